Context: an optimization exercise on an open-source flow, tuned for small area, a short achievable clock period and few clock cycles. The choices shown serve that exercise and are no tape-out recipe.
At most, simulation tests tie the RTL to the original design; equivalence was not proved.
Runs are listed by start time; runs that overlapped did not see each other's results, and the first one shown may already differ from the original design.
Not every run is shown, and edits may drop behaviour that the tests do not exercise.
The RTL of runs 2 and 3 was laid out without a check of its function.

`flow/design.v`:
```
module RoundAnyRawFNToRecFN_7(
  input         io_invalidExc,	 
                io_infiniteExc,	 
                io_in_isNaN,	 
                io_in_isInf,	 
                io_in_isZero,	 
                io_in_sign,	 
  input  [12:0] io_in_sExp,	 
  input  [55:0] io_in_sig,	 
  input  [2:0]  io_roundingMode,	 
  output [64:0] io_out,	 
  output [4:0]  io_exceptionFlags	 
);
  wire        roundingMode_near_even = io_roundingMode == 3'h0;	 
  wire        roundingMode_odd = io_roundingMode == 3'h6;	 
  wire        roundMagUp = io_roundingMode == 3'h2 & io_in_sign | io_roundingMode == 3'h3 & ~io_in_sign;	 
  wire [11:0] _roundMask_T_1 = ~(io_in_sExp[11:0]);	 
  wire [64:0] roundMask_shift = $signed(65'sh10000000000000000 >>> _roundMask_T_1[5:0]);	 
  wire [7:0]  _GEN = {{roundMask_shift[24:21], roundMask_shift[28:27]} & 6'h33, 2'h0} | {roundMask_shift[28:25], roundMask_shift[32:29]} & 8'h33;	 
  wire [18:0] _GEN_0 = {roundMask_shift[18:17], roundMask_shift[20:19], roundMask_shift[22:21], _GEN, roundMask_shift[32:31], roundMask_shift[34:33], roundMask_shift[36]} & 19'h55555;	 
  wire [64:0] roundMask_shift_1 = $signed(65'sh10000000000000000 >>> _roundMask_T_1[5:0]);	 
  wire [53:0] _roundMask_T_129 = _roundMask_T_1[11] ? (_roundMask_T_1[10] ? {~(_roundMask_T_1[9] | _roundMask_T_1[8] | _roundMask_T_1[7] | _roundMask_T_1[6] ? 51'h0 : ~{roundMask_shift[13], roundMask_shift[14], roundMask_shift[15], roundMask_shift[16], roundMask_shift[17], _GEN_0[18:15] | {roundMask_shift[20:19], roundMask_shift[22:21]} & 4'h5, _GEN_0[14:7] | _GEN & 8'h55, _GEN[1], _GEN_0[5] | roundMask_shift[31], roundMask_shift[32], roundMask_shift[33], {_GEN_0[2:0], 1'h0} | {roundMask_shift[36:35], roundMask_shift[38:37]} & 4'h5, roundMask_shift[38], roundMask_shift[39], roundMask_shift[40], roundMask_shift[41], roundMask_shift[42], roundMask_shift[43], roundMask_shift[44], roundMask_shift[45], roundMask_shift[46], roundMask_shift[47], roundMask_shift[48], roundMask_shift[49], {{roundMask_shift[50:49], roundMask_shift[52]} & 3'h5, 1'h0} | {roundMask_shift[52:51], roundMask_shift[54:53]} & 4'h5, roundMask_shift[54], roundMask_shift[55], roundMask_shift[56], roundMask_shift[57], roundMask_shift[58], roundMask_shift[59], roundMask_shift[60], roundMask_shift[61], roundMask_shift[62], roundMask_shift[63]}), 3'h7} : {51'h0, _roundMask_T_1[9] & _roundMask_T_1[8] & _roundMask_T_1[7] & _roundMask_T_1[6] ? {roundMask_shift_1[0], roundMask_shift_1[1], roundMask_shift_1[2]} : 3'h0}) : 54'h0;	 
  wire [54:0] _GEN_1 = {1'h1, ~_roundMask_T_129};	 
  wire [54:0] _GEN_2 = {_roundMask_T_129, 1'h1};	 
  wire [54:0] _roundPosBit_T = io_in_sig[55:1] & _GEN_1 & _GEN_2;	 
  wire [54:0] _anyRoundExtra_T = io_in_sig[54:0] & _GEN_2;	 
  wire        anyRound = (|_roundPosBit_T) | (|_anyRoundExtra_T);	 
  wire        _overflow_roundMagUp_T = roundingMode_near_even | io_roundingMode == 3'h4;	 
  wire [54:0] roundedSig = _overflow_roundMagUp_T & (|_roundPosBit_T) | roundMagUp & anyRound ? {1'h0, io_in_sig[55:2] | _roundMask_T_129} + 55'h1 & ~(roundingMode_near_even & (|_roundPosBit_T) & ~(|_anyRoundExtra_T) ? {_roundMask_T_129, 1'h1} : 55'h0) : {1'h0, io_in_sig[55:2] & ~_roundMask_T_129} | (roundingMode_odd & anyRound ? _GEN_1 & _GEN_2 : 55'h0);	 
  wire [13:0] sRoundedExp = {io_in_sExp[12], io_in_sExp} + {12'h0, roundedSig[54:53]};	 
  wire        common_totalUnderflow = $signed(sRoundedExp) < 14'sh3CE;	 
  wire        isNaNOut = io_invalidExc | io_in_isNaN;	 
  wire        notNaN_isSpecialInfOut = io_infiniteExc | io_in_isInf;	 
  wire        commonCase = ~isNaNOut & ~notNaN_isSpecialInfOut & ~io_in_isZero;	 
  wire        overflow = commonCase & $signed(sRoundedExp[13:10]) > 4'sh2;	 
  wire        overflow_roundMagUp = _overflow_roundMagUp_T | roundMagUp;	 
  wire        pegMinNonzeroMagOut = commonCase & common_totalUnderflow & (roundMagUp | roundingMode_odd);	 
  wire        pegMaxFiniteMagOut = overflow & ~overflow_roundMagUp;	 
  wire        notNaN_isInfOut = notNaN_isSpecialInfOut | overflow & overflow_roundMagUp;	 
  assign io_out = {~isNaNOut & io_in_sign, sRoundedExp[11:0] & ~(io_in_isZero | common_totalUnderflow ? 12'hE00 : 12'h0) & ~(pegMinNonzeroMagOut ? 12'hC31 : 12'h0) & {1'h1, ~pegMaxFiniteMagOut, 10'h3FF} & {2'h3, ~notNaN_isInfOut, 9'h1FF} | (pegMinNonzeroMagOut ? 12'h3CE : 12'h0) | (pegMaxFiniteMagOut ? 12'hBFF : 12'h0) | (notNaN_isInfOut ? 12'hC00 : 12'h0) | (isNaNOut ? 12'hE00 : 12'h0), (isNaNOut | io_in_isZero | common_totalUnderflow ? {isNaNOut, 51'h0} : roundedSig[51:0]) | {52{pegMaxFiniteMagOut}}};	 
  assign io_exceptionFlags = {io_invalidExc, io_infiniteExc, overflow, commonCase & (common_totalUnderflow | anyRound & io_in_sExp[12:11] != 2'h1 & _roundMask_T_129[0]), overflow | commonCase & (common_totalUnderflow | anyRound)};	 
endmodule
module RoundRawFNToRecFN_2(
  input         io_invalidExc,	 
                io_infiniteExc,	 
                io_in_isNaN,	 
                io_in_isInf,	 
                io_in_isZero,	 
                io_in_sign,	 
  input  [12:0] io_in_sExp,	 
  input  [55:0] io_in_sig,	 
  input  [2:0]  io_roundingMode,	 
  output [64:0] io_out,	 
  output [4:0]  io_exceptionFlags	 
);
  RoundAnyRawFNToRecFN_7 roundAnyRawFNToRecFN (	 
    .io_invalidExc     (io_invalidExc),
    .io_infiniteExc    (io_infiniteExc),
    .io_in_isNaN       (io_in_isNaN),
    .io_in_isInf       (io_in_isInf),
    .io_in_isZero      (io_in_isZero),
    .io_in_sign        (io_in_sign),
    .io_in_sExp        (io_in_sExp),
    .io_in_sig         (io_in_sig),
    .io_roundingMode   (io_roundingMode),
    .io_out            (io_out),
    .io_exceptionFlags (io_exceptionFlags)
  );
endmodule
module SrtStage(
  input         sqrt,
  input  [57:0] ws,
  input  [57:0] wc,
  input  [54:0] q,
  input  [54:0] qm,
  input  [54:0] m,        
  input  [57:0] dv,       
  output [57:0] ws_o,
  output [57:0] wc_o,
  output [54:0] q_o,
  output [54:0] qm_o
);
  wire [4:0] es = ws[56:52];
  wire [4:0] ec = wc[56:52];
  wire       dz = &(es ^ ec);           
  wire [4:0] ey = es + ec;
  wire       dp = ~dz & ~ey[4];         
  wire       dn = ~dz & ey[4];          
  wire [57:0] xp = sqrt ? {2'b0, q, 1'b0} | {3'b0, m} : dv;
  wire [57:0] xn = sqrt ? {2'b0, qm, 1'b0} | {2'b0, m, 1'b0} | {3'b0, m} : dv;
  wire [57:0] f  = ({58{dp}} & ~xp) | ({58{dn}} & xn);
  wire [57:0] a  = {ws[56:0], 1'b0};
  wire [57:0] b  = {wc[56:0], 1'b0};
  wire [57:0] mj = (a & b) | (a & f) | (b & f);
  assign ws_o = a ^ b ^ f;
  assign wc_o = {mj[56:0], dp};
  assign q_o  = dp ? (q | m) : dz ? q : (qm | m);
  assign qm_o = dp ? q : dz ? (qm | m) : qm;
endmodule
module DivSqrtRecF64(
  input         clock,
                reset,
  output        io_inReady_div,
                io_inReady_sqrt,
  input         io_inValid,
                io_sqrtOp,
  input  [64:0] io_a,
                io_b,
  input  [2:0]  io_roundingMode,
  output        io_outValid_div,
                io_outValid_sqrt,
  output [64:0] io_out,
  output [4:0]  io_exceptionFlags
);
  reg         busy;
  reg  [4:0]  cnt;
  reg         sqrtOp;
  reg  [2:0]  rm;
  reg         sign;
  reg         isNaN, isInf, isZero, majorExc;
  reg  [12:0] sExp;
  reg  [11:0] expB;
  reg  [51:0] fractB;
  reg  [57:0] ws, wc;
  reg  [54:0] q, qm;
  reg  [64:0] out;
  reg  [4:0]  flags;
  reg         ovDiv, ovSqrt;
  wire rawA_isZero = io_a[63:61] == 3'h0;
  wire rawA_isNaN  = (&io_a[63:62]) & io_a[61];
  wire rawA_isInf  = (&io_a[63:62]) & ~io_a[61];
  wire rawB_isZero = io_b[63:61] == 3'h0;
  wire rawB_isNaN  = (&io_b[63:62]) & io_b[61];
  wire rawB_isInf  = (&io_b[63:62]) & ~io_b[61];
  wire nvDiv  = rawA_isZero & rawB_isZero | rawA_isInf & rawB_isInf;
  wire nvSqrt = ~rawB_isNaN & ~rawB_isZero & io_b[64];
  wire majorExc_S = io_sqrtOp
    ? rawB_isNaN & ~io_b[51] | nvSqrt
    : rawA_isNaN & ~io_a[51] | rawB_isNaN & ~io_b[51] | nvDiv
      | ~rawA_isNaN & ~rawA_isInf & rawB_isZero;
  wire isNaN_S  = io_sqrtOp ? rawB_isNaN | nvSqrt : rawA_isNaN | rawB_isNaN | nvDiv;
  wire isInf_S  = io_sqrtOp ? rawB_isInf : rawA_isInf | rawB_isZero;
  wire isZero_S = io_sqrtOp ? rawB_isZero : rawA_isZero | rawB_isInf;
  wire sign_S   = ~io_sqrtOp & io_a[64] ^ io_b[64];
  wire [57:0] ws0 = io_sqrtOp
    ? (io_b[52] ? {4'b0, 1'b1, io_b[51:0], 1'b0} : {5'b0, 1'b1, io_b[51:0]})
    : {4'b0, 1'b1, io_a[51:0], 1'b1};
  wire [57:0] wc0 = io_sqrtOp ? {4'hF, 54'h0} : ~{4'b0, 1'b1, io_b[51:0], 1'b0};
  wire [57:0] dv = {4'b0, 1'b1, fractB, 1'b0};
  wire [54:0] m1 = 55'h1 << (6'd53 - {cnt, 1'b0});
  wire [54:0] m2 = {1'b0, m1[54:1]};
  wire [57:0] ws1, wc1, ws2, wc2;
  wire [54:0] q1, qm1, q2, qm2;
  SrtStage st1 (.sqrt(sqrtOp), .ws(ws),  .wc(wc),  .q(q),  .qm(qm),  .m(m1), .dv(dv),
                .ws_o(ws1), .wc_o(wc1), .q_o(q1), .qm_o(qm1));
  SrtStage st2 (.sqrt(sqrtOp), .ws(ws1), .wc(wc1), .q(q1), .qm(qm1), .m(m2), .dv(dv),
                .ws_o(ws2), .wc_o(wc2), .q_o(q2), .qm_o(qm2));
  wire [57:0] wsum = ws + wc;
  wire        remNeg = wsum[57];
  wire [57:0] zt0 = (ws ^ wc) ^ {(ws[56:0] | wc[56:0]), 1'b0};
  wire        remZero = ~|zt0;
  wire [57:0] xr = sqrtOp ? {2'b0, qm, 1'b1} : dv;
  wire [57:0] rs = ws ^ wc ^ xr;
  wire [57:0] rc = {((ws[56:0] & wc[56:0]) | (ws[56:0] & xr[56:0]) | (wc[56:0] & xr[56:0])), 1'b0};
  wire [57:0] zt1 = (rs ^ rc) ^ {(rs[56:0] | rc[56:0]), 1'b0};
  wire        remZeroN = ~|zt1;
  wire [54:0] qf = remNeg ? qm : q;
  wire        stk = remNeg ? ~remZeroN : ~remZero;
  wire [54:0] sigF = qf[54] ? {qf[54:1], qf[0] | stk} : {qf[53:0], stk};
  wire [13:0] sExpQuot = {1'b0, sExp} + {{3{expB[11]}}, ~expB[10:0]};
  wire [12:0] sExpDiv  = {$signed(sExpQuot) > 14'shDFF ? 4'h6 : sExpQuot[12:9], sExpQuot[8:0]};
  wire [12:0] sExpSqrt = {2'b0, expB[11:1]} + 13'h400;
  wire [64:0] rOut;
  wire [4:0]  rFlags;
  RoundRawFNToRecFN_2 round (
    .io_invalidExc     (majorExc & isNaN),
    .io_infiniteExc    (majorExc & ~isNaN),
    .io_in_isNaN       (isNaN),
    .io_in_isInf       (isInf),
    .io_in_isZero      (isZero),
    .io_in_sign        (sign),
    .io_in_sExp        (sExp),
    .io_in_sig         ({1'b0, q}),
    .io_roundingMode   (rm),
    .io_out            (rOut),
    .io_exceptionFlags (rFlags)
  );
  always @(posedge clock) begin
    if (reset) begin
      busy   <= 1'b0;
      ovDiv  <= 1'b0;
      ovSqrt <= 1'b0;
    end else begin
      busy   <= busy ? cnt != 5'd28 : io_inValid;
      ovDiv  <= busy & cnt == 5'd28 & ~sqrtOp;
      ovSqrt <= busy & cnt == 5'd28 & sqrtOp;
    end
    cnt <= busy ? cnt + 5'd1 : 5'd0;
    if (~busy) begin
      sqrtOp   <= io_sqrtOp;
      rm       <= io_roundingMode;
      sign     <= sign_S;
      isNaN    <= isNaN_S;
      isInf    <= isInf_S;
      isZero   <= isZero_S;
      majorExc <= majorExc_S;
      expB     <= io_b[63:52];
      fractB   <= io_b[51:0];
    end
    if (~busy)
      sExp <= {1'b0, io_a[63:52]};
    else if (cnt == 5'd0)
      sExp <= sqrtOp ? sExpSqrt : sExpDiv;
    else if (cnt == 5'd27)
      sExp <= sExp + {12'h0, qf[54]};
    ws <= busy ? ws2 : ws0;
    wc <= busy ? wc2 : wc0;
    q  <= ~busy ? {1'b1, 54'h0} : cnt == 5'd27 ? sigF : q2;
    qm <= ~busy ? 55'h0 : qm2;
    out   <= rOut;
    flags <= rFlags;
  end
  assign io_inReady_div    = ~busy;
  assign io_inReady_sqrt   = ~busy;
  assign io_outValid_div   = ovDiv;
  assign io_outValid_sqrt  = ovSqrt;
  assign io_out            = out;
  assign io_exceptionFlags = flags;
endmodule
```
`flow/config.mk`:
```
export PLATFORM = sky130hd
export DESIGN_NAME = DivSqrtRecF64
export DESIGN_NICKNAME = DivSqrtRecF64
export VERILOG_FILES = /design/flow/design.v
export SDC_FILE = /design/flow/constraint.sdc
export NUM_CORES = 8
export LEC_CHECK = 0
export CAP_MARGIN = 20
export CORE_MARGIN = 2
export CORE_UTILIZATION = 40
export SETUP_SLACK_MARGIN = 0.3
export SLEW_MARGIN = 20
```
`flow/constraint.sdc`:
```
create_clock -name core_clock -period 11.0 [get_ports {clock}]
set_input_delay 2.2000 -clock core_clock [delete_from_list [all_inputs] [get_ports {clock}]]
set_output_delay 2.2000 -clock core_clock [all_outputs]
set_load 0.01 [all_outputs]
```
`flow/run.sh`:
```
#!/bin/bash
# synth_recipe.tcl (not shown) runs the flow's synth.tcl, then flattens the netlist and writes it again
# the make line also repeats each setting of config.mk as NAME=value (left out here)
make -C /OpenROAD-flow-scripts/flow DESIGN_CONFIG=/design/flow/config.mk WORK_HOME=/design/flow/orfs CLKGATE_MAP_FILE= SYNTH_SCRIPT=/design/flow/synth_recipe.tcl finish
```
==> run notes, run 1 <==
Yosys cell types 102; final setup fails 0; CTS tree yes; Hold Vio Cnt, Final 0; Synthesized Nets 5232; # placed instances 5873; post-route ant nets 0; starting density of the core 40.2%; worst hold margin 0.507 ns; CORE AREA 94600 µm²; average size of a mapped cell 8.05 µm²; FMAX 117 MHz; global route overflow 0; RD Place Congestion 1.05; Yosys top cell by area dfxtp_1; DR WL/cell 27.4 µm; Yosys top cell area share 16.0%; vias in the first global route 35900; ys flop type dfxtp_1; Pre-antenna DRT Iters 6; crit end category flip-flop; I/O pin total 211; Fill cells 9405; final setup TNS 0 ns; Multi-input gate area 26800 µm²; Max stage delay on crit path 0.84 ns; max_cap viols 0; Worst Path Buf+Inv 1; Yosys reg bits 390; Final Non-Filler Cells 5966; routed vias/inst 6.25; unrepaired setup endpoints after global routing false; largest cells by area after synthesis dfxtp_1 16%, fa_1 8.8%, mux2i_1 7.2%, edfxtp_1 6.7%, ha_1 6.5%; H-tree depth 2; DRT iter0 DRCs 4014; Max Slew Vio Count 0; Clock Pin Slew Worst Setup and Hold Paths 0.06 ns; Die ar. 97600 µm²; Crit Path Max Fanout 37; WL final 163000 µm; pin count of the biggest net entering global routing 204; run status no timing/DRC/antenna violations; initial antenna violation count 2; clk_skew 0.0235 ns; period utilization 77.7%; Worst Hold Depth 1; placed wire-length estimate 121000 µm; width of the die 312 µm; first-pass GRT wire length 240000 µm; GRT Util Overall 32.5%; most frequent cells in the layout 439 x o21ai_0, 378 x nor2_1, 375 x nand2_1; area grow syn2layout 12.2%; Post-synth EDFFs 85; Top delay family on crit path simple AND/OR/NAND/NOR gates; Req. time, crit path 11.52 ns; Die Ht 312 µm; Post-CTS Setup Inserts 0; Worst Hold Class reg -> reg; CTS root buffer clkbuf_16; clock latency on the worst-skew pair 0.64 ns; cts repair resizes 0; share of cells above drive strength 1 7.26%; Least-Margin Pin Slew 1.15 ns; Worst path depth 21; # nets final 5163; Register-to-Register Path Depth 21; Clock Path Buffers 3; Crit-path slowest cell a21oi_2; via count 37300; Crit path arrival time 9.07 ns; asr flop ratio synth 0%; critical path class reg -> reg; total CTS buffers 50; cell area after synthesis 38100 µm²; crit-path cells or2_1 -> a21oi_2 -> a211oi_1 -> or4b_2 -> nor4_4 -> and3_1 -> o211ai_1 -> o32ai_1 -> ha_1 -> inv_1 -> fa_1 -> and4b_1 -> nand3_1 -> mux2i_1 -> nand2_1 -> a32o_1 -> nand3b_2 -> nor2_1 -> nand2_2 -> or4_1 -> o311ai_1; Slew HR 21.6%; min Tclk post-route 8.55 ns; commonest non-fill, non-tap cell in the layout o21ai_0; Num Clock Sinks 390; CP Launch Type flip-flop; row cnt 113; Post-CTS Hold Buffers 0; PortBufs 210; sequential area share after synthesis 22.8%; synth warn 1; Residual DRC 0; FF+latch area 8670 µm²; cell count after synthesis 4729
==> logic make-up (layout without fill, tap and decap cells) <==
kind of cell,Yosys count,count (layout),share of synthesized area [%]
other,0,1,0
buffers and inverters,694,665,7.30
flip-flops,390,390,22.8
XOR/XNOR,271,271,6.24
multiplexers,357,357,9.67
AO/OA/AOI/OAI,1397,1397,23.2
adder cells (fa/ha/maj),366,366,15.3
AND/OR/NAND/NOR,1254,1254,15.5
==> path summary, 6_finish.rpt <==
kind	start	end	slack (ns)
setup / recovery	sExp[10]	out[44]	2.45
hold / removal	majorExc	flags[4]	0.51
setup reg to reg	sExp[10]	out[44]	2.45
hold reg to reg	majorExc	flags[4]	0.51
==> registers in the layout, summed over array words and instances (netlist names) <==
signal / flops
q: 55
majorExc: 1
out: 65
sign: 1
rm: 3
flags: 5
isInf: 1
ws: 58
fractB: 52
wc: 58
expB: 12
busy: 1
isNaN: 1
ovSqrt: 1
isZero: 1
qm: 55
cnt: 5
sqrtOp: 1
ovDiv: 1
sExp: 13
==> per-layer routing <==
layer	routed length, µm	vias up	track usage, %
li1	-	16900	-
met1	66000	17900	42.0
met2	72500	2071	51.2
met3	13800	483	5.29
met4	11000	2	19.3
met5	11	-	0
==> metrics by stage <==
| step | utilization, % | cell area (µm²) | worst slack (ns) |
|---|---|---|---|
| final | 45.2 | 42700 | 2.45 |
| after global routing | 45.1 | 42700 | 1.94 |
| after CTS | 45.1 | 42700 | 2.59 |
| after detailed placement | 43.3 | 40900 | 2.63 |
| after global placement | 43.2 | 40900 | 2.78 |
| after floorplan | - | 38100 | 4.47 |
==> cells in the mapped netlist, drive strengths merged, types with 15 or more instances <==
master / instances
o32a: 28
and2: 24
o22a: 29
nor2b: 17
nand2b: 20
a21oi: 368
nor3: 102
nand3b: 15
o21ai: 445
a221oi: 86
inv: 273
xnor2: 194
nand3: 135
dfxtp: 305
fa: 167
mux2: 85
mux2i: 272
or2: 15
buf: 119
edfxtp: 85
or3: 16
o22ai: 49
o211ai: 41
a21o: 18
nand2: 379
clkbuf: 302
a31oi: 67
nor2: 385
xor2: 77
a211oi: 22
nor4: 32
ha: 199
o2111ai: 33
o311ai: 46
o31ai: 25
nand4: 46
==> final cells by class <==
| type | count | area share, % |
|---|---|---|
| repair buffers | 300 | 6.61 |
| flip-flops and latches | 390 | 20.3 |
| clock inverters | 21 | 0.771 |
| clock buffers | 71 | 3.38 |
| inverters | 273 | 2.41 |
| well taps | 1265 | 3.71 |
| diodes | 1 | 0.00586 |
| multi-input cells | 3645 | 62.8 |
Testbench counts, summed over its fixed seeds: cycles 720,008.
Power of run 1 is not shown: default switching activity piles up to over one toggle a cycle in this logic, so the estimate is an artifact.
==> run 2, diff against run 1 <==
==> flow/design.v (replaced) <==
module RoundMask(
  input  [12:0] sExp,
  output [53:0] mask
);
  wire [11:0] _roundMask_T_1 = ~(sExp[11:0]);
  wire [64:0] roundMask_shift = $signed(65'sh10000000000000000 >>> _roundMask_T_1[5:0]);
  wire [7:0]  _GEN = {{roundMask_shift[24:21], roundMask_shift[28:27]} & 6'h33, 2'h0} | {roundMask_shift[28:25], roundMask_shift[32:29]} & 8'h33;
  wire [18:0] _GEN_0 = {roundMask_shift[18:17], roundMask_shift[20:19], roundMask_shift[22:21], _GEN, roundMask_shift[32:31], roundMask_shift[34:33], roundMask_shift[36]} & 19'h55555;
  wire [64:0] roundMask_shift_1 = $signed(65'sh10000000000000000 >>> _roundMask_T_1[5:0]);
  wire [53:0] _roundMask_T_129 = _roundMask_T_1[11] ? (_roundMask_T_1[10] ? {~(_roundMask_T_1[9] | _roundMask_T_1[8] | _roundMask_T_1[7] | _roundMask_T_1[6] ? 51'h0 : ~{roundMask_shift[13], roundMask_shift[14], roundMask_shift[15], roundMask_shift[16], roundMask_shift[17], _GEN_0[18:15] | {roundMask_shift[20:19], roundMask_shift[22:21]} & 4'h5, _GEN_0[14:7] | _GEN & 8'h55, _GEN[1], _GEN_0[5] | roundMask_shift[31], roundMask_shift[32], roundMask_shift[33], {_GEN_0[2:0], 1'h0} | {roundMask_shift[36:35], roundMask_shift[38:37]} & 4'h5, roundMask_shift[38], roundMask_shift[39], roundMask_shift[40], roundMask_shift[41], roundMask_shift[42], roundMask_shift[43], roundMask_shift[44], roundMask_shift[45], roundMask_shift[46], roundMask_shift[47], roundMask_shift[48], roundMask_shift[49], {{roundMask_shift[50:49], roundMask_shift[52]} & 3'h5, 1'h0} | {roundMask_shift[52:51], roundMask_shift[54:53]} & 4'h5, roundMask_shift[54], roundMask_shift[55], roundMask_shift[56], roundMask_shift[57], roundMask_shift[58], roundMask_shift[59], roundMask_shift[60], roundMask_shift[61], roundMask_shift[62], roundMask_shift[63]}), 3'h7} : {51'h0, _roundMask_T_1[9] & _roundMask_T_1[8] & _roundMask_T_1[7] & _roundMask_T_1[6] ? {roundMask_shift_1[0], roundMask_shift_1[1], roundMask_shift_1[2]} : 3'h0}) : 54'h0;
  assign mask = _roundMask_T_129;
endmodule
module RoundPre(
  input  [12:0] sExp,
  input  [54:0] sig,         
  output [53:0] kept,        
  output        roundPos,
  output        extra
);
  wire [53:0] mask;
  RoundMask rm (.sExp(sExp), .mask(mask));
  wire [55:0] s = {1'b0, sig};
  assign kept     = s[55:2] | mask;
  assign roundPos = |(s[55:1] & {1'b1, ~mask} & {mask, 1'b1});
  assign extra    = |(s[54:0] & {mask, 1'b1});
endmodule
module RoundPost(
  input         io_invalidExc,
                io_infiniteExc,
                io_in_isNaN,
                io_in_isInf,
                io_in_isZero,
                io_in_sign,
  input  [12:0] io_in_sExp,
  input  [53:0] kept,
  input         roundPos,
  input         extra,
  input  [2:0]  io_roundingMode,
  output [64:0] io_out,
  output [4:0]  io_exceptionFlags
);
  wire [53:0] mask;
  RoundMask rm (.sExp(io_in_sExp), .mask(mask));
  wire        roundingMode_near_even = io_roundingMode == 3'h0;
  wire        roundingMode_odd = io_roundingMode == 3'h6;
  wire        roundMagUp = io_roundingMode == 3'h2 & io_in_sign | io_roundingMode == 3'h3 & ~io_in_sign;
  wire [54:0] _GEN_1 = {1'h1, ~mask};
  wire [54:0] _GEN_2 = {mask, 1'h1};
  wire        anyRound = roundPos | extra;
  wire        _overflow_roundMagUp_T = roundingMode_near_even | io_roundingMode == 3'h4;
  wire        doInc = _overflow_roundMagUp_T & roundPos | roundMagUp & anyRound;
  wire [54:0] incSig = {1'h0, kept} + 55'h1 & ~(roundingMode_near_even & roundPos & ~extra ? {mask, 1'h1} : 55'h0);
  wire [54:0] truncSig = {1'h0, kept & ~mask} | (roundingMode_odd & anyRound ? _GEN_1 & _GEN_2 : 55'h0);
  wire [54:0] roundedSig = doInc ? incSig : truncSig;
  wire [13:0] e0 = {io_in_sExp[12], io_in_sExp};
  wire [13:0] e1 = e0 + 14'h1;
  wire [13:0] e2 = e0 + 14'h2;
  wire        tu0 = $signed(e0) < 14'sh3CE;
  wire        tu1 = $signed(e1) < 14'sh3CE;
  wire        tu2 = $signed(e2) < 14'sh3CE;
  wire        ov0 = $signed(e0[13:10]) > 4'sh2;
  wire        ov1 = $signed(e1[13:10]) > 4'sh2;
  wire        ov2 = $signed(e2[13:10]) > 4'sh2;
  wire        sel1 = ~roundedSig[54] & roundedSig[53];
  wire        sel2 = roundedSig[54];
  wire [13:0] sRoundedExp = sel2 ? e2 : sel1 ? e1 : e0;
  wire        common_totalUnderflow = sel2 ? tu2 : sel1 ? tu1 : tu0;
  wire        expOverflow = sel2 ? ov2 : sel1 ? ov1 : ov0;
  wire        isNaNOut = io_invalidExc | io_in_isNaN;
  wire        notNaN_isSpecialInfOut = io_infiniteExc | io_in_isInf;
  wire        commonCase = ~isNaNOut & ~notNaN_isSpecialInfOut & ~io_in_isZero;
  wire        overflow = commonCase & expOverflow;
  wire        overflow_roundMagUp = _overflow_roundMagUp_T | roundMagUp;
  wire        pegMinNonzeroMagOut = commonCase & common_totalUnderflow & (roundMagUp | roundingMode_odd);
  wire        pegMaxFiniteMagOut = overflow & ~overflow_roundMagUp;
  wire        notNaN_isInfOut = notNaN_isSpecialInfOut | overflow & overflow_roundMagUp;
  assign io_out = {~isNaNOut & io_in_sign, sRoundedExp[11:0] & ~(io_in_isZero | common_totalUnderflow ? 12'hE00 : 12'h0) & ~(pegMinNonzeroMagOut ? 12'hC31 : 12'h0) & {1'h1, ~pegMaxFiniteMagOut, 10'h3FF} & {2'h3, ~notNaN_isInfOut, 9'h1FF} | (pegMinNonzeroMagOut ? 12'h3CE : 12'h0) | (pegMaxFiniteMagOut ? 12'hBFF : 12'h0) | (notNaN_isInfOut ? 12'hC00 : 12'h0) | (isNaNOut ? 12'hE00 : 12'h0), (isNaNOut | io_in_isZero | common_totalUnderflow ? {isNaNOut, 51'h0} : roundedSig[51:0]) | {52{pegMaxFiniteMagOut}}};
  assign io_exceptionFlags = {io_invalidExc, io_infiniteExc, overflow, commonCase & (common_totalUnderflow | anyRound & io_in_sExp[12:11] != 2'h1 & mask[0]), overflow | commonCase & (common_totalUnderflow | anyRound)};
endmodule
module SrtDigit(
  input  [4:0] es,
  input  [4:0] ec,
  output       dp,
  output       dz,
  output       dn
);
  wire [4:0] ey = es + ec;
  assign dz = &(es ^ ec);
  assign dp = ~dz & ~ey[4];
  assign dn = ~dz & ey[4];
endmodule
module SrtStep(
  input  [57:0] ws,
  input  [57:0] wc,
  input  [54:0] q,
  input  [54:0] qm,
  input  [54:0] m,        
  input  [57:0] xp,
  input  [57:0] xn,
  input         dp,
  input         dz,
  input         dn,
  output [57:0] ws_o,
  output [57:0] wc_o,
  output [54:0] q_o,
  output [54:0] qm_o
);
  wire [57:0] f  = ({58{dp}} & ~xp) | ({58{dn}} & xn);
  wire [57:0] a  = {ws[56:0], 1'b0};
  wire [57:0] b  = {wc[56:0], 1'b0};
  wire [57:0] mj = (a & b) | (a & f) | (b & f);
  assign ws_o = a ^ b ^ f;
  assign wc_o = {mj[56:0], dp};
  assign q_o  = dp ? (q | m) : dz ? q : (qm | m);
  assign qm_o = dp ? q : dz ? (qm | m) : qm;
endmodule
module SrtNextDigit(
  input  [5:0] ws,        
  input  [5:0] wc,
  input  [5:0] xp,        
  input  [5:0] xn,
  input        dp,
  input        dn,
  output       ndp,
  output       ndz,
  output       ndn
);
  wire [5:0] f  = ({6{dp}} & ~xp) | ({6{dn}} & xn);
  wire [5:0] s  = ws ^ wc ^ f;
  wire [5:0] c  = (ws & wc) | (ws & f) | (wc & f);
  SrtDigit d (.es(s[5:1]), .ec(c[4:0]), .dp(ndp), .dz(ndz), .dn(ndn));
endmodule
module DivSqrtRecF64(
  input         clock,
                reset,
  output        io_inReady_div,
                io_inReady_sqrt,
  input         io_inValid,
                io_sqrtOp,
  input  [64:0] io_a,
                io_b,
  input  [2:0]  io_roundingMode,
  output        io_outValid_div,
                io_outValid_sqrt,
  output [64:0] io_out,
  output [4:0]  io_exceptionFlags
);
  reg         busy;
  reg         ready;       
  reg  [4:0]  cnt;
  reg         sqrtOp;
  reg  [2:0]  rm;
  reg         sign;
  reg         isNaN, isInf, isZero, majorExc;
  reg  [12:0] sExp;
  reg  [11:0] expB;
  reg  [51:0] fractB;
  reg  [57:0] ws, wc;
  reg  [54:0] q, qm;
  reg  [64:0] out;
  reg  [4:0]  flags;
  reg         ovDiv, ovSqrt;
  reg         nrm, rExtra;
  wire rawA_isZero = io_a[63:61] == 3'h0;
  wire rawA_isNaN  = (&io_a[63:62]) & io_a[61];
  wire rawA_isInf  = (&io_a[63:62]) & ~io_a[61];
  wire rawB_isZero = io_b[63:61] == 3'h0;
  wire rawB_isNaN  = (&io_b[63:62]) & io_b[61];
  wire rawB_isInf  = (&io_b[63:62]) & ~io_b[61];
  wire nvDiv  = rawA_isZero & rawB_isZero | rawA_isInf & rawB_isInf;
  wire nvSqrt = ~rawB_isNaN & ~rawB_isZero & io_b[64];
  wire majorExc_S = io_sqrtOp
    ? rawB_isNaN & ~io_b[51] | nvSqrt
    : rawA_isNaN & ~io_a[51] | rawB_isNaN & ~io_b[51] | nvDiv
      | ~rawA_isNaN & ~rawA_isInf & rawB_isZero;
  wire isNaN_S  = io_sqrtOp ? rawB_isNaN | nvSqrt : rawA_isNaN | rawB_isNaN | nvDiv;
  wire isInf_S  = io_sqrtOp ? rawB_isInf : rawA_isInf | rawB_isZero;
  wire isZero_S = io_sqrtOp ? rawB_isZero : rawA_isZero | rawB_isInf;
  wire sign_S   = ~io_sqrtOp & io_a[64] ^ io_b[64];
  wire [57:0] ws0 = io_sqrtOp
    ? (io_b[52] ? {4'b0, 1'b1, io_b[51:0], 1'b0} : {5'b0, 1'b1, io_b[51:0]})
    : {4'b0, 1'b1, io_a[51:0], 1'b1};
  wire [57:0] wc0 = io_sqrtOp ? {4'hF, 54'h0} : ~{4'b0, 1'b1, io_b[51:0], 1'b0};
  wire [57:0] dv = {4'b0, 1'b1, fractB, 1'b0};
  wire [54:0] m1, m2;
  genvar k;
  generate
    for (k = 0; k < 27; k = k + 1) begin : g_pos
      wire hit = cnt == k;
      assign m1[53 - 2*k] = hit;
      assign m1[52 - 2*k] = 1'b0;
      assign m2[52 - 2*k] = hit;
      assign m2[53 - 2*k] = 1'b0;
    end
  endgenerate
  assign m1[54] = 1'b0;
  assign m2[54] = 1'b0;
  wire [57:0] xp1 = sqrtOp ? {2'b0, q, 1'b0} | {3'b0, m1} : dv;
  wire [57:0] xn1 = sqrtOp ? {2'b0, qm, 1'b0} | {2'b0, m1, 1'b0} | {3'b0, m1} : dv;
  wire        dp1, dz1, dn1;
  SrtDigit dg1 (.es(ws[56:52]), .ec(wc[56:52]), .dp(dp1), .dz(dz1), .dn(dn1));
  wire        pdp, pdz, pdn, zdp, zdz, zdn, ndp, ndz, ndn;
  SrtNextDigit nxp (.ws(ws[55:50]), .wc(wc[55:50]), .xp(xp1[56:51]), .xn(xn1[56:51]),
                    .dp(1'b1), .dn(1'b0), .ndp(pdp), .ndz(pdz), .ndn(pdn));
  SrtNextDigit nxz (.ws(ws[55:50]), .wc(wc[55:50]), .xp(xp1[56:51]), .xn(xn1[56:51]),
                    .dp(1'b0), .dn(1'b0), .ndp(zdp), .ndz(zdz), .ndn(zdn));
  SrtNextDigit nxn (.ws(ws[55:50]), .wc(wc[55:50]), .xp(xp1[56:51]), .xn(xn1[56:51]),
                    .dp(1'b0), .dn(1'b1), .ndp(ndp), .ndz(ndz), .ndn(ndn));
  wire        dp2 = dp1 ? pdp : dz1 ? zdp : ndp;
  wire        dz2 = dp1 ? pdz : dz1 ? zdz : ndz;
  wire        dn2 = dp1 ? pdn : dz1 ? zdn : ndn;
  wire [57:0] ws1, wc1, ws2, wc2;
  wire [54:0] q1, qm1, q2, qm2;
  SrtStep st1 (.ws(ws), .wc(wc), .q(q), .qm(qm), .m(m1), .xp(xp1), .xn(xn1),
               .dp(dp1), .dz(dz1), .dn(dn1), .ws_o(ws1), .wc_o(wc1), .q_o(q1), .qm_o(qm1));
  wire [57:0] xp2 = sqrtOp ? {2'b0, q1, 1'b0} | {3'b0, m2} : dv;
  wire [57:0] xn2 = sqrtOp ? {2'b0, qm1, 1'b0} | {2'b0, m2, 1'b0} | {3'b0, m2} : dv;
  SrtStep st2 (.ws(ws1), .wc(wc1), .q(q1), .qm(qm1), .m(m2), .xp(xp2), .xn(xn2),
               .dp(dp2), .dz(dz2), .dn(dn2), .ws_o(ws2), .wc_o(wc2), .q_o(q2), .qm_o(qm2));
  wire [57:0] wsum = ws + wc;
  wire        remNeg = wsum[57];
  wire [57:0] zt0 = (ws ^ wc) ^ {(ws[56:0] | wc[56:0]), 1'b0};
  wire        remZero = ~|zt0;
  wire [57:0] xr = sqrtOp ? {2'b0, qm, 1'b1} : dv;
  wire [57:0] rs = ws ^ wc ^ xr;
  wire [57:0] rc = {((ws[56:0] & wc[56:0]) | (ws[56:0] & xr[56:0]) | (wc[56:0] & xr[56:0])), 1'b0};
  wire [57:0] zt1 = (rs ^ rc) ^ {(rs[56:0] | rc[56:0]), 1'b0};
  wire        remZeroN = ~|zt1;
  wire [54:0] sigQ  = nrm ? {q[54:1], q[0]} : {q[53:0], 1'b0};
  wire [54:0] sigQM = nrm ? {qm[54:1], qm[0]} : {qm[53:0], 1'b0};
  wire [54:0] sigS  = remNeg ? sigQM : sigQ;
  wire        stk   = remNeg ? ~remZeroN : ~remZero;
  wire [54:0] sigF  = {sigS[54:1], sigS[0] | stk};
  wire [53:0] kept;
  wire        roundPos, extra;
  RoundPre rpre (.sExp(sExp), .sig(sigF), .kept(kept), .roundPos(roundPos), .extra(extra));
  wire [13:0] sExpQuot = {1'b0, sExp} + {{3{expB[11]}}, ~expB[10:0]};
  wire [12:0] sExpDiv  = {$signed(sExpQuot) > 14'shDFF ? 4'h6 : sExpQuot[12:9], sExpQuot[8:0]};
  wire [12:0] sExpSqrt = {2'b0, expB[11:1]} + 13'h400;
  wire        ge = ws[52:1] >= fractB;       
  wire [64:0] rOut;
  wire [4:0]  rFlags;
  RoundPost rpost (
    .io_invalidExc     (majorExc & isNaN),
    .io_infiniteExc    (majorExc & ~isNaN),
    .io_in_isNaN       (isNaN),
    .io_in_isInf       (isInf),
    .io_in_isZero      (isZero),
    .io_in_sign        (sign),
    .io_in_sExp        (sExp),
    .kept              (q[53:0]),
    .roundPos          (q[54]),
    .extra             (rExtra),
    .io_roundingMode   (rm),
    .io_out            (rOut),
    .io_exceptionFlags (rFlags)
  );
  always @(posedge clock) begin
    if (reset) begin
      busy   <= 1'b0;
      ready  <= 1'b1;
      ovDiv  <= 1'b0;
      ovSqrt <= 1'b0;
    end else begin
      busy   <= busy ? cnt != 5'd28 : io_inValid;
      ready  <= busy ? cnt == 5'd28 : ~io_inValid;
      ovDiv  <= busy & cnt == 5'd28 & ~sqrtOp;
      ovSqrt <= busy & cnt == 5'd28 & sqrtOp;
    end
    cnt <= busy ? cnt + 5'd1 : 5'd0;
    if (~busy) begin
      sqrtOp   <= io_sqrtOp;
      rm       <= io_roundingMode;
      sign     <= sign_S;
      isNaN    <= isNaN_S;
      isInf    <= isInf_S;
      isZero   <= isZero_S;
      majorExc <= majorExc_S;
      expB     <= io_b[63:52];
      fractB   <= io_b[51:0];
    end
    if (~busy)
      sExp <= {1'b0, io_a[63:52]};
    else if (cnt == 5'd0)
      sExp <= sqrtOp ? sExpSqrt : sExpDiv;
    else if (cnt == 5'd1)
      sExp <= sExp + {12'h0, nrm};
    if (cnt == 5'd0)
      nrm <= ~sqrtOp & ge;
    if (cnt == 5'd27)
      rExtra <= extra;
    ws <= busy ? ws2 : ws0;
    wc <= busy ? wc2 : wc0;
    q  <= ~busy ? {1'b1, 54'h0} : cnt == 5'd27 ? {roundPos, kept} : q2;
    qm <= ~busy ? 55'h0 : qm2;
    out   <= rOut;
    flags <= rFlags;
  end
  assign io_inReady_div    = ready;
  assign io_inReady_sqrt   = ready;
  assign io_outValid_div   = ovDiv;
  assign io_outValid_sqrt  = ovSqrt;
  assign io_out            = out;
  assign io_exceptionFlags = flags;
endmodule
==> flow/flow/run.sh (new file) <==
#!/bin/bash
# The standard layout, with the timing repair asked to leave extra setup slack
# (the clock, constraints and every other setting stay the design's).
set -euo pipefail
bash standard.sh SETUP_SLACK_MARGIN=7.7 finish > layout.log 2>&1
==> flow/standard.sh (new file) <==
#!/bin/bash
# synth_recipe.tcl (not shown) runs the flow's synth.tcl, then flattens the netlist and writes it again
# the make line also repeats each setting of config.mk as NAME=value (left out here)
make -C /OpenROAD-flow-scripts/flow DESIGN_CONFIG=/design/flow/config.mk WORK_HOME=/design/flow/orfs CLKGATE_MAP_FILE= SYNTH_SCRIPT=/design/flow/synth_recipe.tcl "${@:-finish}"
removed: flow/run.sh
==> run notes, run 2 <==
Max Slew Vio Count 0; CORE AREA 91700 µm²; DRT iter0 DRCs 6331; CTS tree yes; Largest register FFs 65; area grow syn2layout 35.3%; Num Clock Sinks 393; final setup fails 0; FF+latch area 9060 µm²; Req. time, crit path 11.59 ns; average size of a mapped cell 7.96 µm²; via count 40600; sequential area share after synthesis 23.6%; first-pass GRT wire length 268000 µm; Yosys top cell area share 16.6%; post-route ant nets 0; min Tclk post-route 4.67 ns; Yosys top cell by area dfxtp_1; Residual DRC 0; Crit path arrival time 5.26 ns; ys flop type dfxtp_1; global route overflow 0; pin count of the biggest net entering global routing 94; vias in the first global route 37700; PortBufs 210; top cells by count, synth 467 x nand2_1, 445 x o21ai_0, 403 x nor2_1; Slew HR 24.6%; period utilization 42.5%; r2r setup slk 6.33 ns; Register-to-Register Path Depth 13; CTS root buffer clkbuf_16; cell count after synthesis 4647; Top delay family on crit path simple AND/OR/NAND/NOR gates; crit-path cells inv_2 -> ha_4 -> and4_4 -> nand2_1 -> nand2_2 -> buf_8 -> mux2i_1 -> a31oi_1 -> o21ai_2 -> o211ai_1 -> fa_2 -> nand2_1 -> o21ai_1; # nets final 5515; Clock Path Buffers 3; crit end category flip-flop; row cnt 111; DR WL/cell 31.6 µm; asr flop ratio synth 0%; Worst Hold Class reg -> reg; Yosys cell types 78; GRT Util Overall 38.7%; cell mode on critical path nand2_1; CP Launch Type flip-flop; Hold Vio Cnt, Final 0; Clock Pin Slew Worst Setup and Hold Paths 0.06 ns; RD Place Congestion 1.05; Fill cells 8293; placed wire-length estimate 129000 µm; Crit Path Max Fanout 62; count leader, synth nand2_1; commonest non-fill, non-tap cell in the layout nand2_1; H-tree depth 2; initial antenna violation count 7; Die Ht 308 µm; final setup TNS 0 ns; Crit-path slowest cell mux2i_1; Least-Margin Pin Slew 1.13 ns; synth warn 1; most frequent cells in the layout 439 x nand2_1, 357 x nor2_1, 324 x inv_1; clock latency on the worst-skew pair 0.67 ns; starting density of the core 40.3%; share of cells above drive strength 1 27.7%; Worst Path Buf+Inv 2; critical path class reg -> reg; Max stage delay on crit path 0.88 ns; width of the die 308 µm; WL final 195000 µm; unrepaired setup endpoints after global routing true; Worst Hold Depth 1; cell area after synthesis 37000 µm²; Pre-antenna DRT Iters 9; Post-synth EDFFs 87; Largest regs out x65, wc x58, ws x58; clk_skew 0.0239 ns; total CTS buffers 50; I/O pin total 211; max_cap viols 0; run status no timing/DRC/antenna violations; largest reg by FF count out; Worst path depth 13; largest cells by area after synthesis dfxtp_1 17%, fa_1 9.6%, ha_1 8.9%, edfxtp_1 7.1%, o21ai_0 6.0%; routed vias/inst 6.58; FMAX 214 MHz; Die ar. 94900 µm²; Yosys reg bits 393; Multi-input gate area 29700 µm²; Synthesized Nets 5225
-- run 2: cells by family after synthesis --
logic type / Yosys count / synth area share [%]
compound gates: 1340 / 22.3
simple gates: 1404 / 17.1
fa+ha+maj: 441 / 18.5
mux: 164 / 6.27
buf+inv: 699 / 7.24
flops: 393 / 23.6
xor+xnor: 206 / 4.88
-- run 2: per-stage QoR --
stage          setup slack (ns)  hold slack [ns]  utilization, %  area [µm²]  cells
2_1_floorplan              6.82            0.424               -       38000   4647
3_3_place_gp               5.04            0.441            44.1       40500   5749
3_5_place_dp               4.87            0.447            44.1       40500   5749
4_1_cts                    6.48            0.461            51.6       47300   6044
5_1_grt                    6.26            0.495            54.6       50000   6166
6_report                   6.33            0.487            54.6       50000   6171
-- run 2: layer usage --
layer / vias to the layer above / global-route usage, % / share of wire (%)
li1: 17200 / - / -
met1: 19400 / 50.8 / 38
met2: 3145 / 55.2 / 41
met5: - / 0.672 / 0.14
met3: 826 / 12.1 / 13
met4: 10 / 23.2 / 8.0
-- run 2: worst paths after layout --
path                             start      to
worst min-delay path            cnt[0]  cnt[0]
worst max register to register  ws[54]  ws[45]
worst min register to register  cnt[0]  cnt[0]
worst max-delay path            ws[54]  ws[45]
-- run 2: timing repair --
action                     4_1_cts  5_1_grt
resized for setup             1125      387
hold buffers                     0        0
gates cloned                    45       17
pin swaps                      149      164
buffers inserted               156      104
setup endpoints to repair      372      342
-- run 2: area by class of cell --
cell class	count	area share, %
multi-input cells	3564	59.4
flip-flops and latches	393	18.1
repair buffers	574	13.2
well taps	1186	2.97
inverters	353	2.79
clock buffers	61	2.68
clock inverters	33	0.818
diodes	6	0.0300
repair inverters	1	0.0100
Power of run 2 is left out for the same reason.
==> run 3, diff against run 2 <==
--- a/flow/design.v
+++ b/flow/design.v
@@ -79,32 +79,26 @@
 endmodule
 module SrtDigit(
-  input  [4:0] es,
-  input  [4:0] ec,
+  input  [3:0] es,
+  input  [3:0] ec,
   output       dp,
   output       dz,
   output       dn
 );
-  wire [4:0] ey = es + ec;
-  assign dz = &(es ^ ec);
-  assign dp = ~dz & ~ey[4];
-  assign dn = ~dz & ey[4];
+  wire [3:0] g = es & ec;
+  wire [3:0] t = es | ec;
+  wire       c3 = g[2] | t[2] & g[1] | t[2] & t[1] & g[0];    
+  wire       neg = es[3] ^ ec[3] ^ c3;                        
+  assign dz = &(t & ~g);                                      
+  assign dp = ~dz & ~neg;
+  assign dn = ~dz & neg;
 endmodule
 module SrtStep(
   input  [57:0] ws,
   input  [57:0] wc,
-  input  [54:0] q,
-  input  [54:0] qm,
-  input  [54:0] m,        
-  input  [57:0] xp,
-  input  [57:0] xn,
-  input         dp,
-  input         dz,
-  input         dn,
+  input  [57:0] f,
+  input         dp,       
   output [57:0] ws_o,
-  output [57:0] wc_o,
-  output [54:0] q_o,
-  output [54:0] qm_o
+  output [57:0] wc_o
 );
-  wire [57:0] f  = ({58{dp}} & ~xp) | ({58{dn}} & xn);
   wire [57:0] a  = {ws[56:0], 1'b0};
   wire [57:0] b  = {wc[56:0], 1'b0};
@@ -112,12 +106,10 @@
   assign ws_o = a ^ b ^ f;
   assign wc_o = {mj[56:0], dp};
-  assign q_o  = dp ? (q | m) : dz ? q : (qm | m);
-  assign qm_o = dp ? q : dz ? (qm | m) : qm;
 endmodule
 module SrtNextDigit(
-  input  [5:0] ws,        
-  input  [5:0] wc,
-  input  [5:0] xp,        
-  input  [5:0] xn,
+  input  [4:0] ws,        
+  input  [4:0] wc,
+  input  [4:0] xp,        
+  input  [4:0] xn,
   input        dp,
   input        dn,
@@ -126,8 +118,8 @@
   output       ndn
 );
-  wire [5:0] f  = ({6{dp}} & ~xp) | ({6{dn}} & xn);
-  wire [5:0] s  = ws ^ wc ^ f;
-  wire [5:0] c  = (ws & wc) | (ws & f) | (wc & f);
-  SrtDigit d (.es(s[5:1]), .ec(c[4:0]), .dp(ndp), .dz(ndz), .dn(ndn));
+  wire [4:0] f  = ({5{dp}} & ~xp) | ({5{dn}} & xn);
+  wire [4:0] s  = ws ^ wc ^ f;
+  wire [4:0] c  = (ws & wc) | (ws & f) | (wc & f);
+  SrtDigit d (.es(s[4:1]), .ec(c[3:0]), .dp(ndp), .dz(ndz), .dn(ndn));
 endmodule
 module DivSqrtRecF64(
@@ -162,4 +154,6 @@
   reg         ovDiv, ovSqrt;
   reg         nrm, rExtra;
+  reg         c0, c1;      
+  reg  [4:0]  xpt, xnt;    
   wire rawA_isZero = io_a[63:61] == 3'h0;
   wire rawA_isNaN  = (&io_a[63:62]) & io_a[61];
@@ -180,12 +174,12 @@
   wire [57:0] ws0 = io_sqrtOp
     ? (io_b[52] ? {4'b0, 1'b1, io_b[51:0], 1'b0} : {5'b0, 1'b1, io_b[51:0]})
-    : {4'b0, 1'b1, io_a[51:0], 1'b1};
-  wire [57:0] wc0 = io_sqrtOp ? {4'hF, 54'h0} : ~{4'b0, 1'b1, io_b[51:0], 1'b0};
-  wire [57:0] dv = {4'b0, 1'b1, fractB, 1'b0};
+    : {3'b0, 1'b1, io_a[51:0], 2'b01};
+  wire [57:0] wc0 = io_sqrtOp ? {4'hF, 54'h0} : ~{3'b0, 1'b1, io_b[51:0], 2'b00};
+  wire [57:0] dv = {3'b0, 1'b1, fractB, 2'b0};
   wire [54:0] m1, m2;
   genvar k;
   generate
     for (k = 0; k < 27; k = k + 1) begin : g_pos
-      wire hit = cnt == k;
+      wire hit = k == 0 ? c0 : k == 1 ? c1 : cnt == k;
       assign m1[53 - 2*k] = hit;
       assign m1[52 - 2*k] = 1'b0;
@@ -196,31 +190,52 @@
   assign m1[54] = 1'b0;
   assign m2[54] = 1'b0;
-  wire [57:0] xp1 = sqrtOp ? {2'b0, q, 1'b0} | {3'b0, m1} : dv;
-  wire [57:0] xn1 = sqrtOp ? {2'b0, qm, 1'b0} | {2'b0, m1, 1'b0} | {3'b0, m1} : dv;
+  wire [57:0] pa  = sqrtOp ? {2'b0, q, 1'b0}  : dv;
+  wire [57:0] pb  = sqrtOp ? {2'b0, qm, 1'b0} : dv;
+  wire [57:0] m1p = sqrtOp ? {3'b0, m1} : 58'h0;
+  wire [57:0] m1n = sqrtOp ? {2'b0, m1, 1'b0} : 58'h0;
+  wire [57:0] m2p = sqrtOp ? {3'b0, m2} : 58'h0;
+  wire [57:0] m2n = sqrtOp ? {2'b0, m2, 1'b0} : 58'h0;
+  wire [57:0] xp1 = pa | m1p;
+  wire [57:0] xn1 = pb | m1n | m1p;
   wire        dp1, dz1, dn1;
-  SrtDigit dg1 (.es(ws[56:52]), .ec(wc[56:52]), .dp(dp1), .dz(dz1), .dn(dn1));
+  SrtDigit dg1 (.es(ws[56:53]), .ec(wc[56:53]), .dp(dp1), .dz(dz1), .dn(dn1));
   wire        pdp, pdz, pdn, zdp, zdz, zdn, ndp, ndz, ndn;
-  SrtNextDigit nxp (.ws(ws[55:50]), .wc(wc[55:50]), .xp(xp1[56:51]), .xn(xn1[56:51]),
+  SrtNextDigit nxp (.ws(ws[55:51]), .wc(wc[55:51]), .xp(xpt), .xn(xnt),
                     .dp(1'b1), .dn(1'b0), .ndp(pdp), .ndz(pdz), .ndn(pdn));
-  SrtNextDigit nxz (.ws(ws[55:50]), .wc(wc[55:50]), .xp(xp1[56:51]), .xn(xn1[56:51]),
+  SrtNextDigit nxz (.ws(ws[55:51]), .wc(wc[55:51]), .xp(xpt), .xn(xnt),
                     .dp(1'b0), .dn(1'b0), .ndp(zdp), .ndz(zdz), .ndn(zdn));
-  SrtNextDigit nxn (.ws(ws[55:50]), .wc(wc[55:50]), .xp(xp1[56:51]), .xn(xn1[56:51]),
+  SrtNextDigit nxn (.ws(ws[55:51]), .wc(wc[55:51]), .xp(xpt), .xn(xnt),
                     .dp(1'b0), .dn(1'b1), .ndp(ndp), .ndz(ndz), .ndn(ndn));
   wire        dp2 = dp1 ? pdp : dz1 ? zdp : ndp;
   wire        dz2 = dp1 ? pdz : dz1 ? zdz : ndz;
   wire        dn2 = dp1 ? pdn : dz1 ? zdn : ndn;
+  wire [57:0] f1 = ({58{dp1}} & ~xp1) | ({58{dn1}} & xn1);
   wire [57:0] ws1, wc1, ws2, wc2;
-  wire [54:0] q1, qm1, q2, qm2;
-  SrtStep st1 (.ws(ws), .wc(wc), .q(q), .qm(qm), .m(m1), .xp(xp1), .xn(xn1),
-               .dp(dp1), .dz(dz1), .dn(dn1), .ws_o(ws1), .wc_o(wc1), .q_o(q1), .qm_o(qm1));
-  wire [57:0] xp2 = sqrtOp ? {2'b0, q1, 1'b0} | {3'b0, m2} : dv;
-  wire [57:0] xn2 = sqrtOp ? {2'b0, qm1, 1'b0} | {2'b0, m2, 1'b0} | {3'b0, m2} : dv;
-  SrtStep st2 (.ws(ws1), .wc(wc1), .q(q1), .qm(qm1), .m(m2), .xp(xp2), .xn(xn2),
-               .dp(dp2), .dz(dz2), .dn(dn2), .ws_o(ws2), .wc_o(wc2), .q_o(q2), .qm_o(qm2));
+  SrtStep st1 (.ws(ws), .wc(wc), .f(f1), .dp(dp1), .ws_o(ws1), .wc_o(wc1));
+  wire [57:0] xp2 = (dn1 ? pb : pa) | (m1n & {58{~dz1}}) | m2p;
+  wire [57:0] xn2 = (dp1 ? pa : pb) | (m1n & {58{dz1}}) | m2n | m2p;
+  wire [57:0] f2 = ({58{dp2}} & ~xp2) | ({58{dn2}} & xn2);
+  SrtStep st2 (.ws(ws1), .wc(wc1), .f(f2), .dp(dp2), .ws_o(ws2), .wc_o(wc2));
+  wire        vge = dp1 | dz1 & ~dn2;
+  wire        vgt = dp1 | dz1 & dp2;
+  wire        hiq = ~dz1 ^ dn2;                  
+  wire        loq = ~dz2;
+  wire        him = dz1 ^ dp2;                   
+  wire        lom = dz2;
+  wire [54:0] q2  = (vge ? q : qm) | (m1 & {55{hiq}}) | (m2 & {55{loq}});
+  wire [54:0] qm2 = (vgt ? q : qm) | (m1 & {55{him}}) | (m2 & {55{lom}});
+  wire        sqN  = busy ? sqrtOp : io_sqrtOp;
+  wire [54:0] qN   = busy ? q2 : {1'b1, 54'h0};
+  wire [54:0] qmN  = busy ? qm2 : 55'h0;
+  wire [1:0]  fbN  = busy ? fractB[51:50] : io_b[51:50];
+  wire        c0N  = ~busy;
+  wire        c1N  = busy & c0;
+  wire [4:0]  xptN = sqN ? {1'b0, qN[54], qN[53], qN[52] | c0N, qN[51]} : {2'b0, 1'b1, fbN};
+  wire [4:0]  xntN = sqN ? {1'b0, qmN[54], qmN[53] | c0N, qmN[52] | c0N, qmN[51] | c1N} : {2'b0, 1'b1, fbN};
   wire [57:0] wsum = ws + wc;
   wire        remNeg = wsum[57];
   wire [57:0] zt0 = (ws ^ wc) ^ {(ws[56:0] | wc[56:0]), 1'b0};
   wire        remZero = ~|zt0;
-  wire [57:0] xr = sqrtOp ? {2'b0, qm, 1'b1} : dv;
+  wire [57:0] xr = pb | {57'h0, sqrtOp};
   wire [57:0] rs = ws ^ wc ^ xr;
   wire [57:0] rc = {((ws[56:0] & wc[56:0]) | (ws[56:0] & xr[56:0]) | (wc[56:0] & xr[56:0])), 1'b0};
@@ -229,14 +244,16 @@
   wire [54:0] sigQ  = nrm ? {q[54:1], q[0]} : {q[53:0], 1'b0};
   wire [54:0] sigQM = nrm ? {qm[54:1], qm[0]} : {qm[53:0], 1'b0};
-  wire [54:0] sigS  = remNeg ? sigQM : sigQ;
   wire        stk   = remNeg ? ~remZeroN : ~remZero;
-  wire [54:0] sigF  = {sigS[54:1], sigS[0] | stk};
-  wire [53:0] kept;
-  wire        roundPos, extra;
-  RoundPre rpre (.sExp(sExp), .sig(sigF), .kept(kept), .roundPos(roundPos), .extra(extra));
+  wire [53:0] keptQ, keptQM;
+  wire        posQ, posQM, extQ, extQM;
+  RoundPre rpq  (.sExp(sExp), .sig(sigQ),  .kept(keptQ),  .roundPos(posQ),  .extra(extQ));
+  RoundPre rpqm (.sExp(sExp), .sig(sigQM), .kept(keptQM), .roundPos(posQM), .extra(extQM));
+  wire [53:0] kept     = remNeg ? keptQM : keptQ;
+  wire        roundPos = remNeg ? posQM : posQ;
+  wire        extra    = (remNeg ? extQM : extQ) | stk;
   wire [13:0] sExpQuot = {1'b0, sExp} + {{3{expB[11]}}, ~expB[10:0]};
   wire [12:0] sExpDiv  = {$signed(sExpQuot) > 14'shDFF ? 4'h6 : sExpQuot[12:9], sExpQuot[8:0]};
   wire [12:0] sExpSqrt = {2'b0, expB[11:1]} + 13'h400;
-  wire        ge = ws[52:1] >= fractB;       
+  wire        ge = ws[53:2] >= fractB;       
   wire [64:0] rOut;
   wire [4:0]  rFlags;
@@ -269,4 +286,8 @@
     end
     cnt <= busy ? cnt + 5'd1 : 5'd0;
+    c0  <= c0N;
+    c1  <= c1N;
+    xpt <= xptN;
+    xnt <= xntN;
     if (~busy) begin
       sqrtOp   <= io_sqrtOp;
==> flow/flow/run.sh (replaced) <==
#!/bin/bash
# The standard layout (standard.sh), with two changes to how it is made:
#  - adders are left to ABC as plain gates instead of being mapped to the
#    library's full/half adder cells (ADDER_MAP_FILE empty);
#  - the timing repair steps aim for extra setup slack (SETUP_SLACK_MARGIN).
# The clock, the constraints and the rest of the flow are the design's.
set -euo pipefail
bash standard.sh ADDER_MAP_FILE= SETUP_SLACK_MARGIN=7.9 finish > layout.log 2>&1
--- a/flow/config.mk
+++ b/flow/config.mk
@@ -6,4 +6,5 @@
 export NUM_CORES = 8
 export LEC_CHECK = 0
+export ABC_AREA = 1
 export CAP_MARGIN = 20
 export CORE_MARGIN = 2
==> run notes, run 3 <==
run status no timing/DRC/antenna violations; CP Launch Type flip-flop; FMAX 301 MHz; Clock Path Buffers 3; Die ar. 98800 µm²; H-tree depth 2; row cnt 113; ys flop type dfxtp_1; global route overflow 0; first-pass GRT wire length 296000 µm; Clock Pin Slew Worst Setup and Hold Paths 0.06 ns; commonest non-fill, non-tap cell in the layout nand2_1; top cells by count, synth 2106 x nand2_1, 887 x inv_1, 803 x nor2_1; Hold Vio Cnt, Final 0; period utilization 30.2%; unrepaired setup endpoints after global routing true; crit end category output port; final setup TNS 0 ns; Worst Path Buf+Inv 1; count leader, synth nand2_1; Post-CTS Hold Buffers 0; Crit path arrival time 1.13 ns; Worst path depth 1; Yosys reg bits 403; synth warn 1; Yosys top cell by area nand2_1; max_cap viols 0; GRT Util Overall 40.4%; Crit-path slowest cell dfxtp_2; Num Clock Sinks 403; clk_skew 0.0367 ns; share of cells above drive strength 1 11.7%; Max stage delay on crit path 0.36 ns; initial antenna violation count 8; Residual DRC 0; starting density of the core 40.5%; vias in the first global route 43200; clock latency on the worst-skew pair 0.69 ns; asr flop ratio synth 0%; DRT iter0 DRCs 6868; RD Place Congestion 1.07; Synthesized Nets 7036; placed wire-length estimate 153000 µm; cell count after synthesis 6899; DR WL/cell 24.9 µm; largest reg by FF count out; critical path class reg -> out; # nets final 7257; routed vias/inst 5.83; final setup fails 0; Crit Path Max Fanout 2; Yosys top cell area share 20.5%; Max Slew Vio Count 0; Worst Hold Class reg -> reg; Least-Margin Pin Slew 1.02 ns; via count 49200; Req. time, crit path 8.80 ns; Yosys cell types 70; sequential area share after synthesis 23.2%; crit-path cells buf_6; area grow syn2layout 21.5%; PortBufs 210; Slew HR 32.1%; I/O pin total 211; Largest register FFs 65; width of the die 314 µm; Largest regs out x65, wc x58, ws x58; cell area after synthesis 38500 µm²; min Tclk post-route 3.33 ns; WL final 210000 µm; average size of a mapped cell 5.58 µm²; Post-synth EDFFs 86; CTS root buffer clkbuf_16; Worst Hold Depth 2; Register-to-Register Path Depth 19; Pre-antenna DRT Iters 8; total CTS buffers 51; most frequent cells in the layout 2042 x nand2_1, 859 x inv_1, 731 x nor2_1; Top delay family on crit path flip-flops; CORE AREA 95200 µm²; Die Ht 314 µm; post-route ant nets 0; largest cells by area after synthesis nand2_1 21%, dfxtp_1 16%, o21ai_0 9.8%, inv_1 8.6%, nor2_1 7.8%; pin count of the biggest net entering global routing 104; CTS tree yes
## run 3: cell count changes after synthesis, moves of 178 or more
cell     change
fa_1       -178
ha_1       -263
inv_1      +537
nand2_1   +1639
nand3_1    +467
nor2_1     +400
o21ai_0    +307
## run 3: layout make-up
class | count | area, µm²
Antenna cell | 5 | 12.5
Multi-Input combinational cell | 5328 | 26600
Fill cell | 10400 | 48300
Timing Repair Buffer | 429 | 4240
Inverter | 903 | 3510
Clock buffer | 67 | 1470
Sequential cell | 403 | 9010
Tap cell | 1265 | 1580
Timing Repair inverter | 4 | 37.5
Clock inverter | 28 | 382
## run 3: timing repair
| item | in CTS | in global routing |
|---|---|---|
| resized for setup | 582 | 292 |
| endpoints found under the hold margin | 0 | 0 |
| pin swaps | 32 | 33 |
| gates cloned | 22 | 9 |
| setup buffers | 81 | 68 |
| endpoints found under the setup margin | 376 | 371 |
## run 3: worst register-to-register path: cells and delay by family, from the launching register on
family | cells | cell delay [ns]
flip-flops | 1 | 0.48
AO/OA/AOI/OAI | 2 | 0.41
buffers and inverters | 3 | 0.53
AND/OR/NAND/NOR | 14 | 1.50
## run 3: path summary, 6_finish.rpt
path / start / to / slack (ns)
worst min-delay path: qm[44] / qm[44] / 0.49
worst min register to register: qm[44] / qm[44] / 0.49
worst max-delay path: ready / io_inReady_div / 7.67
worst max register to register: sExp[2] / rExtra / 7.83
## run 3: cell families after synthesis
| group | after synthesis | synth area share [%] |
|---|---|---|
| mux | 1 | 0.0260 |
| compound gates | 1358 | 19.8 |
| buf+inv | 1184 | 12.0 |
| flops | 403 | 23.2 |
| simple gates | 3740 | 40.1 |
| xor+xnor | 213 | 4.84 |
## run 3: stage by stage
| stage | setup WS (ns) | util (%) | hold WS [ns] | area, µm² | instances |
|---|---|---|---|---|---|
| detailed placement | 5.73 | 43.6 | 0.484 | 41500 | 8152 |
| finish | 7.67 | 49.2 | 0.494 | 46800 | 8432 |
| CTS | 7.65 | 47.5 | 0.494 | 45200 | 8350 |
| global placement | 5.94 | 43.6 | 0.478 | 41500 | 8151 |
| floorplan | 7.90 | - | 0.432 | 38600 | 6899 |
| global route | 7.66 | 49.2 | 0.524 | 46800 | 8427 |
## run 3: routing by layer
layer,track usage [%],up-vias,wire [µm]
met5,0,-,59
met4,24.0,8,15200
met3,8.46,636,24700
met2,60.1,3159,86700
met1,53.8,22600,83700
li1,-,22800,-
Power of run 3 is not shown: the default activity estimate is doubtful for this run.
==> run 4, diff against run 3 <==
==> flow/design.v (replaced) <==
module RoundTinyShift(
  input  [12:0] sExp,
  output [5:0]  shift,
  output        tiny         
);
  wire [11:0] e = sExp[11:0];
  wire [11:0] d = 12'h402 - e;
  assign tiny  = e <= 12'h401;
  assign shift = e <= 12'h3CC ? 6'd54 : tiny ? d[5:0] : 6'd0;
endmodule
module RoundFix(
  input         io_invalidExc,
                io_infiniteExc,
                io_in_isNaN,
                io_in_isInf,
                io_in_isZero,
                io_in_sign,
  input  [12:0] io_in_sExp,
  input  [53:0] kept,        
  input         keptTop,     
  input         roundPos,
  input         extra,
  input         passThru,    
  input         anyIn,
  input  [2:0]  io_roundingMode,
  output [54:0] roundedSig,
  output        anyRound,    
  output [64:0] io_out,
  output [4:0]  io_exceptionFlags
);
  wire        roundingMode_near_even = io_roundingMode == 3'h0;
  wire        roundingMode_odd = io_roundingMode == 3'h6;
  wire        roundMagUp = io_roundingMode == 3'h2 & io_in_sign | io_roundingMode == 3'h3 & ~io_in_sign;
  wire        _overflow_roundMagUp_T = roundingMode_near_even | io_roundingMode == 3'h4;
  assign      anyRound = roundPos | extra;
  wire        doInc = _overflow_roundMagUp_T & roundPos | roundMagUp & anyRound;
  wire [54:0] incSig = {1'h0, kept} + 55'h1 & ~{54'h0, roundingMode_near_even & roundPos & ~extra};
  wire [54:0] truncSig = {keptTop, kept} | {54'h0, roundingMode_odd & anyRound};
  assign      roundedSig = doInc ? incSig : truncSig;
  wire        anyR = passThru ? anyIn : anyRound;
  wire [5:0]  shift;
  wire        tiny;
  RoundTinyShift ts (.sExp(io_in_sExp), .shift(shift), .tiny(tiny));
  wire [13:0] e0 = {io_in_sExp[12], io_in_sExp};
  wire [13:0] e1 = e0 + 14'h1;
  wire [13:0] e2 = e0 + 14'h2;
  wire        tu0 = $signed(e0) < 14'sh3CE;
  wire        tu1 = $signed(e1) < 14'sh3CE;
  wire        tu2 = $signed(e2) < 14'sh3CE;
  wire        ov0 = $signed(e0[13:10]) > 4'sh2;
  wire        ov1 = $signed(e1[13:10]) > 4'sh2;
  wire        ov2 = $signed(e2[13:10]) > 4'sh2;
  wire        sel1 = ~roundedSig[54] & roundedSig[53];
  wire        sel2 = roundedSig[54];
  wire [13:0] sRoundedExp = sel2 ? e2 : sel1 ? e1 : e0;
  wire        common_totalUnderflow = sel2 ? tu2 : sel1 ? tu1 : tu0;
  wire        expOverflow = sel2 ? ov2 : sel1 ? ov1 : ov0;
  wire        isNaNOut = io_invalidExc | io_in_isNaN;
  wire        notNaN_isSpecialInfOut = io_infiniteExc | io_in_isInf;
  wire        commonCase = ~isNaNOut & ~notNaN_isSpecialInfOut & ~io_in_isZero;
  wire        overflow = commonCase & expOverflow;
  wire        overflow_roundMagUp = _overflow_roundMagUp_T | roundMagUp;
  wire        pegMinNonzeroMagOut = commonCase & common_totalUnderflow & (roundMagUp | roundingMode_odd);
  wire        pegMaxFiniteMagOut = overflow & ~overflow_roundMagUp;
  wire        notNaN_isInfOut = notNaN_isSpecialInfOut | overflow & overflow_roundMagUp;
  assign io_out = {~isNaNOut & io_in_sign, sRoundedExp[11:0] & ~(io_in_isZero | common_totalUnderflow ? 12'hE00 : 12'h0) & ~(pegMinNonzeroMagOut ? 12'hC31 : 12'h0) & {1'h1, ~pegMaxFiniteMagOut, 10'h3FF} & {2'h3, ~notNaN_isInfOut, 9'h1FF} | (pegMinNonzeroMagOut ? 12'h3CE : 12'h0) | (pegMaxFiniteMagOut ? 12'hBFF : 12'h0) | (notNaN_isInfOut ? 12'hC00 : 12'h0) | (isNaNOut ? 12'hE00 : 12'h0), (isNaNOut | io_in_isZero | common_totalUnderflow ? {isNaNOut, 51'h0} : roundedSig[51:0]) | {52{pegMaxFiniteMagOut}}};
  assign io_exceptionFlags = {io_invalidExc, io_infiniteExc, overflow, commonCase & (common_totalUnderflow | anyR & io_in_sExp[12:11] != 2'h1 & tiny), overflow | commonCase & (common_totalUnderflow | anyR)};
endmodule
module SrtDigit(
  input  [3:0] es,
  input  [3:0] ec,
  output       dp,
  output       dz,
  output       dn
);
  wire [3:0] g = es & ec;
  wire [3:0] t = es | ec;
  wire       c3 = g[2] | t[2] & g[1] | t[2] & t[1] & g[0];    
  wire       neg = es[3] ^ ec[3] ^ c3;                        
  assign dz = &(t & ~g);                                      
  assign dp = ~dz & ~neg;
  assign dn = ~dz & neg;
endmodule
module SrtStep(
  input  [56:0] ws,
  input  [56:0] wc,
  input  [56:0] f,
  input         dp,       
  output [56:0] ws_o,
  output [56:0] wc_o
);
  wire [56:0] a  = {ws[55:0], 1'b0};
  wire [56:0] b  = {wc[55:0], 1'b0};
  wire [56:0] mj = (a & b) | (a & f) | (b & f);
  assign ws_o = a ^ b ^ f;
  assign wc_o = {mj[55:0], dp};
endmodule
module SrtNextDigit(
  input  [4:0] ws,        
  input  [4:0] wc,
  input  [4:0] xp,        
  input  [4:0] xn,
  input        dp,
  input        dn,
  output       ndp,
  output       ndz,
  output       ndn
);
  wire [4:0] f  = ({5{dp}} & ~xp) | ({5{dn}} & xn);
  wire [4:0] s  = ws ^ wc ^ f;
  wire [4:0] c  = (ws & wc) | (ws & f) | (wc & f);
  SrtDigit d (.es(s[4:1]), .ec(c[3:0]), .dp(ndp), .dz(ndz), .dn(ndn));
endmodule
module DivSqrtRecF64(
  input         clock,
                reset,
  output        io_inReady_div,
                io_inReady_sqrt,
  input         io_inValid,
                io_sqrtOp,
  input  [64:0] io_a,
                io_b,
  input  [2:0]  io_roundingMode,
  output        io_outValid_div,
                io_outValid_sqrt,
  output [64:0] io_out,
  output [4:0]  io_exceptionFlags
);
  reg         busy;
  reg         ready;       
  reg  [4:0]  cnt;
  reg         sqrtOp;
  reg  [2:0]  rm;
  reg         sign;
  reg         isNaN, isInf, isZero, majorExc;
  reg  [12:0] sExp;
  reg  [11:0] expB;
  reg  [51:0] fractB;
  reg  [56:0] ws, wc;
  reg  [54:0] q, qm;
  reg  [64:0] out;
  reg  [4:0]  flags;
  reg         ovDiv, ovSqrt;
  reg         rExtra, rAny;
  reg         shr, shl;    
  reg  [5:0]  tcnt;
  reg         c0, c1;      
  reg  [4:0]  xpt, xnt;    
  wire rawA_isZero = io_a[63:61] == 3'h0;
  wire rawA_isNaN  = (&io_a[63:62]) & io_a[61];
  wire rawA_isInf  = (&io_a[63:62]) & ~io_a[61];
  wire rawB_isZero = io_b[63:61] == 3'h0;
  wire rawB_isNaN  = (&io_b[63:62]) & io_b[61];
  wire rawB_isInf  = (&io_b[63:62]) & ~io_b[61];
  wire nvDiv  = rawA_isZero & rawB_isZero | rawA_isInf & rawB_isInf;
  wire nvSqrt = ~rawB_isNaN & ~rawB_isZero & io_b[64];
  wire majorExc_S = io_sqrtOp
    ? rawB_isNaN & ~io_b[51] | nvSqrt
    : rawA_isNaN & ~io_a[51] | rawB_isNaN & ~io_b[51] | nvDiv
      | ~rawA_isNaN & ~rawA_isInf & rawB_isZero;
  wire isNaN_S  = io_sqrtOp ? rawB_isNaN | nvSqrt : rawA_isNaN | rawB_isNaN | nvDiv;
  wire isInf_S  = io_sqrtOp ? rawB_isInf : rawA_isInf | rawB_isZero;
  wire isZero_S = io_sqrtOp ? rawB_isZero : rawA_isZero | rawB_isInf;
  wire sign_S   = ~io_sqrtOp & io_a[64] ^ io_b[64];
  wire [56:0] ws0 = io_sqrtOp ? {4'b0, 1'b1, io_b[51:0]} : {2'b0, 1'b1, io_a[51:0], 2'b01};
  wire [56:0] wc0 = io_sqrtOp ? {3'h7, 1'b0, io_b[52], {52{io_b[52]}} & io_b[51:0]}
                              : ~{2'b0, 1'b1, io_b[51:0], 2'b00};
  wire [56:0] dv = {2'b0, 1'b1, fractB, 2'b0};
  wire [54:0] m1, m2;
  genvar k;
  generate
    for (k = 0; k < 27; k = k + 1) begin : g_pos
      wire hit = k == 0 ? c0 : k == 1 ? c1 : cnt == k;
      assign m1[53 - 2*k] = hit;
      assign m1[52 - 2*k] = 1'b0;
      assign m2[52 - 2*k] = hit;
      assign m2[53 - 2*k] = 1'b0;
    end
  endgenerate
  assign m1[54] = 1'b0;
  assign m2[54] = 1'b0;
  wire [56:0] pa  = sqrtOp ? {1'b0, q, 1'b0}  : dv;
  wire [56:0] pb  = sqrtOp ? {1'b0, qm, 1'b0} : dv;
  wire [56:0] m1p = sqrtOp ? {2'b0, m1} : 57'h0;
  wire [56:0] m1n = sqrtOp ? {1'b0, m1, 1'b0} : 57'h0;
  wire [56:0] m2p = sqrtOp ? {2'b0, m2} : 57'h0;
  wire [56:0] m2n = sqrtOp ? {1'b0, m2, 1'b0} : 57'h0;
  wire [56:0] xp1 = pa | m1p;
  wire [56:0] xn1 = pb | m1n | m1p;
  wire        dp1, dz1, dn1;
  SrtDigit dg1 (.es(ws[56:53]), .ec(wc[56:53]), .dp(dp1), .dz(dz1), .dn(dn1));
  wire        pdp, pdz, pdn, zdp, zdz, zdn, ndp, ndz, ndn;
  SrtNextDigit nxp (.ws(ws[55:51]), .wc(wc[55:51]), .xp(xpt), .xn(xnt),
                    .dp(1'b1), .dn(1'b0), .ndp(pdp), .ndz(pdz), .ndn(pdn));
  SrtNextDigit nxz (.ws(ws[55:51]), .wc(wc[55:51]), .xp(xpt), .xn(xnt),
                    .dp(1'b0), .dn(1'b0), .ndp(zdp), .ndz(zdz), .ndn(zdn));
  SrtNextDigit nxn (.ws(ws[55:51]), .wc(wc[55:51]), .xp(xpt), .xn(xnt),
                    .dp(1'b0), .dn(1'b1), .ndp(ndp), .ndz(ndz), .ndn(ndn));
  wire        dp2 = dp1 ? pdp : dz1 ? zdp : ndp;
  wire        dz2 = dp1 ? pdz : dz1 ? zdz : ndz;
  wire        dn2 = dp1 ? pdn : dz1 ? zdn : ndn;
  wire [56:0] f1 = ({57{dp1}} & ~xp1) | ({57{dn1}} & xn1);
  wire [56:0] ws1, wc1, ws2, wc2;
  SrtStep st1 (.ws(ws), .wc(wc), .f(f1), .dp(dp1), .ws_o(ws1), .wc_o(wc1));
  wire        sa = dp2 & ~dn1, sb = dp2 & dn1, sc = dn2 & dp1, sd = dn2 & ~dp1;
  wire [56:0] mp2 = (m1n & {57{~dz1}}) | m2p;                
  wire [56:0] mn2 = (m1n & {57{dz1}}) | m2n | m2p;           
  wire [56:0] f2 = (({57{sa}} & ~pa) | ({57{sb}} & ~pb) | ({57{sc}} & pa) | ({57{sd}} & pb))
                   & ~(mp2 & {57{dp2}}) | (mn2 & {57{dn2}});
  SrtStep st2 (.ws(ws1), .wc(wc1), .f(f2), .dp(dp2), .ws_o(ws2), .wc_o(wc2));
  wire        vge = dp1 | dz1 & ~dn2;
  wire        vgt = dp1 | dz1 & dp2;
  wire        hiq = ~dz1 ^ dn2;                  
  wire        loq = ~dz2;
  wire        him = dz1 ^ dp2;                   
  wire        lom = dz2;
  wire [54:0] q2  = (vge ? q : qm) | (m1 & {55{hiq}}) | (m2 & {55{loq}});
  wire [54:0] qm2 = (vgt ? q : qm) | (m1 & {55{him}}) | (m2 & {55{lom}});
  wire        sqN  = busy ? sqrtOp : io_sqrtOp;
  wire [54:0] qN   = busy ? q2 : {1'b1, 54'h0};
  wire [54:0] qmN  = busy ? qm2 : 55'h0;
  wire [1:0]  fbN  = busy ? fractB[51:50] : io_b[51:50];
  wire        c0N  = ~busy;
  wire        c1N  = busy & c0;
  wire [4:0]  xptN = sqN ? {1'b0, qN[54], qN[53], qN[52] | c0N, qN[51]} : {2'b0, 1'b1, fbN};
  wire [4:0]  xntN = sqN ? {1'b0, qmN[54], qmN[53] | c0N, qmN[52] | c0N, qmN[51] | c1N} : {2'b0, 1'b1, fbN};
  wire [56:0] wsum = ws + wc;
  wire        remNeg = wsum[56];
  wire [56:0] zt0 = (ws ^ wc) ^ {(ws[55:0] | wc[55:0]), 1'b0};
  wire        remZero = ~|zt0;
  wire [56:0] xr = pb | {56'h0, sqrtOp};
  wire [56:0] rs = ws ^ wc ^ xr;
  wire [56:0] rc = {((ws[55:0] & wc[55:0]) | (ws[55:0] & xr[55:0]) | (wc[55:0] & xr[55:0])), 1'b0};
  wire [56:0] zt1 = (rs ^ rc) ^ {(rs[55:0] | rc[55:0]), 1'b0};
  wire        remZeroN = ~|zt1;
  wire        stk   = remNeg ? ~remZeroN : ~remZero;
  wire [54:0] sigU  = remNeg ? qm : q;
  wire [54:0] qF    = {sigU[0], sigU[54:1]};
  wire [5:0]  tShift, tShift1;
  wire        tiny, tiny1;
  RoundTinyShift ts (.sExp(sExp), .shift(tShift), .tiny(tiny));
  wire        nrm   = ~sqrtOp & sigU[54];
  wire [12:0] sExp1 = sExp + 13'h1;
  RoundTinyShift ts1 (.sExp(sExp1), .shift(tShift1), .tiny(tiny1));
  wire [5:0]  tShiftF = nrm ? tShift1 + 6'd1 : tShift;
  wire        shrF    = nrm | tiny;
  wire        tDone = tcnt == 6'd0;
  wire        last  = cnt == 5'd28 & (shl ? tDone : ~tiny & (~shr | tDone));
  wire [13:0] sExpQuot = {1'b0, sExp} + {{3{expB[11]}}, ~expB[10:0]};
  wire [12:0] sExpDiv  = {$signed(sExpQuot) > 14'shDFF ? 4'h6 : sExpQuot[12:9], sExpQuot[8:0]};
  wire [12:0] sExpSqrt = {2'b0, expB[11:1]} + 13'h400;
  wire [64:0] rOut;
  wire [4:0]  rFlags;
  wire [54:0] rSig;
  wire        rAnyNow;
  RoundFix rfix (
    .io_invalidExc     (majorExc & isNaN),
    .io_infiniteExc    (majorExc & ~isNaN),
    .io_in_isNaN       (isNaN),
    .io_in_isInf       (isInf),
    .io_in_isZero      (isZero),
    .io_in_sign        (sign),
    .io_in_sExp        (sExp),
    .kept              (q[53:0]),
    .keptTop           (shl & q[54]),
    .roundPos          (~shl & q[54]),
    .extra             (~shl & rExtra),
    .passThru          (shl),
    .anyIn             (rAny),
    .io_roundingMode   (rm),
    .roundedSig        (rSig),
    .anyRound          (rAnyNow),
    .io_out            (rOut),
    .io_exceptionFlags (rFlags)
  );
  always @(posedge clock) begin
    if (reset) begin
      busy   <= 1'b0;
      ready  <= 1'b1;
      ovDiv  <= 1'b0;
      ovSqrt <= 1'b0;
    end else begin
      busy   <= busy ? ~last : io_inValid;
      ready  <= busy ? last : ~io_inValid;
      ovDiv  <= busy & last & ~sqrtOp;
      ovSqrt <= busy & last & sqrtOp;
    end
    cnt <= busy ? cnt + {4'h0, cnt != 5'd28} : 5'd0;
    c0  <= c0N;
    c1  <= c1N;
    xpt <= xptN;
    xnt <= xntN;
    if (~busy) begin
      sqrtOp   <= io_sqrtOp;
      rm       <= io_roundingMode;
      sign     <= sign_S;
      isNaN    <= isNaN_S;
      isInf    <= isInf_S;
      isZero   <= isZero_S;
      majorExc <= majorExc_S;
      expB     <= io_b[63:52];
      fractB   <= io_b[51:0];
    end
    if (~busy)
      sExp <= {1'b0, io_a[63:52]};
    else if (cnt == 5'd0)
      sExp <= sqrtOp ? sExpSqrt : sExpDiv;
    else if (cnt == 5'd27 & nrm)
      sExp <= sExp1;
    if (cnt == 5'd27) begin
      rExtra <= stk;
      tcnt   <= tShiftF;
      shr    <= shrF;
      shl    <= 1'b0;
    end else if (shr) begin
      if (~tDone) begin
        rExtra <= rExtra | q[54];
        tcnt   <= tcnt - 6'd1;
      end else if (tiny) begin
        rAny   <= rAnyNow;
        tcnt   <= tShift;
        shr    <= 1'b0;
        shl    <= 1'b1;
      end
    end else if (~tDone)
      tcnt <= tcnt - 6'd1;
    ws <= busy ? ws2 : ws0;
    wc <= busy ? wc2 : wc0;
    q  <= ~busy ? {1'b1, 54'h0} : cnt == 5'd27 ? qF :
          cnt != 5'd28 ? q2 :
          ~shr ? {q[53:0], 1'b0} :                 
          ~tDone ? {q[0], 1'b0, q[53:1]} : rSig;   
    qm <= ~busy ? 55'h0 : qm2;
    out   <= rOut;
    flags <= rFlags;
  end
  assign io_inReady_div    = ready;
  assign io_inReady_sqrt   = ready;
  assign io_outValid_div   = ovDiv;
  assign io_outValid_sqrt  = ovSqrt;
  assign io_out            = out;
  assign io_exceptionFlags = flags;
endmodule
--- a/flow/flow/run.sh
+++ b/flow/flow/run.sh
@@ -5,4 +5,5 @@
 #  - the timing repair steps aim for extra setup slack (SETUP_SLACK_MARGIN).
 # The clock, the constraints and the rest of the flow are the design's.
+# make's output goes to layout.log; ORFS keeps each step's log under orfs/logs.
 set -euo pipefail
-bash standard.sh ADDER_MAP_FILE= SETUP_SLACK_MARGIN=7.9 finish > layout.log 2>&1
+bash standard.sh ADDER_MAP_FILE= SETUP_SLACK_MARGIN=7.7 finish > layout.log 2>&1
--- a/flow/config.mk
+++ b/flow/config.mk
@@ -9,5 +9,5 @@
 export CAP_MARGIN = 20
 export CORE_MARGIN = 2
-export CORE_UTILIZATION = 40
+export CORE_UTILIZATION = 50
 export SETUP_SLACK_MARGIN = 0.3
 export SLEW_MARGIN = 20
==> run notes, run 4 <==
Least-Margin Pin Slew 1.12 ns; CTS tree yes; RD Place Congestion 1.01; run status no timing/DRC/antenna violations; main combinational cell family by area after synthesis simple AND/OR/NAND/NOR gates; crit-path cells inv_1 -> nand2_1 -> nor2_1 -> nand2_2 -> clkbuf_8 -> nor2_1 -> inv_1 -> o21ai_0 -> a21oi_1 -> nor2_1; Largest register FFs 65; Max Slew Vio Count 0; FMAX 304 MHz; ys flop type dfxtp_1; Post-synth EDFFs 92; routed vias/inst 5.93; adder-cell area share of the yosys netlist 0%; worst hold margin 0.536 ns; PortBufs 210; vias in the first global route 36500; largest cells by area after synthesis nand2_1 20%, dfxtp_1 18%, edfxtp_1 7.9%, nand3_1 7.7%, inv_1 7.1%; CP Launch Type flip-flop; Largest regs out x65, wc x57, ws x57; critical path class reg -> reg; Num Clock Sinks 409; DR WL/cell 21.9 µm; # nets final 6137; largest reg by FF count out; crit end category flip-flop; DRT iter0 DRCs 5779; Hold Vio Cnt, Final 0; first-pass GRT wire length 223000 µm; synth warn 1; most frequent cells in the layout 1810 x nand2_1, 654 x inv_1, 532 x nand3_1; Synth Area in XOR/XNOR 5.59%; final setup fails 0; Die Ht 268 µm; cell area after synthesis 34800 µm²; clock latency on the worst-skew pair 0.65 ns; Worst Hold Class reg -> reg; cell count after synthesis 5918; multiplexer share of the synthesized area 0.0863%; H-tree depth 2; post-route ant nets 0; Post-Synth Simple-Gate Area 38.2%; global route overflow 0; asr flop ratio synth 0%; Yosys top cell by area nand2_1; GRT busiest layer met2; count leader, synth nand2_1; Crit path arrival time 3.86 ns; sequential area share after synthesis 26.2%; row cnt 96; Max stage delay on crit path 0.69 ns; I/O pin total 211; Req. time, crit path 11.57 ns; Clock Path Buffers 3; GRT Util Overall 40.7%; met1 usage 55.8%; Post-CTS Hold Buffers 0; pin count of the biggest net entering global routing 102; Crit Path Max Fanout 64; starting density of the core 50.7%; share of cells above drive strength 1 8.01%; Crit-path slowest cell nor2_1; Residual DRC 0; area grow syn2layout 13.7%; Pre-antenna DRT Iters 7; final setup TNS 0 ns; clk_skew 0.0371 ns; commonest non-fill, non-tap cell in the layout nand2_1; Clock Pin Slew Worst Setup and Hold Paths 0.07 ns; Yosys top cell area share 19.7%; met3 Use GR 8.27%; final setup margin 7.71 ns; via count 41400; period utilization 29.9%; CTS root buffer clkbuf_16; # placed instances 6840; max_cap viols 0; Slew HR 25.0%; min Tclk post-route 3.29 ns; unrepaired setup endpoints after global routing true; Yosys reg bits 409; Synthesized Nets 6055; cell mode on critical path nor2_1; Die ar. 71700 µm²; compound-cell area share of the yosys netlist 19.0%; CORE AREA 68700 µm²; dpl ws 6.25 ns; WL final 153000 µm; Yosys cell types 61; average size of a mapped cell 5.88 µm²; total CTS buffers 48; GR met2 Demand/Resource 61.6%; initial antenna violation count 10; placed wire-length estimate 110000 µm; top cells by count, synth 1822 x nand2_1, 658 x inv_1, 535 x nand3_1; width of the die 268 µm; Final Non-Filler Cells 6975
## run 4: cell count changes in the layout (fill, tap and decap cells not counted), moves of 41 or more
cell and change:
buf_4 -111, inv_1 -205, o21ai_0 -262, nor2_1 -229, a22oi_1 +41, a21oi_1 +187
nand2_1 -232
## run 4: worst paths after layout
check,startpoint,cells past startpoint,slack (ns),endpoint
max,cnt[0],10,7.71,q[9]
min,qm[42],2,0.54,qm[42]
max reg2reg,cnt[0],10,7.71,q[9]
min reg2reg,qm[42],2,0.54,qm[42]
## run 4: area by class of cell
type / count / area [µm²]
fill: 7102 / 29100
multi-input combinational: 4574 / 22300
sequential: 409 / 9160
inverter: 688 / 2660
timing repair buffer: 279 / 2650
clock buffer: 60 / 1330
tap: 931 / 1160
clock inverter: 30 / 338
antenna: 4 / 10.0
## run 4: cell families (layout without fill, tap and decap cells)
logic type                Yosys count  in the layout
and+or+nand+nor                  3157           3160
AOI/OAI and AO/OA                1190           1191
buffers and inverters             940           1057
DFF                               409            409
xor gates and xnor gates          219            220
muxes                               3              3
other                               0              4
## run 4: stage by stage
step / utilization [%] / area (µm²)
after floorplan: - / 34800
after global placement: 54.1 / 37100
after detailed placement: 54.1 / 37100
after CTS: 56.7 / 39000
after global routing: 57.6 / 39600
final: 57.6 / 39600
## run 4: routing by layer
layer  wire length (µm)  up-vias
met5                 68        -
met4               7600       10
met3              19600      400
met2              64500     2655
met1              61000    18800
li1                   -    19500
## run 4: worst max-delay path: cells and delay by family (launching register included)
kind,cells,cell delay (ns)
compound gates,2,0.41
buf+inv,3,0.85
flops,1,0.31
simple gates,5,1.60
## run 4: repair_timing
item / 4_1_cts / 5_1_grt
setup endpoints to repair: 391 / 261
gates cloned: 5 / 6
buffers inserted: 12 / 18
gates resized for setup: 392 / 116
pin swaps: 4 / 7
Testbench counts for the RTL of run 4, summed over its fixed seeds: cycles 727,358.
Power of run 4 is not shown: the default activity estimate is doubtful for this run.
==> run 5, diff against run 4 <==
--- a/flow/design.v
+++ b/flow/design.v
@@ -42,18 +42,7 @@
   wire        tiny;
   RoundTinyShift ts (.sExp(io_in_sExp), .shift(shift), .tiny(tiny));
-  wire [13:0] e0 = {io_in_sExp[12], io_in_sExp};
-  wire [13:0] e1 = e0 + 14'h1;
-  wire [13:0] e2 = e0 + 14'h2;
-  wire        tu0 = $signed(e0) < 14'sh3CE;
-  wire        tu1 = $signed(e1) < 14'sh3CE;
-  wire        tu2 = $signed(e2) < 14'sh3CE;
-  wire        ov0 = $signed(e0[13:10]) > 4'sh2;
-  wire        ov1 = $signed(e1[13:10]) > 4'sh2;
-  wire        ov2 = $signed(e2[13:10]) > 4'sh2;
-  wire        sel1 = ~roundedSig[54] & roundedSig[53];
-  wire        sel2 = roundedSig[54];
-  wire [13:0] sRoundedExp = sel2 ? e2 : sel1 ? e1 : e0;
-  wire        common_totalUnderflow = sel2 ? tu2 : sel1 ? tu1 : tu0;
-  wire        expOverflow = sel2 ? ov2 : sel1 ? ov1 : ov0;
+  wire [13:0] sRoundedExp = {io_in_sExp[12], io_in_sExp} + {12'h0, roundedSig[54:53]};
+  wire        common_totalUnderflow = $signed(sRoundedExp) < 14'sh3CE;
+  wire        expOverflow = $signed(sRoundedExp[13:10]) > 4'sh2;
   wire        isNaNOut = io_invalidExc | io_in_isNaN;
   wire        notNaN_isSpecialInfOut = io_infiniteExc | io_in_isInf;
@@ -139,6 +128,4 @@
   reg  [56:0] ws, wc;
   reg  [54:0] q, qm;
-  reg  [64:0] out;
-  reg  [4:0]  flags;
   reg         ovDiv, ovSqrt;
   reg         rExtra, rAny;
@@ -163,7 +150,12 @@
   wire isZero_S = io_sqrtOp ? rawB_isZero : rawA_isZero | rawB_isInf;
   wire sign_S   = ~io_sqrtOp & io_a[64] ^ io_b[64];
-  wire [56:0] ws0 = io_sqrtOp ? {4'b0, 1'b1, io_b[51:0]} : {2'b0, 1'b1, io_a[51:0], 2'b01};
-  wire [56:0] wc0 = io_sqrtOp ? {3'h7, 1'b0, io_b[52], {52{io_b[52]}} & io_b[51:0]}
+  wire        sqOne = io_b[52] & io_b[51];
+  wire [56:0] ws0 = ~io_sqrtOp ? {2'b0, 1'b1, io_a[51:0], 2'b01} :
+                     io_b[52] ? {1'b0, 1'b1, io_b[51:0], 3'b000} : {2'b0, 1'b1, io_b[51:0], 2'b00};
+  wire [56:0] wc0 = io_sqrtOp ? {1'b1, 1'b0, ~sqOne, ~sqOne, ~sqOne, 52'h0}
                               : ~{2'b0, 1'b1, io_b[51:0], 2'b00};
+  wire [54:0] q0  = io_sqrtOp & ~sqOne ? {3'b011, 52'h0} : {1'b1, 54'h0};
+  wire [54:0] qm0 = ~io_sqrtOp ? 55'h0 : sqOne ? {3'b011, 52'h0} : {3'b010, 52'h0};
+  wire [12:0] sExpSqrtIn = {io_b[63], ~io_b[63], io_b[62:53]};    
   wire [56:0] dv = {2'b0, 1'b1, fractB, 2'b0};
   wire [54:0] m1, m2;
@@ -218,9 +210,9 @@
   wire [54:0] qm2 = (vgt ? q : qm) | (m1 & {55{him}}) | (m2 & {55{lom}});
   wire        sqN  = busy ? sqrtOp : io_sqrtOp;
-  wire [54:0] qN   = busy ? q2 : {1'b1, 54'h0};
-  wire [54:0] qmN  = busy ? qm2 : 55'h0;
+  wire [54:0] qN   = busy ? q2 : q0;
+  wire [54:0] qmN  = busy ? qm2 : qm0;
   wire [1:0]  fbN  = busy ? fractB[51:50] : io_b[51:50];
-  wire        c0N  = ~busy;
-  wire        c1N  = busy & c0;
+  wire        c0N  = ~busy & ~io_sqrtOp;
+  wire        c1N  = busy ? c0 : io_sqrtOp;
   wire [4:0]  xptN = sqN ? {1'b0, qN[54], qN[53], qN[52] | c0N, qN[51]} : {2'b0, 1'b1, fbN};
   wire [4:0]  xntN = sqN ? {1'b0, qmN[54], qmN[53] | c0N, qmN[52] | c0N, qmN[51] | c1N} : {2'b0, 1'b1, fbN};
@@ -249,5 +241,4 @@
   wire [13:0] sExpQuot = {1'b0, sExp} + {{3{expB[11]}}, ~expB[10:0]};
   wire [12:0] sExpDiv  = {$signed(sExpQuot) > 14'shDFF ? 4'h6 : sExpQuot[12:9], sExpQuot[8:0]};
-  wire [12:0] sExpSqrt = {2'b0, expB[11:1]} + 13'h400;
   wire [64:0] rOut;
   wire [4:0]  rFlags;
@@ -286,5 +277,5 @@
       ovSqrt <= busy & last & sqrtOp;
     end
-    cnt <= busy ? cnt + {4'h0, cnt != 5'd28} : 5'd0;
+    cnt <= busy ? cnt + {4'h0, cnt != 5'd28} : {4'h0, io_sqrtOp};
     c0  <= c0N;
     c1  <= c1N;
@@ -303,7 +294,7 @@
     end
     if (~busy)
-      sExp <= {1'b0, io_a[63:52]};
+      sExp <= io_sqrtOp ? sExpSqrtIn : {1'b0, io_a[63:52]};
     else if (cnt == 5'd0)
-      sExp <= sqrtOp ? sExpSqrt : sExpDiv;
+      sExp <= sExpDiv;
     else if (cnt == 5'd27 & nrm)
       sExp <= sExp1;
@@ -327,11 +318,10 @@
     ws <= busy ? ws2 : ws0;
     wc <= busy ? wc2 : wc0;
-    q  <= ~busy ? {1'b1, 54'h0} : cnt == 5'd27 ? qF :
+    q  <= ~busy ? q0 : cnt == 5'd27 ? qF :
           cnt != 5'd28 ? q2 :
+          last ? {3'h0, rOut[51:0]} :               
           ~shr ? {q[53:0], 1'b0} :                 
           ~tDone ? {q[0], 1'b0, q[53:1]} : rSig;   
-    qm <= ~busy ? 55'h0 : qm2;
-    out   <= rOut;
-    flags <= rFlags;
+    qm <= ~busy ? qm0 : last ? {37'h0, rFlags, rOut[64:52]} : qm2;
   end
   assign io_inReady_div    = ready;
@@ -339,5 +329,5 @@
   assign io_outValid_div   = ovDiv;
   assign io_outValid_sqrt  = ovSqrt;
-  assign io_out            = out;
-  assign io_exceptionFlags = flags;
+  assign io_out            = {qm[12:0], q[51:0]};
+  assign io_exceptionFlags = qm[17:13];
 endmodule
--- a/flow/flow/run.sh
+++ b/flow/flow/run.sh
@@ -7,3 +7,3 @@
 # make's output goes to layout.log; ORFS keeps each step's log under orfs/logs.
 set -euo pipefail
-bash standard.sh ADDER_MAP_FILE= SETUP_SLACK_MARGIN=7.7 finish > layout.log 2>&1
+bash standard.sh ADDER_MAP_FILE= SETUP_SLACK_MARGIN=7.6 finish > layout.log 2>&1
--- a/flow/config.mk
+++ b/flow/config.mk
@@ -10,4 +10,5 @@
 export CORE_MARGIN = 2
 export CORE_UTILIZATION = 50
+export PLACE_DENSITY = 0.75
 export SETUP_SLACK_MARGIN = 0.3
 export SLEW_MARGIN = 20
==> run notes, run 5 <==
run status no timing/DRC/antenna violations; Multi-input gate area 21400 µm²; main combinational cell family by area after synthesis simple AND/OR/NAND/NOR gates; area grow syn2layout 23.2%; Pre-antenna DRT Iters 11; GRT Util Overall 45.3%; CTS tree yes; Slew HR 23.1%; Hold EP qm[50]; Fill cells 5951; width of the die 257 µm; crit end category output port; Crit Path Max Fanout 3; critical path class reg -> out; pin count of the biggest net entering global routing 94; cell area after synthesis 32000 µm²; CP Launch Type flip-flop; Num Clock Sinks 339; reg2reg end q[47]; # nets final 5680; sequential area share after synthesis 24.2%; DRT iter0 DRCs 6628; most frequent cells in the layout 1314 x nand2_1, 659 x inv_1, 594 x o21ai_0; Crit path arrival time 1.31 ns; Worst Hold Depth 2; Clock Path Buffers 3; top cells by count, synth 1362 x nand2_1, 682 x inv_1, 655 x o21ai_0; Yosys top cell area share 16.0%; ys flop type dfxtp_1; Yosys cell types 60; total CTS buffers 42; I/O pin total 211; Max Slew Vio Count 0; H-tree depth 2; Least-Margin Pin Slew 1.15 ns; final setup TNS 0 ns; Die ar. 65900 µm²; period utilization 31.9%; average size of a mapped cell 5.99 µm²; adder-cell area share of the yosys netlist 0%; Clock Pin Slew Worst Setup and Hold Paths 0.07 ns; r2r setup slk 7.51 ns; WL final 161000 µm; clk_skew 0.0268 ns; reg2reg start rExtra; Residual DRC 0; Register-to-Register Path Depth 19; Post-synth EDFFs 94; Largest regs wc x57, ws x57; max_cap viols 0; commonest non-fill, non-tap cell in the layout nand2_1; count leader, synth nand2_1; compound-cell area share of the yosys netlist 24.3%; share of cells above drive strength 1 15.1%; CTS root buffer clkbuf_16; Yosys top cell by area nand2_1; starting density of the core 50.7%; multiplexer share of the synthesized area 0%; FF+latch area 7990 µm²; post-route ant nets 0; Hold Crit Start c1; final setup fails 0; Worst Hold Class reg -> reg; clock latency on the worst-skew pair 0.61 ns; via count 40100; Die Ht 257 µm; Hold Vio Cnt, Final 0; placed wire-length estimate 106000 µm; CORE AREA 63100 µm²; synth warn 1; Synthesized Nets 5473; largest cells by area after synthesis nand2_1 16%, dfxtp_1 15%, o21ai_0 10%, edfxtp_1 8.8%, inv_1 8.0%; Synth Area in XOR/XNOR 8.33%; initial antenna violation count 19; DR WL/cell 25.0 µm; first-pass GRT wire length 226000 µm; PortBufs 210; unrepaired setup endpoints after global routing true; routed vias/inst 6.25; Req. time, crit path 8.80 ns; min Tclk post-route 3.51 ns; row cnt 92; cell count after synthesis 5336; vias in the first global route 35100; global route overflow 0; RD Place Congestion 1.07; Yosys reg bits 339; Post-Synth Simple-Gate Area 30.2%; asr flop ratio synth 0%; FMAX 285 MHz
run 5: changes by cell type after synthesis, sizes merged, moves of 61 or more:
cell,change
clkbuf,+61
nand2,-472
xnor2,+61
o21ai,+153
nand3,-284
nor2,-112
dfxtp,-72
run 5: worst max-delay path by stage:
stage	from	endpoint	slack, ns	cells after the start
after floorplan	io_sqrtOp	nxn.f[1]	7.60	9
after global placement	ws[55]	wc[36]	5.97	17
after detailed placement	io_sqrtOp	nxn.f[1]	5.78	9
after CTS	q[8]	q[3]	7.56	24
after global routing	q[21]	q[47]	7.39	22
final	q[9]	io_out[9]	7.49	3
run 5: metal layers:
layer	track usage (%)	up-vias	routed length [µm]
li1	-	18000	-
met1	59.7	18100	59000
met2	64.4	3202	62600
met3	16.3	779	27000
met4	23.5	18	12100
met5	0	-	106
run 5: cells by family after synthesis:
group,Yosys count
AO/OA/AOI/OAI,1380
buffers and inverters,1015
XOR/XNOR,304
AND/OR/NAND/NOR,2298
flip-flops,339
run 5: through the flow:
step	instance area [µm²]	setup slack, ns	utilization [%]	std cells	hold slack (ns)
floorplan	32000	7.60	-	5336	0.454
global placement	34000	5.97	53.9	6128	0.467
detailed placement	34000	5.78	53.9	6128	0.483
CTS	37500	7.56	59.5	6346	0.491
global route	39300	7.39	62.4	6421	0.528
finish	39400	7.49	62.4	6423	0.499
run 5: area by class of cell:
class                      instances  area share, %
timing repair inverter             6          0.175
antenna                            2         0.0127
multi-input combinational       3992           54.3
timing repair buffer             460           11.8
tap                              846           2.69
clock buffer                      56           3.06
inverter                         702           7.16
sequential                       339           20.3
clock inverter                    20          0.550
run 5: timing repair:
action,4_1_cts,5_1_grt
buffers inserted,123,64
setup endpoints to repair,320,226
gates cloned,19,11
pin swaps,16,71
hold buffers,0,0
resized for setup,543,347
run 5: worst max-delay path, stage by stage, from the launching register on:
cell     delay, ns
dfxtp_2       0.33
buf_8         0.12
buf_12        0.13
buf_6         0.12
Testbench counts for the RTL of run 5, summed over its fixed seeds: cycles 717,792.
Power of run 5 is not shown: the default activity estimate is doubtful for this run.
==> run 6, diff against run 5 <==
--- a/flow/flow/run.sh
+++ b/flow/flow/run.sh
@@ -7,3 +7,3 @@
 # make's output goes to layout.log; ORFS keeps each step's log under orfs/logs.
 set -euo pipefail
-bash standard.sh ADDER_MAP_FILE= SETUP_SLACK_MARGIN=7.6 finish > layout.log 2>&1
+bash standard.sh ADDER_MAP_FILE= SETUP_SLACK_MARGIN=7.7 finish > layout.log 2>&1
--- a/flow/config.mk
+++ b/flow/config.mk
@@ -10,5 +10,4 @@
 export CORE_MARGIN = 2
 export CORE_UTILIZATION = 50
-export PLACE_DENSITY = 0.75
 export SETUP_SLACK_MARGIN = 0.3
 export SLEW_MARGIN = 20
==> run notes, run 6 <==
Clock Path Buffers 3; FMAX 285 MHz; # nets final 5745; crit-path cells buf_8 -> buf_12 -> buf_6; Worst Path Buf+Inv 3; Slew HR 20.4%; ys flop type dfxtp_1; share of cells above drive strength 1 18.3%; PortBufs 210; crit end category output port; Pre-antenna DRT Iters 9; compound-cell area share of the yosys netlist 24.3%; Worst Hold Depth 2; Post-CTS Hold Buffers 0; Worst Hold Class reg -> reg; clock latency on the worst-skew pair 0.61 ns; CORE AREA 63100 µm²; Least-Margin Pin Slew 1.18 ns; pin count of the biggest net entering global routing 121; unrepaired setup endpoints after global routing true; Crit-path slowest cell dfxtp_2; count leader, synth nand2_1; Yosys cell types 60; min Tclk post-route 3.50 ns; Synthesized Nets 5473; placed wire-length estimate 107000 µm; top cells by count, synth 1362 x nand2_1, 682 x inv_1, 655 x o21ai_0; H-tree depth 2; CP Launch Type flip-flop; RD Place Congestion 1.03; Max stage delay on crit path 0.32 ns; average size of a mapped cell 5.99 µm²; Register-to-Register Path Depth 26; routed vias/inst 6.21; Worst path depth 3; Yosys top cell by area nand2_1; Yosys top cell area share 16.0%; Die Ht 257 µm; Num Clock Sinks 339; Die ar. 65900 µm²; row cnt 92; first-pass GRT wire length 228000 µm; Max Slew Vio Count 0; DR WL/cell 25.2 µm; Req. time, crit path 8.80 ns; DRT iter0 DRCs 6485; cell count after synthesis 5336; Yosys reg bits 339; width of the die 257 µm; asr flop ratio synth 0%; post-route ant nets 0; commonest non-fill, non-tap cell in the layout nand2_1; global route overflow 0; GRT Util Overall 45.8%; main combinational cell family by area after synthesis simple AND/OR/NAND/NOR gates; synth warn 1; final setup TNS 0 ns; initial antenna violation count 12; Crit path arrival time 1.30 ns; Crit Path Max Fanout 2; max_cap viols 0; most frequent cells in the layout 1301 x nand2_1, 650 x inv_1, 579 x o21ai_0; dpl ws 5.77 ns; critical path class reg -> out; total CTS buffers 44; WL final 163000 µm; final setup fails 0; run status no timing/DRC/antenna violations; Core Util, Final 64.9%; area grow syn2layout 28.2%; starting density of the core 50.7%; adder-cell area share of the yosys netlist 0%; Top delay family on crit path buffers and inverters; vias in the first global route 35600; CTS root buffer clkbuf_16; CTS tree yes; I/O pin total 211; clk_skew 0.0184 ns; period utilization 31.9%; Post-Synth Simple-Gate Area 30.2%; Clock Pin Slew Worst Setup and Hold Paths 0.06 ns; Hold Vio Cnt, Final 0; Residual DRC 0; via count 40400; Largest regs wc x57, ws x57; Synth Area in XOR/XNOR 8.33%; multiplexer share of the synthesized area 0%; sequential area share after synthesis 24.2%; cell area after synthesis 32000 µm²; largest cells by area after synthesis nand2_1 16%, dfxtp_1 15%, o21ai_0 10%, edfxtp_1 8.8%, inv_1 8.0%; final setup margin 7.50 ns; Post-synth EDFFs 94
[run 6: cell counts after synthesis]
No cell type changed its count.
[run 6: metrics by stage]
| stage | hold slack, ns | cell area [µm²] | cells |
|---|---|---|---|
| 2_1_floorplan | 0.454 | 32000 | 5336 |
| 3_3_place_gp | 0.472 | 34000 | 6128 |
| 3_5_place_dp | 0.476 | 34000 | 6129 |
| 4_1_cts | 0.485 | 38300 | 6381 |
| 5_1_grt | 0.517 | 40900 | 6490 |
| 6_report | 0.483 | 41000 | 6496 |
[run 6: layout make-up]
class | count | area, µm²
Fill cell | 5938 | 22100
Multi-Input combinational cell | 3989 | 22000
Sequential cell | 339 | 7990
Timing Repair Buffer | 523 | 5500
Inverter | 702 | 2810
Clock buffer | 61 | 1240
Tap cell | 846 | 1060
Clock inverter | 20 | 184
Timing Repair inverter | 9 | 156
Antenna cell | 7 | 17.5
[run 6: cells by family (layout without fill, tap and decap cells)]
| kind of cell | count (synthesis) | count (layout) |
|---|---|---|
| compound gates | 1380 | 1381 |
| xor+xnor | 304 | 304 |
| buf+inv | 1015 | 1315 |
| simple gates | 2298 | 2304 |
| flops | 339 | 339 |
| other cells | 0 | 7 |
[run 6: final timing paths]
kind	startpoint	end	slack, ns
hold / removal	c1	qm[50]	0.48
hold reg to reg	c1	qm[50]	0.48
setup reg to reg	q[17]	q[5]	7.53
setup / recovery	q[10]	io_out[10]	7.50
[run 6: repair_timing]
item                                    4_1_cts  5_1_grt
resized for setup                           766      413
buffers inserted                            151       93
gates cloned                                 20       15
endpoints found under the setup margin      323      234
pin swaps                                    39      103
[run 6: metal layers]
layer,vias to the layer above,track usage [%],part of all wire [%]
li1,18200,-,-
met3,710,14.8,16
met5,-,0,0.045
met2,3035,65.3,40
met4,12,24.0,7.2
met1,18500,61.2,37
[run 6: worst reg2reg max path: cells and delay by family, from the launching register on]
family                 cells  cell delay, ns
AOI/OAI and AO/OA          3            0.43
DFF                        1            0.37
and+or+nand+nor           15            1.62
buffers and inverters      8            0.96
Power of run 6 is not shown: the default activity estimate is doubtful for this run.
==> run 7, diff against run 6 <==
--- a/flow/design.v
+++ b/flow/design.v
@@ -129,4 +129,6 @@
   reg  [54:0] q, qm;
   reg         ovDiv, ovSqrt;
+  reg  [64:0] out;
+  reg  [4:0]  flags;
   reg         rExtra, rAny;
   reg         shr, shl;    
@@ -320,8 +322,9 @@
     q  <= ~busy ? q0 : cnt == 5'd27 ? qF :
           cnt != 5'd28 ? q2 :
-          last ? {3'h0, rOut[51:0]} :               
           ~shr ? {q[53:0], 1'b0} :                 
           ~tDone ? {q[0], 1'b0, q[53:1]} : rSig;   
-    qm <= ~busy ? qm0 : last ? {37'h0, rFlags, rOut[64:52]} : qm2;
+    qm <= ~busy ? qm0 : qm2;
+    out   <= rOut;
+    flags <= rFlags;
   end
   assign io_inReady_div    = ready;
@@ -329,5 +332,5 @@
   assign io_outValid_div   = ovDiv;
   assign io_outValid_sqrt  = ovSqrt;
-  assign io_out            = {qm[12:0], q[51:0]};
-  assign io_exceptionFlags = qm[17:13];
+  assign io_out            = out;
+  assign io_exceptionFlags = flags;
 endmodule
==> run notes, run 7 <==
run status no timing/DRC/antenna violations; Largest regs out x65, wc x57, ws x57; Largest register FFs 65; Max Slew Vio Count 0; reg2reg start sqrtOp; clock latency on the worst-skew pair 0.67 ns; RD Place Congestion 1.06; Num Clock Sinks 409; GRT Util Overall 42.3%; post-route ant nets 0; Yosys top cell by area dfxtp_1; dpl cell area 35900 µm²; Final Instance Area 39900 µm²; FMAX 303 MHz; Worst Path Buf+Inv 4; vias in the first global route 35000; Max stage delay on crit path 0.27 ns; Worst setup startpoint io_b[52]; Yosys cell types 66; starting density of the core 50.7%; largest reg by FF count out; Die Ht 262 µm; critical path class in -> reg; most frequent cells in the layout 1474 x nand2_1, 650 x inv_1, 433 x o21ai_0; Die ar. 68800 µm²; WL final 156000 µm; DRT iter0 DRCs 5678; Hold Crit Start majorExc; share of cells above drive strength 1 12.4%; Clock Path Buffers 3; largest cells by area after synthesis dfxtp_1 19%, nand2_1 17%, edfxtp_1 8.5%, inv_1 7.5%, o21ai_0 7.0%; PortBufs 210; via count 39400; pin count of the biggest net entering global routing 109; total CTS buffers 49; sequential area share after synthesis 27.4%; max_cap viols 0; Crit Path Max Fanout 33; synth warn 1; cell count after synthesis 5419; crit-path cells buf_2 -> buf_8 -> inv_2 -> buf_12 -> nand2_1 -> a21oi_1 -> a21oi_4 -> o22ai_1; Post-CTS Hold Buffers 0; crit end category flip-flop; CTS root buffer clkbuf_16; final setup fails 0; I/O pin total 211; Clock Pin Slew Worst Setup and Hold Paths 0.06 ns; worst hold margin 0.464 ns; row cnt 94; Crit-path slowest cell a21oi_4; ys flop type dfxtp_1; placed wire-length estimate 108000 µm; CORE AREA 65900 µm²; CP Launch Type input pin; Pre-antenna DRT Iters 7; initial antenna violation count 7; Worst Hold Class reg -> reg; Slew HR 22.5%; commonest non-fill, non-tap cell in the layout nand2_1; asr flop ratio synth 0%; Synthesized Nets 5556; Yosys top cell area share 18.9%; Crit path arrival time 3.82 ns; Req. time, crit path 11.52 ns; final setup TNS 0 ns; clk_skew 0.0517 ns; Residual DRC 0; Top delay family on crit path buffers and inverters; Least-Margin Pin Slew 1.16 ns; Yosys reg bits 409; H-tree depth 2; average size of a mapped cell 6.16 µm²; DR WL/cell 23.9 µm; top cells by count, synth 1508 x nand2_1, 663 x inv_1, 464 x o21ai_0; Hold Vio Cnt, Final 0; # nets final 5731; unrepaired setup endpoints after global routing true; width of the die 262 µm; first-pass GRT wire length 223000 µm; routed vias/inst 6.06; CTS tree yes; min Tclk post-route 3.30 ns; area grow syn2layout 19.5%; count leader, synth nand2_1; period utilization 30.0%; cell area after synthesis 33400 µm²; Post-synth EDFFs 94; global route overflow 0
-- run 7: repair_timing --
action	4_1_cts	5_1_grt
resized for setup	476	249
gates cloned	16	10
pin swaps	18	27
setup endpoints to repair	375	295
buffers inserted	42	51
hold endpoints to repair	0	0
-- run 7: area by class of cell --
| class | instances | area (µm²) |
|---|---|---|
| clock inverters | 22 | 235 |
| inverters | 691 | 2750 |
| flip-flops and latches | 409 | 9260 |
| multi-input cells | 4080 | 21500 |
| fillers | 6490 | 26000 |
| repair inverters | 8 | 70.1 |
| diodes | 2 | 5.00 |
| repair buffers | 355 | 3480 |
| well taps | 864 | 1080 |
| clock buffers | 70 | 1460 |
-- run 7: worst paths after layout --
| check | end | slack, ns | depth (start not counted) |
|---|---|---|---|
| worst max-delay path | ws[25] | 7.70 | 8 |
| worst max register to register | rExtra | 7.75 | 13 |
| worst min register to register | flags[4] | 0.46 | 2 |
| worst min-delay path | flags[4] | 0.46 | 2 |
-- run 7: stage by stage --
step | instances | worst slack, ns | util (%)
2_1_floorplan | 5419 | 7.71 | -
3_3_place_gp | 6288 | 5.79 | 54.4
3_5_place_dp | 6288 | 5.74 | 54.4
4_1_cts | 6438 | 7.65 | 58.5
5_1_grt | 6499 | 7.62 | 60.5
6_report | 6501 | 7.70 | 60.5
-- run 7: tightest hold or removal path, cell delays in order (launching register included) --
cell	delay, ns
edfxtp_1	0.34
nand2_1	0.06
inv_1	0.04
-- run 7: cells by family after synthesis --
| logic type | count (synthesis) | share of synthesized area [%] |
|---|---|---|
| compound gates | 1199 | 20.6 |
| simple gates | 2562 | 32.9 |
| xor+xnor | 310 | 8.18 |
| buf+inv | 939 | 11.0 |
| flops | 409 | 27.4 |
-- run 7: metal layers --
metal / vias to the layer above / share of wire, % / GRT usage (%)
met5: - / 0.025 / 0
met4: 6 / 7.0 / 22.9
met3: 582 / 14 / 12.0
met2: 2753 / 40 / 61.2
met1: 17900 / 38 / 56.5
li1: 18200 / - / -
Testbench counts for the RTL of run 7, summed over its fixed seeds: cycles 717,792.
Power of run 7 is not shown: the default activity estimate is doubtful for this run.
==> run 8, diff against run 7 <==
--- a/flow/design.v
+++ b/flow/design.v
@@ -42,7 +42,18 @@
   wire        tiny;
   RoundTinyShift ts (.sExp(io_in_sExp), .shift(shift), .tiny(tiny));
-  wire [13:0] sRoundedExp = {io_in_sExp[12], io_in_sExp} + {12'h0, roundedSig[54:53]};
-  wire        common_totalUnderflow = $signed(sRoundedExp) < 14'sh3CE;
-  wire        expOverflow = $signed(sRoundedExp[13:10]) > 4'sh2;
+  wire [13:0] e0 = {io_in_sExp[12], io_in_sExp};
+  wire [13:0] e1 = e0 + 14'h1;
+  wire [13:0] e2 = e0 + 14'h2;
+  wire        tu0 = $signed(e0) < 14'sh3CE;
+  wire        tu1 = $signed(e1) < 14'sh3CE;
+  wire        tu2 = $signed(e2) < 14'sh3CE;
+  wire        ov0 = $signed(e0[13:10]) > 4'sh2;
+  wire        ov1 = $signed(e1[13:10]) > 4'sh2;
+  wire        ov2 = $signed(e2[13:10]) > 4'sh2;
+  wire        sel1 = ~roundedSig[54] & roundedSig[53];
+  wire        sel2 = roundedSig[54];
+  wire [13:0] sRoundedExp = sel2 ? e2 : sel1 ? e1 : e0;
+  wire        common_totalUnderflow = sel2 ? tu2 : sel1 ? tu1 : tu0;
+  wire        expOverflow = sel2 ? ov2 : sel1 ? ov1 : ov0;
   wire        isNaNOut = io_invalidExc | io_in_isNaN;
   wire        notNaN_isSpecialInfOut = io_infiniteExc | io_in_isInf;
==> run notes, run 8 <==
Multi-input gate area 22000 µm²; largest reg by FF count out; Largest register FFs 65; placed wire-length estimate 112000 µm; largest cells by area after synthesis dfxtp_1 18%, nand2_1 18%, edfxtp_1 8.2%, inv_1 7.3%, o21ai_0 7.3%; top cells by count, synth 1665 x nand2_1, 669 x inv_1, 499 x o21ai_0; width of the die 266 µm; asr flop ratio synth 0%; Slew HR 28.4%; met3 Use GR 9.50%; Die ar. 70800 µm²; global route overflow 0; cell area after synthesis 34300 µm²; Hold Vio Cnt, Final 0; post-route ant nets 0; CTS root buffer clkbuf_16; clk_skew 0.0369 ns; met1 usage 56.9%; Pre-antenna DRT Iters 7; CTS tree yes; Die Ht 266 µm; average size of a mapped cell 6.00 µm²; Clock Pin Slew Worst Setup and Hold Paths 0.06 ns; Synthesized Nets 5863; Core Util, Final 58.5%; Yosys top cell area share 18.4%; RD Place Congestion 1.02; H-tree depth 2; I/O pin total 211; crit end category flip-flop; sequential area share after synthesis 26.6%; Final Non-Filler Cells 6776; final setup TNS 0 ns; CP Launch Type flip-flop; final setup fails 0; pin count of the biggest net entering global routing 155; unrepaired setup endpoints after global routing true; GR met2 Demand/Resource 61.7%; Least-Margin Pin Slew 1.07 ns; first-pass GRT wire length 224000 µm; starting density of the core 50.2%; FF+latch area 9210 µm²; Post-synth EDFFs 94; Worst Hold Class reg -> reg; Crit path arrival time 3.79 ns; Residual DRC 0; ys flop type dfxtp_1; Yosys cell types 66; Clock Path Buffers 3; WL final 159000 µm; synth warn 1; period utilization 31.0%; GRT Util Overall 41.6%; Largest regs out x65, wc x57, ws x57; critical path class reg -> reg; most frequent cells in the layout 1644 x nand2_1, 646 x inv_1, 478 x o21ai_0; max_cap viols 0; Crit Path Max Fanout 4; via count 40900; routed vias/inst 6.03; # placed instances 6586; run status no timing/DRC/antenna violations; commonest non-fill, non-tap cell in the layout nand2_1; PortBufs 210; Fill cells 6926; area grow syn2layout 16.4%; GRT busiest layer met2; Yosys top cell by area dfxtp_1; count leader, synth nand2_1; share of cells above drive strength 1 9.92%; initial antenna violation count 8; CORE AREA 68300 µm²; vias in the first global route 35500; Req. time, crit path 11.38 ns; row cnt 96; total CTS buffers 49; cell count after synthesis 5726; DRT iter0 DRCs 5670; FMAX 293 MHz; DR WL/cell 23.5 µm; Num Clock Sinks 409; Max Slew Vio Count 0; # nets final 5987; min Tclk post-route 3.41 ns; clock latency on the worst-skew pair 0.65 ns; Yosys reg bits 409
[run 8: metal layers]
layer  up-vias  part of all wire (%)
met5         -                0.0094
met3       443                    14
met2      2766                    42
met4         2                   6.0
met1     18700                    39
li1      19000                     -
[run 8: repair_timing]
item / CTS / global route
pin swaps: 5 / 10
hold buffers: 0 / 0
buffers inserted: 21 / 50
gates resized for setup: 456 / 148
gates cloned: 6 / 18
setup endpoints to repair: 405 / 285
[run 8: per-stage QoR]
step	worst slack [ns]	area (µm²)	hold WS [ns]
final	7.59	40000	0.464
after global routing	7.61	40000	0.501
after CTS	7.63	38700	0.466
after detailed placement	5.91	36700	0.453
after global placement	6.00	36700	0.452
after floorplan	7.67	34400	0.432
[run 8: logic make-up after synthesis]
family,synth area share (%)
simple gates,35.4
mux,0.164
xor+xnor,7.09
flops,26.6
buf+inv,11.0
compound gates,19.7
[run 8: area by class of cell]
class                      instances  area share [%]
clock inverter                    18           0.329
inverter                         693            6.84
tap                              882            2.76
timing repair inverter             3          0.0626
multi-input combinational       4361            55.1
sequential                       409            23.0
clock buffer                      72            3.50
antenna                            5          0.0313
timing repair buffer             333            8.29
[run 8: worst max-delay path: stages (launching register included)]
cell	delay (ns)
dfxtp_1	0.32
nor2_1	0.33
inv_1	0.18
nand2_1	0.16
xor2_1	0.38
nand4_1	0.17
a2111oi_1	0.79
nand4_1	0.46
nand3_2	0.27
nand2_1	0.07
[run 8: path summary, 6_finish.rpt]
check             startpoint        to  slack, ns  cells after the start
hold reg to reg     majorExc  flags[4]       0.46                      2
setup / recovery      ws[47]    rExtra       7.59                      9
setup reg to reg      ws[47]    rExtra       7.59                      9
hold / removal      majorExc  flags[4]       0.46                      2
Testbench counts for the RTL of run 8, summed over its fixed seeds: cycles 717,792.
Power of run 8 is not shown: the default activity estimate is doubtful for this run.
==> run 9, diff against run 8 <==
--- a/flow/design.v
+++ b/flow/design.v
@@ -42,18 +42,7 @@
   wire        tiny;
   RoundTinyShift ts (.sExp(io_in_sExp), .shift(shift), .tiny(tiny));
-  wire [13:0] e0 = {io_in_sExp[12], io_in_sExp};
-  wire [13:0] e1 = e0 + 14'h1;
-  wire [13:0] e2 = e0 + 14'h2;
-  wire        tu0 = $signed(e0) < 14'sh3CE;
-  wire        tu1 = $signed(e1) < 14'sh3CE;
-  wire        tu2 = $signed(e2) < 14'sh3CE;
-  wire        ov0 = $signed(e0[13:10]) > 4'sh2;
-  wire        ov1 = $signed(e1[13:10]) > 4'sh2;
-  wire        ov2 = $signed(e2[13:10]) > 4'sh2;
-  wire        sel1 = ~roundedSig[54] & roundedSig[53];
-  wire        sel2 = roundedSig[54];
-  wire [13:0] sRoundedExp = sel2 ? e2 : sel1 ? e1 : e0;
-  wire        common_totalUnderflow = sel2 ? tu2 : sel1 ? tu1 : tu0;
-  wire        expOverflow = sel2 ? ov2 : sel1 ? ov1 : ov0;
+  wire [13:0] sRoundedExp = {io_in_sExp[12], io_in_sExp} + {12'h0, roundedSig[54:53]};
+  wire        common_totalUnderflow = $signed(sRoundedExp) < 14'sh3CE;
+  wire        expOverflow = $signed(sRoundedExp[13:10]) > 4'sh2;
   wire        isNaNOut = io_invalidExc | io_in_isNaN;
   wire        notNaN_isSpecialInfOut = io_infiniteExc | io_in_isInf;
--- a/flow/flow/run.sh
+++ b/flow/flow/run.sh
@@ -7,3 +7,3 @@
 # make's output goes to layout.log; ORFS keeps each step's log under orfs/logs.
 set -euo pipefail
-bash standard.sh ADDER_MAP_FILE= SETUP_SLACK_MARGIN=7.7 finish > layout.log 2>&1
+bash standard.sh ADDER_MAP_FILE= SETUP_SLACK_MARGIN=7.6 finish > layout.log 2>&1
==> run notes, run 9 <==
run status no timing/DRC/antenna violations; H-tree depth 2; DR WL/cell 23.6 µm; RD Place Congestion 1.02; pin count of the biggest net entering global routing 109; most frequent cells in the layout 1488 x nand2_1, 652 x inv_1, 426 x o21ai_0; Yosys top cell area share 18.9%; area grow syn2layout 18.0%; final setup fails 0; count leader, synth nand2_1; ys flop type dfxtp_1; commonest non-fill, non-tap cell in the layout nand2_1; Final Non-Filler Cells 6463; CP Launch Type flip-flop; Largest regs out x65, wc x57, ws x57; Fill cells 6406; clock latency on the worst-skew pair 0.65 ns; vias in the first global route 35100; CORE AREA 65900 µm²; I/O pin total 211; via count 39100; Pre-antenna DRT Iters 7; asr flop ratio synth 0%; Final Instance Area 39400 µm²; max_cap viols 0; first-pass GRT wire length 222000 µm; final setup margin 7.53 ns; share of cells above drive strength 1 9.49%; clk_skew 0.0367 ns; r2r setup slk 7.53 ns; cell count after synthesis 5419; largest reg by FF count out; unrepaired setup endpoints after global routing true; Yosys cell types 66; Yosys top cell by area dfxtp_1; Die ar. 68800 µm²; width of the die 262 µm; CTS root buffer clkbuf_16; largest cells by area after synthesis dfxtp_1 19%, nand2_1 17%, edfxtp_1 8.5%, inv_1 7.5%, o21ai_0 7.0%; Hold Vio Cnt, Final 0; min Tclk post-route 3.47 ns; Slew HR 21.4%; Worst Hold Depth 2; total CTS buffers 49; starting density of the core 50.7%; Synthesized Nets 5556; period utilization 31.6%; Worst Hold Class reg -> reg; sequential area share after synthesis 27.4%; crit end category flip-flop; Yosys reg bits 409; critical path class reg -> reg; global route overflow 0; crit-path cells or2_2 -> nand2_1 -> xor2_1 -> o211ai_1 -> nor4b_1 -> nand4_1 -> nor3_1 -> nor2_1 -> nand2_2 -> o21ai_0; Largest register FFs 65; PortBufs 210; cell area after synthesis 33400 µm²; GRT Util Overall 41.9%; dpl cell area 35800 µm²; Die Ht 262 µm; Max Slew Vio Count 0; Max stage delay on crit path 0.57 ns; routed vias/inst 6.04; # placed instances 6286; DRT iter0 DRCs 5590; top cells by count, synth 1508 x nand2_1, 663 x inv_1, 464 x o21ai_0; # nets final 5691; Least-Margin Pin Slew 1.18 ns; Req. time, crit path 11.37 ns; post-route ant nets 0; Crit Path Max Fanout 5; FMAX 288 MHz; row cnt 94; initial antenna violation count 9; Num Clock Sinks 409; Crit-path slowest cell nor4b_1; Register-to-Register Path Depth 10; CTS tree yes; dpl ws 5.35 ns; WL final 153000 µm; placed wire-length estimate 105000 µm; Residual DRC 0; Post-synth EDFFs 94; synth warn 1; final setup TNS 0 ns; Crit path arrival time 3.85 ns; Clock Pin Slew Worst Setup and Hold Paths 0.06 ns; Clock Path Buffers 3; average size of a mapped cell 6.16 µm²
run 9: cell types whose count changed after synthesis, moves of 16 or more:
cell     previous run  this run
nand3_1           478       287
nand2_1          1665      1508
xnor2_1            72       119
a21oi_1           334       380
o21ai_0           499       464
nand3_2             0        34
o21ai_1            46        21
nor2_1            458       434
o21a_1             33         9
o31ai_1             8        29
o22ai_1            10        28
nor4_1             15        31
run 9: final timing paths:
kind	end	startpoint
setup / recovery	rExtra	wc[21]
hold / removal	flags[4]	majorExc
setup reg to reg	rExtra	wc[21]
hold reg to reg	flags[4]	majorExc
run 9: what timing repair did:
action                                  4_1_cts  5_1_grt
endpoints found under the setup margin      377      283
hold buffers                                  0        0
buffers inserted                             39       18
gates resized for setup                     318      158
pin swaps                                    16       13
cloned                                       18        6
run 9: final cells by class:
class / instances / area (µm²) / share of cell area [%]
multi-input combinational: 4078 / 21300 / 54.0
sequential: 409 / 9200 / 23.4
timing repair buffer: 318 / 3370 / 8.55
inverter: 691 / 2740 / 6.95
clock buffer: 73 / 1430 / 3.62
tap: 864 / 1080 / 2.74
clock inverter: 18 / 219 / 0.556
timing repair inverter: 7 / 66.3 / 0.168
antenna: 5 / 12.5 / 0.0318
run 9: critical path: cells and delay by family, from the launching register on:
kind / cells / cell delay (ns)
AND/OR/NAND/NOR: 7 / 1.96
flip-flops: 1 / 0.30
AO/OA/AOI/OAI: 2 / 0.48
XOR/XNOR: 1 / 0.48
run 9: cell families after synthesis:
| family | Yosys count | share of synthesized area [%] |
|---|---|---|
| compound gates | 1199 | 20.6 |
| xor+xnor | 310 | 8.18 |
| buf+inv | 939 | 11.0 |
| flops | 409 | 27.4 |
| simple gates | 2562 | 32.9 |
run 9: stage by stage:
| stage | hold slack [ns] | util, % |
|---|---|---|
| detailed placement | 0.450 | 54.4 |
| global placement | 0.449 | 54.4 |
| global route | 0.527 | 59.8 |
| CTS | 0.472 | 58.9 |
| floorplan | 0.432 | - |
| finish | 0.502 | 59.8 |
run 9: routing by layer:
layer / track usage (%) / routed length (µm)
met3: 12.4 / 21600
met4: 20.6 / 9420
met2: 60.3 / 61400
met5: 0 / 24
met1: 56.8 / 60200
Testbench counts for the RTL of run 9, summed over its fixed seeds: cycles 717,792.
Power of run 9 is not shown: the default activity estimate is doubtful for this run.
==> run 10, diff against run 9 <==
--- a/flow/flow/run.sh
+++ b/flow/flow/run.sh
@@ -7,3 +7,3 @@
 # make's output goes to layout.log; ORFS keeps each step's log under orfs/logs.
 set -euo pipefail
-bash standard.sh ADDER_MAP_FILE= SETUP_SLACK_MARGIN=7.6 finish > layout.log 2>&1
+bash standard.sh ADDER_MAP_FILE= SETUP_SLACK_MARGIN=7.5 finish > layout.log 2>&1
==> run notes, run 10 <==
Multi-input gate area 21000 µm²; Hold EP flags[4]; routed vias/inst 5.98; WL final 148000 µm; share of cells above drive strength 1 7.79%; Post-synth EDFFs 94; Hold Crit Start majorExc; post-route ant nets 0; Die ar. 68800 µm²; reg2reg end q[51]; DRT iter0 DRCs 5245; largest cells by area after synthesis dfxtp_1 19%, nand2_1 17%, edfxtp_1 8.5%, inv_1 7.5%, o21ai_0 7.0%; Crit path arrival time 3.97 ns; most frequent cells in the layout 1495 x nand2_1, 653 x inv_1, 444 x o21ai_0; min Tclk post-route 3.47 ns; CTS tree yes; via count 38500; cell mode on critical path nand2_1; largest reg by FF count out; max_cap viols 0; DR WL/cell 23.0 µm; ys flop type dfxtp_1; Clock Path Buffers 3; I/O pin total 211; Crit-path slowest cell dfxtp_1; Max Slew Vio Count 0; CP Launch Type flip-flop; CORE AREA 65900 µm²; main combinational cell family by area after synthesis simple AND/OR/NAND/NOR gates; critical path class reg -> reg; compound-cell area share of the yosys netlist 20.6%; Yosys top cell by area dfxtp_1; cell count after synthesis 5419; crit end category flip-flop; Die Ht 262 µm; Clock Pin Slew Worst Setup and Hold Paths 0.06 ns; Largest register FFs 65; cell area after synthesis 33400 µm²; top cells by count, synth 1508 x nand2_1, 663 x inv_1, 464 x o21ai_0; Synth Area in XOR/XNOR 8.18%; run status no timing/DRC/antenna violations; final setup fails 0; Residual DRC 0; dpl cell area 35800 µm²; H-tree depth 2; Fill cells 6635; Yosys cell types 66; synth warn 1; width of the die 262 µm; global route overflow 0; row cnt 94; Crit Path Max Fanout 58; FMAX 288 MHz; adder-cell area share of the yosys netlist 0%; # nets final 5667; Least-Margin Pin Slew 1.10 ns; Synthesized Nets 5556; Yosys reg bits 409; final setup TNS 0 ns; PortBufs 210; Hold Vio Cnt, Final 0; Register-to-Register Path Depth 20; reg2reg start ws[53]; RD Place Congestion 1.07; Slew HR 26.8%; Worst Hold Class reg -> reg; Max stage delay on crit path 0.36 ns; FF+latch area 9190 µm²; starting density of the core 50.7%; Pre-antenna DRT Iters 6; Worst setup startpoint ws[53]; asr flop ratio synth 0%; count leader, synth nand2_1; area grow syn2layout 16.0%; unrepaired setup endpoints after global routing true; average size of a mapped cell 6.16 µm²; r2r setup slk 7.53 ns; total CTS buffers 50; Req. time, crit path 11.50 ns; Post-Synth Simple-Gate Area 32.9%; GRT Util Overall 40.7%; pin count of the biggest net entering global routing 109; CTS root buffer clkbuf_16; multiplexer share of the synthesized area 0%; vias in the first global route 34300; clk_skew 0.0360 ns; Worst Hold Depth 2; Final Instance Area 38700 µm²; period utilization 31.5%; first-pass GRT wire length 216000 µm; sequential area share after synthesis 27.4%; initial antenna violation count 9; placed wire-length estimate 104000 µm; clock latency on the worst-skew pair 0.66 ns; commonest non-fill, non-tap cell in the layout nand2_1; Yosys top cell area share 18.9%; crit-path cells nand2_1 -> inv_4 -> a31oi_1 -> or2_1 -> nand2_4 -> buf_12 -> nand2_2 -> nor2_1 -> nand2_1 -> nand2_4 -> clkinv_8 -> nand2_2 -> nand2_2 -> buf_12 -> inv_16 -> nand2_1 -> a22oi_1 -> nand2_1 -> nand2_1 -> a21oi_1; Num Clock Sinks 409; Largest regs out x65, wc x57, ws x57
## run 10: per-stage QoR
step                worst slack [ns]  cells  hold slack (ns)  utilization [%]
floorplan                       7.54   5419            0.432                -
global placement                5.65   6285            0.440             54.4
detailed placement              5.56   6285            0.451             54.4
CTS                             7.50   6415            0.464             57.9
global route                    7.43   6435            0.487             58.8
finish                          7.53   6439            0.467             58.8
## run 10: cell type report
| type | instances | share of cell area, % |
|---|---|---|
| tap | 864 | 2.79 |
| inverter | 691 | 7.02 |
| sequential | 409 | 23.7 |
| multi-input combinational | 4078 | 54.2 |
| timing repair buffer | 295 | 7.97 |
| clock inverter | 14 | 0.323 |
| antenna | 4 | 0.0258 |
| timing repair inverter | 5 | 0.110 |
| clock buffer | 79 | 3.89 |
## run 10: critical path: cells and delay by family (launching register included)
family                 cells  cell delay [ns]
buffers and inverters      5             0.93
DFF                        1             0.36
AOI/OAI and AO/OA          3             0.41
and+or+nand+nor           12             1.57
## run 10: cells by family after synthesis
group	count (synthesis)
and+or+nand+nor	2562
buffers and inverters	939
AOI/OAI and AO/OA	1199
DFF	409
xor gates and xnor gates	310
## run 10: how the worst max path moves through the flow
stage	slack [ns]	endpoint	cells past startpoint
after floorplan	7.54	ws[27]	7
after global placement	5.65	ws[41]	9
after detailed placement	5.56	ws[41]	9
after CTS	7.50	out[61]	22
after global routing	7.43	q[51]	20
final	7.53	q[51]	20
## run 10: layer usage
layer / up-vias / GRT usage (%) / share of wire (%) / routed length [µm]
met5: - / 0 / 0.012 / 18
met4: 4 / 21.3 / 6.3 / 9280
met3: 439 / 11.0 / 14 / 20600
met2: 2466 / 58.2 / 40 / 59800
met1: 17600 / 55.7 / 39 / 58500
li1: 18000 / - / - / -
## run 10: repair_timing
item / 4_1_cts / 5_1_grt
setup buffers: 26 / 11
endpoints found under the setup margin: 403 / 308
cloned: 11 / 8
pin swaps: 8 / 5
hold buffers: 0 / 0
resized for setup: 174 / 111
Power of run 10 is not shown: the default activity estimate is doubtful for this run.
==> run 11, diff against run 10 <==
--- a/flow/flow/run.sh
+++ b/flow/flow/run.sh
@@ -7,3 +7,3 @@
 # make's output goes to layout.log; ORFS keeps each step's log under orfs/logs.
 set -euo pipefail
-bash standard.sh ADDER_MAP_FILE= SETUP_SLACK_MARGIN=7.5 finish > layout.log 2>&1
+bash standard.sh ADDER_MAP_FILE= SETUP_SLACK_MARGIN=7.8 finish > layout.log 2>&1
==> run notes, run 11 <==
Post-CTS Hold Buffers 0; cell count after synthesis 5419; Hold Vio Cnt, Final 0; PortBufs 210; CTS root buffer clkbuf_16; Die ar. 68800 µm²; initial antenna violation count 6; Pre-antenna DRT Iters 8; Hold Crit Start majorExc; Yosys reg bits 409; Hold EP flags[4]; reg2reg start wc[27]; row cnt 94; Num Clock Sinks 409; sequential area share after synthesis 27.4%; DRT iter0 DRCs 6160; share of cells above drive strength 1 15.8%; synth warn 1; Largest register FFs 65; most frequent cells in the layout 1434 x nand2_1, 648 x inv_1, 412 x o21ai_0; Die Ht 262 µm; routed vias/inst 6.12; final setup fails 0; post-route ant nets 0; Least-Margin Pin Slew 1.25 ns; run status no timing/DRC/antenna violations; Max stage delay on crit path 0.34 ns; first-pass GRT wire length 224000 µm; DR WL/cell 24.2 µm; CORE AREA 65900 µm²; GRT busiest layer met2; Req. time, crit path 8.80 ns; Synthesized Nets 5556; global route overflow 0; average size of a mapped cell 6.16 µm²; top cells by count, synth 1508 x nand2_1, 663 x inv_1, 464 x o21ai_0; Worst Hold Depth 2; period utilization 29.9%; unrepaired setup endpoints after global routing true; Worst Hold Class reg -> reg; critical path class reg -> out; final setup TNS 0 ns; largest reg by FF count out; Yosys top cell by area dfxtp_1; placed wire-length estimate 107000 µm; Register-to-Register Path Depth 16; Core Util, Final 63.0%; Clock Path Buffers 3; Crit path arrival time 1.09 ns; total CTS buffers 50; Crit-path slowest cell dfxtp_2; # nets final 5783; r2r setup slk 7.73 ns; min Tclk post-route 3.29 ns; commonest non-fill, non-tap cell in the layout nand2_1; Largest regs out x65, wc x57, ws x57; Slew HR 16.6%; count leader, synth nand2_1; GRT Util Overall 42.6%; met3 Use GR 13.4%; GR met2 Demand/Resource 61.8%; via count 40100; Top delay family on crit path flip-flops; Residual DRC 0; Max Slew Vio Count 0; Clock Pin Slew Worst Setup and Hold Paths 0.06 ns; ys flop type dfxtp_1; width of the die 262 µm; CTS tree yes; RD Place Congestion 1.05; clock latency on the worst-skew pair 0.65 ns; cell area after synthesis 33400 µm²; WL final 159000 µm; Crit Path Max Fanout 2; area grow syn2layout 24.3%; FMAX 304 MHz; met1 usage 56.0%; crit-path cells buf_6; H-tree depth 2; dpl ws 5.17 ns; crit end category output port; max_cap viols 0; Yosys top cell area share 18.9%; final setup margin 7.71 ns; I/O pin total 211; Post-synth EDFFs 94; asr flop ratio synth 0%; starting density of the core 50.7%; vias in the first global route 35300; pin count of the biggest net entering global routing 109; Worst Path Buf+Inv 1; clk_skew 0.0401 ns; Yosys cell types 66; largest cells by area after synthesis dfxtp_1 19%, nand2_1 17%, edfxtp_1 8.5%, inv_1 7.5%, o21ai_0 7.0%; reg2reg end q[54]; CP Launch Type flip-flop
run 11: cell count changes in the layout (fill, tap and decap cells not counted), moves of 41 or more:
cell           delta
buf_2            +42
nor2_1           -42
dfxtp_1          -55
nand2_2          +41
dlygate4sd2_1    -74
buf_4            +91
nand2_1          -61
run 11: kinds of logic after synthesis:
family / share of synthesized area, %
flops: 27.4
simple gates: 32.9
xor+xnor: 8.18
compound gates: 20.6
buf+inv: 11.0
run 11: worst min-delay path, delay by kind of cell (launching register included):
family / cells / cell delay (ns)
DFF: 1 / 0.34
buffers and inverters: 1 / 0.05
and+or+nand+nor: 1 / 0.05
run 11: through the flow:
stage          hold slack, ns  std cells  instance area [µm²]
3_5_place_dp            0.464       6285                35800
6_report                0.472       6554                41500
2_1_floorplan           0.432       5419                33400
5_1_grt                 0.505       6551                41500
4_1_cts                 0.478       6449                39100
3_3_place_gp            0.443       6285                35800
run 11: how the worst max path moves through the flow:
stage                         start  cells past startpoint              end
after global routing         wc[23]                     17            q[54]
after CTS                     ready                      1  io_inReady_sqrt
after global placement       ws[54]                     21            q[53]
after detailed placement     wc[54]                     17           wc[10]
final                         ready                      1  io_inReady_sqrt
after floorplan           io_sqrtOp                      5          sExp[9]
run 11: timing repair:
action	CTS	global route
gates resized for setup	606	374
buffers inserted	47	92
cloned	24	10
pin swaps	28	59
setup endpoints to repair	384	333
run 11: cell type report:
type / count / area, µm²
clock inverter: 24 / 226
inverter: 691 / 2750
timing repair inverter: 5 / 71.3
tap: 864 / 1080
fill: 6326 / 24400
antenna: 3 / 7.51
timing repair buffer: 409 / 4260
clock buffer: 69 / 1410
multi-input combinational: 4080 / 22300
sequential: 409 / 9330
run 11: metal layers:
layer  routed length (µm)  vias up
met5                   26        -
met4                10700        4
met3                22600      628
met2                64500     2898
met1                60900    18300
li1                     -    18300
Power of run 11 is not shown: the default activity estimate is doubtful for this run.
==> run 12, diff against run 11 <==
--- a/flow/flow/run.sh
+++ b/flow/flow/run.sh
@@ -7,3 +7,3 @@
 # make's output goes to layout.log; ORFS keeps each step's log under orfs/logs.
 set -euo pipefail
-bash standard.sh ADDER_MAP_FILE= SETUP_SLACK_MARGIN=7.8 finish > layout.log 2>&1
+bash standard.sh ADDER_MAP_FILE= SETUP_SLACK_MARGIN=7.7 "BUFFER_PORTS_ARGS=-buffer_cell sky130_fd_sc_hd__buf_2" finish > layout.log 2>&1
==> run notes, run 12 <==
ys flop type dfxtp_1; Synthesized Nets 5556; Least-Margin Pin Slew 1.14 ns; Clock Pin Slew Worst Setup and Hold Paths 0.06 ns; average size of a mapped cell 6.16 µm²; unrepaired setup endpoints after global routing true; run status no timing/DRC/antenna violations; FMAX 305 MHz; DRT iter0 DRCs 5704; Worst Path Buf+Inv 1; largest reg by FF count out; Register-to-Register Path Depth 14; largest cells by area after synthesis dfxtp_1 19%, nand2_1 17%, edfxtp_1 8.5%, inv_1 7.5%, o21ai_0 7.0%; crit end category output port; pin count of the biggest net entering global routing 107; placed wire-length estimate 106000 µm; Yosys top cell by area dfxtp_1; Yosys cell types 66; first-pass GRT wire length 225000 µm; Residual DRC 0; Crit-path slowest cell dfxtp_1; min Tclk post-route 3.28 ns; Post-synth EDFFs 94; cell count after synthesis 5419; synth warn 1; global route overflow 0; Yosys top cell area share 18.9%; row cnt 94; final setup fails 0; cell area after synthesis 33400 µm²; Crit Path Max Fanout 1; Pre-antenna DRT Iters 6; Hold Vio Cnt, Final 0; asr flop ratio synth 0%; reg2reg end rExtra; Top delay family on crit path flip-flops; clock latency on the worst-skew pair 0.65 ns; count leader, synth nand2_1; Worst Hold Depth 2; Fill cells 6531; CORE AREA 65900 µm²; critical path class reg -> out; initial antenna violation count 8; # nets final 5728; top cells by count, synth 1508 x nand2_1, 663 x inv_1, 464 x o21ai_0; CP Launch Type flip-flop; via count 39400; Clock Path Buffers 3; clk_skew 0.0433 ns; WL final 156000 µm; Die ar. 68800 µm²; crit-path cells buf_6; starting density of the core 50.7%; Largest register FFs 65; GRT Util Overall 42.6%; most frequent cells in the layout 1461 x nand2_1, 648 x inv_1, 415 x o21ai_0; sequential area share after synthesis 27.4%; Die Ht 262 µm; Hold Crit Start majorExc; vias in the first global route 35100; Core Util, Final 60.2%; period utilization 29.9%; CTS root buffer clkbuf_16; r2r setup slk 7.72 ns; RD Place Congestion 1.04; Max Slew Vio Count 0; Req. time, crit path 8.80 ns; worst hold margin 0.483 ns; Crit path arrival time 1.08 ns; area grow syn2layout 18.9%; share of cells above drive strength 1 15.6%; Num Clock Sinks 409; total CTS buffers 50; max_cap viols 0; Yosys reg bits 409; width of the die 262 µm; Slew HR 24.1%; routed vias/inst 6.07; H-tree depth 2; Largest regs out x65, wc x57, ws x57; CTS tree yes; commonest non-fill, non-tap cell in the layout nand2_1; Worst Hold Class reg -> reg; Max stage delay on crit path 0.33 ns; post-route ant nets 0; final setup TNS 0 ns; Hold EP flags[4]; DR WL/cell 24.0 µm; I/O pin total 211; PortBufs 210; reg2reg start sqrtOp
run 12: cell counts after synthesis:
No cell type changed its count.
run 12: cells by family after synthesis:
group	Yosys count	synth area share (%)
AND/OR/NAND/NOR	2562	32.9
flip-flops	409	27.4
XOR/XNOR	310	8.18
buffers and inverters	939	11.0
AO/OA/AOI/OAI	1199	20.6
run 12: worst max-delay path by stage:
| stage | slack (ns) | from | endpoint | cells past startpoint |
|---|---|---|---|---|
| final | 7.72 | out[20] | io_out[20] | 1 |
| after global routing | 7.61 | wc[54] | q[52] | 20 |
| after CTS | 7.63 | wc[56] | q[52] | 19 |
| after detailed placement | 4.99 | wc[55] | wc[41] | 18 |
| after global placement | 5.07 | ws[53] | wc[10] | 18 |
| after floorplan | 7.71 | io_sqrtOp | sExp[2] | 6 |
run 12: routing by layer:
metal | vias to the layer above | track usage, % | share of wire (%)
met3 | 530 | 11.1 | 14
li1 | 18200 | - | -
met2 | 2749 | 61.6 | 40
met1 | 18000 | 58.0 | 39
met5 | - | 0 | 0.035
met4 | 10 | 22.4 | 6.3
run 12: tightest hold or removal path, cell delays in order (launching register included):
cell and delay [ns]:
edfxtp_1 0.35, nand2_1 0.06, inv_1 0.04
run 12: cell type report:
cell class	count	area, µm²	area share (%)
tap	864	1080	2.73
timing repair inverter	5	41.3	0.104
clock buffer	71	1430	3.61
antenna	3	7.51	0.0189
clock inverter	22	290	0.732
sequential	409	9260	23.3
timing repair buffer	356	2950	7.43
inverter	691	2730	6.88
multi-input combinational	4078	21900	55.2
run 12: stage by stage:
| stage | area (µm²) | instances | setup WS (ns) |
|---|---|---|---|
| 2_1_floorplan | 33400 | 5419 | 7.71 |
| 3_3_place_gp | 34800 | 6284 | 5.07 |
| 3_5_place_dp | 34800 | 6284 | 4.99 |
| 4_1_cts | 38400 | 6444 | 7.63 |
| 5_1_grt | 39700 | 6496 | 7.61 |
| 6_report | 39700 | 6499 | 7.72 |
run 12: what timing repair did:
item / 4_1_cts / 5_1_grt
resized for setup: 268 / 232
setup endpoints to repair: 307 / 289
setup buffers: 41 / 48
hold buffers: 0 / 0
gates cloned: 26 / 4
pin swaps: 24 / 40
Power of run 12 is left out: the tool's default activity adds up to more than one toggle a clock period on the data nets, which glitch-free logic cannot reach.
==> run 13, diff against run 12 <==
--- a/flow/config.mk
+++ b/flow/config.mk
@@ -12,2 +12,3 @@
 export SETUP_SLACK_MARGIN = 0.3
 export SLEW_MARGIN = 20
+export TNS_END_PERCENT = 5
==> run notes, run 13 <==
run status no timing/DRC/antenna violations; PortBufs 210; DRT iter0 DRCs 5161; Crit-path slowest cell o21ai_0; largest cells by area after synthesis dfxtp_1 19%, nand2_1 17%, edfxtp_1 8.5%, inv_1 7.5%, o21ai_0 7.0%; crit-path cells clkinv_8 -> buf_16 -> o21ai_0 -> a21oi_1 -> xnor2_1 -> xor2_1 -> o2111ai_1 -> nor4_1 -> nand2_1 -> nor2_1 -> nand3_2 -> nand2_4 -> o21ai_0; Hold Crit Start majorExc; most frequent cells in the layout 1482 x nand2_1, 651 x inv_1, 435 x o21ai_0; compound-cell area share of the yosys netlist 20.6%; unrepaired setup endpoints after global routing true; cell area after synthesis 33400 µm²; CP Launch Type flip-flop; post-route ant nets 0; initial antenna violation count 5; top cells by count, synth 1508 x nand2_1, 663 x inv_1, 464 x o21ai_0; sequential area share after synthesis 27.4%; width of the die 262 µm; Yosys cell types 66; Yosys reg bits 409; ant diodes 0; RD Place Congestion 1.03; Crit path arrival time 3.82 ns; main combinational cell family by area after synthesis simple AND/OR/NAND/NOR gates; Hold EP flags[4]; Largest regs out x65, wc x57, ws x57; vias in the first global route 34500; CTS tree yes; Top delay family on crit path compound AO/OA/AOI/OAI gates; synth warn 1; global route overflow 0; adder-cell area share of the yosys netlist 0%; H-tree depth 2; Least-Margin Pin Slew 1.13 ns; Post-Synth Simple-Gate Area 32.9%; total CTS buffers 49; Slew HR 24.8%; placed wire-length estimate 107000 µm; Worst setup startpoint sqrtOp; reg2reg end rExtra; crit end category flip-flop; final setup fails 0; Yosys top cell by area dfxtp_1; max_cap viols 0; Clock Pin Slew Worst Setup and Hold Paths 0.07 ns; multiplexer share of the synthesized area 0%; I/O pin total 211; CORE AREA 65900 µm²; Yosys top cell area share 18.9%; Residual DRC 0; Max stage delay on crit path 0.71 ns; Die ar. 68800 µm²; min Tclk post-route 3.44 ns; Crit Path Max Fanout 24; worst hold margin 0.466 ns; row cnt 94; largest reg by FF count out; pin count of the biggest net entering global routing 109; Register-to-Register Path Depth 13; ys flop type dfxtp_1; Worst Hold Depth 2; Post-synth EDFFs 94; critical path class reg -> reg; first-pass GRT wire length 219000 µm; Die Ht 262 µm; Synthesized Nets 5556; commonest non-fill, non-tap cell in the layout nand2_1; final setup TNS 0 ns; routed vias/inst 6.01; Worst Hold Class reg -> reg; cell count after synthesis 5419; Max Slew Vio Count 0; Clock Path Buffers 3; WL final 152000 µm; Pre-antenna DRT Iters 9; Largest register FFs 65; count leader, synth nand2_1; clock latency on the worst-skew pair 0.64 ns; average size of a mapped cell 6.16 µm²; FMAX 290 MHz; Num Clock Sinks 409; Worst Path Buf+Inv 2; clk_skew 0.0393 ns; # nets final 5694; Hold Vio Cnt, Final 0; cell mode on critical path o21ai_0; starting density of the core 50.7%; share of cells above drive strength 1 13.0%; area grow syn2layout 15.1%; Synth Area in XOR/XNOR 8.18%; DR WL/cell 23.6 µm; Post-CTS Hold Buffers 0; CTS root buffer clkbuf_16; period utilization 31.3%; via count 38800; r2r setup slk 7.56 ns; asr flop ratio synth 0%; Req. time, crit path 11.38 ns; reg2reg start sqrtOp; GRT Util Overall 41.3%
## run 13: how the worst max path moves through the flow
stage	to	slack, ns	cells after the start
6_report	rExtra	7.56	13
5_1_grt	ws[15]	7.52	14
4_1_cts	sExp[7]	7.54	17
3_5_place_dp	wc[41]	5.42	17
3_3_place_gp	wc[41]	5.50	18
2_1_floorplan	q[52]	7.66	6
## run 13: area by class of cell
cell class	count	area [µm²]
Multi-Input combinational cell	4080	21300
Sequential cell	409	9220
Timing Repair inverter	3	27.5
Clock inverter	23	225
Tap cell	864	1080
Timing Repair Buffer	323	2410
Inverter	691	2740
Clock buffer	68	1360
Fill cell	6634	27500
## run 13: kinds of logic after synthesis
kind of cell | after synthesis
buffers and inverters | 939
AO/OA/AOI/OAI | 1199
AND/OR/NAND/NOR | 2562
flip-flops | 409
XOR/XNOR | 310
## run 13: timing repair
action,CTS,global route
gates resized for setup,139,169
setup endpoints to repair,333,279
buffers inserted,28,33
cloned,15,10
pin swaps,17,23
## run 13: per-layer routing
layer	track usage (%)	up-vias	wire (µm)
met4	19.0	6	8510
li1	-	18100	-
met1	56.3	17700	60900
met2	60.9	2537	62800
met5	0	-	42
met3	10.7	447	20100
## run 13: stage by stage
stage	utilization, %	cell area (µm²)	std cells	worst slack (ns)
detailed placement	52.8	34800	6284	5.42
CTS	56.8	37400	6418	7.54
finish	58.3	38400	6461	7.56
floorplan	-	33400	5419	7.66
global route	58.3	38400	6461	7.52
global placement	52.8	34800	6284	5.50
## run 13: tightest hold or removal path: cells and delay by family, from the launching register on
family                 cells  cell delay, ns
buffers and inverters      1            0.04
flip-flops                 1            0.34
AND/OR/NAND/NOR            1            0.05
Power of run 13 is not shown: the default activity estimate is doubtful for this run.
==> run 14, diff against run 13 <==
--- a/flow/config.mk
+++ b/flow/config.mk
@@ -12,3 +12,3 @@
 export SETUP_SLACK_MARGIN = 0.3
 export SLEW_MARGIN = 20
-export TNS_END_PERCENT = 5
+export TNS_END_PERCENT = 25
==> run notes, run 14 <==
run status no timing/DRC/antenna violations; Clock Pin Slew Worst Setup and Hold Paths 0.06 ns; Yosys cell types 66; Pre-antenna DRT Iters 7; PortBufs 210; initial antenna violation count 9; sequential area share after synthesis 27.4%; Num Clock Sinks 409; cell count after synthesis 5419; Crit path arrival time 3.94 ns; Max Slew Vio Count 0; Die ar. 68800 µm²; met1 usage 56.9%; clock latency on the worst-skew pair 0.65 ns; share of cells above drive strength 1 15.7%; Crit Path Max Fanout 31; Post-synth EDFFs 94; largest reg by FF count out; dpl cell area 34800 µm²; I/O pin total 211; average size of a mapped cell 6.16 µm²; Slew HR 22.8%; width of the die 262 µm; largest cells by area after synthesis dfxtp_1 19%, nand2_1 17%, edfxtp_1 8.5%, inv_1 7.5%, o21ai_0 7.0%; period utilization 30.5%; asr flop ratio synth 0%; Synthesized Nets 5556; WL final 157000 µm; Hold Vio Cnt, Final 0; Least-Margin Pin Slew 1.16 ns; Clock Path Buffers 3; max_cap viols 0; top cells by count, synth 1508 x nand2_1, 663 x inv_1, 464 x o21ai_0; row cnt 94; DR WL/cell 24.1 µm; FMAX 298 MHz; most frequent cells in the layout 1455 x nand2_1, 646 x inv_1, 415 x o21ai_0; Yosys reg bits 409; placed wire-length estimate 106000 µm; unrepaired setup endpoints after global routing true; Register-to-Register Path Depth 16; Req. time, crit path 11.58 ns; starting density of the core 50.7%; commonest non-fill, non-tap cell in the layout nand2_1; CP Launch Type input pin; first-pass GRT wire length 221000 µm; total CTS buffers 50; met3 Use GR 10.3%; Die Ht 262 µm; synth warn 1; RD Place Congestion 1.04; CORE AREA 65900 µm²; Largest register FFs 65; Yosys top cell area share 18.9%; ys flop type dfxtp_1; Hold Crit Start majorExc; GR met2 Demand/Resource 61.0%; cell area after synthesis 33400 µm²; Worst Hold Depth 2; GRT Util Overall 41.7%; Hold EP flags[4]; Worst Hold Class reg -> reg; worst hold margin 0.477 ns; H-tree depth 2; post-route ant nets 0; r2r setup slk 7.68 ns; Fill cells 6532; critical path class in -> reg; DRT iter0 DRCs 5623; reg2reg start wc[23]; # nets final 5740; final setup TNS 0 ns; final setup fails 0; CTS root buffer clkbuf_16; clk_skew 0.0397 ns; count leader, synth nand2_1; Largest regs out x65, wc x57, ws x57; Residual DRC 0; vias in the first global route 34800; CTS tree yes; pin count of the biggest net entering global routing 107; min Tclk post-route 3.36 ns; reg2reg end sExp[10]; global route overflow 0; Yosys top cell by area dfxtp_1; GRT busiest layer met2; Final Instance Area 39700 µm²; routed vias/inst 6.04; area grow syn2layout 19.1%; via count 39300; crit end category flip-flop; Post-CTS Hold Buffers 0
run 14: cell type report:
class / instances / area [µm²] / area share, %
multi-input cells: 4078 / 21900 / 55.1
flip-flops and latches: 409 / 9240 / 23.2
repair buffers: 370 / 3020 / 7.60
inverters: 691 / 2740 / 6.90
clock buffers: 71 / 1430 / 3.60
well taps: 864 / 1080 / 2.72
clock inverters: 22 / 290 / 0.730
repair inverters: 3 / 23.8 / 0.0598
diodes: 4 / 10.0 / 0.0252
run 14: what timing repair did:
item,4_1_cts,5_1_grt
pin swaps,16,63
cloned,17,15
endpoints found under the setup margin,307,289
buffers inserted,33,66
gates resized for setup,193,300
run 14: cell families (layout without fill, tap and decap cells):
logic type                after synthesis  after routing  synth area share (%)
AOI/OAI and AO/OA                    1199           1199                  20.6
xor gates and xnor gates              310            311                  8.18
other                                   0              4                     0
and+or+nand+nor                      2562           2568                  32.9
buffers and inverters                 939           1157                  11.0
DFF                                   409            409                  27.4
run 14: critical path, stage by stage:
cell and delay, ns:
buf_2 0.32, clkinv_8 0.19, nor2_4 0.21, buf_12 0.28, clkinvlp_4 0.15, buf_4 0.19
a21oi_1 0.13, a21oi_1 0.11, nand2_1 0.12
run 14: worst max path at each step:
stage          startpoint  slack [ns]  depth (start not counted)      end
3_3_place_gp       ws[53]        5.07                         18   wc[10]
3_5_place_dp       wc[55]        4.99                         18   wc[41]
5_1_grt              busy        7.61                          7    ws[2]
6_report        io_sqrtOp        7.64                          9    ws[6]
2_1_floorplan   io_sqrtOp        7.71                          6  sExp[2]
4_1_cts            sqrtOp        7.61                         16   rExtra
run 14: layer usage:
layer  wire length [µm]  vias up  part of all wire, %
met5                 69        -                0.044
met4               9890        8                  6.3
met3              22000      512                   14
met2              63800     2708                   41
met1              60900    17900                   39
li1                   -    18200                    -
run 14: per-stage QoR:
step | utilization (%) | cells | setup slack, ns
floorplan | - | 5419 | 7.71
CTS | 57.4 | 6427 | 7.61
global placement | 52.8 | 6284 | 5.07
global route | 60.3 | 6508 | 7.61
detailed placement | 52.8 | 6284 | 4.99
finish | 60.4 | 6512 | 7.64
Power of run 14 is left out: the tool's default activity adds up to more than one toggle a clock period on the data nets, which glitch-free logic cannot reach.

-- static timing again, ports no longer ideal --
No port has a modelled driver above. Below, the same layouts with a new extraction and two added sets of constraints.
Step 1: set_driving_cell puts a clkbuf_16 on clock and a buf_2 on each other input, an assumption about the parent block.
Step 2, shift: input delay + t, output delay - t, t = (earliest + latest rising clock arrival at the registers) / 2. This alone moves slack from input paths to output paths.
a / b / c = ideal / step 1 / step 2; a / b = the first two.
run	shift t [ns]	setup WS [ns]	pins driven straight from the clock port
run 1	0.700	2.451 / 2.451 / 2.451	1
run 2	0.728	6.326 / 6.326 / 6.326	1
run 3	0.744	7.674 / 7.597 / 7.280	1
run 4	0.703	7.712 / 7.646 / 7.129	1
run 5	0.662	7.495 / 7.431 / 6.957	1
run 6	0.676	7.496 / 7.425 / 7.055	1
run 7	0.709	7.700 / 7.639 / 7.039	1
run 8	0.699	7.590 / 7.590 / 7.052	1
run 9	0.692	7.527 / 7.527 / 6.920	1
run 10	0.709	7.532 / 7.492 / 6.920	1
run 11	0.704	7.710 / 7.638 / 7.182	1
run 12	0.699	7.716 / 7.644 / 7.105	1
run 13	0.695	7.556 / 7.556 / 6.992	1
run 14	0.700	7.642 / 7.637 / 6.996	1
After both steps setup and hold are still met in every run listed. The setup slack of run 7, which loses most, moves by -0.061 ns with the drivers and by -0.661 ns with both steps.
